Context: an optimization exercise on an open-source flow, tuned for small area. The choices shown serve that exercise and are no tape-out recipe. At most, simulation tests tie the RTL to the original design; equivalence was not proved. Order is by start time. A run may have started before the one above it ended, and the first run may already hold edits. Some runs may be left out. An edit can pass the tests and still lose a function that they never use. The RTL of runs 9 and 10 was laid out without a check of its function. Power figures rest on the tool's default switching activity, not on a simulated workload.

## design/flow/design.v

```verilog
module memory_controller( CLK_48MHZ,RESET,SDRAM_STATUS,READ_CMD, GEIG_DATA, MAG_DATA, BA_READ,COL_READ, ROW_READ, 
BA_WRITE, COL_WRITE, ROW_WRITE
,NEXT_READ,NEXT_WRITE,DATA_OUT,BA_OUT,COL_OUT,ROW_OUT,CMD_OUT);
input CLK_48MHZ,RESET,SDRAM_STATUS, READ_CMD;
input [79:0] GEIG_DATA;
input [79:0] MAG_DATA;
input [1:0] BA_READ;
input [8:0] COL_READ;
input [12:0] ROW_READ;
input [1:0] BA_WRITE;
input [8:0] COL_WRITE;
input [12:0] ROW_WRITE;
output NEXT_READ, NEXT_WRITE;
output [15:0] DATA_OUT;
output [1:0] BA_OUT;
output [8:0] COL_OUT;
output [12:0] ROW_OUT;
output [1:0] CMD_OUT;
reg [79:0] geig_prev;
reg [79:0] geig_buffer;
parameter new_geig_cmd =2'b01;
parameter num_geig_cycles = 5;
reg [79:0] mag_prev;
reg [79:0] mag_buffer;
parameter new_mag_cmd =2'b10;
parameter num_mag_cycles = 5;
reg [79:0] data_buffer;
reg read_prev;
parameter new_read_cmd = 2'b11;
reg [23:0] read_address;
reg [23:0] write_address;
reg [7:0] schedule;
reg [2:0] num_cycles;
reg [2:0] write_count;
reg busy_hold;
reg next_write;
reg next_read;
reg [1:0] ba_out;
reg [12:0] row_out;
reg [8:0] col_out;
reg [15:0] data_out;
reg [1:0] cmd_out;
assign NEXT_WRITE = next_write;
assign NEXT_READ = next_read;
assign CMD_OUT = cmd_out;
assign BA_OUT = ba_out;
assign ROW_OUT = row_out;
assign COL_OUT = col_out;
assign DATA_OUT = data_out;
always @(posedge CLK_48MHZ or negedge RESET)
begin
if (RESET==1'b0) begin
    schedule = 8'b00000000;
    busy_hold = 1'b0;
    write_count=4'b0000;
    next_write<=0;
    next_read<=0;
    cmd_out<=2'b00;
    num_cycles=0;
    ba_out<=0;
    row_out<=0;
    col_out<=0;
    data_out<=0;
    write_address=0;
    read_address=0;
    mag_prev=80'b0;
    geig_prev=80'b0;
end else begin
write_address = {BA_WRITE,COL_WRITE,ROW_WRITE};
read_address = {BA_READ,COL_READ,ROW_READ};
if ((schedule[1:0] ==2'b00) && (RESET==1'b1)) begin
    schedule=schedule>>2;
end
if ((geig_prev!=GEIG_DATA) && (RESET==1'b1)) begin
    geig_buffer[79:0] = GEIG_DATA;
    geig_prev = GEIG_DATA;
    if (schedule[1:0] == 2'b00) begin
        schedule[1:0] = new_geig_cmd;
    end else if (schedule[3:2] ==2'b00) begin
        schedule[3:2] = new_geig_cmd;
    end else if (schedule[5:4] == 2'b00) begin
        schedule[5:4] = new_geig_cmd;
    end else begin
        schedule[7:6] = new_geig_cmd;
    end
end else begin
    geig_prev= GEIG_DATA;
end
if ((mag_prev!=MAG_DATA) && (RESET==1'b1)) begin
    mag_buffer[79:0] = MAG_DATA;
    mag_prev = MAG_DATA;
    if (schedule[1:0] == 2'b00) begin
        schedule[1:0] = new_mag_cmd;
    end else if (schedule[3:2] ==2'b00) begin
        schedule[3:2] = new_mag_cmd;
    end else if (schedule[5:4] == 2'b00) begin
        schedule[5:4] = new_mag_cmd;
    end else begin
        schedule[7:6] = new_mag_cmd;
    end
end else begin
    mag_prev=MAG_DATA;
end
if ((READ_CMD ==1'b1) && (read_prev ==1'b0) && (RESET==1'b1))begin
    read_prev=READ_CMD;
    if (schedule[1:0] == 2'b00) begin
        schedule[1:0] = new_read_cmd;
    end else if (schedule[3:2] ==2'b00) begin
        schedule[3:2] = new_read_cmd;
    end else if (schedule[5:4] == 2'b00) begin
        schedule[5:4] = new_read_cmd;
    end else begin
        schedule[7:6] = new_read_cmd;
    end
end else begin
    read_prev = READ_CMD;
end
if (((schedule[1:0] == new_geig_cmd) || (schedule[1:0] == new_mag_cmd)) && (RESET==1'b1)) begin
    if ((schedule[1:0] == new_geig_cmd) && (write_count==0)) begin
        num_cycles=num_geig_cycles;
        data_buffer[79:0] = geig_buffer;
    end else if ((schedule[1:0] == new_mag_cmd) && (write_count==0)) begin
        num_cycles = num_mag_cycles;
        data_buffer[79:0]=mag_buffer;
    end
    if (write_count<num_cycles) begin
        if ((SDRAM_STATUS==1'b1) && (busy_hold==1)) begin
            cmd_out<=2'b00;
        end
        if ((busy_hold==1'b1)&&(SDRAM_STATUS==1'b0)) begin
            next_write<=1'b1;
            data_buffer = data_buffer >>16;
            busy_hold=1'b0;
            write_count=write_count+1;
        end else if ((SDRAM_STATUS==1'b0) && (busy_hold==0)) begin
            next_write<=1'b0;
            cmd_out<=2'b10;
            ba_out<=BA_WRITE;
            row_out<=ROW_WRITE;
            col_out<=COL_WRITE;
            data_out<=data_buffer[15:0];
            busy_hold=1'b1;
        end
    end else if (write_count==num_cycles) begin
        write_count=0;
        schedule=schedule>>2;
    end
end else if ((schedule[1:0]==new_read_cmd) && (RESET==1'b1)) begin
    if (read_address == write_address) begin 
        schedule=schedule>>2;
    end else begin
        if ((SDRAM_STATUS==1'b1) && (busy_hold==1)) begin
            cmd_out<=2'b00;
        end    
        if ((SDRAM_STATUS==1'b0) && (busy_hold==1)) begin
            next_read<=1'b1;
            busy_hold=0;
            schedule=schedule>>2;
        end else if ((SDRAM_STATUS==1'b0) && (busy_hold==0)) begin
            next_read<=1'b0;
            cmd_out<=2'b01;
            ba_out<=BA_READ;
            row_out<=ROW_READ;
            col_out<=COL_READ;
            busy_hold=1'b1;
        end
    end
end
end  
end
endmodule
module sdram_interface(CLK_48MHZ,RESET,TIMESTAMP,A_IN_BANK,A_IN_COL,A_IN_ROW,D_IN,CMD_IN,
SDRAM_DQ_IN,SDRAM_DQ_OUT,SDRAM_DQ_OE,
SDRAM_A0,SDRAM_A1,SDRAM_A2,SDRAM_A3,SDRAM_A4,SDRAM_A5,SDRAM_A6,SDRAM_A7,SDRAM_A8,SDRAM_A9,SDRAM_A10,SDRAM_A11,
SDRAM_A12,
SDRAM_CLK_EN,SDRAM_BA0,SDRAM_BA1,SDRAM_CKE,SDRAM_CS,SDRAM_RAS,SDRAM_CAS,SDRAM_WE,SDRAM_DQML,SDRAM_DQMU,
STATUS,DATA_READ);
parameter t_rc = 4;  
parameter t_ras = 3;  
parameter t_rcd= 1;  
parameter t_rp = 2;  
parameter t_dpl = 1;  
parameter t_rrd =1;  
parameter t_ref = 1;  
input CLK_48MHZ;
input RESET;
input [23:0] TIMESTAMP;
input [1:0] CMD_IN;  
input [1:0] A_IN_BANK;
input [8:0] A_IN_COL;
input [12:0] A_IN_ROW;
input [15:0] D_IN;
input [15:0] SDRAM_DQ_IN;
output [15:0] SDRAM_DQ_OUT;
output SDRAM_DQ_OE;
output SDRAM_A0,SDRAM_A1,SDRAM_A2,SDRAM_A3,SDRAM_A4,SDRAM_A5,SDRAM_A6,SDRAM_A7,SDRAM_A8,SDRAM_A9,SDRAM_A10,
SDRAM_A11,SDRAM_A12,
SDRAM_CLK_EN,SDRAM_BA0,SDRAM_BA1,SDRAM_CKE,SDRAM_CS,SDRAM_RAS,SDRAM_CAS,SDRAM_WE,SDRAM_DQML,SDRAM_DQMU;
output STATUS;
output [15:0] DATA_READ;
reg busy;
assign STATUS=busy;
reg [15:0] dout;  
reg weVAL;  
assign SDRAM_DQ_OUT = dout;
assign SDRAM_DQ_OE = weVAL;
reg [15:0] dread;  
assign DATA_READ[0] = dread[0];
assign DATA_READ[1] = dread[1];
assign DATA_READ[2] = dread[2];
assign DATA_READ[3] = dread[3];
assign DATA_READ[4] = dread[4];
assign DATA_READ[5] = dread[5];
assign DATA_READ[6] = dread[6];
assign DATA_READ[7] = dread[7];
assign DATA_READ[8] = dread[8];
assign DATA_READ[9] = dread[9];
assign DATA_READ[10] = dread[10];
assign DATA_READ[11] = dread[11];
assign DATA_READ[12] = dread[12];
assign DATA_READ[13] = dread[13];
assign DATA_READ[14] = dread[14];
assign DATA_READ[15] = dread[15];
reg [12:0] address;
assign SDRAM_A0 = address[0];
assign SDRAM_A1 = address[1];
assign SDRAM_A2 = address[2];
assign SDRAM_A3 = address[3];
assign SDRAM_A4 = address[4];
assign SDRAM_A5 = address[5];
assign SDRAM_A6 = address[6];
assign SDRAM_A7 = address[7];
assign SDRAM_A8 = address[8];
assign SDRAM_A9 = address[9];
assign SDRAM_A10 = address[10];
assign SDRAM_A11 = address[11];
assign SDRAM_A12 = address[12];
reg pwr_up_hold;
reg pwr_stabalize;
reg [3:0] init_counter;
reg [23:0] ts_delay;
assign SDRAM_CLK_EN = pwr_stabalize;  
reg cke;
reg cs;
reg ras;
reg cas;
reg we;
reg ba0;
reg ba1;
reg dqmu;
reg dqml;
assign SDRAM_CKE = cke;
assign SDRAM_CS =  cs;
assign SDRAM_RAS=  ras;
assign SDRAM_CAS=  cas;
assign SDRAM_WE=   we;
assign SDRAM_BA0=  ba0;
assign SDRAM_BA1=  ba1;
assign SDRAM_DQMU= dqmu;
assign SDRAM_DQML= dqml;
reg write_cycle;
reg write_exit;
reg [3:0] write_counter;
reg read_cycle;
reg [3:0] read_counter;
reg read_exit;
reg idle_cycle;
always @(negedge CLK_48MHZ or negedge RESET)
begin
if (RESET==1'b0) begin
    weVAL<=1'b0;
    pwr_up_hold=1'b1;
    busy=1'b1;
    pwr_stabalize=1'b0;
    init_counter=4'b0;
    write_cycle=1'b0;
    write_exit=1'b0;
    write_counter=4'b0;
    read_cycle=1'b0;
    read_counter=4'b0;
    read_exit=1'b0;
    idle_cycle=1'b0;
    dout<=0;
    address=0;
    dread<=0;
    ts_delay=0;
    cke<=1'b0;
    cs<=1'b0;
    ras<=1'b0;
    cas<=1'b0;
    we<=1'b0;
    ba0<=1'b0;
    ba1<=1'b0;
    dqmu<=1'b0;
    dqml<=1'b0;
end else begin
    if (busy==0) begin
        if (CMD_IN==2) begin
            write_cycle=1;
            write_exit=0;
        end else if (CMD_IN==1) begin
            read_cycle=1;
            read_exit=0;
        end else begin
            idle_cycle=1;
        end
    end
    if (write_cycle==1) begin
        if (write_counter==t_rc+t_ras+2) begin
            cke<=0;
            cs<=0;
            ras<=0;
            cas<=0;
            we<=1;
            address=13'b0;
            busy=0;
            write_cycle=0;
            write_counter=0;
            write_exit=1;
        end
        if ((write_counter>t_rc+t_ras) && (write_counter<t_rc+t_ras+2)) begin
            cke<=1;
            cs<=0;
            ras<=1;
            cas<=1;
            we<=1;
            dqml<=1;
            dqmu<=1;
            weVAL<=0;
            address=13'b0;
            write_counter=write_counter+1;
        end
        if (write_counter==t_rc+t_ras) begin
            cke<=1;
            cs<=0;
            ras<=1;
            cas<=0;
            we<=0;
            address[8:0] = A_IN_COL;
            address[10] =1;
            weVAL<=1;
            dout<=D_IN;  
            write_counter=write_counter+1;
        end
        if ((write_counter>t_rc) && (write_counter<t_rc+t_ras)) begin
            cke<=1;
            cs<=0;
            ras<=1;
            cas<=1;
            we<=1;
            address=13'b0;
            write_counter=write_counter+1;
        end
        if (write_counter==t_rc) begin
            cke<=1;
            cs<=0;
            ras<=0;
            cas<=1;
            we<=1;
            dqmu<=0;
            dqml<=0;
            ba0<=A_IN_BANK[0];
            ba1<=A_IN_BANK[1];
            address=A_IN_ROW;
            write_counter=write_counter+1;
        end
        if ((write_counter>0) && (write_counter<t_rc)) begin
            cke<=1;
            cs<=0;
            ras<=1;
            cas<=1;
            we<=1;
            address=13'b0;
            write_counter=write_counter+1;
        end
        if ((write_counter==0) && (write_exit==0)) begin
            cke<=1;
            cs<=0;
            ras<=1;
            cas<=1;
            we<=1;
            busy=1;
            write_counter=write_counter+1;
        end
    end
    if (read_cycle==1) begin
        if (read_counter==t_rc+t_ras+5) begin
            cke<=0;
            cs<=0;
            ras<=0;
            cas<=0;
            we<=1;
            address=13'b0;
            busy=0;
            read_cycle=0;
            read_counter=0;
            read_exit=1;
        end
        if (read_counter==t_rc+t_ras+4) begin
            cke<=1;
            cs<=0;
            ras<=1;
            cas<=1;
            we<=1;
            dqmu<=1;
            dqml<=1;
            address=13'b0;
            read_counter=read_counter+1;
        end
        if (read_counter==t_rc+t_ras+3) begin
            cke<=1;
            cs<=0;
            ras<=1;
            cas<=1;
            we<=1;
            dread<=SDRAM_DQ_IN;
            address=13'b0;
            read_counter=read_counter+1;
        end
        if ((read_counter>t_rc+t_ras) && (read_counter<t_rc+t_ras+3)) begin
            cke<=1;
            cs<=0;
            ras<=1;
            cas<=1;
            we<=1;
            address=13'b0;
            read_counter=read_counter+1;
        end
        if (read_counter==t_rc+t_ras) begin
            cke<=1;
            cs<=0;
            ras<=1;
            cas<=0;
            we<=1;
            address[8:0] = A_IN_COL;
            address[10] =1; 
            dread<= 16'b0;
            read_counter=read_counter+1;
        end
        if ((read_counter>t_rc) && (read_counter<t_rc+t_ras)) begin
            cke<=1;
            cs<=0;
            ras<=1;
            cas<=1;
            we<=1;
            address=13'b0;
            read_counter=read_counter+1;
        end
        if (read_counter==t_rc) begin
            cke<=1;
            cs<=0;
            ras<=0;
            cas<=1;
            we<=1;
            dqmu<=0;
            dqml<=0;
            ba0<=A_IN_BANK[0];
            ba1<=A_IN_BANK[1];
            address=A_IN_ROW;
            read_counter=read_counter+1;
        end
        if ((read_counter>0) && (read_counter<t_rc)) begin
            cke<=1;
            cs<=0;
            ras<=1;
            cas<=1;
            we<=1;
            address=13'b0;
            read_counter=read_counter+1;
        end
        if ((read_counter==0) && (read_exit==0)) begin
            cke<=1;
            cs<=0;
            ras<=1;
            cas<=1;
            we<=1;
            busy=1;
            read_counter=read_counter+1;
        end
    end
    if (pwr_up_hold==1'b1) begin
        if (TIMESTAMP < 2) begin
            cke<=1'b0;
            cs<=1'b0;
            dqml<=1'b0;
            dqmu<=1'b0;
            dout<=16'b0;
            busy=1;
        end else if ((TIMESTAMP>=2)&&(TIMESTAMP<4)) begin
            pwr_stabalize=1'b1;
            cke<=1'b1;
            dqml<=1'b1;
            dqmu<=1'b1;
        end else if (TIMESTAMP>=4) begin  
            if (init_counter==t_rp+1+t_rc+1+1) begin
                cke<=0;
                cs<=0;
                ras<=0;
                cas<=0;
                we<=1;
                address=13'b0;
                pwr_up_hold=1'b0;  
                busy=0;
            end
            if (init_counter==t_rp+1+t_rc+1) begin
                cke<=1;
                cs<=0;
                ras<=1;
                cas<=1;
                we<=1;
                address=13'b0;
                init_counter=init_counter+1;
            end
            if (init_counter==t_rp+1+t_rc) begin
                cke<=1;
                cs<=0;
                ras<=0;
                cas<=0;
                we<=0;
                ba1<=0;
                ba0<=1;
                address=13'b0001000100000;
                init_counter=init_counter+1;
            end
            if ((init_counter>t_rp+1) && (init_counter<t_rp+1+t_rc)) begin
                cke<=1;
                cs<=0;
                ras<=1;
                cas<=1;
                we<=1;
                address=13'b0;
                init_counter=init_counter+1;
            end
            if ((init_counter==t_rp+1) && (TIMESTAMP==ts_delay)) begin
                cke<=1;
                cs<=0;
                ras<=1;
                cas<=1;
                we<=1;
                init_counter=init_counter+1;
            end
            if ((init_counter==t_rp+1) && (TIMESTAMP!=ts_delay)) begin
                cke<=0;
                cs<=0;
                ras<=1;
                cas<=1;
                we<=1;
                address=13'b0;
            end
            if (init_counter==t_rp) begin
                cke<=0;
                cs<=0;
                ras<=0;
                cas<=0;
                we<=1;
                address=13'b0;
                init_counter=init_counter+1;
                ts_delay=TIMESTAMP+1;
            end
            if ((init_counter>0) && (init_counter<t_rp)) begin
                cke<=1;
                cs<=0;
                ras<=1;
                cas<=1;
                we<=1;
                address=13'b0;
                init_counter=init_counter+1;
            end
            if (init_counter==0) begin
                cke<=1;
                cs<=0;
                ras<=0;
                cas<=1;
                we<=0;
                address[10]=1;
                init_counter=init_counter+1;
            end
        end
    end
end  
end
endmodule
module read_buffer( CLK_48MHZ,RESET,NEXT_BYTE,DATA_READ,ROW_WRITE,READ_CMD,BYTE_OUT);
input CLK_48MHZ, RESET, NEXT_BYTE;
input [15:0] DATA_READ;
input [12:0] ROW_WRITE;
output READ_CMD;
output [7:0] BYTE_OUT;
reg read_cmd;
reg [1:0] init_stage;
reg [8:0] init_wait;
reg [7:0] byte_out;
reg [1:0] position;
reg next_byte_prev;
reg [15:0] buffer_a;
reg [15:0] buffer_b;
assign BYTE_OUT = byte_out;
assign READ_CMD = read_cmd;
always @(posedge CLK_48MHZ or negedge RESET) begin
    if (RESET==1'b0) begin
        read_cmd<=1'b0;
        position<= 2'b00;
        byte_out<=8'b0;
        next_byte_prev<=1'b0;
        init_stage=1;
        init_wait=0;
        buffer_a<=0;
        buffer_b<=0;
    end else begin
        next_byte_prev<=NEXT_BYTE;
        if ((NEXT_BYTE==1'b1) && (next_byte_prev==1'b0) && (init_stage==0)) begin
            if (position==2'b00) begin
                byte_out<=buffer_a[7:0];
                position<=position+1;
            end else if (position==2'b01) begin
                byte_out<=buffer_a[15:8];
                position<=position+1;
            end else if (position==2'b10) begin
                byte_out<=buffer_b[7:0];
                position<=position+1;
            end else begin
                byte_out<=buffer_b[15:8];
                position<=2'b00;
            end
        end
        if ((init_stage==1) && (ROW_WRITE>=13'b0000000000011)) begin
            read_cmd<=1'b1;
            init_stage=2;
        end
        if (init_stage==2) begin
            if (init_wait<300) begin
                buffer_a<=DATA_READ;
                init_wait=init_wait+1;
            end else if ((init_wait>=300) && (init_wait<400)) begin
                read_cmd<=1'b0;
                init_wait=init_wait+1;
            end else if (init_wait>=400) begin
                read_cmd<=1'b1;
                init_wait=0;
                init_stage=0;
            end 
        end
        if ((position==2'b00) && (init_stage==0)) begin
            read_cmd<=1'b1;
        end
        if ((position==2'b01) && (init_stage==0)) begin
            read_cmd<=1'b0;
            buffer_b<=DATA_READ;
        end
        if ((position==2'b10) && (init_stage==0)) begin
            read_cmd<=1'b1;
        end
        if ((position==2'b11) && (init_stage==0)) begin
            buffer_a<=DATA_READ;
            read_cmd<=1'b0;
        end
    end
end
endmodule
module write_address_traversal( CLK,RESET,NEXT, BA_WRITE_OUT, ROW_WRITE_OUT,COL_WRITE_OUT );
input CLK, NEXT, RESET;
output [1:0] BA_WRITE_OUT;
output [8:0] COL_WRITE_OUT;
output [12:0] ROW_WRITE_OUT;
reg [23:0] current_count;
reg next_prev;  
assign BA_WRITE_OUT = current_count[23:22];
assign COL_WRITE_OUT = current_count[21:13];
assign ROW_WRITE_OUT = current_count[12:0];
always @(negedge CLK or negedge RESET)
begin
if (RESET==1'b0) begin
    current_count=24'b0;
    next_prev=1'b0;
end else begin
    if (NEXT && !next_prev) begin
    if (current_count == 24'b111111111111111111111111) begin
        current_count = 24'b0;
    end else begin
        current_count = current_count+1;
    end
end
    next_prev = NEXT;
end
end
endmodule
module read_address_traversal( CLK,NEXT,RESET, BA_READ_OUT, ROW_READ_OUT,COL_READ_OUT );
input CLK,NEXT,RESET;
output [1:0] BA_READ_OUT;
output [8:0] COL_READ_OUT;
output [12:0] ROW_READ_OUT;
reg [23:0] current_count;
reg next_prev;  
assign BA_READ_OUT = current_count[23:22];
assign COL_READ_OUT = current_count[21:13];
assign ROW_READ_OUT = current_count[12:0];
always @(negedge CLK or negedge RESET)
begin
if (RESET==1'b0) begin
    current_count=24'b0;
    next_prev=1'b0;
end else begin
    if (NEXT && !next_prev) begin
    if (current_count == 24'b111111111111111111111111) begin
        current_count = 24'b0;
    end else begin
        current_count = current_count+1;
    end
    end
    next_prev = NEXT;
    end
end
endmodule
module sdram_logger (
    input         clk,           
    input         rst_n,         
    input  [23:0] timestamp,     
    input  [79:0] geig_data,     
    input  [79:0] mag_data,      
    input         next_byte,     
    input  [15:0] sdram_dq_in,   
    output [15:0] sdram_dq_out,  
    output        sdram_dq_oe,   
    output [12:0] sdram_a,
    output [1:0]  sdram_ba,
    output        sdram_clk_en,
    output        sdram_cke,
    output        sdram_cs,
    output        sdram_ras,
    output        sdram_cas,
    output        sdram_we,
    output        sdram_dqml,
    output        sdram_dqmu,
    output [7:0]  byte_out       
);
wire        sdram_status;
wire [15:0] data_read;
wire        next_read, next_write, read_cmd;
wire [15:0] mc_data_out;
wire [1:0]  mc_ba_out, mc_cmd_out;
wire [8:0]  mc_col_out;
wire [12:0] mc_row_out;
wire [1:0]  ba_read, ba_write;
wire [8:0]  col_read, col_write;
wire [12:0] row_read, row_write;
memory_controller memory_controller_0(
    .CLK_48MHZ    ( clk ),
    .RESET        ( rst_n ),
    .SDRAM_STATUS ( sdram_status ),
    .READ_CMD     ( read_cmd ),
    .GEIG_DATA    ( geig_data ),
    .MAG_DATA     ( mag_data ),
    .BA_READ      ( ba_read ),
    .COL_READ     ( col_read ),
    .ROW_READ     ( row_read ),
    .BA_WRITE     ( ba_write ),
    .COL_WRITE    ( col_write ),
    .ROW_WRITE    ( row_write ),
    .NEXT_READ    ( next_read ),
    .NEXT_WRITE   ( next_write ),
    .DATA_OUT     ( mc_data_out ),
    .BA_OUT       ( mc_ba_out ),
    .COL_OUT      ( mc_col_out ),
    .ROW_OUT      ( mc_row_out ),
    .CMD_OUT      ( mc_cmd_out )
);
read_address_traversal read_address_traversal_0(
    .CLK          ( clk ),
    .NEXT         ( next_read ),
    .RESET        ( rst_n ),
    .BA_READ_OUT  ( ba_read ),
    .ROW_READ_OUT ( row_read ),
    .COL_READ_OUT ( col_read )
);
write_address_traversal write_address_traversal_0(
    .CLK           ( clk ),
    .RESET         ( rst_n ),
    .NEXT          ( next_write ),
    .BA_WRITE_OUT  ( ba_write ),
    .ROW_WRITE_OUT ( row_write ),
    .COL_WRITE_OUT ( col_write )
);
read_buffer read_buffer_0(
    .CLK_48MHZ ( clk ),
    .RESET     ( rst_n ),
    .NEXT_BYTE ( next_byte ),
    .DATA_READ ( data_read ),
    .ROW_WRITE ( row_write ),
    .READ_CMD  ( read_cmd ),
    .BYTE_OUT  ( byte_out )
);
sdram_interface sdram_interface_0(
    .CLK_48MHZ    ( clk ),
    .RESET        ( rst_n ),
    .TIMESTAMP    ( timestamp ),
    .A_IN_BANK    ( mc_ba_out ),
    .A_IN_COL     ( mc_col_out ),
    .A_IN_ROW     ( mc_row_out ),
    .D_IN         ( mc_data_out ),
    .CMD_IN       ( mc_cmd_out ),
    .SDRAM_DQ_IN  ( sdram_dq_in ),
    .SDRAM_DQ_OUT ( sdram_dq_out ),
    .SDRAM_DQ_OE  ( sdram_dq_oe ),
    .SDRAM_A0  ( sdram_a[0] ),  .SDRAM_A1  ( sdram_a[1] ),  .SDRAM_A2  ( sdram_a[2] ),
    .SDRAM_A3  ( sdram_a[3] ),  .SDRAM_A4  ( sdram_a[4] ),  .SDRAM_A5  ( sdram_a[5] ),
    .SDRAM_A6  ( sdram_a[6] ),  .SDRAM_A7  ( sdram_a[7] ),  .SDRAM_A8  ( sdram_a[8] ),
    .SDRAM_A9  ( sdram_a[9] ),  .SDRAM_A10 ( sdram_a[10] ), .SDRAM_A11 ( sdram_a[11] ),
    .SDRAM_A12 ( sdram_a[12] ),
    .SDRAM_CLK_EN ( sdram_clk_en ),
    .SDRAM_BA0    ( sdram_ba[0] ),
    .SDRAM_BA1    ( sdram_ba[1] ),
    .SDRAM_CKE    ( sdram_cke ),
    .SDRAM_CS     ( sdram_cs ),
    .SDRAM_RAS    ( sdram_ras ),
    .SDRAM_CAS    ( sdram_cas ),
    .SDRAM_WE     ( sdram_we ),
    .SDRAM_DQML   ( sdram_dqml ),
    .SDRAM_DQMU   ( sdram_dqmu ),
    .STATUS       ( sdram_status ),
    .DATA_READ    ( data_read )
);
endmodule
```

## design/flow/run.sh

```bash
#!/bin/bash
# synth_recipe.tcl (not shown) runs the flow's synth.tcl, then flattens the netlist and writes it again
# the make line also repeats each setting of config.mk as NAME=value (left out here)
make -C /OpenROAD-flow-scripts/flow DESIGN_CONFIG=/design/flow/config.mk WORK_HOME=/design/flow/orfs CLKGATE_MAP_FILE= SYNTH_SCRIPT=/design/flow/synth_recipe.tcl finish
```

## design/flow/config.mk

```make
export PLATFORM = sky130hd
export DESIGN_NAME = sdram_logger
export DESIGN_NICKNAME = sdram_logger
export VERILOG_FILES = /design/flow/design.v
export SDC_FILE = /design/flow/constraint.sdc
export NUM_CORES = 4
export LEC_CHECK = 0
export CAP_MARGIN = 20
export CORE_MARGIN = 2
export CORE_UTILIZATION = 40
export SLEW_MARGIN = 20
```

## design/flow/constraint.sdc

```tcl
create_clock -name core_clock -period 14.0 [get_ports {clk}]
set_input_delay 2.8000 -clock core_clock [delete_from_list [all_inputs] [get_ports {clk}]]
set_output_delay 2.8000 -clock core_clock [all_outputs]
set_load 0.01 [all_outputs]
```

==> results of run 1 <==
[metrics by stage]
| step | utilization (%) | cell area [um2] | setup slack (ps) | hold slack (ps) | cells |
|---|---|---|---|---|---|
| floorplan | - | 32900 | 1610 | 411 | 3075 |
| global placement | 44.2 | 36100 | 628 | 419 | 4244 |
| detailed placement | 44.2 | 36100 | 633 | 423 | 4244 |
| CTS | 47.3 | 38700 | 1270 | 425 | 4385 |
| global route | 47.3 | 38700 | 989 | 433 | 4387 |
| finish | 47.3 | 38700 | 1210 | 420 | 4389 |
[registers in the layout, summed over array words and instances (netlist names), 16 cells and up]
| name | flops |
|---|---|
| memory_controller_0.mag_buffer | 80 |
| sdram_interface_0.ts_delay | 24 |
| memory_controller_0.geig_prev | 80 |
| memory_controller_0.data_buffer | 80 |
| read_buffer_0.buffer_a | 16 |
| sdram_interface_0.dout | 16 |
| memory_controller_0.geig_buffer | 80 |
| sdram_interface_0.dread | 16 |
| read_buffer_0.buffer_b | 16 |
| memory_controller_0.data_out | 16 |
| read_address_traversal_0.current_count | 24 |
| write_address_traversal_0.current_count | 24 |
| memory_controller_0.mag_prev | 80 |
[worst max path at each step]
| stage | start | endpoint | slack [ps] | cells after the start |
|---|---|---|---|---|
| after floorplan | timestamp[8] | sdram_interface_0.ras | 1610 | 13 |
| after global placement | timestamp[8] | sdram_interface_0.ras | 630 | 13 |
| after detailed placement | timestamp[8] | sdram_interface_0.ras | 630 | 13 |
| after CTS | timestamp[8] | sdram_interface_0.ras | 1270 | 13 |
| after global routing | timestamp[8] | sdram_interface_0.ras | 990 | 13 |
| final | timestamp[8] | sdram_interface_0.ras | 1210 | 13 |
[cells by family after synthesis]
kind of cell               Yosys count
adders and majority gates           45
buffers and inverters              311
xor gates and xnor gates           279
muxes                              218
DFF                                663
and+or+nand+nor                    840
AOI/OAI and AO/OA                  719
[layout make-up]
class | count | area [um2] | area share, %
antenna | 4 | 10.0 | 0.0259
inverter | 127 | 479 | 1.24
multi-input combinational | 2101 | 13700 | 35.5
clock buffer | 94 | 2010 | 5.19
clock inverter | 48 | 539 | 1.39
sequential | 663 | 17800 | 46.0
timing repair buffer | 282 | 2770 | 7.17
tap | 1070 | 1340 | 3.46
[synthesized netlist by cell type (10+ instances only)]
library cell / count / share of area (%)
nand2_1: 318 / 3.6
dfrtp_1: 273 / 21
o21ai_0: 246 / 3.7
edfxtp_1: 241 / 22
nor2_1: 237 / 2.7
a21oi_1: 193 / 2.9
dfrtn_1: 146 / 11
xor2_1: 146 / 3.9
xnor2_1: 133 / 3.5
inv_1: 127 / 1.5
clkbuf_1: 123 / 1.4
mux2_2: 122 / 4.2
mux2i_1: 86 / 2.6
nand3_1: 61 / 0.93
a2bb2oi_1: 50 / 1.3
nand4_1: 45 / 0.86
ha_1: 44 / 1.7
nor4_1: 39 / 0.74
a31oi_1: 36 / 0.69
o22a_1: 34 / 0.91
and3_1: 26 / 0.49
a211oi_1: 21 / 0.48
buf_2: 19 / 0.29
a21o_1: 18 / 0.41
buf_4: 18 / 0.41
and2_1: 17 / 0.32
nand2b_1: 17 / 0.32
nor3_1: 17 / 0.26
nor2b_1: 14 / 0.27
o31ai_1: 14 / 0.32
a22o_1: 11 / 0.29
a22oi_1: 11 / 0.25
buf_1: 10 / 0.11
mux2_4: 10 / 0.46
o22ai_1: 10 / 0.19
[layer usage]
| layer | share of wire (%) | vias up | routed length (um) |
|---|---|---|---|
| li1 | - | 11250 | - |
| met1 | 44 | 11692 | 41300 |
| met2 | 47 | 632 | 44100 |
| met3 | 6.1 | 120 | 5710 |
| met4 | 2.3 | 14 | 2110 |
| met5 | 0.11 | - | 103 |
[report_power, final]
group | internal [mW] | switching (mW) | leakage [nW]
logic | 1.09 | 1.61 | 7.00
registers | 2.53 | 0.272 | 7.45
clock network | 1.17 | 0.865 | 1.25
[worst max-delay path, stage by stage]
cell and delay (ps):
clkdlybuf4s50_1 550, xor2_1 220, nor4_1 410, nand4_1 150
nor3_1 220, buf_4 190, nand3_1 360, mux2i_1 370
ha_1 260, nand3_1 240, nand2_1 160, a21oi_1 70
a31o_2 230
==> flow_metrics.env, run 1 <==
export IMPL_syn_avg_cell_area_um2=10.7
export IMPL_ff2ff_setup_slack_ps=3170
export IMPL_die_area_um2=84500
export IMPL_dr_total_vias=23708
export IMPL_viasPerCell=5.40
export IMPL_synth_simple_area_share_pct=11.8
export IMPL_antenna_found_initial=12
export IMPL_grt_pass1_wl_mm=142
export IMPL_post_cts_buffers=0
export IMPL_synthFlopType="dfrtp_1"
export IMPL_core_area_um2=81700
export IMPL_timing_rr_end="read_buffer_0.buffer_a[4]"
export IMPL_clkLatencyLatePin_ps=670
export IMPL_drive_gt1_share_pct=9.89
export IMPL_clock_root_buffer="clkbuf_16"
export IMPL_grt_max_degree=152
export IMPL_arrival_ps=6250
export IMPL_path_class="input port to register"
export IMPL_tns_ps=0
export IMPL_ant_nets=0
export IMPL_crit_path_end_kind="register"
export IMPL_leakagePower_nw=15.7
export IMPL_die_w_um=291
export IMPL_place_gp_congestion=0.844
export IMPL_power_mw=7.54
export IMPL_synth_compound_area_share_pct=13.5
export IMPL_overflow=0
export IMPL_tightest_slew_ps=1160
export IMPL_worstPathRequired_ps=7460
export IMPL_synth_seq_area_share_pct=54.2
export IMPL_slew_headroom_pct=22.1
export IMPL_synthCells=3075
export IMPL_start_util_pct=40.2
export IMPL_cts_repair_resized=0
export IMPL_hold_start="sdram_interface_0.pwr_stabalize"
export IMPL_io_buffers=250
export IMPL_r2r_start="write_address_traversal_0.current_count[0]"
export IMPL_ys_types=96
export IMPL_use_met1_pct=30.4
export IMPL_synth_xor_area_share_pct=7.43
export IMPL_htreeDepth=3
export IMPL_hold_path_class="register to register"
export IMPL_drv_slew=0
export IMPL_synth_top_family_by_area="compound AO/OA/AOI/OAI gates"
export IMPL_wirelength_mm=93.4
export IMPL_synth_area_um2=32900
export IMPL_synthArstFlopShare_pct=63.7
export IMPL_synth_seq_cells=663
export IMPL_rows=105
export IMPL_drtIter0Drc=2014
export IMPL_holdPathEnd="sdram_interface_0.pwr_stabalize"
export IMPL_maxCapViolations=0
export IMPL_busiest_layer="met2"
export IMPL_critPathLaunchType="input port"
export IMPL_grt_pass1_vias=23070
export IMPL_cts_tree="yes"
export IMPL_grt_use_total_pct=21.8
export IMPL_peakVddDrop_v=0.000105
export IMPL_synthMuxAreaShare_pct=7.26
export IMPL_final_common_cell="nand2_1"
export IMPL_synth_edf_count=241
export IMPL_ys_warn_count=5
export IMPL_syn_to_final_growth_pct=17.7
export IMPL_hold_buffers=0
export IMPL_skew_ps=86.1
export IMPL_finalNetCount=3499
export IMPL_max_clock_path_buffers=3
export IMPL_die_h_um=291
export IMPL_cts_sinks=663
export IMPL_finalSetupViolations=0
export IMPL_layout_common_cells="nand2_1, dfrtp_1, clkdlybuf4s50_1"
export IMPL_hpwl_mm=66.6
export IMPL_io_pins=251
export IMPL_cts_made_buffers=75
export IMPL_clk_pin_slew_ps=50
export IMPL_status="timing/DRC/antenna clean"
export IMPL_crit_fanout=13
export IMPL_drc_errors=0
export IMPL_hold_path_depth=1
export IMPL_powerDensity_nw_per_um2=195
export IMPL_met3_usage_pct=3.82
export IMPL_wl_per_cell_um=21.3
export IMPL_rsz0062_at_grt="false"
export IMPL_nFillCells=7581
export IMPL_synthAdderAreaFrac_pct=1.71
export IMPL_met2_usage_pct=35.0
export IMPL_drtPass1Iterations=6
export IMPL_r2r_cells=8
export IMPL_timing_hold_violations_final=0
==> run 2, diff against run 1 <==
==> design/flow/design.v (replaced) <==
module memory_controller(CLK_48MHZ, RESET, SDRAM_STATUS, READ_CMD, GEIG_DATA, MAG_DATA,
    READ_ADDR, WRITE_ADDR, NEXT_READ, NEXT_WRITE, BUSY_HOLD, OP_READ, WORD);
input CLK_48MHZ, RESET, SDRAM_STATUS, READ_CMD;
input [79:0] GEIG_DATA;
input [79:0] MAG_DATA;
input [23:0] READ_ADDR;
input [23:0] WRITE_ADDR;
output NEXT_READ, NEXT_WRITE;
output BUSY_HOLD;
output OP_READ;
output [15:0] WORD;
reg [79:0] geig_prev;
reg [79:0] mag_prev;
reg read_prev;
reg [7:0] schedule;    
reg [2:0] write_count;
reg busy_hold;
reg [15:0] word;
reg [47:0] pend;
assign BUSY_HOLD = busy_hold;
assign OP_READ = (schedule[1:0] == 2'b11);
assign WORD = word;
function [7:0] ins;
    input [7:0] s;
    input [1:0] cmd;
    begin
        ins = s;
        if (s[1:0] == 2'b00) ins[1:0] = cmd;
        else if (s[3:2] == 2'b00) ins[3:2] = cmd;
        else if (s[5:4] == 2'b00) ins[5:4] = cmd;
        else ins[7:6] = cmd;
    end
endfunction
reg [7:0] s_ins;
always @(*) begin
    s_ins = schedule;
    if (geig_prev != GEIG_DATA) s_ins = ins(s_ins, 2'b01);
    if (mag_prev != MAG_DATA) s_ins = ins(s_ins, 2'b10);
    if (READ_CMD && !read_prev) s_ins = ins(s_ins, 2'b11);
end
wire [1:0] head = s_ins[1:0];
wire is_write = (head == 2'b01) || (head == 2'b10);
wire is_read = (head == 2'b11);
wire [79:0] src = head[0] ? GEIG_DATA : MAG_DATA;
wire wc0 = (write_count == 3'd0);
wire wdone = (write_count == 3'd5);
wire step3 = busy_hold && !SDRAM_STATUS;    
wire step1 = !busy_hold && !SDRAM_STATUS;   
wire raw_eq = (READ_ADDR == WRITE_ADDR);
assign NEXT_WRITE = is_write && !wdone && step3;
assign NEXT_READ = is_read && step3;
always @(posedge CLK_48MHZ or negedge RESET) begin
    if (!RESET) begin
        geig_prev <= 80'b0;
        mag_prev <= 80'b0;
        schedule <= 8'b0;
        write_count <= 3'b0;
        busy_hold <= 1'b0;
    end else begin
        geig_prev <= GEIG_DATA;
        mag_prev <= MAG_DATA;
        schedule <= s_ins;
        if (is_write) begin
            if (wdone) begin
                write_count <= 3'd0;
                schedule <= s_ins >> 2;
            end else if (step3) begin
                busy_hold <= 1'b0;
                write_count <= write_count + 3'd1;
            end else if (step1) begin
                busy_hold <= 1'b1;
            end
        end else if (is_read) begin
            if (step3) begin
                busy_hold <= 1'b0;
                schedule <= s_ins >> 2;
            end else if (!busy_hold && raw_eq) begin
                schedule <= s_ins >> 2;
            end else if (step1) begin
                busy_hold <= 1'b1;
            end
        end
    end
end
always @(posedge CLK_48MHZ)
    read_prev <= READ_CMD;
always @(posedge CLK_48MHZ) begin
    if (is_write && !wdone) begin
        if (step3) begin
            if (wc0) begin
                word <= src[31:16];
                pend <= src[79:32];
            end else begin
                word <= pend[15:0];
                pend[31:0] <= pend[47:16];
            end
        end else if (step1 && wc0) begin
            word <= src[15:0];
        end
    end
end
endmodule
module sdram_interface(CLK_48MHZ, RESET, TIMESTAMP, START, OP_READ, A_BANK, A_COL, A_ROW,
    SDRAM_DQ_IN, SDRAM_DQ_OE, SDRAM_A, SDRAM_BA, SDRAM_CLK_EN, SDRAM_CKE, SDRAM_CS,
    SDRAM_RAS, SDRAM_CAS, SDRAM_WE, SDRAM_DQM, STATUS, DATA_READ);
input CLK_48MHZ;
input RESET;
input [23:0] TIMESTAMP;
input START;
input OP_READ;
input [1:0] A_BANK;
input [8:0] A_COL;
input [12:0] A_ROW;
input [15:0] SDRAM_DQ_IN;
output SDRAM_DQ_OE;
output [12:0] SDRAM_A;
output [1:0] SDRAM_BA;
output SDRAM_CLK_EN, SDRAM_CKE, SDRAM_CS, SDRAM_RAS, SDRAM_CAS, SDRAM_WE, SDRAM_DQM;
output STATUS;
output [15:0] DATA_READ;
reg pu;             
reg [3:0] c;
reg cke_pu;         
reg dqm;
reg [1:0] ba;
reg pwr_stabalize;
reg [23:0] ts_delay;
reg [15:0] dread;
wire acc = !pu && (c != 4'd0);
wire ts_lt2 = (TIMESTAMP[23:1] == 23'b0);
wire ts_lt4 = (TIMESTAMP[23:2] == 22'b0);
wire c_wait = (c == 4'd3) || (c == 4'd10);
wire ts_hit = (TIMESTAMP == ts_delay);
wire last = OP_READ ? (c == 4'd12) : (c == 4'd9);
assign STATUS = pu || (c != 4'd0);
assign SDRAM_CLK_EN = pwr_stabalize;
assign SDRAM_CS = 1'b0;
assign SDRAM_CKE = pu ? cke_pu : (c != 4'd0);
assign SDRAM_DQM = dqm;
assign SDRAM_BA = ba;
assign DATA_READ = dread;
assign SDRAM_DQ_OE = !pu && !OP_READ && (c == 4'd8);
assign SDRAM_RAS = pu ? !((c == 4'd0) || (c == 4'd1) || (c == 4'd3) || (c == 4'd8))
                      : !((c == 4'd0) || (c == 4'd5));
assign SDRAM_CAS = !((c == 4'd0) || (c == 4'd8) || (pu && (c == 4'd3)));
assign SDRAM_WE  = pu ? !((c == 4'd0) || (c == 4'd1) || (c == 4'd8))
                      : !((c == 4'd8) && !OP_READ);
assign SDRAM_A = (pu && (c == 4'd1)) ? 13'h0400 :
                 (pu && (c == 4'd8)) ? 13'h0220 :
                 (!pu && (c == 4'd5)) ? A_ROW :
                 (!pu && (c == 4'd8)) ? {3'b001, 1'b0, A_COL} : 13'h0000;
always @(negedge CLK_48MHZ or negedge RESET) begin
    if (!RESET) begin
        pu <= 1'b1;
        c <= 4'd0;
        cke_pu <= 1'b0;
        dqm <= 1'b0;
        ba <= 2'b00;
        pwr_stabalize <= 1'b0;
        ts_delay <= 24'b0;
        dread <= 16'b0;
    end else if (pu) begin
        if (ts_lt2) begin
            cke_pu <= 1'b0;
            dqm <= 1'b0;
        end else if (ts_lt4) begin
            pwr_stabalize <= 1'b1;
            cke_pu <= 1'b1;
            dqm <= 1'b1;
        end else begin
            case (c)
                4'd2: begin    
                    cke_pu <= 1'b0;
                    c <= 4'd3;
                    ts_delay <= TIMESTAMP + 24'd1;
                end
                4'd3, 4'd10: begin
                    cke_pu <= ts_hit;
                    c <= ts_hit ? 4'd4 : 4'd10;
                end
                4'd7: begin    
                    cke_pu <= 1'b1;
                    ba <= 2'b01;
                    c <= 4'd8;
                end
                4'd9: begin    
                    cke_pu <= 1'b0;
                    pu <= 1'b0;
                    c <= 4'd0;
                end
                default: begin   
                    cke_pu <= 1'b1;
                    c <= c + 4'd1;
                end
            endcase
        end
    end else if (c == 4'd0) begin
        if (START) c <= 4'd1;    
    end else begin
        if (last) c <= 4'd0;     
        else c <= c + 4'd1;
        if (c == 4'd4) begin     
            ba <= A_BANK;
            dqm <= 1'b0;
        end
        if (OP_READ ? (c == 4'd11) : (c == 4'd8)) dqm <= 1'b1;
        if (OP_READ && (c == 4'd7)) dread <= 16'b0;
        if (OP_READ && (c == 4'd10)) dread <= SDRAM_DQ_IN;
    end
end
endmodule
module read_buffer( CLK_48MHZ,RESET,NEXT_BYTE,DATA_READ,ROW_WRITE,READ_CMD,BYTE_OUT);
input CLK_48MHZ, RESET, NEXT_BYTE;
input [15:0] DATA_READ;
input [12:0] ROW_WRITE;
output READ_CMD;
output [7:0] BYTE_OUT;
reg read_cmd;
reg [1:0] init_stage;
reg [8:0] init_wait;
reg [7:0] byte_out;
reg [1:0] position;
reg next_byte_prev;
reg [7:0] lo, hi_a, hi_b;
assign BYTE_OUT = byte_out;
assign READ_CMD = read_cmd;
wire run = (init_stage == 2'd0);
wire enter = (init_stage == 2'd1) && (ROW_WRITE >= 13'd3);
wire st2 = (init_stage == 2'd2) || enter;    
wire fill = st2 && (init_wait < 9'd300);
always @(posedge CLK_48MHZ or negedge RESET) begin
    if (!RESET) begin
        read_cmd <= 1'b0;
        position <= 2'b00;
        byte_out <= 8'b0;
        next_byte_prev <= 1'b0;
        init_stage <= 2'd1;
        init_wait <= 9'd0;
    end else begin
        next_byte_prev <= NEXT_BYTE;
        if (NEXT_BYTE && !next_byte_prev && run) begin
            case (position)
                2'b00: byte_out <= lo;
                2'b01: byte_out <= hi_a;
                2'b10: byte_out <= lo;
                default: byte_out <= hi_b;
            endcase
            position <= position + 2'b01;
        end
        if (run) read_cmd <= !position[0];
        if (enter) begin
            read_cmd <= 1'b1;
            init_stage <= 2'd2;
        end
        if (st2) begin
            if (init_wait < 9'd300) begin
                init_wait <= init_wait + 9'd1;
            end else if (init_wait < 9'd400) begin
                read_cmd <= 1'b0;
                init_wait <= init_wait + 9'd1;
            end else begin
                read_cmd <= 1'b1;
                init_wait <= 9'd0;
                init_stage <= 2'd0;
            end
        end
    end
end
always @(posedge CLK_48MHZ) begin
    if (fill || (run && position[0])) lo <= DATA_READ[7:0];
    if (fill || (run && (position == 2'b11))) hi_a <= DATA_READ[15:8];
    if (run && (position == 2'b01)) hi_b <= DATA_READ[15:8];
end
endmodule
module write_address_traversal( CLK,RESET,NEXT, BA_WRITE_OUT, ROW_WRITE_OUT,COL_WRITE_OUT );
input CLK, NEXT, RESET;
output [1:0] BA_WRITE_OUT;
output [8:0] COL_WRITE_OUT;
output [12:0] ROW_WRITE_OUT;
reg [23:0] current_count;
assign BA_WRITE_OUT = current_count[23:22];
assign COL_WRITE_OUT = current_count[21:13];
assign ROW_WRITE_OUT = current_count[12:0];
always @(posedge CLK or negedge RESET)
    if (!RESET) current_count <= 24'b0;
    else current_count <= current_count + {23'b0, NEXT};
endmodule
module read_address_traversal( CLK,RESET,NEXT, BA_READ_OUT, ROW_READ_OUT,COL_READ_OUT );
input CLK, NEXT, RESET;
output [1:0] BA_READ_OUT;
output [8:0] COL_READ_OUT;
output [12:0] ROW_READ_OUT;
reg [23:0] current_count;
assign BA_READ_OUT = current_count[23:22];
assign COL_READ_OUT = current_count[21:13];
assign ROW_READ_OUT = current_count[12:0];
always @(posedge CLK or negedge RESET)
    if (!RESET) current_count <= 24'b0;
    else current_count <= current_count + {23'b0, NEXT};
endmodule
module sdram_logger (
    input         clk,           
    input         rst_n,         
    input  [23:0] timestamp,     
    input  [79:0] geig_data,     
    input  [79:0] mag_data,      
    input         next_byte,     
    input  [15:0] sdram_dq_in,   
    output [15:0] sdram_dq_out,  
    output        sdram_dq_oe,   
    output [12:0] sdram_a,
    output [1:0]  sdram_ba,
    output        sdram_clk_en,
    output        sdram_cke,
    output        sdram_cs,
    output        sdram_ras,
    output        sdram_cas,
    output        sdram_we,
    output        sdram_dqml,
    output        sdram_dqmu,
    output [7:0]  byte_out       
);
wire        sdram_status;
wire [15:0] data_read;
wire        next_read, next_write, read_cmd;
wire        busy_hold, op_read;
wire [1:0]  ba_read, ba_write;
wire [8:0]  col_read, col_write;
wire [12:0] row_read, row_write;
wire        dqm;
memory_controller memory_controller_0(
    .CLK_48MHZ    ( clk ),
    .RESET        ( rst_n ),
    .SDRAM_STATUS ( sdram_status ),
    .READ_CMD     ( read_cmd ),
    .GEIG_DATA    ( geig_data ),
    .MAG_DATA     ( mag_data ),
    .READ_ADDR    ( {ba_read, col_read, row_read} ),
    .WRITE_ADDR   ( {ba_write, col_write, row_write} ),
    .NEXT_READ    ( next_read ),
    .NEXT_WRITE   ( next_write ),
    .BUSY_HOLD    ( busy_hold ),
    .OP_READ      ( op_read ),
    .WORD         ( sdram_dq_out )
);
read_address_traversal read_address_traversal_0(
    .CLK          ( clk ),
    .NEXT         ( next_read ),
    .RESET        ( rst_n ),
    .BA_READ_OUT  ( ba_read ),
    .ROW_READ_OUT ( row_read ),
    .COL_READ_OUT ( col_read )
);
write_address_traversal write_address_traversal_0(
    .CLK           ( clk ),
    .RESET         ( rst_n ),
    .NEXT          ( next_write ),
    .BA_WRITE_OUT  ( ba_write ),
    .ROW_WRITE_OUT ( row_write ),
    .COL_WRITE_OUT ( col_write )
);
read_buffer read_buffer_0(
    .CLK_48MHZ ( clk ),
    .RESET     ( rst_n ),
    .NEXT_BYTE ( next_byte ),
    .DATA_READ ( data_read ),
    .ROW_WRITE ( row_write ),
    .READ_CMD  ( read_cmd ),
    .BYTE_OUT  ( byte_out )
);
sdram_interface sdram_interface_0(
    .CLK_48MHZ    ( clk ),
    .RESET        ( rst_n ),
    .TIMESTAMP    ( timestamp ),
    .START        ( busy_hold ),
    .OP_READ      ( op_read ),
    .A_BANK       ( op_read ? ba_read : ba_write ),
    .A_COL        ( op_read ? col_read : col_write ),
    .A_ROW        ( op_read ? row_read : row_write ),
    .SDRAM_DQ_IN  ( sdram_dq_in ),
    .SDRAM_DQ_OE  ( sdram_dq_oe ),
    .SDRAM_A      ( sdram_a ),
    .SDRAM_BA     ( sdram_ba ),
    .SDRAM_CLK_EN ( sdram_clk_en ),
    .SDRAM_CKE    ( sdram_cke ),
    .SDRAM_CS     ( sdram_cs ),
    .SDRAM_RAS    ( sdram_ras ),
    .SDRAM_CAS    ( sdram_cas ),
    .SDRAM_WE     ( sdram_we ),
    .SDRAM_DQM    ( dqm ),
    .STATUS       ( sdram_status ),
    .DATA_READ    ( data_read )
);
assign sdram_dqml = dqm;
assign sdram_dqmu = dqm;
endmodule
==> run 2 against run 1 <==
Utilization increased by 3.3 points; wire length shrank 47%; sequential share of layout area shrank 1.3 points; clock power decreased by 43%; critical path type is now register to primary output; largest power group unchanged.
==> flow_metrics.env, run 2 <==
export IMPL_synth_seq_area_share_pct=56.1
export IMPL_clock_root_buffer="clkbuf_16"
export IMPL_maxCapViolations=0
export IMPL_wirelength_mm=49.3
export IMPL_core_area_um2=44100
export IMPL_fin_cells=2411
export IMPL_clk_pin_slew_ps=40
export IMPL_drtIter0Drc=860
export IMPL_placed_area_um2=20900
export IMPL_drv_slew=0
export IMPL_synthAdderAreaFrac_pct=1.26
export IMPL_post_cts_buffers=0
export IMPL_path_class="register to primary output"
export IMPL_nFillCells=4028
export IMPL_drtPass1Iterations=5
export IMPL_start_util_pct=40.4
export IMPL_synth_top_family_by_area="XOR/XNOR gates"
export IMPL_synth_top_area_cell="dfrtp_1"
export IMPL_place_gp_congestion=0.877
export IMPL_whs_ps=423
export IMPL_finalNetCount=1999
export IMPL_rsz0062_at_grt="false"
export IMPL_crit_path_end_kind="primary output"
export IMPL_cts_tree="yes"
export IMPL_die_area_um2=46300
export IMPL_post_route_cell_area_um2=22300
export IMPL_htreeDepth=2
export IMPL_yosysMostFrequentCell="dfrtp_1"
export IMPL_ant_nets=0
export IMPL_hpwl_mm=35.6
export IMPL_skew_ps=50.4
export IMPL_final_core_util_pct=50.6
export IMPL_synth_simple_area_share_pct=11.2
export IMPL_antenna_found_initial=13
export IMPL_finalWorstSetupSlack_ps=1120
export IMPL_grt_max_degree=111
export IMPL_ys_warn_count=5
export IMPL_synth_commonest_cells="dfrtp_1, xnor2_1, nand2_1"
export IMPL_finalSetupViolations=0
export IMPL_synth_xor_area_share_pct=13.7
export IMPL_grt_pass1_vias=12750
export IMPL_dp_cells=2325
export IMPL_powerDensity_nw_per_um2=162
export IMPL_ff2ff_setup_slack_ps=2730
export IMPL_leakagePower_nw=9.27
export IMPL_crit_fanout=10
export IMPL_rows=77
export IMPL_layout_common_cells="clkdlybuf4s50_1, dfrtp_1, xnor2_1"
export IMPL_largestRegisters="memory_controller_0.geig_prev x80, memory_controller_0.mag_prev x80, memory_controller_0.pend x48"
export IMPL_die_h_um=215
export IMPL_synthCells=1539
export IMPL_status="timing/DRC/antenna clean"
export IMPL_io_pins=251
export IMPL_drive_gt1_share_pct=8.17
export IMPL_final_common_cell="clkdlybuf4s50_1"
export IMPL_cts_sinks=382
export IMPL_syn_avg_cell_area_um2=11.6
export IMPL_drc_errors=0
export IMPL_dpl_worst_slack_ps=1330
export IMPL_synthArstFlopShare_pct=76.7
export IMPL_synth_top_area_share_pct=34.0
export IMPL_syn_to_final_growth_pct=25.3
export IMPL_grt_use_total_pct=21.6
export IMPL_slew_headroom_pct=34.4
export IMPL_worstPathRequired_ps=11200
export IMPL_synthFlopType="dfrtp_1"
export IMPL_max_clock_path_buffers=3
export IMPL_critPathLaunchType="register"
export IMPL_clkLatencyLatePin_ps=610
export IMPL_synth_area_leaders="dfrtp_1, edfxtp_1, xnor2_1, dfrtn_1, xor2_1"
export IMPL_cts_repair_resized=0
export IMPL_arrival_ps=10080
export IMPL_tightest_slew_ps=983
export IMPL_dr_total_vias=12475
export IMPL_timing_hold_violations_final=0
export IMPL_synth_compound_area_share_pct=8.67
export IMPL_peakVddDrop_v=0.0000962
export IMPL_wl_per_cell_um=20.4
export IMPL_die_w_um=215
export IMPL_ys_types=61
export IMPL_synthMuxAreaShare_pct=6.73
export IMPL_synth_area_um2=17800
export IMPL_synth_seq_cells=382
export IMPL_overflow=0
export IMPL_power_mw=3.61
export IMPL_tns_ps=0
export IMPL_io_buffers=249
export IMPL_hold_path_class="register to register"
export IMPL_grt_pass1_wl_mm=76.7
export IMPL_hold_buffers=0
export IMPL_synth_edf_count=88
export IMPL_viasPerCell=5.17
export IMPL_cts_made_buffers=43
run 2: cell types whose count changed after synthesis, sizes merged, moves of 97 or more:
cell	delta
edfxtp	-153
dfrtn	-97
nor2	-152
o21ai	-146
nand2	-179
inv	-105
a21oi	-162
run 2: path summary, 6_finish.rpt:
kind	cells after the start	endpoint	from
worst max-delay path	5	sdram_a[2]	sdram_interface_0.c[3]
worst min-delay path	1	sdram_interface_0.pwr_stabalize	sdram_interface_0.pwr_stabalize
worst max register to register	14	write_address_traversal_0.current_count[23]	sdram_interface_0.c[0]
worst min register to register	1	sdram_interface_0.pwr_stabalize	sdram_interface_0.pwr_stabalize
max in group asynchronous	1	sdram_interface_0.dread[14]	rst_n
min in group asynchronous	1	read_address_traversal_0.current_count[22]	rst_n
run 2: critical path, cell delays in order (launching register included):
cell	delay [ps]
dfrtn_1	560
clkinv_1	290
nor2_1	310
nand3_1	370
o22ai_1	380
clkdlybuf4s50_1	600
run 2: layout make-up:
cell class,count,area (um2),area share [%]
antenna,7,17.5,0.0784
clock buffer,65,1290,5.77
clock inverter,15,159,0.712
inverter,23,86.3,0.387
multi-input combinational,1066,7460,33.4
sequential,382,10000,44.8
tap,592,741,3.32
timing repair buffer,261,2590,11.6
run 2: where the power goes:
part | leakage, nW | total [mW] | switching (mW) | internal [mW]
registers | 4.43 | 1.47 | 0.114 | 1.36
logic | 4.11 | 0.987 | 0.569 | 0.418
clock network | 0.723 | 1.15 | 0.471 | 0.678
total | 9.27 | 3.61 | 1.15 | 2.46
run 2: layer usage:
| metal | part of all wire (%) | up-vias | GRT usage (%) |
|---|---|---|---|
| li1 | - | 5924 | - |
| met1 | 44 | 6101 | 29.1 |
| met2 | 47 | 342 | 34.4 |
| met3 | 6.5 | 96 | 4.91 |
| met4 | 2.8 | 12 | 7.06 |
| met5 | 0.14 | - | 0 |
run 2: kinds of logic after synthesis:
logic type	count (synthesis)
adder cells (fa/ha/maj)	18
AO/OA/AOI/OAI	239
other	1
buffers and inverters	91
XOR/XNOR	278
multiplexers	110
AND/OR/NAND/NOR	420
flip-flops	382
==> run 3, diff against run 2 <==
--- a/design/flow/config.mk
+++ b/design/flow/config.mk
@@ -8,4 +8,5 @@
 export CAP_MARGIN = 20
 export CORE_MARGIN = 2
 export CORE_UTILIZATION = 40
+export CTS_BUF_LIST = sky130_fd_sc_hd__clkbuf_4
 export SLEW_MARGIN = 20
==> run 3 against run 2 <==
Total power down 1.6%; combinational power about the same; hold slack worse by 0.55 ps; wire length up 1.2%; first-iteration DRC count down 13%; utilization up 0.094 points; synthesized cell count unchanged; sequential power about the same; sequential cell count unchanged; count of clock-buffer cells in the layout up 99; critical endpoint unchanged; largest cell class unchanged; largest power group unchanged.
==> flow_metrics.env, run 3 <==
export IMPL_synth_seq_area_share_pct=56.1
export IMPL_rows=77
export IMPL_clkLatencyLatePin_ps=870
export IMPL_clk_pin_slew_ps=50
export IMPL_finalSetupViolations=0
export IMPL_hold_path_depth=1
export IMPL_hold_buffers=0
export IMPL_post_cts_buffers=0
export IMPL_drive_gt1_share_pct=13.5
export IMPL_cts_tree="yes"
export IMPL_critical_path_max_stage_delay_ps=600
export IMPL_crit_slowest_cell="clkdlybuf4s50_1"
export IMPL_synth_area_um2=17800
export IMPL_skew_ps=158
export IMPL_cts_made_buffers=104
export IMPL_r2r_cells=14
export IMPL_busiest_layer="met2"
export IMPL_powerDensity_nw_per_um2=159
export IMPL_dp_cells=2325
export IMPL_crit_fanout=10
export IMPL_syn_to_final_growth_pct=25.5
export IMPL_grt_pass1_vias=13152
export IMPL_dpl_worst_slack_ps=1330
export IMPL_die_area_um2=46300
export IMPL_crit_chain="clkinv_1 -> nor2_1 -> nand3_1 -> o22ai_1 -> clkdlybuf4s50_1"
export IMPL_drtPass1Iterations=5
export IMPL_ys_types=61
export IMPL_leakagePower_nw=9.45
export IMPL_peakVddDrop_v=0.0000742
export IMPL_rsz0062_at_grt="false"
export IMPL_slew_headroom_pct=35.1
export IMPL_whs_ps=423
export IMPL_ff2ff_setup_slack_ps=2780
export IMPL_synth_seq_cells=382
export IMPL_clock_root_buffer="clkbuf_4"
export IMPL_htreeDepth=3
export IMPL_syn_avg_cell_area_um2=11.6
export IMPL_antenna_found_initial=14
export IMPL_final_common_cell="clkdlybuf4s50_1"
export IMPL_met2_usage_pct=34.3
export IMPL_synth_commonest_cells="dfrtp_1, xnor2_1, nand2_1"
export IMPL_finalNetCount=2060
export IMPL_ant_nets=0
export IMPL_hold_start="sdram_interface_0.pwr_stabalize"
export IMPL_io_buffers=249
export IMPL_nFillCells=4100
export IMPL_timing_rr_end="write_address_traversal_0.current_count[23]"
export IMPL_max_clock_path_buffers=3
export IMPL_drtIter0Drc=749
export IMPL_drc_errors=0
export IMPL_fin_cells=2527
export IMPL_timing_hold_violations_final=0
export IMPL_die_w_um=215
export IMPL_seqCellArea_um2=10000
export IMPL_overflow=0
export IMPL_holdPathEnd="sdram_interface_0.pwr_stabalize"
export IMPL_path_delay_family="buffers and inverters"
export IMPL_tns_ps=0
export IMPL_wirelength_mm=49.9
export IMPL_largestRegisters="memory_controller_0.geig_prev x80, memory_controller_0.mag_prev x80, memory_controller_0.pend x48"
export IMPL_yosysMostFrequentCell="dfrtp_1"
export IMPL_path_class="register to primary output"
export IMPL_cts_repair_resized=0
export IMPL_arrival_ps=10260
export IMPL_status="timing/DRC/antenna clean"
export IMPL_synth_area_leaders="dfrtp_1, edfxtp_1, xnor2_1, dfrtn_1, xor2_1"
export IMPL_final_core_util_pct=50.7
export IMPL_dr_total_vias=12846
export IMPL_layout_common_cells="clkdlybuf4s50_1, dfrtp_1, clkbuf_4"
export IMPL_synth_edf_count=88
export IMPL_maxCapViolations=0
export IMPL_synthCells=1539
export IMPL_worstPathRequired_ps=11200
export IMPL_critPathLaunchType="register"
export IMPL_grt_max_degree=111
export IMPL_multi_input_area_um2=7460
export IMPL_met3_usage_pct=6.75
export IMPL_cts_sinks=382
export IMPL_io_pins=251
export IMPL_use_met1_pct=28.9
export IMPL_wl_per_cell_um=19.7
export IMPL_place_gp_congestion=0.877
export IMPL_synth_top_area_share_pct=34.0
export IMPL_crit_path_end_kind="primary output"
export IMPL_finalWorstSetupSlack_ps=940
export IMPL_drv_slew=0
export IMPL_die_h_um=215
export IMPL_hold_path_class="register to register"
export IMPL_hpwl_mm=35.6
export IMPL_viasPerCell=5.08
export IMPL_grt_pass1_wl_mm=77.3
export IMPL_crit_buf_inv=2
export IMPL_grt_use_total_pct=21.9
export IMPL_synth_top_area_cell="dfrtp_1"
export IMPL_synthArstFlopShare_pct=76.7
export IMPL_tightest_slew_ps=974
export IMPL_r2r_start="sdram_interface_0.c[0]"
export IMPL_start_util_pct=40.4
export IMPL_ys_warn_count=5
export IMPL_core_area_um2=44100
export IMPL_synthFlopType="dfrtp_1"
## run 3: area by class of cell
cell class | count | share of cell area (%)
Sequential cell | 382 | 44.7
Multi-Input combinational cell | 1066 | 33.3
Timing Repair Buffer | 261 | 11.6
Clock buffer | 164 | 5.50
Tap cell | 592 | 3.31
Clock inverter | 30 | 1.13
Inverter | 23 | 0.386
Antenna cell | 9 | 0.101
## run 3: where the power goes
group	internal (mW)	total (mW)	switching, mW
combinational	0.418	0.986	0.569
clock	0.607	1.09	0.487
sequential	1.36	1.47	0.113
## run 3: layer usage
layer / vias to the layer above / wire length (um)
met5: - / 87
met4: 14 / 1240
met3: 100 / 3170
met2: 380 / 23200
met1: 6235 / 22200
li1: 6117 / -
## run 3: metrics by stage
step / instance area [um2] / total power, mW
after CTS: 22300 / 3.60
after global placement: 20900 / 2.48
after floorplan: 17800 / 2.09
after detailed placement: 20900 / 2.49
after global routing: 22400 / 3.77
final: 22400 / 3.55
## run 3: cell families (layout without fill, tap and decap cells)
group | count (synthesis) | count (layout) | share of synthesized area (%)
xor gates and xnor gates | 278 | 278 | 13.7
other | 1 | 10 | 0.0210
muxes | 110 | 110 | 6.73
and+or+nand+nor | 420 | 420 | 11.2
AOI/OAI and AO/OA | 239 | 239 | 8.67
DFF | 382 | 382 | 56.1
adders and majority gates | 18 | 18 | 1.26
buffers and inverters | 91 | 478 | 2.37
## run 3: worst max-delay path by stage
stage / start / end / cells after the start
floorplan: timestamp[14] / sdram_interface_0.c[1] / 6
global placement: timestamp[10] / sdram_interface_0.ts_delay[22] / 7
detailed placement: timestamp[12] / sdram_interface_0.ts_delay[20] / 6
CTS: sdram_interface_0.c[3] / sdram_a[2] / 5
global route: sdram_interface_0.c[3] / sdram_a[2] / 5
finish: sdram_interface_0.c[3] / sdram_a[2] / 5
==> run 4, diff against run 3 <==
==> design/flow/flow/run.sh (new file) <==
#!/bin/bash
# Standard ORFS layout (standard.sh), with two changes:
#  - input/output ports are buffered with buf_1 instead of the default choice
#  - clock tree built from small clock buffers, no dummy loads
bash standard.sh \
  'BUFFER_PORTS_ARGS=-buffer_cell sky130_fd_sc_hd__buf_1' \
  'CTS_ARGS=-sink_clustering_enable -repair_clock_nets -dont_use_dummy_load -buf_list {sky130_fd_sc_hd__clkbuf_4}' \
  finish > standard.log 2>&1
==> design/flow/standard.sh (new file) <==
#!/bin/bash
# synth_recipe.tcl (not shown) runs the flow's synth.tcl, then flattens the netlist and writes it again
# the make line also repeats each setting of config.mk as NAME=value (left out here)
make -C /OpenROAD-flow-scripts/flow DESIGN_CONFIG=/design/flow/config.mk WORK_HOME=/design/flow/orfs CLKGATE_MAP_FILE= SYNTH_SCRIPT=/design/flow/synth_recipe.tcl "${@:-finish}"
--- a/design/flow/config.mk
+++ b/design/flow/config.mk
@@ -8,5 +8,4 @@
 export CAP_MARGIN = 20
 export CORE_MARGIN = 2
 export CORE_UTILIZATION = 40
-export CTS_BUF_LIST = sky130_fd_sc_hd__clkbuf_4
 export SLEW_MARGIN = 20
removed: design/flow/run.sh
==> run 4 against run 3 <==
Still clean; wire length is 2.4% lower; sequential share of layout area is 5.0 points higher; final cell count is 3.4% lower; hold slack better by 3.8 ps; total power is 13% lower; synthesized cell count stayed put; non-clock buffer count is 1 higher; global-route usage is 0.67 points lower; die area stayed put; critical path depth stayed put; critical endpoint unchanged.
==> flow_metrics.env, run 4 <==
export IMPL_slew_headroom_pct=29.7
export IMPL_grt_pass1_wl_mm=74.9
export IMPL_critical_path_max_stage_delay_ps=580
export IMPL_tns_ps=0
export IMPL_hpwl_mm=35.2
export IMPL_crit_fanout=10
export IMPL_final_common_cell="buf_1"
export IMPL_finalSetupViolations=0
export IMPL_grt_use_total_pct=21.2
export IMPL_drive_gt1_share_pct=9.97
export IMPL_drc_errors=0
export IMPL_synth_top_area_cell="dfrtp_1"
export IMPL_combinationalPowerShare_pct=28.9
export IMPL_whs_ps=426
export IMPL_rsz0062_at_grt="false"
export IMPL_synth_area_leaders="dfrtp_1, edfxtp_1, xnor2_1, dfrtn_1, xor2_1"
export IMPL_synth_seq_area_share_pct=56.1
export IMPL_synthCells=1539
export IMPL_die_h_um=215
export IMPL_synth_top_area_share_pct=34.0
export IMPL_grt_max_degree=158
export IMPL_core_area_um2=44100
export IMPL_synth_seq_cells=382
export IMPL_p_int_mw=2.02
export IMPL_viasPerCell=5.17
export IMPL_overflow=0
export IMPL_grt_pass1_vias=12902
export IMPL_p_sw_mw=1.09
export IMPL_crit_path_end_kind="primary output"
export IMPL_crit_slowest_cell="dfrtn_1"
export IMPL_hold_buffers=0
export IMPL_crit_chain="clkinv_1 -> nor2_1 -> nand3_1 -> o22ai_1 -> buf_1"
export IMPL_cts_repair_resized=0
export IMPL_finalWorstSetupSlack_ps=1360
export IMPL_peakVddDrop_v=0.0000860
export IMPL_dpl_worst_slack_ps=1760
export IMPL_clock_power_share_pct=23.8
export IMPL_clock_root_buffer="clkbuf_4"
export IMPL_worstPathRequired_ps=11200
export IMPL_swShare_pct=34.9
export IMPL_place_gp_congestion=0.870
export IMPL_start_util_pct=40.4
export IMPL_crit_buf_inv=2
export IMPL_drtPass1Iterations=5
export IMPL_maxCapViolations=0
export IMPL_largestRegisters="memory_controller_0.geig_prev x80, memory_controller_0.mag_prev x80, memory_controller_0.pend x48"
export IMPL_die_w_um=215
export IMPL_io_pins=251
export IMPL_ys_types=61
export IMPL_path_class="register to primary output"
export IMPL_powerDensity_nw_per_um2=154
export IMPL_timing_hold_violations_final=0
export IMPL_status="timing/DRC/antenna clean"
export IMPL_ys_warn_count=5
export IMPL_leakagePower_nw=8.36
export IMPL_critPathLaunchType="register"
export IMPL_io_buffers=249
export IMPL_skew_ps=158
export IMPL_max_clock_path_buffers=3
export IMPL_drtIter0Drc=718
export IMPL_synthArstFlopShare_pct=76.7
export IMPL_path_delay_family="simple AND/OR/NAND/NOR gates"
export IMPL_synth_edf_count=88
export IMPL_htreeDepth=3
export IMPL_yosysMostFrequentCell="dfrtp_1"
export IMPL_cts_made_buffers=102
export IMPL_antenna_found_initial=11
export IMPL_die_area_um2=46300
export IMPL_clk_pin_slew_ps=60
export IMPL_layout_common_cells="buf_1, dfrtp_1, xnor2_1"
export IMPL_pwr_share_seq_pct=47.3
export IMPL_synth_commonest_cells="dfrtp_1, xnor2_1, nand2_1"
export IMPL_cts_tree="yes"
export IMPL_dr_total_vias=12604
export IMPL_post_cts_buffers=0
export IMPL_rows=77
export IMPL_ant_nets=0
export IMPL_clkLatencyLatePin_ps=820
export IMPL_syn_to_final_growth_pct=12.9
export IMPL_wl_per_cell_um=19.9
export IMPL_arrival_ps=9840
export IMPL_power_mw=3.11
export IMPL_tightest_slew_ps=1060
export IMPL_synth_area_um2=17800
export IMPL_cts_sinks=382
export IMPL_finalNetCount=2059
export IMPL_wirelength_mm=48.6
export IMPL_synthFlopType="dfrtp_1"
export IMPL_drv_slew=0
export IMPL_hold_path_class="register to register"
export IMPL_syn_avg_cell_area_um2=11.6
run 4: layout make-up:
class                   count  area (um2)
fillers                  4271       24000
clock inverters             1        3.75
well taps                 592         741
flip-flops and latches    382       10000
clock buffers             102         766
diodes                     12        30.0
repair buffers            262        1050
multi-input cells        1066        7450
inverters                  23        86.3
run 4: layer usage:
metal | GRT usage, % | up-vias | share of wire (%)
met4 | 8.05 | 4 | 3.1
li1 | - | 6038 | -
met2 | 33.2 | 387 | 46
met5 | 0 | - | 0.068
met1 | 27.2 | 6072 | 44
met3 | 7.18 | 103 | 6.9
run 4: power groups by stage:
stage          logic [mW]  registers [mW]  clock network [mW]
2_1_floorplan       0.623            1.46            0.000894
5_1_grt             0.999            1.49               0.830
3_3_place_gp        0.898            1.49            0.000894
4_1_cts             0.912            1.47               0.777
6_report            0.898            1.47               0.739
3_5_place_dp        0.909            1.49            0.000894
run 4: worst paths after layout:
kind | end | cells after the start | slack, ps | start
worst max-delay path | sdram_a[2] | 5 | 1360 | sdram_interface_0.c[3]
worst min-delay path | memory_controller_0.read_prev | 0 | 430 | read_buffer_0.read_cmd
worst max register to register | write_address_traversal_0.current_count[23] | 15 | 2260 | sdram_interface_0.c[0]
worst min register to register | memory_controller_0.read_prev | 0 | 430 | read_buffer_0.read_cmd
max in group asynchronous | sdram_interface_0.pu | 2 | 3960 | rst_n
min in group asynchronous | read_buffer_0.byte_out[4] | 1 | 2060 | rst_n
run 4: logic make-up (layout without fill, tap and decap cells):
group           Yosys count  in the layout  share of synthesized area (%)
xor+xnor                278            278                           13.7
fa+ha+maj                18             18                           1.26
mux                     110            110                           6.73
simple gates            420            420                           11.2
compound gates          239            239                           8.67
other cells               1             13                         0.0210
flops                   382            382                           56.1
buf+inv                  91            388                           2.37
run 4: through the flow:
step	utilization [%]	instances	instance area (um2)
2_1_floorplan	-	1539	17800
3_3_place_gp	43.8	2326	19300
3_5_place_dp	43.8	2326	19300
4_1_cts	45.5	2428	20100
5_1_grt	45.6	2434	20100
6_report	45.6	2440	20100
==> run 5, diff against run 4 <==
==> design/flow/flow/run.sh (replaced) <==
#!/bin/bash
# The standard ORFS layout (standard.sh) with these changes:
#  - synthesis: ABC maps the logic with an area-oriented script (synth_area.tcl)
#  - input/output ports are buffered with buf_1
#  - clock tree built from small clock buffers, without dummy loads
# Each tool's output is in ./orfs/logs (ORFS) and ./standard.log (make).
set -uo pipefail
F=$(cd "$(dirname "$0")" && pwd)
export AREA_ABC_SCRIPT=$F/abc_area.script
CTS="${CTS_OVERRIDE:--sink_clustering_enable -repair_clock_nets -dont_use_dummy_load -buf_list {sky130_fd_sc_hd__clkbuf_4}}"
bash standard.sh \
  "SYNTH_SCRIPT=$F/synth_area.tcl" \
  'BUFFER_PORTS_ARGS=-buffer_cell sky130_fd_sc_hd__buf_1' \
  "CTS_ARGS=$CTS" \
  finish > standard.log 2>&1
==> design/flow/flow/abc_area.script (new file) <==
strash
dch
amap
strash
dch
amap
topo
dnsize -c
==> design/flow/flow/synth_area.tcl (new file) <==
# The standard flow's synthesis script (synth_recipe.tcl), with ABC's technology mapping
# run with an area-oriented script (abc_area.script beside this file) in place
# of ORFS's speed script. Registers are mapped before ABC and are unchanged.
proc synth {args} { yosys synth -nofsm -noshare {*}$args }
proc abc {args} {
  set i [lsearch -exact $args -script]
  if { $i >= 0 } { lset args [expr {$i + 1}] $::env(AREA_ABC_SCRIPT) }
  yosys abc {*}$args
}
source $::env(SCRIPTS_DIR)/synth.tcl
# left out here: clear keep_hierarchy, flatten, clean up, hide names made inside functions, write 1_2_yosys.v
==> run 5 against run 4 <==
Total power shrank 4.6%; highest routed layer unchanged; final cell count grew 7.3%; clock skew grew 21 ps; non-clock buffer count shrank 1; area after synthesis shrank 5.0%; global-route usage grew 1.3 points; die area shrank 4.9%; critical path type unchanged; still clean on timing, DRC and antenna.
==> flow_metrics.env, run 5 <==
export IMPL_crit_fanout=15
export IMPL_cts_repair_resized=0
export IMPL_worstPathRequired_ps=11200
export IMPL_io_buffers=249
export IMPL_synth_edf_count=88
export IMPL_swShare_pct=34.8
export IMPL_crit_path_end_kind="primary output"
export IMPL_core_area_um2=41900
export IMPL_drtPass1Iterations=5
export IMPL_clkLatencyLatePin_ps=850
export IMPL_cts_sinks=382
export IMPL_syn_avg_cell_area_um2=9.93
export IMPL_synth_compound_area_share_pct=21.4
export IMPL_r2r_cells=31
export IMPL_final_common_cell="buf_1"
export IMPL_synthArstFlopShare_pct=76.7
export IMPL_synth_seq_cells=382
export IMPL_hold_buffers=0
export IMPL_synth_commonest_cells="dfrtp_1, nor2_1, clkinv_1"
export IMPL_largestRegisters="memory_controller_0.geig_prev x80, memory_controller_0.mag_prev x80, memory_controller_0.pend x48"
export IMPL_grt_pass1_wl_mm=76.1
export IMPL_slew_headroom_pct=25.2
export IMPL_p_sw_mw=1.03
export IMPL_maxCapViolations=0
export IMPL_die_w_um=210
export IMPL_io_pins=251
export IMPL_status="timing/DRC/antenna clean"
export IMPL_viasPerCell=5.40
export IMPL_antenna_found_initial=12
export IMPL_arrival_ps=10040
export IMPL_clock_root_buffer="clkbuf_4"
export IMPL_synth_xor_area_share_pct=0.621
export IMPL_clock_power_share_pct=25.0
export IMPL_cts_made_buffers=103
export IMPL_layout_common_cells="buf_1, dfrtp_1, nor2_1"
export IMPL_die_h_um=210
export IMPL_post_cts_buffers=0
export IMPL_finalWorstSetupSlack_ps=1160
export IMPL_synth_seq_area_share_pct=59.0
export IMPL_powerDensity_nw_per_um2=152
export IMPL_critPathLaunchType="register"
export IMPL_max_clock_path_buffers=3
export IMPL_yosysMostFrequentCell="dfrtp_1"
export IMPL_wirelength_mm=49.1
export IMPL_critical_path_max_stage_delay_ps=700
export IMPL_rows=75
export IMPL_finalNetCount=2291
export IMPL_drtIter0Drc=839
export IMPL_synth_area_um2=16900
export IMPL_hold_path_class="register to register"
export IMPL_synth_top_area_cell="dfrtp_1"
export IMPL_grt_use_total_pct=22.5
export IMPL_htreeDepth=3
export IMPL_overflow=0
export IMPL_ant_nets=0
export IMPL_dr_total_vias=14144
export IMPL_drive_gt1_share_pct=6.04
export IMPL_multi_input_area_um2=6130
export IMPL_synth_top_area_share_pct=35.8
export IMPL_leakagePower_nw=7.41
export IMPL_die_area_um2=44000
export IMPL_peakVddDrop_v=0.0000849
export IMPL_skew_ps=178
export IMPL_drv_slew=0
export IMPL_synthCells=1706
export IMPL_nFillCells=4076
export IMPL_tightest_slew_ps=1120
export IMPL_syn_to_final_growth_pct=15.0
export IMPL_ys_warn_count=5
export IMPL_synthMuxAreaShare_pct=0
export IMPL_timing_hold_violations_final=0
export IMPL_ys_types=50
export IMPL_start_util_pct=40.5
export IMPL_path_class="register to primary output"
export IMPL_combinationalPowerShare_pct=26.5
export IMPL_grt_pass1_vias=13801
export IMPL_crit_slowest_cell="dfstp_2"
export IMPL_seqCellArea_um2=10000
export IMPL_cts_tree="yes"
export IMPL_drc_errors=0
export IMPL_rsz0062_at_grt="false"
export IMPL_p_int_mw=1.93
export IMPL_synth_simple_area_share_pct=12.6
export IMPL_hpwl_mm=35.3
export IMPL_synthAdderAreaFrac_pct=1.33
export IMPL_crit_chain="clkinv_1 -> nand2_1 -> nor2_1 -> a221o_1 -> buf_1"
export IMPL_hold_path_depth=0
export IMPL_synthFlopType="dfrtp_1"
export IMPL_power_mw=2.97
export IMPL_dpl_worst_slack_ps=630
export IMPL_tns_ps=0
export IMPL_finalSetupViolations=0
export IMPL_grt_max_degree=116
export IMPL_synth_top_family_by_area="compound AO/OA/AOI/OAI gates"
export IMPL_clk_pin_slew_ps=50
export IMPL_place_gp_congestion=0.886
export IMPL_synth_area_leaders="dfrtp_1, edfxtp_1, dfrtn_1, nor2_1, clkinv_1"
export IMPL_pwr_share_seq_pct=48.5
export IMPL_wl_per_cell_um=18.8
==> run 5: changes by cell type in the layout (fill, tap and decap cells not counted), moves of 42 or more <==
cell      delta
a21oi_1    +124
a22oi_1     +42
clkinv_1   +214
mux2i_1     -73
nor2_1     +150
o22ai_1     +86
xnor2_1    -148
xor2_1     -118
==> run 5: critical path: cells and delay by family, from the launching register on <==
kind | cells | cell delay [ps]
flip-flops | 1 | 700
AND/OR/NAND/NOR | 2 | 670
buffers and inverters | 2 | 540
AO/OA/AOI/OAI | 1 | 400
==> run 5: layer usage <==
| layer | global-route usage, % | up-vias | wire length, um |
|---|---|---|---|
| li1 | - | 7013 | - |
| met1 | 30.8 | 6600 | 22200 |
| met2 | 33.4 | 436 | 21800 |
| met3 | 6.58 | 91 | 3800 |
| met4 | 9.51 | 4 | 1330 |
| met5 | 0 | - | 25 |
==> run 5: kinds of logic after synthesis <==
logic type | count (synthesis)
flip-flops | 382
adder cells (fa/ha/maj) | 18
AO/OA/AOI/OAI | 572
AND/OR/NAND/NOR | 501
XOR/XNOR | 12
other | 1
buffers and inverters | 220
==> run 5: path summary, 6_finish.rpt <==
check | slack (ps) | endpoint | start
max in group asynchronous | 3770 | sdram_interface_0.ts_delay[20] | rst_n
min in group asynchronous | 2150 | write_address_traversal_0.current_count[22] | rst_n
min reg2reg | 430 | memory_controller_0.read_prev | read_buffer_0.read_cmd
max | 1160 | sdram_a[8] | sdram_interface_0.pu
max reg2reg | 1410 | write_address_traversal_0.current_count[22] | sdram_interface_0.c[0]
min | 430 | memory_controller_0.read_prev | read_buffer_0.read_cmd
==> run 5: area by class of cell <==
class,instances,area share (%)
Clock buffer,103,3.97
Sequential cell,382,51.3
Inverter,217,4.18
Tap cell,539,3.46
Timing Repair Buffer,261,5.45
Antenna cell,12,0.154
Clock inverter,1,0.0193
Multi-Input combinational cell,1104,31.5
==> run 5: power groups by stage <==
stage	Combinational [mW]	Clock, mW	Sequential, mW
3_3_place_gp	0.778	0.000972	1.45
6_report	0.786	0.742	1.44
5_1_grt	0.881	0.832	1.46
4_1_cts	0.790	0.780	1.44
3_5_place_dp	0.788	0.000972	1.46
2_1_floorplan	0.508	0.000972	1.43
==> run 5: stage by stage <==
step,area (um2),hold WS [ps],cells,utilization (%)
2_1_floorplan,16900,356,1706,-
3_3_place_gp,18700,429,2503,44.6
3_5_place_dp,18700,427,2503,44.6
4_1_cts,19400,435,2606,46.4
5_1_grt,19500,449,2612,46.5
6_report,19500,426,2619,46.6
==> run 6, diff against run 5 <==
--- a/design/flow/flow/run.sh
+++ b/design/flow/flow/run.sh
@@ -7,7 +7,7 @@
 set -uo pipefail
 F=$(cd "$(dirname "$0")" && pwd)
 export AREA_ABC_SCRIPT=$F/abc_area.script
-CTS="${CTS_OVERRIDE:--sink_clustering_enable -repair_clock_nets -dont_use_dummy_load -buf_list {sky130_fd_sc_hd__clkbuf_4}}"
+CTS="-sink_clustering_enable -repair_clock_nets -dont_use_dummy_load -sink_clustering_size 24 -sink_clustering_max_diameter 80 -buf_list {sky130_fd_sc_hd__clkbuf_16}"
 bash standard.sh \
   "SYNTH_SCRIPT=$F/synth_area.tcl" \
   'BUFFER_PORTS_ARGS=-buffer_cell sky130_fd_sc_hd__buf_1' \
==> run 6 against run 5 <==
Via count fell by 2.6%; highest routed layer unchanged; wire length fell by 1.6%; cell area fell by 0.68%; still clean on timing, DRC and antenna; first-iteration DRC count rose by 8.6%; combinational power barely moved; sequential power barely moved; count of clock-buffer cells in the layout fell by 77; synthesized cell count did not move; sequential share of layout area rose by 0.35 points; final cell count fell by 3.1%; utilization fell by 0.32 points; non-clock buffer count did not move.
==> flow_metrics.env, run 6 <==
export IMPL_status="timing/DRC/antenna clean"
export IMPL_rsz0062_at_grt="false"
export IMPL_worstPathRequired_ps=7420
export IMPL_hold_start="sdram_interface_0.pwr_stabalize"
export IMPL_timing_hold_violations_final=0
export IMPL_synth_seq_area_share_pct=59.0
export IMPL_post_cts_buffers=0
export IMPL_clock_power_share_pct=23.9
export IMPL_skew_ps=60.4
export IMPL_clk_pin_slew_ps=60
export IMPL_syn_to_final_growth_pct=14.3
export IMPL_leakagePower_nw=7.25
export IMPL_crit_path_end_kind="register"
export IMPL_synth_seq_cells=382
export IMPL_synth_edf_count=88
export IMPL_wl_per_cell_um=19.0
export IMPL_hpwl_mm=35.3
export IMPL_crit_fanout=4
export IMPL_layout_common_cells="buf_1, dfrtp_1, nor2_1"
export IMPL_synth_top_area_share_pct=35.8
export IMPL_p_int_mw=1.93
export IMPL_finalWorstSetupSlack_ps=1170
export IMPL_clock_root_buffer="clkbuf_16"
export IMPL_drv_slew=0
export IMPL_die_h_um=210
export IMPL_hold_buffers=0
export IMPL_p_sw_uw=987
export IMPL_synth_commonest_cells="dfrtp_1, nor2_1, clkinv_1"
export IMPL_nFillCells=4030
export IMPL_arrival_ps=6250
export IMPL_slew_headroom_pct=25.3
export IMPL_grt_pass1_wl_mm=74.5
export IMPL_grt_pass1_vias=13178
export IMPL_max_clock_path_buffers=3
export IMPL_path_delay_family="simple AND/OR/NAND/NOR gates"
export IMPL_io_pins=251
export IMPL_clkLatencyLatePin_ps=580
export IMPL_peakVddDrop_v=0.0000826
export IMPL_cp_startpoint="timestamp[1]"
export IMPL_pwr_share_seq_pct=49.2
export IMPL_die_area_um2=44000
export IMPL_die_w_um=210
export IMPL_final_common_cell="buf_1"
export IMPL_synthArstFlopShare_pct=76.7
export IMPL_synth_area_um2=16900
export IMPL_combinationalPowerShare_pct=26.9
export IMPL_hold_path_class="register to register"
export IMPL_synth_area_leaders="dfrtp_1, edfxtp_1, dfrtn_1, nor2_1, clkinv_1"
export IMPL_tightest_slew_ps=1120
export IMPL_cp_common_cell="nor2_1"
export IMPL_synth_top_area_cell="dfrtp_1"
export IMPL_crit_slowest_cell="nor3_1"
export IMPL_syn_avg_cell_area_um2=9.93
export IMPL_ys_types=50
export IMPL_grt_max_degree=116
export IMPL_synthCells=1706
export IMPL_place_gp_congestion=0.886
export IMPL_wirelength_mm=48.3
export IMPL_drc_errors=0
export IMPL_crit_chain="buf_1 -> clkinv_1 -> nor3_1 -> clkinv_1 -> nor3_1 -> clkinv_1 -> nor3_1 -> nand2_1 -> nor2_1 -> nand2_1 -> nor2_1 -> nand2_1 -> nor2_1 -> nand2_1 -> nor2_1 -> nand2_1 -> nor2_1 -> clkinv_1 -> nor3_1 -> clkinv_1 -> nor2_1 -> a31oi_1 -> o22a_1"
export IMPL_htreeDepth=1
export IMPL_powerDensity_nw_per_um2=151
export IMPL_swShare_pct=33.9
export IMPL_ys_warn_count=5
export IMPL_start_util_pct=40.5
export IMPL_cts_sinks=382
export IMPL_largestRegisters="memory_controller_0.geig_prev x80, memory_controller_0.mag_prev x80, memory_controller_0.pend x48"
export IMPL_antenna_found_initial=12
export IMPL_dr_total_vias=13777
export IMPL_critical_path_max_stage_delay_ps=330
export IMPL_dpl_worst_slack_ps=630
export IMPL_synthFlopType="dfrtp_1"
export IMPL_rows=75
export IMPL_r2r_start="sdram_interface_0.c[0]"
export IMPL_cts_repair_resized=0
export IMPL_cts_made_buffers=26
export IMPL_cts_tree="yes"
export IMPL_path_class="input port to register"
export IMPL_tns_ps=0
export IMPL_grt_use_total_pct=21.7
export IMPL_core_area_um2=41900
export IMPL_power_mw=2.92
export IMPL_viasPerCell=5.43
export IMPL_drtPass1Iterations=5
export IMPL_crit_buf_inv=6
export IMPL_maxCapViolations=0
export IMPL_drtIter0Drc=911
export IMPL_yosysMostFrequentCell="dfrtp_1"
export IMPL_finalSetupViolations=0
export IMPL_ant_nets=0
export IMPL_finalNetCount=2214
export IMPL_critPathLaunchType="input port"
export IMPL_io_buffers=249
export IMPL_overflow=0
export IMPL_drive_gt1_share_pct=2.41
## run 6: final cells by class
type	count	area, um2	share of cell area, %
Sequential cell	382	10000	51.7
Multi-Input combinational cell	1104	6130	31.7
Timing Repair Buffer	261	1060	5.48
Inverter	217	815	4.21
Tap cell	539	674	3.49
Clock buffer	26	651	3.36
Antenna cell	8	20.0	0.103
Clock inverter	1	3.75	0.0194
## run 6: per-stage QoR
step	std cells	hold WS [ps]	utilization, %	cell area, um2
2_1_floorplan	1706	356	-	16900
4_1_cts	2529	435	46.1	19300
3_3_place_gp	2503	429	44.6	18700
5_1_grt	2534	467	46.2	19300
3_5_place_dp	2503	427	44.6	18700
6_report	2538	430	46.2	19400
## run 6: final timing paths
check	endpoint	slack [ps]	cells past startpoint
max reg2reg	write_address_traversal_0.current_count[22]	1260	31
min	sdram_interface_0.pwr_stabalize	430	1
min reg2reg	sdram_interface_0.pwr_stabalize	430	1
max in group asynchronous	sdram_interface_0.ts_delay[21]	3600	2
min in group asynchronous	write_address_traversal_0.current_count[20]	2370	1
max	sdram_interface_0.ts_delay[23]	1170	23
## run 6: kinds of logic (layout without fill, tap and decap cells)
logic type               Yosys count  after routing  share of synthesized area (%)
adder cells (fa/ha/maj)           18             18                           1.33
other                              1              9                         0.0221
XOR/XNOR                          12             12                          0.621
AO/OA/AOI/OAI                    572            572                           21.4
buffers and inverters            220            505                           4.92
flip-flops                       382            382                           59.0
AND/OR/NAND/NOR                  501            501                           12.6
## run 6: worst reg2reg max path: cells and delay by family, from the launching register on
| kind | cells | cell delay [ps] |
|---|---|---|
| buffers and inverters | 11 | 1260 |
| AO/OA/AOI/OAI | 1 | 130 |
| AND/OR/NAND/NOR | 15 | 3090 |
| adder cells (fa/ha/maj) | 4 | 700 |
| flip-flops | 1 | 400 |
## run 6: layer usage
metal  wire length, um  global-route usage [%]
met1             22200                    31.0
met2             21500                    33.5
met5                83                       0
met4              1150                    6.19
met3              3380                    4.82
## run 6: power groups by stage
stage / combinational, mW / sequential [mW] / clock, mW
after global routing: 0.880 / 1.46 / 0.763
after detailed placement: 0.788 / 1.46 / 0.000972
after global placement: 0.778 / 1.45 / 0.000972
after floorplan: 0.508 / 1.43 / 0.000972
after CTS: 0.789 / 1.44 / 0.723
final: 0.785 / 1.44 / 0.697
==> run 7, diff against run 6 <==
--- a/design/flow/flow/run.sh
+++ b/design/flow/flow/run.sh
@@ -7,7 +7,7 @@
 set -uo pipefail
 F=$(cd "$(dirname "$0")" && pwd)
 export AREA_ABC_SCRIPT=$F/abc_area.script
-CTS="-sink_clustering_enable -repair_clock_nets -dont_use_dummy_load -sink_clustering_size 24 -sink_clustering_max_diameter 80 -buf_list {sky130_fd_sc_hd__clkbuf_16}"
+CTS="-sink_clustering_enable -repair_clock_nets -dont_use_dummy_load -sink_clustering_size 16 -sink_clustering_max_diameter 60 -buf_list {sky130_fd_sc_hd__clkbuf_8}"
 bash standard.sh \
   "SYNTH_SCRIPT=$F/synth_area.tcl" \
   'BUFFER_PORTS_ARGS=-buffer_cell sky130_fd_sc_hd__buf_1' \
==> run 7 against run 6 <==
Still clean on timing, DRC and antenna; clock power fell by 12%; critical path depth unchanged; hold slack improved by 5.9 ps; final cell count is 0.47% higher; synthesized cell count is the same; die area stayed put; total power shrank 2.9%; global-route usage is 0.31 points higher; first-iteration DRC count down 1.4%; count of clock-buffer cells in the layout up 12; critical endpoint unchanged; largest cell class unchanged; largest power group unchanged.
==> flow_metrics.env, run 7 <==
export IMPL_grt_use_total_pct=22.1
export IMPL_synth_seq_area_share_pct=59.0
export IMPL_largestRegisters="memory_controller_0.geig_prev x80, memory_controller_0.mag_prev x80, memory_controller_0.pend x48"
export IMPL_rows=75
export IMPL_ys_warn_count=5
export IMPL_final_common_cell="buf_1"
export IMPL_drc_errors=0
export IMPL_synth_edf_count=88
export IMPL_drtPass1Iterations=6
export IMPL_yosysMostFrequentCell="dfrtp_1"
export IMPL_grt_max_degree=116
export IMPL_synth_top_area_share_pct=35.8
export IMPL_synthCells=1706
export IMPL_cts_made_buffers=38
export IMPL_start_util_pct=40.5
export IMPL_syn_to_final_growth_pct=13.5
export IMPL_whs_ps=436
export IMPL_leakagePower_nw=7.21
export IMPL_grt_pass1_vias=13269
export IMPL_die_w_um=210
export IMPL_ant_nets=0
export IMPL_finalNetCount=2226
export IMPL_fin_cells=2550
export IMPL_place_gp_congestion=0.886
export IMPL_path_class="input port to register"
export IMPL_tightest_slew_ps=1100
export IMPL_clock_root_buffer="clkbuf_8"
export IMPL_rsz0062_at_grt="false"
export IMPL_die_h_um=210
export IMPL_finalSetupViolations=0
export IMPL_skew_ps=85.4
export IMPL_viasPerCell=5.42
export IMPL_timing_hold_violations_final=0
export IMPL_dp_cells=2503
export IMPL_drive_gt1_share_pct=3.00
export IMPL_hold_path_class="register to register"
export IMPL_hold_buffers=0
export IMPL_cts_tree="yes"
export IMPL_maxCapViolations=0
export IMPL_dr_total_vias=13821
export IMPL_antenna_found_initial=11
export IMPL_drv_slew=0
export IMPL_crit_fanout=5
export IMPL_slew_headroom_pct=26.7
export IMPL_max_clock_path_buffers=3
export IMPL_io_pins=251
export IMPL_die_area_um2=44000
export IMPL_powerDensity_nw_per_um2=147
export IMPL_synth_top_area_cell="dfrtp_1"
export IMPL_critPathLaunchType="input port"
export IMPL_peakVddDrop_v=0.0000721
export IMPL_nFillCells=4034
export IMPL_wl_per_cell_um=19.0
export IMPL_wirelength_mm=48.5
export IMPL_grt_pass1_wl_mm=74.9
export IMPL_overflow=0
export IMPL_synth_area_um2=16900
export IMPL_core_area_um2=41900
export IMPL_tns_ps=0
export IMPL_synthFlopType="dfrtp_1"
export IMPL_post_cts_buffers=0
export IMPL_status="timing/DRC/antenna clean"
export IMPL_synth_seq_cells=382
export IMPL_ys_types=50
export IMPL_clk_pin_slew_ps=50
export IMPL_htreeDepth=2
export IMPL_synth_commonest_cells="dfrtp_1, nor2_1, clkinv_1"
export IMPL_clkLatencyLatePin_ps=630
export IMPL_drtIter0Drc=898
export IMPL_cts_sinks=382
export IMPL_crit_path_end_kind="register"
export IMPL_io_buffers=249
export IMPL_arrival_ps=6240
export IMPL_syn_avg_cell_area_um2=9.93
export IMPL_cts_repair_resized=0
export IMPL_worstPathRequired_ps=7390
export IMPL_synth_area_leaders="dfrtp_1, edfxtp_1, dfrtn_1, nor2_1, clkinv_1"
export IMPL_hpwl_mm=35.3
export IMPL_synthArstFlopShare_pct=76.7
export IMPL_layout_common_cells="buf_1, dfrtp_1, nor2_1"
==> run 7: cell types whose count changed in the layout (fill, tap and decap cells not counted) <==
cell       before  now
clkbuf_8        0   38
clkbuf_16      26    0
==> run 7: critical path: stages <==
cell      delay [ps]
buf_1            130
clkinv_1         160
nor3_1           270
clkinv_1         120
nor3_1           260
clkinv_1         130
nor3_1           200
nand2_1          100
nor2_1           120
nand2_1           80
nor2_1           130
nand2_1           80
nor2_1           140
nand2_1           90
nor2_1           130
nand2_1           80
nor2_1           150
clkinv_1         100
nor3_1           340
clkinv_1         170
nor2_1           190
a31oi_1          110
o22a_1           170
==> run 7: final timing paths <==
path / startpoint / end / slack (ps) / depth (start not counted)
max: timestamp[2] / sdram_interface_0.ts_delay[23] / 1150 / 23
min: sdram_interface_0.pwr_stabalize / sdram_interface_0.pwr_stabalize / 440 / 1
max reg2reg: sdram_interface_0.c[0] / write_address_traversal_0.current_count[22] / 1300 / 31
min reg2reg: sdram_interface_0.pwr_stabalize / sdram_interface_0.pwr_stabalize / 440 / 1
max in group asynchronous: rst_n / sdram_interface_0.ts_delay[23] / 3610 / 2
min in group asynchronous: rst_n / write_address_traversal_0.current_count[20] / 2330 / 1
==> run 7: layer usage <==
| layer | track usage [%] | vias to the layer above | wire, um |
|---|---|---|---|
| li1 | - | 6856 | - |
| met1 | 31.0 | 6480 | 22100 |
| met2 | 33.4 | 386 | 21500 |
| met3 | 5.37 | 89 | 3490 |
| met4 | 7.63 | 10 | 1290 |
| met5 | 0 | - | 75 |
==> run 7: power by group <==
part | total (mW) | internal [mW] | switching [mW]
clock | 0.613 | 0.243 | 0.370
sequential | 1.43 | 1.33 | 0.104
combinational | 0.784 | 0.270 | 0.514
total | 2.83 | 1.84 | 0.988
==> run 7: layout make-up <==
class                   instances  area, um2  share of cell area, %
flip-flops and latches        382      10000                   52.0
well taps                     539        674                   3.51
inverters                     217        815                   4.24
repair buffers                261       1060                   5.52
clock inverters                 1       3.75                 0.0195
diodes                          8       20.0                  0.104
clock buffers                  38        523                   2.72
multi-input cells            1104       6130                   31.9
==> run 7: stage by stage <==
stage	cell area (um2)	worst slack (ps)	utilization, %	total power, mW
global route	19200	479	45.9	3.02
global placement	18700	693	44.6	2.23
detailed placement	18700	630	44.6	2.24
finish	19200	1150	45.9	2.83
floorplan	16900	43.3	-	1.94
CTS	19200	1200	45.8	2.86
==> run 7: kinds of logic after synthesis <==
kind of cell	after synthesis	synth area share [%]
AO/OA/AOI/OAI	572	21.4
buffers and inverters	220	4.92
adder cells (fa/ha/maj)	18	1.33
AND/OR/NAND/NOR	501	12.6
flip-flops	382	59.0
XOR/XNOR	12	0.621
other	1	0.0221
==> run 8, diff against run 7 <==
--- a/design/flow/design.v
+++ b/design/flow/design.v
@@ -11,15 +11,15 @@
 output [15:0] WORD;
 reg [79:0] geig_prev;
 reg [79:0] mag_prev;
+reg prev_clr;          
 reg read_prev;
 reg [7:0] schedule;    
 reg [2:0] write_count;
 reg busy_hold;
-reg [15:0] word;
-reg [47:0] pend;
+reg [15:0] w01, w2, w3, w4;
 assign BUSY_HOLD = busy_hold;
 assign OP_READ = (schedule[1:0] == 2'b11);
-assign WORD = word;
+assign WORD = write_count[2] ? w4 : !write_count[1] ? w01 : write_count[0] ? w3 : w2;
 function [7:0] ins;
     input [7:0] s;
     input [1:0] cmd;
@@ -31,11 +31,13 @@
         else ins[7:6] = cmd;
     end
 endfunction
+wire geig_chg = prev_clr ? (GEIG_DATA != 80'b0) : (geig_prev != GEIG_DATA);
+wire mag_chg = prev_clr ? (MAG_DATA != 80'b0) : (mag_prev != MAG_DATA);
 reg [7:0] s_ins;
 always @(*) begin
     s_ins = schedule;
-    if (geig_prev != GEIG_DATA) s_ins = ins(s_ins, 2'b01);
-    if (mag_prev != MAG_DATA) s_ins = ins(s_ins, 2'b10);
+    if (geig_chg) s_ins = ins(s_ins, 2'b01);
+    if (mag_chg) s_ins = ins(s_ins, 2'b10);
     if (READ_CMD && !read_prev) s_ins = ins(s_ins, 2'b11);
 end
 wire [1:0] head = s_ins[1:0];
@@ -51,14 +53,12 @@
 assign NEXT_READ = is_read && step3;
 always @(posedge CLK_48MHZ or negedge RESET) begin
     if (!RESET) begin
-        geig_prev <= 80'b0;
-        mag_prev <= 80'b0;
+        prev_clr <= 1'b1;
         schedule <= 8'b0;
         write_count <= 3'b0;
         busy_hold <= 1'b0;
     end else begin
-        geig_prev <= GEIG_DATA;
-        mag_prev <= MAG_DATA;
+        prev_clr <= 1'b0;
         schedule <= s_ins;
         if (is_write) begin
             if (wdone) begin
@@ -82,22 +82,23 @@
         end
     end
 end
-always @(posedge CLK_48MHZ)
+always @(posedge CLK_48MHZ) begin
+    geig_prev <= GEIG_DATA;
+    mag_prev <= MAG_DATA;
     read_prev <= READ_CMD;
+end
+wire ld = is_write && !wdone && wc0;
+wire ld3 = ld && step3;              
+wire ld1 = ld && !step3 && step1;    
+wire ld3g = ld3 && head[0], ld3m = ld3 && !head[0];
+wire ld1g = ld1 && head[0], ld1m = ld1 && !head[0];
+wire hold01 = !(ld3 || ld1);
 always @(posedge CLK_48MHZ) begin
-    if (is_write && !wdone) begin
-        if (step3) begin
-            if (wc0) begin
-                word <= src[31:16];
-                pend <= src[79:32];
-            end else begin
-                word <= pend[15:0];
-                pend[31:0] <= pend[47:16];
-            end
-        end else if (step1 && wc0) begin
-            word <= src[15:0];
-        end
-    end
+    w01 <= ({16{ld3g}} & GEIG_DATA[31:16]) | ({16{ld3m}} & MAG_DATA[31:16]) |
+           ({16{ld1g}} & GEIG_DATA[15:0]) | ({16{ld1m}} & MAG_DATA[15:0]) | ({16{hold01}} & w01);
+    w2 <= ({16{ld3g}} & GEIG_DATA[47:32]) | ({16{ld3m}} & MAG_DATA[47:32]) | ({16{!ld3}} & w2);
+    w3 <= ({16{ld3g}} & GEIG_DATA[63:48]) | ({16{ld3m}} & MAG_DATA[63:48]) | ({16{!ld3}} & w3);
+    w4 <= ({16{ld3g}} & GEIG_DATA[79:64]) | ({16{ld3m}} & MAG_DATA[79:64]) | ({16{!ld3}} & w4);
 end
 endmodule
 module sdram_interface(CLK_48MHZ, RESET, TIMESTAMP, START, OP_READ, A_BANK, A_COL, A_ROW,
@@ -124,13 +125,14 @@
 reg dqm;
 reg [1:0] ba;
 reg pwr_stabalize;
-reg [23:0] ts_delay;
+reg [23:0] ts_cap;     
+reg ts_wait_prev;
 reg [15:0] dread;
 wire acc = !pu && (c != 4'd0);
 wire ts_lt2 = (TIMESTAMP[23:1] == 23'b0);
 wire ts_lt4 = (TIMESTAMP[23:2] == 22'b0);
 wire c_wait = (c == 4'd3) || (c == 4'd10);
-wire ts_hit = (TIMESTAMP == ts_delay);
+wire ts_hit = (TIMESTAMP == ts_cap + 24'd1);
 wire last = OP_READ ? (c == 4'd12) : (c == 4'd9);
 assign STATUS = pu || (c != 4'd0);
 assign SDRAM_CLK_EN = pwr_stabalize;
@@ -157,7 +159,6 @@
         dqm <= 1'b0;
         ba <= 2'b00;
         pwr_stabalize <= 1'b0;
-        ts_delay <= 24'b0;
         dread <= 16'b0;
     end else if (pu) begin
         if (ts_lt2) begin
@@ -172,7 +173,6 @@
                 4'd2: begin    
                     cke_pu <= 1'b0;
                     c <= 4'd3;
-                    ts_delay <= TIMESTAMP + 24'd1;
                 end
                 4'd3, 4'd10: begin
                     cke_pu <= ts_hit;
@@ -208,6 +208,11 @@
         if (OP_READ && (c == 4'd10)) dread <= SDRAM_DQ_IN;
     end
 end
+wire ts_wait = pu && c_wait;
+always @(posedge CLK_48MHZ) begin
+    ts_wait_prev <= ts_wait;
+    if (ts_wait && !ts_wait_prev) ts_cap <= TIMESTAMP;
+end
 endmodule
 module read_buffer( CLK_48MHZ,RESET,NEXT_BYTE,DATA_READ,ROW_WRITE,READ_CMD,BYTE_OUT);
 input CLK_48MHZ, RESET, NEXT_BYTE;
==> design/flow/flow/abc_area.script (replaced) <==
&get -n
&st
&dch -f
&nf -a
&put
strash
dch -f
amap
strash
dch -f
amap
topo
dnsize -c
==> run 8 against run 7 <==
Still clean on timing, DRC and antenna; first-iteration DRC count up 42%; wire length up 2.2%; global-route usage up 1.2 points; critical path type unchanged.
==> flow_metrics.env, run 8 <==
export IMPL_start_util_pct=40.7
export IMPL_layout_common_cells="clkinv_1, buf_1, nor2_1"
export IMPL_core_area_um2=40000
export IMPL_synth_area_um2=16300
export IMPL_route_met2_wl_mm=22.8
export IMPL_dr_total_vias=14523
export IMPL_io_buffers=249
export IMPL_finalSetupViolations=0
export IMPL_path_class="input port to register"
export IMPL_die_w_um=206
export IMPL_synth_seq_area_share_pct=53.6
export IMPL_power_mw=2.67
export IMPL_critPathLaunchType="input port"
export IMPL_worstPathRequired_ps=7330
export IMPL_synth_simple_area_share_pct=15.5
export IMPL_post_cts_buffers=0
export IMPL_post_route_cell_area_um2=18500
export IMPL_peakVddDrop_v=0.0000902
export IMPL_tightest_slew_ps=1030
export IMPL_timing_hold_violations_final=0
export IMPL_ys_types=59
export IMPL_hold_path_class="register to register"
export IMPL_viasPerCell=5.58
export IMPL_wirelength_met1_mm=21.5
export IMPL_arrival_ps=6290
export IMPL_drive_gt1_share_pct=2.84
export IMPL_max_clock_path_buffers=3
export IMPL_synth_top_area_cell="dfxtp_1"
export IMPL_synth_commonest_cells="clkinv_1, nor2_1, dfxtp_1"
export IMPL_hpwl_mm=37.7
export IMPL_synth_edf_count=48
export IMPL_seqCellArea_um2=8720
export IMPL_grt_pass1_wl_mm=76.6
export IMPL_clkLatencyLatePin_ps=640
export IMPL_drv_slew=0
export IMPL_place_gp_congestion=0.895
export IMPL_clock_root_buffer="clkbuf_8"
export IMPL_crit_fanout=5
export IMPL_dp_cells=2562
export IMPL_drtPass1Iterations=8
export IMPL_rows=73
export IMPL_htreeDepth=2
export IMPL_die_area_um2=42300
export IMPL_powerDensity_nw_per_um2=144
export IMPL_synth_top_family_by_area="compound AO/OA/AOI/OAI gates"
export IMPL_synth_seq_cells=384
export IMPL_multi_input_area_um2=6600
export IMPL_synthArstFlopShare_pct=28.6
export IMPL_fin_cells=2601
export IMPL_ys_warn_count=5
export IMPL_wirelength_mm=49.5
export IMPL_cts_tree="yes"
export IMPL_tns_ps=0
export IMPL_slew_headroom_pct=30.9
export IMPL_synthAdderAreaFrac_pct=1.38
export IMPL_grt_use_total_pct=23.3
export IMPL_syn_to_final_growth_pct=13.6
export IMPL_final_common_cell="clkinv_1"
export IMPL_wl_met3_mm=3.50
export IMPL_drc_errors=0
export IMPL_yosysMostFrequentCell="clkinv_1"
export IMPL_finalNetCount=2298
export IMPL_cts_repair_resized=0
export IMPL_synthMuxAreaShare_pct=0
export IMPL_io_pins=251
export IMPL_skew_ps=112
export IMPL_largestRegisters="memory_controller_0.geig_prev x80, memory_controller_0.mag_prev x80"
export IMPL_highest_layer="met5"
export IMPL_wl_per_cell_um=19.0
export IMPL_clk_pin_slew_ps=50
export IMPL_crit_path_end_kind="register"
export IMPL_overflow=0
export IMPL_ant_nets=0
export IMPL_synth_area_leaders="dfxtp_1, dfrtp_1, edfxtp_1, clkinv_1, nor2_1"
export IMPL_synth_top_area_share_pct=27.8
export IMPL_maxCapViolations=0
export IMPL_antenna_found_initial=5
export IMPL_rsz0062_at_grt="false"
export IMPL_cts_sinks=384
export IMPL_synth_compound_area_share_pct=22.7
export IMPL_syn_avg_cell_area_um2=9.15
export IMPL_leakagePower_nw=6.44
export IMPL_hold_buffers=0
export IMPL_synth_xor_area_share_pct=0.699
export IMPL_synthCells=1780
export IMPL_drtIter0Drc=1271
export IMPL_grt_pass1_vias=13800
export IMPL_cts_made_buffers=38
export IMPL_nFillCells=4016
export IMPL_synthFlopType="dfxtp_1"
export IMPL_placed_area_um2=18000
export IMPL_die_h_um=206
export IMPL_grt_max_degree=52
export IMPL_status="timing/DRC/antenna clean"
[run 8: cells by family after synthesis]
family | count (synthesis)
simple gates | 549
compound gates | 550
fa+ha+maj | 18
other cells | 1
flops | 384
buf+inv | 265
xor+xnor | 13
[run 8: metal layers]
layer	global-route usage, %	vias to the layer above
met5	0	-
met4	8.47	8
met3	4.64	101
met2	37.7	448
met1	30.9	6821
li1	-	7145
[run 8: critical path: stages]
cell and delay, ps:
buf_1 120, nor2_1 100, a21oi_1 50, a21oi_1 100, o21ai_0 110, or4_1 580
a2111o_1 350, or4_1 470, or4b_1 480, nor4b_1 550, nor2_1 110, nor3_1 190
a21oi_1 60, a21oi_1 140, a22oi_1 80
[run 8: stage by stage]
stage / util [%] / setup slack (ps) / hold slack [ps]
5_1_grt: 46.2 / 765 / 422
2_1_floorplan: - / 1170 / 361
4_1_cts: 46.2 / 1020 / 408
6_report: 46.2 / 1040 / 402
3_3_place_gp: 44.9 / 595 / 406
3_5_place_dp: 44.9 / 445 / 406
[run 8: worst paths after layout]
check                                                start                                         end  slack [ps]  depth (start not counted)
min in group asynchronous                            rst_n  read_address_traversal_0.current_count[12]        2210                          1
hold / removal             sdram_interface_0.pwr_stabalize             sdram_interface_0.pwr_stabalize         400                          1
setup reg to reg                    sdram_interface_0.c[0]  read_address_traversal_0.current_count[22]        1640                         28
hold reg to reg            sdram_interface_0.pwr_stabalize             sdram_interface_0.pwr_stabalize         400                          1
setup / recovery                              timestamp[1]                      sdram_interface_0.c[1]        1040                         15
max in group asynchronous                            rst_n                 sdram_interface_0.dread[12]        3830                          2
[run 8: power breakdown]
| part | internal [mW] | leakage, nW | switching, mW | total, mW |
|---|---|---|---|---|
| combinational | 0.229 | 2.58 | 0.441 | 0.671 |
| clock | 0.243 | 0.275 | 0.373 | 0.616 |
| sequential | 1.27 | 3.58 | 0.111 | 1.39 |
[run 8: layout make-up]
type	count	share of cell area [%]
Multi-Input combinational cell	1132	35.7
Clock buffer	38	2.83
Inverter	262	5.32
Tap cell	525	3.55
Sequential cell	384	47.1
Antenna cell	1	0.0135
Clock inverter	1	0.0203
Timing Repair Buffer	258	5.44
==> run 9, diff against run 8 <==
--- a/design/flow/design.v
+++ b/design/flow/design.v
@@ -159,7 +159,6 @@
         dqm <= 1'b0;
         ba <= 2'b00;
         pwr_stabalize <= 1'b0;
-        dread <= 16'b0;
     end else if (pu) begin
         if (ts_lt2) begin
             cke_pu <= 1'b0;
@@ -204,10 +203,14 @@
             dqm <= 1'b0;
         end
         if (OP_READ ? (c == 4'd11) : (c == 4'd8)) dqm <= 1'b1;
-        if (OP_READ && (c == 4'd7)) dread <= 16'b0;
-        if (OP_READ && (c == 4'd10)) dread <= SDRAM_DQ_IN;
     end
 end
+wire dr_clr = acc && OP_READ && (c == 4'd7);
+wire dr_cap = acc && OP_READ && (c == 4'd10);
+wire dr_keep = !(dr_clr || dr_cap);
+always @(negedge CLK_48MHZ or negedge RESET)
+    if (!RESET) dread <= 16'b0;
+    else dread <= ({16{dr_cap}} & SDRAM_DQ_IN) | ({16{dr_keep}} & dread);
 wire ts_wait = pu && c_wait;
 always @(posedge CLK_48MHZ) begin
     ts_wait_prev <= ts_wait;
@@ -286,9 +289,10 @@
 assign BA_WRITE_OUT = current_count[23:22];
 assign COL_WRITE_OUT = current_count[21:13];
 assign ROW_WRITE_OUT = current_count[12:0];
+wire [24:0] carry = {carry[23:0] & current_count, NEXT};
 always @(posedge CLK or negedge RESET)
     if (!RESET) current_count <= 24'b0;
-    else current_count <= current_count + {23'b0, NEXT};
+    else current_count <= current_count ^ carry[23:0];
 endmodule
 module read_address_traversal( CLK,RESET,NEXT, BA_READ_OUT, ROW_READ_OUT,COL_READ_OUT );
 input CLK, NEXT, RESET;
@@ -299,9 +303,10 @@
 assign BA_READ_OUT = current_count[23:22];
 assign COL_READ_OUT = current_count[21:13];
 assign ROW_READ_OUT = current_count[12:0];
+wire [24:0] carry = {carry[23:0] & current_count, NEXT};
 always @(posedge CLK or negedge RESET)
     if (!RESET) current_count <= 24'b0;
-    else current_count <= current_count + {23'b0, NEXT};
+    else current_count <= current_count ^ carry[23:0];
 endmodule
 module sdram_logger (
     input         clk,           
==> design/flow/flow/abc_area.script (replaced) <==
&get -n
&st
&dch
&nf -a -R 1000
&put
strash
dch
amap
topo
dnsize -c
--- a/design/flow/config.mk
+++ b/design/flow/config.mk
@@ -7,5 +7,5 @@
 export LEC_CHECK = 0
 export CAP_MARGIN = 20
 export CORE_MARGIN = 2
-export CORE_UTILIZATION = 40
+export CORE_UTILIZATION = 65
 export SLEW_MARGIN = 20
==> run 9 against run 8 <==
Still clean; sequential cell count unchanged; cell area fell by 3.0%; setup slack lost 470 ps; utilization rose by 28 points; non-clock buffer count unchanged; highest routed layer is now met4.
==> flow_metrics.env, run 9 <==
export IMPL_arrival_ps=13920
export IMPL_rsz0062_at_grt="false"
export IMPL_ff2ff_setup_slack_ps=560
export IMPL_finalWorstSetupSlack_ps=564
export IMPL_r2r_start="sdram_interface_0.c[0]"
export IMPL_clock_power_share_pct=18.7
export IMPL_status="timing/DRC/antenna clean"
export IMPL_synthCells=1673
export IMPL_core_area_um2=24300
export IMPL_max_clock_path_buffers=3
export IMPL_timing_rr_end="write_address_traversal_0.current_count[23]"
export IMPL_path_delay_family="adder cells"
export IMPL_synth_commonest_cells="nor2_1, dfxtp_1, a21oi_1"
export IMPL_skew_ps=98.5
export IMPL_syn_to_final_growth_pct=11.7
export IMPL_nFillCells=1892
export IMPL_cts_repair_resized=0
export IMPL_drv_slew=0
export IMPL_ant_nets=0
export IMPL_ys_warn_count=5
export IMPL_die_h_um=161
export IMPL_tns_ps=0
export IMPL_placed_area_um2=17500
export IMPL_synth_top_area_share_pct=28.2
export IMPL_pwr_share_seq_pct=52.2
export IMPL_drive_gt1_share_pct=2.55
export IMPL_wirelength_mm=40.4
export IMPL_synthFlopType="dfxtp_1"
export IMPL_cp_common_cell="ha_1"
export IMPL_synth_edf_count=48
export IMPL_place_gp_congestion=0.933
export IMPL_maxCapViolations=0
export IMPL_slew_headroom_pct=33.2
export IMPL_leakagePower_nw=6.88
export IMPL_die_w_um=161
export IMPL_synth_seq_cells=384
export IMPL_yosysMostFrequentCell="nor2_1"
export IMPL_clk_pin_slew_ps=100
export IMPL_drc_errors=0
export IMPL_viasPerCell=6.01
export IMPL_peakVddDrop_v=0.000117
export IMPL_p_int_mw=1.83
export IMPL_clock_root_buffer="clkbuf_8"
export IMPL_critical_path_max_stage_delay_ps=460
export IMPL_worstPathRequired_ps=14480
export IMPL_synth_area_um2=16100
export IMPL_crit_path_end_kind="register"
export IMPL_htreeDepth=1
export IMPL_synth_seq_area_share_pct=54.3
export IMPL_die_area_um2=26000
export IMPL_io_pins=251
export IMPL_cts_tree="yes"
export IMPL_hold_path_class="register to register"
export IMPL_cp_depth=34
export IMPL_synth_area_leaders="dfxtp_1, dfrtp_1, edfxtp_1, nor2_1, a21oi_1"
export IMPL_finalNetCount=2224
export IMPL_post_cts_buffers=0
export IMPL_hpwl_mm=30.4
export IMPL_drtPass1Iterations=7
export IMPL_combinationalPowerShare_pct=29.1
export IMPL_path_class="register to register"
export IMPL_largestRegisters="memory_controller_0.geig_prev x80, memory_controller_0.mag_prev x80"
export IMPL_wl_per_cell_um=17.7
export IMPL_syn_avg_cell_area_um2=9.60
export IMPL_post_route_cell_area_um2=17900
export IMPL_clkLatencyLatePin_ps=620
export IMPL_finalSetupViolations=0
export IMPL_dr_total_vias=13731
export IMPL_powerDensity_nw_per_um2=157
export IMPL_timing_hold_violations_final=0
export IMPL_grt_use_total_pct=30.5
export IMPL_crit_end="write_address_traversal_0.current_count[23]"
export IMPL_final_common_cell="nor2_1"
export IMPL_r2r_cells=34
export IMPL_tightest_slew_ps=1000
export IMPL_crit_buf_inv=4
export IMPL_cts_made_buffers=30
export IMPL_hold_buffers=0
export IMPL_crit_fanout=5
export IMPL_ys_types=54
export IMPL_overflow=0
export IMPL_layout_common_cells="nor2_1, buf_1, dfxtp_1"
export IMPL_rows=57
export IMPL_dpl_worst_slack_ps=509
export IMPL_cp_startpoint="sdram_interface_0.c[0]"
export IMPL_antenna_found_initial=2
export IMPL_grt_max_degree=56
export IMPL_critPathLaunchType="register"
export IMPL_start_util_pct=66.1
export IMPL_crit_slowest_cell="dfrtn_1"
export IMPL_synthArstFlopShare_pct=28.6
export IMPL_grt_pass1_wl_mm=63.9
export IMPL_drtIter0Drc=1506
export IMPL_synth_top_area_cell="dfxtp_1"
export IMPL_cts_sinks=384
export IMPL_swShare_pct=35.2
export IMPL_p_sw_uw=994
export IMPL_io_buffers=249
export IMPL_grt_pass1_vias=12709
[run 9: cell count changes after synthesis, sizes merged, moves of 11 or more]
cell / delta
a2111oi: -11
a21oi: +43
clkinv: -73
ha: +41
nand2: -22
nand3: -15
nor2: +34
nor3: -23
o21ai: -45
o22ai: -43
or4: +27
[run 9: cell type report]
| class | instances | area [um2] | area share [%] |
|---|---|---|---|
| tap | 324 | 405 | 2.26 |
| sequential | 384 | 8720 | 48.6 |
| multi-input combinational | 1098 | 6660 | 37.1 |
| antenna | 2 | 5.00 | 0.0279 |
| inverter | 189 | 709 | 3.95 |
| timing repair buffer | 258 | 1020 | 5.68 |
| clock inverter | 1 | 3.75 | 0.0209 |
| clock buffer | 30 | 413 | 2.30 |
[run 9: logic make-up after synthesis]
family | Yosys count | synth area share (%)
buffers and inverters | 192 | 4.53
DFF | 384 | 54.3
adders and majority gates | 59 | 4.59
xor gates and xnor gates | 11 | 0.600
other | 1 | 0.0233
AOI/OAI and AO/OA | 479 | 20.1
and+or+nand+nor | 547 | 15.8
[run 9: how the worst min path moves through the flow]
| stage | slack (ps) | cells after the start | endpoint | startpoint |
|---|---|---|---|---|
| after global placement | 400 | 0 | memory_controller_0.read_prev | read_buffer_0.read_cmd |
| after CTS | 420 | 0 | memory_controller_0.read_prev | read_buffer_0.read_cmd |
| after global routing | 430 | 0 | memory_controller_0.read_prev | read_buffer_0.read_cmd |
| after floorplan | 360 | 0 | memory_controller_0.read_prev | read_buffer_0.read_cmd |
| after detailed placement | 400 | 0 | memory_controller_0.read_prev | read_buffer_0.read_cmd |
| final | 390 | 0 | memory_controller_0.read_prev | read_buffer_0.read_cmd |
[run 9: metrics by stage]
step	instances	hold slack [ps]	total power, mW	util [%]
2_1_floorplan	1674	361	1.99	-
3_3_place_gp	2253	396	2.27	71.9
3_5_place_dp	2253	405	2.30	71.9
4_1_cts	2283	418	2.82	73.6
5_1_grt	2285	431	2.98	73.8
6_report	2286	390	2.82	73.8
[run 9: layer usage]
layer / part of all wire [%] / GRT usage [%] / vias up
li1: - / - / 6777
met2: 48 / 52.1 / 483
met3: 6.8 / 3.49 / 78
met5: 0 / 0 / -
met4: 3.0 / 8.81 / 0
met1: 42 / 41.6 / 6393
[run 9: power groups by stage]
stage / clock network (mW) / logic [mW] / registers [mW]
after floorplan: 0.000972 / 0.539 / 1.45
final: 0.527 / 0.821 / 1.47
after global routing: 0.576 / 0.915 / 1.49
after global placement: 0.000972 / 0.784 / 1.48
after detailed placement: 0.000972 / 0.808 / 1.49
after CTS: 0.535 / 0.813 / 1.47
==> run 10, diff against run 9 <==
--- a/design/flow/flow/run.sh
+++ b/design/flow/flow/run.sh
@@ -7,7 +7,7 @@
 set -uo pipefail
 F=$(cd "$(dirname "$0")" && pwd)
 export AREA_ABC_SCRIPT=$F/abc_area.script
-CTS="-sink_clustering_enable -repair_clock_nets -dont_use_dummy_load -sink_clustering_size 16 -sink_clustering_max_diameter 60 -buf_list {sky130_fd_sc_hd__clkbuf_8}"
+CTS="-sink_clustering_enable -repair_clock_nets -dont_use_dummy_load -sink_clustering_size 20 -sink_clustering_max_diameter 70 -buf_list {sky130_fd_sc_hd__clkbuf_8}"
 bash standard.sh \
   "SYNTH_SCRIPT=$F/synth_area.tcl" \
   'BUFFER_PORTS_ARGS=-buffer_cell sky130_fd_sc_hd__buf_1' \
==> run 10 against run 9 <==
Still clean on timing, DRC and antenna; register-to-register slack barely moved; non-clock buffer count fell by 1; sequential share of layout area rose by 0.28 points; sequential power barely moved; synthesized cell count did not move; global-route usage barely moved; final cell count fell by 0.31%; sequential cell count did not move; cell area fell by 0.57%; critical path type unchanged; highest routed layer unchanged.
==> flow_metrics.env, run 10 <==
export IMPL_status="timing/DRC/antenna clean"
export IMPL_layout_common_cells="nor2_1, buf_1, dfxtp_1"
export IMPL_die_area_um2=26000
export IMPL_drtIter0Drc=1445
export IMPL_timing_rr_end="write_address_traversal_0.current_count[23]"
export IMPL_hold_start="read_buffer_0.read_cmd"
export IMPL_hold_path_depth=0
export IMPL_dr_total_vias=13637
export IMPL_finalNetCount=2217
export IMPL_antenna_found_initial=1
export IMPL_drc_errors=0
export IMPL_grt_pass1_wl_mm=64.1
export IMPL_holdPathEnd="memory_controller_0.read_prev"
export IMPL_synth_seq_cells=384
export IMPL_tightest_slew_ps=1140
export IMPL_whs_ps=418
export IMPL_yosysMostFrequentCell="nor2_1"
export IMPL_rows=57
export IMPL_die_h_um=161
export IMPL_final_core_util_pct=73.3
export IMPL_synth_commonest_cells="nor2_1, dfxtp_1, a21oi_1"
export IMPL_cts_made_buffers=24
export IMPL_synthCells=1673
export IMPL_timing_hold_violations_final=0
export IMPL_skew_ps=78.6
export IMPL_multi_input_area_um2=6660
export IMPL_die_w_um=161
export IMPL_ff2ff_setup_slack_ps=570
export IMPL_rsz0062_at_grt="false"
export IMPL_peakVddDrop_v=0.000125
export IMPL_seqCellArea_um2=8720
export IMPL_overflow=0
export IMPL_synthFlopType="dfxtp_1"
export IMPL_r2r_start="sdram_interface_0.c[0]"
export IMPL_cts_repair_resized=0
export IMPL_drv_slew=0
export IMPL_ys_types=54
export IMPL_drtPass1Iterations=10
export IMPL_critPathLaunchType="register"
export IMPL_core_area_um2=24300
export IMPL_crit_slowest_cell="dfrtn_1"
export IMPL_post_cts_buffers=0
export IMPL_hold_path_class="register to register"
export IMPL_dp_cells=2253
export IMPL_critical_path_max_stage_delay_ps=460
export IMPL_largestRegisters="memory_controller_0.geig_prev x80, memory_controller_0.mag_prev x80"
export IMPL_clock_root_buffer="clkbuf_8"
export IMPL_arrival_ps=13920
export IMPL_drive_gt1_share_pct=2.20
export IMPL_slew_headroom_pct=23.8
export IMPL_worstPathRequired_ps=14490
export IMPL_clkLatencyLatePin_ps=580
export IMPL_crit_fanout=5
export IMPL_cp_common_cell="ha_1"
export IMPL_viasPerCell=5.98
export IMPL_final_common_cell="nor2_1"
export IMPL_finalSetupViolations=0
export IMPL_synthArstFlopShare_pct=28.6
export IMPL_path_class="register to register"
export IMPL_ant_nets=0
export IMPL_grt_max_degree=56
export IMPL_r2r_cells=34
export IMPL_synth_area_um2=16100
export IMPL_grt_pass1_vias=12704
export IMPL_ys_warn_count=5
export IMPL_maxCapViolations=0
export IMPL_cts_tree="yes"
export IMPL_syn_avg_cell_area_um2=9.60
export IMPL_hold_buffers=0
export IMPL_post_route_cell_area_um2=17800
export IMPL_wl_per_cell_um=17.6
export IMPL_wirelength_mm=40.2
export IMPL_htreeDepth=1
export IMPL_io_buffers=249
export IMPL_placed_area_um2=17500
export IMPL_fin_cells=2279
export IMPL_synth_top_area_cell="dfxtp_1"
export IMPL_synth_edf_count=48
export IMPL_grt_use_total_pct=30.6
export IMPL_nFillCells=1891
export IMPL_max_clock_path_buffers=3
export IMPL_tns_ps=0
export IMPL_powerDensity_nw_per_um2=155
export IMPL_leakagePower_nw=6.83
export IMPL_start_util_pct=66.1
export IMPL_place_gp_congestion=0.933
export IMPL_syn_to_final_growth_pct=11.0
export IMPL_synth_seq_area_share_pct=54.3
export IMPL_clk_pin_slew_ps=120
export IMPL_synth_area_leaders="dfxtp_1, dfrtp_1, edfxtp_1, nor2_1, a21oi_1"
export IMPL_synth_top_area_share_pct=28.2
export IMPL_io_pins=251
export IMPL_cts_sinks=384
export IMPL_hpwl_mm=30.4
export IMPL_crit_path_end_kind="register"
run 10: changes by cell type in the layout (fill, tap and decap cells not counted):
cell / delta
clkbuf_8: -6
buf_12: -1
run 10: cell families (layout without fill, tap and decap cells):
logic type / count (synthesis) / count (layout) / share of synthesized area, %
xor+xnor: 11 / 11 / 0.600
simple gates: 547 / 547 / 15.8
fa+ha+maj: 59 / 59 / 4.59
buf+inv: 192 / 471 / 4.53
flops: 384 / 384 / 54.3
compound gates: 479 / 479 / 20.1
other cells: 1 / 4 / 0.0233
run 10: stage by stage:
step	setup slack, ps	total power [mW]
after detailed placement	509	2.30
after floorplan	1130	1.99
after CTS	544	2.77
final	569	2.77
after global placement	752	2.27
after global routing	233	2.93
run 10: power by group:
part           leakage (nW)  internal, mW  switching, mW
logic                  2.97         0.301          0.517
clock network         0.174         0.155          0.325
registers              3.69          1.33          0.137
total                  6.83          1.79          0.979
run 10: layout make-up:
type,instances,area share (%)
sequential,384,48.9
antenna,2,0.0281
timing repair buffer,257,5.60
multi-input combinational,1098,37.3
inverter,189,3.98
clock inverter,1,0.0210
tap,324,2.27
clock buffer,24,1.85
run 10: how the worst max path moves through the flow:
| stage | startpoint | end | slack (ps) |
|---|---|---|---|
| after floorplan | sdram_interface_0.c[0] | write_address_traversal_0.current_count[23] | 1130 |
| after detailed placement | sdram_interface_0.c[0] | write_address_traversal_0.current_count[23] | 510 |
| after global routing | sdram_interface_0.c[0] | write_address_traversal_0.current_count[23] | 230 |
| after CTS | sdram_interface_0.c[0] | write_address_traversal_0.current_count[23] | 540 |
| final | sdram_interface_0.c[0] | write_address_traversal_0.current_count[23] | 570 |
| after global placement | sdram_interface_0.c[0] | write_address_traversal_0.current_count[23] | 750 |
run 10: layer usage:
| layer | wire (um) | GRT usage [%] | vias up |
|---|---|---|---|
| li1 | - | - | 6767 |
| met1 | 17400 | 41.4 | 6375 |
| met2 | 19100 | 52.4 | 424 |
| met3 | 2490 | 3.24 | 71 |
| met4 | 1230 | 9.42 | 0 |
| met5 | 0 | 0 | - |
run 10: critical path, delay by kind of cell (launching register included):
family / cells / cell delay, ps
adders and majority gates: 25 / 5030
DFF: 1 / 460
and+or+nand+nor: 4 / 330
AOI/OAI and AO/OA: 1 / 40
buffers and inverters: 4 / 500
==> run 11, diff against run 10 <==
--- a/design/flow/design.v
+++ b/design/flow/design.v
@@ -16,10 +16,11 @@
 reg [7:0] schedule;    
 reg [2:0] write_count;
 reg busy_hold;
-reg [15:0] w01, w2, w3, w4;
+reg [15:0] word;
+reg [47:0] pend;
 assign BUSY_HOLD = busy_hold;
 assign OP_READ = (schedule[1:0] == 2'b11);
-assign WORD = write_count[2] ? w4 : !write_count[1] ? w01 : write_count[0] ? w3 : w2;
+assign WORD = word;
 function [7:0] ins;
     input [7:0] s;
     input [1:0] cmd;
@@ -90,15 +91,21 @@
 wire ld = is_write && !wdone && wc0;
 wire ld3 = ld && step3;              
 wire ld1 = ld && !step3 && step1;    
+wire sh = is_write && !wdone && !wc0 && step3;
 wire ld3g = ld3 && head[0], ld3m = ld3 && !head[0];
 wire ld1g = ld1 && head[0], ld1m = ld1 && !head[0];
-wire hold01 = !(ld3 || ld1);
+wire hold_w = !(ld3 || ld1 || sh);
+wire hold_p = !(ld3 || sh);
 always @(posedge CLK_48MHZ) begin
-    w01 <= ({16{ld3g}} & GEIG_DATA[31:16]) | ({16{ld3m}} & MAG_DATA[31:16]) |
-           ({16{ld1g}} & GEIG_DATA[15:0]) | ({16{ld1m}} & MAG_DATA[15:0]) | ({16{hold01}} & w01);
-    w2 <= ({16{ld3g}} & GEIG_DATA[47:32]) | ({16{ld3m}} & MAG_DATA[47:32]) | ({16{!ld3}} & w2);
-    w3 <= ({16{ld3g}} & GEIG_DATA[63:48]) | ({16{ld3m}} & MAG_DATA[63:48]) | ({16{!ld3}} & w3);
-    w4 <= ({16{ld3g}} & GEIG_DATA[79:64]) | ({16{ld3m}} & MAG_DATA[79:64]) | ({16{!ld3}} & w4);
+    word <= ({16{ld3g}} & GEIG_DATA[31:16]) | ({16{ld3m}} & MAG_DATA[31:16]) |
+            ({16{ld1g}} & GEIG_DATA[15:0]) | ({16{ld1m}} & MAG_DATA[15:0]) |
+            ({16{sh}} & pend[15:0]) | ({16{hold_w}} & word);
+    pend[15:0] <= ({16{ld3g}} & GEIG_DATA[47:32]) | ({16{ld3m}} & MAG_DATA[47:32]) |
+                  ({16{sh}} & pend[31:16]) | ({16{hold_p}} & pend[15:0]);
+    pend[31:16] <= ({16{ld3g}} & GEIG_DATA[63:48]) | ({16{ld3m}} & MAG_DATA[63:48]) |
+                   ({16{sh}} & pend[47:32]) | ({16{hold_p}} & pend[31:16]);
+    pend[47:32] <= ({16{ld3g}} & GEIG_DATA[79:64]) | ({16{ld3m}} & MAG_DATA[79:64]) |
+                   ({16{!ld3}} & pend[47:32]);
 end
 endmodule
 module sdram_interface(CLK_48MHZ, RESET, TIMESTAMP, START, OP_READ, A_BANK, A_COL, A_ROW,
@@ -233,6 +240,10 @@
 assign BYTE_OUT = byte_out;
 assign READ_CMD = read_cmd;
 wire run = (init_stage == 2'd0);
+wire nb = NEXT_BYTE && !next_byte_prev && run;
+wire nb_lo = nb && !position[0];
+wire nb_ha = nb && (position == 2'b01);
+wire nb_hb = nb && (position == 2'b11);
 wire enter = (init_stage == 2'd1) && (ROW_WRITE >= 13'd3);
 wire st2 = (init_stage == 2'd2) || enter;    
 wire fill = st2 && (init_wait < 9'd300);
@@ -246,15 +257,8 @@
         init_wait <= 9'd0;
     end else begin
         next_byte_prev <= NEXT_BYTE;
-        if (NEXT_BYTE && !next_byte_prev && run) begin
-            case (position)
-                2'b00: byte_out <= lo;
-                2'b01: byte_out <= hi_a;
-                2'b10: byte_out <= lo;
-                default: byte_out <= hi_b;
-            endcase
-            position <= position + 2'b01;
-        end
+        byte_out <= ({8{nb_lo}} & lo) | ({8{nb_ha}} & hi_a) | ({8{nb_hb}} & hi_b) | ({8{!nb}} & byte_out);
+        if (nb) position <= position + 2'b01;
         if (run) read_cmd <= !position[0];
         if (enter) begin
             read_cmd <= 1'b1;
--- a/design/flow/flow/run.sh
+++ b/design/flow/flow/run.sh
@@ -7,7 +7,7 @@
 set -uo pipefail
 F=$(cd "$(dirname "$0")" && pwd)
 export AREA_ABC_SCRIPT=$F/abc_area.script
-CTS="-sink_clustering_enable -repair_clock_nets -dont_use_dummy_load -sink_clustering_size 20 -sink_clustering_max_diameter 70 -buf_list {sky130_fd_sc_hd__clkbuf_8}"
+CTS="-sink_clustering_enable -repair_clock_nets -dont_use_dummy_load -sink_clustering_size 16 -sink_clustering_max_diameter 60 -buf_list {sky130_fd_sc_hd__clkbuf_8}"
 bash standard.sh \
   "SYNTH_SCRIPT=$F/synth_area.tcl" \
   'BUFFER_PORTS_ARGS=-buffer_cell sky130_fd_sc_hd__buf_1' \
--- a/design/flow/config.mk
+++ b/design/flow/config.mk
@@ -7,5 +7,5 @@
 export LEC_CHECK = 0
 export CAP_MARGIN = 20
 export CORE_MARGIN = 2
-export CORE_UTILIZATION = 65
+export CORE_UTILIZATION = 75
 export SLEW_MARGIN = 20
==> run 11 against run 10 <==
Largest power group unchanged; critical path type unchanged; synthesized cell count fell by 3.7%; still clean; count of clock-buffer cells in the layout rose by 4; wire length rose by 7.2%; setup slack got worse by 120 ps; sequential cell count did not move; global-route usage rose by 8.0 points; sequential share of layout area rose by 0.90 points; register-to-register slack got worse by 120 ps; first-iteration DRC count rose by 13%; largest cell class unchanged; final cell count fell by 4.7%.
==> flow_metrics.env, run 11 <==
export IMPL_status="timing/DRC/antenna clean"
export IMPL_maxCapViolations=0
export IMPL_synth_area_leaders="dfxtp_1, dfrtp_1, edfxtp_1, nor2_1, a21oi_1"
export IMPL_tns_ps=0
export IMPL_crit_path_end_kind="register"
export IMPL_timing_hold_violations_final=0
export IMPL_rsz0062_at_grt="false"
export IMPL_die_h_um=149
export IMPL_ys_warn_count=5
export IMPL_final_common_cell="nor2_1"
export IMPL_clk_pin_slew_ps=110
export IMPL_multi_input_area_um2=6450
export IMPL_tightest_slew_ps=1140
export IMPL_peakVddDrop_v=0.000133
export IMPL_synthFlopType="dfxtp_1"
export IMPL_critical_path_max_stage_delay_ps=490
export IMPL_crit_fanout=6
export IMPL_drive_gt1_share_pct=2.69
export IMPL_die_w_um=149
export IMPL_largestRegisters="memory_controller_0.geig_prev x80, memory_controller_0.mag_prev x80, memory_controller_0.pend x48"
export IMPL_post_cts_buffers=0
export IMPL_fin_cells=2172
export IMPL_cts_made_buffers=28
export IMPL_overflow=0
export IMPL_start_util_pct=77.0
export IMPL_p_int_mw=1.80
export IMPL_p_sw_uw=951
export IMPL_worstPathRequired_ps=14460
export IMPL_skew_ps=82.9
export IMPL_cts_repair_resized=0
export IMPL_synthArstFlopShare_pct=28.6
export IMPL_critPathLaunchType="register"
export IMPL_clkLatencyLatePin_ps=600
export IMPL_hold_path_depth=0
export IMPL_io_buffers=249
export IMPL_viasPerCell=6.58
export IMPL_antenna_found_initial=2
export IMPL_hold_path_class="register to register"
export IMPL_finalNetCount=2160
export IMPL_synth_top_area_share_pct=28.8
export IMPL_crit_slowest_cell="dfrtn_1"
export IMPL_ys_types=51
export IMPL_pwr_share_seq_pct=54.8
export IMPL_synth_top_area_cell="dfxtp_1"
export IMPL_cts_tree="yes"
export IMPL_die_area_um2=22100
export IMPL_layout_common_cells="nor2_1, buf_1, dfxtp_1"
export IMPL_leakagePower_nw=6.87
export IMPL_power_mw=2.75
export IMPL_io_pins=251
export IMPL_hpwl_mm=31.4
export IMPL_hold_buffers=0
export IMPL_seqCellArea_um2=8720
export IMPL_synth_seq_area_share_pct=55.5
export IMPL_nFillCells=1153
export IMPL_wirelength_mm=43.1
export IMPL_ant_nets=0
export IMPL_place_gp_congestion=0.983
export IMPL_whs_ps=404
export IMPL_synth_area_um2=15700
export IMPL_combinationalPowerShare_pct=26.9
export IMPL_rows=52
export IMPL_dp_cells=2141
export IMPL_synth_commonest_cells="nor2_1, dfxtp_1, a21oi_1"
export IMPL_yosysMostFrequentCell="nor2_1"
export IMPL_powerDensity_nw_per_um2=157
export IMPL_r2r_cells=36
export IMPL_synth_seq_cells=384
export IMPL_timing_rr_end="write_address_traversal_0.current_count[23]"
export IMPL_arrival_ps=14010
export IMPL_grt_pass1_wl_mm=68.0
export IMPL_max_clock_path_buffers=3
export IMPL_grt_pass1_vias=13797
export IMPL_drtPass1Iterations=9
export IMPL_r2r_start="sdram_interface_0.c[0]"
export IMPL_ff2ff_setup_slack_ps=450
export IMPL_path_class="register to register"
export IMPL_cp_common_cell="ha_1"
export IMPL_clock_power_share_pct=18.3
export IMPL_syn_avg_cell_area_um2=9.76
export IMPL_synthCells=1611
export IMPL_dr_total_vias=14294
export IMPL_drv_slew=0
export IMPL_slew_headroom_pct=23.8
export IMPL_htreeDepth=1
export IMPL_grt_max_degree=71
export IMPL_hold_start="read_buffer_0.read_cmd"
export IMPL_drc_errors=0
export IMPL_path_delay_family="adder cells"
export IMPL_syn_to_final_growth_pct=11.4
export IMPL_core_area_um2=20400
export IMPL_wl_per_cell_um=19.8
export IMPL_crit_buf_inv=5
export IMPL_swShare_pct=34.5
export IMPL_synth_edf_count=48
export IMPL_clock_root_buffer="clkbuf_8"
export IMPL_finalSetupViolations=0
export IMPL_cts_sinks=384
export IMPL_holdPathEnd="memory_controller_0.read_prev"
export IMPL_grt_use_total_pct=38.6
export IMPL_drtIter0Drc=1630
-- run 11: power groups by stage --
stage / registers (mW) / logic, mW / clock network (mW)
finish: 1.51 / 0.741 / 0.504
global route: 1.53 / 0.824 / 0.543
CTS: 1.50 / 0.729 / 0.505
detailed placement: 1.52 / 0.719 / 0.000972
global placement: 1.50 / 0.684 / 0.000972
floorplan: 1.49 / 0.464 / 0.000972
-- run 11: layer usage --
| layer | share of wire, % | vias up | track usage (%) |
|---|---|---|---|
| met5 | 0.060 | - | 0 |
| met4 | 5.2 | 4 | 18.7 |
| met3 | 10 | 201 | 7.49 |
| met2 | 47 | 865 | 64.4 |
| met1 | 37 | 6622 | 48.8 |
| li1 | - | 6602 | - |
-- run 11: final cells by class --
type                            count  area share, %
Timing Repair Buffer              261           5.87
Inverter                          154           3.30
Sequential cell                   384           49.8
Multi-Input combinational cell   1071           36.8
Tap cell                          270           1.93
Clock buffer                       28           2.20
Clock inverter                      1         0.0214
Antenna cell                        3         0.0429
-- run 11: worst max-delay path by stage --
stage                           start                                          end  slack [ps]  cells after the start
2_1_floorplan  sdram_interface_0.c[0]  write_address_traversal_0.current_count[23]         560                     36
3_3_place_gp   sdram_interface_0.c[0]  write_address_traversal_0.current_count[23]         810                     36
3_5_place_dp   sdram_interface_0.c[0]  write_address_traversal_0.current_count[23]         490                     36
4_1_cts        sdram_interface_0.c[0]  write_address_traversal_0.current_count[23]         480                     36
5_1_grt        sdram_interface_0.c[0]  write_address_traversal_0.current_count[23]          20                     36
6_report       sdram_interface_0.c[0]  write_address_traversal_0.current_count[23]         450                     36
-- run 11: cells by family (layout without fill, tap and decap cells) --
logic type / after synthesis / in the layout / share of synthesized area, %
AOI/OAI and AO/OA: 464 / 464 / 20.1
buffers and inverters: 157 / 444 / 3.80
DFF: 384 / 384 / 55.5
adders and majority gates: 56 / 56 / 4.46
xor gates and xnor gates: 15 / 15 / 0.836
other: 1 / 5 / 0.0239
and+or+nand+nor: 534 / 534 / 15.4
-- run 11: per-stage QoR --
| step | setup slack [ps] | instance area (um2) | utilization [%] |
|---|---|---|---|
| floorplan | 561 | 15700 | - |
| global placement | 806 | 17100 | 83.8 |
| detailed placement | 487 | 17100 | 83.8 |
| CTS | 484 | 17500 | 85.7 |
| global route | 17.7 | 17500 | 85.7 |
| finish | 450 | 17500 | 85.7 |
==> run 12, diff against run 11 <==
--- a/design/flow/flow/run.sh
+++ b/design/flow/flow/run.sh
@@ -7,7 +7,7 @@
 set -uo pipefail
 F=$(cd "$(dirname "$0")" && pwd)
 export AREA_ABC_SCRIPT=$F/abc_area.script
-CTS="-sink_clustering_enable -repair_clock_nets -dont_use_dummy_load -sink_clustering_size 16 -sink_clustering_max_diameter 60 -buf_list {sky130_fd_sc_hd__clkbuf_8}"
+CTS="-sink_clustering_enable -repair_clock_nets -dont_use_dummy_load -sink_clustering_size 18 -sink_clustering_max_diameter 64 -buf_list {sky130_fd_sc_hd__clkbuf_8}"
 bash standard.sh \
   "SYNTH_SCRIPT=$F/synth_area.tcl" \
   'BUFFER_PORTS_ARGS=-buffer_cell sky130_fd_sc_hd__buf_1' \
--- a/design/flow/config.mk
+++ b/design/flow/config.mk
@@ -7,5 +7,5 @@
 export LEC_CHECK = 0
 export CAP_MARGIN = 20
 export CORE_MARGIN = 2
-export CORE_UTILIZATION = 75
+export CORE_UTILIZATION = 65
 export SLEW_MARGIN = 20
==> run 12 against run 11 <==
Sequential power barely moved; die area rose by 15%; first-iteration DRC count fell by 8.0%; sequential cell count did not move; synthesized cell count did not move; non-clock buffer count rose by 2; total power fell by 1.2%; critical path depth did not move; still clean on timing, DRC and antenna; largest power group unchanged; area after synthesis did not move; sequential share of layout area fell by 0.15 points; cell area rose by 0.29%.
==> flow_metrics.env, run 12 <==
export IMPL_critPathLaunchType="register"
export IMPL_die_w_um=160
export IMPL_clock_power_share_pct=18.5
export IMPL_clkLatencyLatePin_ps=610
export IMPL_p_sw_uw=924
export IMPL_status="timing/DRC/antenna clean"
export IMPL_start_util_pct=66.6
export IMPL_clock_root_buffer="clkbuf_8"
export IMPL_viasPerCell=6.08
export IMPL_nFillCells=1776
export IMPL_synthCells=1611
export IMPL_cts_repair_resized=0
export IMPL_grt_use_total_pct=29.8
export IMPL_overflow=0
export IMPL_finalSetupViolations=0
export IMPL_r2r_cells=36
export IMPL_cp_depth=36
export IMPL_synthArstFlopShare_pct=28.6
export IMPL_finalWorstSetupSlack_ps=555
export IMPL_crit_fanout=6
export IMPL_io_buffers=249
export IMPL_wl_per_cell_um=17.7
export IMPL_antenna_found_initial=1
export IMPL_ff2ff_setup_slack_ps=550
export IMPL_path_class="register to register"
export IMPL_powerDensity_nw_per_um2=155
export IMPL_synth_commonest_cells="nor2_1, dfxtp_1, a21oi_1"
export IMPL_ys_types=51
export IMPL_final_common_cell="nor2_1"
export IMPL_die_area_um2=25400
export IMPL_synth_area_leaders="dfxtp_1, dfrtp_1, edfxtp_1, nor2_1, a21oi_1"
export IMPL_maxCapViolations=0
export IMPL_largestRegisters="memory_controller_0.geig_prev x80, memory_controller_0.mag_prev x80, memory_controller_0.pend x48"
export IMPL_path_delay_family="adder cells"
export IMPL_die_h_um=160
export IMPL_leakagePower_nw=6.87
export IMPL_hold_path_class="register to register"
export IMPL_power_mw=2.72
export IMPL_tns_ps=0
export IMPL_swShare_pct=33.9
export IMPL_finalNetCount=2161
export IMPL_drtIter0Drc=1500
export IMPL_timing_hold_violations_final=0
export IMPL_drtPass1Iterations=8
export IMPL_max_clock_path_buffers=3
export IMPL_crit_buf_inv=5
export IMPL_peakVddDrop_v=0.000133
export IMPL_crit_path_end_kind="register"
export IMPL_grt_max_degree=63
export IMPL_io_pins=251
export IMPL_cp_common_cell="ha_1"
export IMPL_htreeDepth=1
export IMPL_layout_common_cells="nor2_1, buf_1, dfxtp_1"
export IMPL_ys_warn_count=5
export IMPL_crit_end="write_address_traversal_0.current_count[23]"
export IMPL_arrival_ps=13900
export IMPL_drive_gt1_share_pct=2.74
export IMPL_synth_seq_area_share_pct=55.5
export IMPL_hold_buffers=0
export IMPL_crit_slowest_cell="dfrtn_1"
export IMPL_cts_made_buffers=27
export IMPL_dr_total_vias=13501
export IMPL_cts_sinks=384
export IMPL_grt_pass1_vias=12546
export IMPL_whs_ps=420
export IMPL_timing_rr_end="write_address_traversal_0.current_count[23]"
export IMPL_wirelength_mm=39.2
export IMPL_pwr_share_seq_pct=55.2
export IMPL_p_int_mw=1.80
export IMPL_worstPathRequired_ps=14450
export IMPL_combinationalPowerShare_pct=26.3
export IMPL_clk_pin_slew_ps=100
export IMPL_cts_tree="yes"
export IMPL_grt_pass1_wl_mm=61.8
export IMPL_syn_avg_cell_area_um2=9.76
export IMPL_cp_startpoint="sdram_interface_0.c[0]"
export IMPL_synth_area_um2=15700
export IMPL_post_cts_buffers=0
export IMPL_tightest_slew_ps=1110
export IMPL_slew_headroom_pct=25.6
export IMPL_drv_slew=0
export IMPL_synth_top_area_share_pct=28.8
export IMPL_ant_nets=0
export IMPL_hpwl_mm=29.6
export IMPL_yosysMostFrequentCell="nor2_1"
export IMPL_place_gp_congestion=0.909
export IMPL_drc_errors=0
export IMPL_synthFlopType="dfxtp_1"
export IMPL_skew_ps=96.0
export IMPL_critical_path_max_stage_delay_ps=500
export IMPL_synth_top_area_cell="dfxtp_1"
export IMPL_r2r_start="sdram_interface_0.c[0]"
export IMPL_rsz0062_at_grt="false"
export IMPL_synth_edf_count=48
export IMPL_syn_to_final_growth_pct=11.7
export IMPL_synth_seq_cells=384
export IMPL_core_area_um2=23600
export IMPL_rows=56
export IMPL_dpl_worst_slack_ps=473
[run 12: cell counts after synthesis]
No cell type changed its count.
[run 12: cells by family (layout without fill, tap and decap cells)]
group	count (synthesis)	in the layout	synth area share, %
compound gates	464	464	20.1
xor+xnor	15	15	0.836
fa+ha+maj	56	56	4.46
buf+inv	157	445	3.80
flops	384	384	55.5
other cells	1	3	0.0239
simple gates	534	534	15.4
[run 12: worst min path at each step]
stage,to,cells after the start,slack (ps),from
4_1_cts,memory_controller_0.read_prev,0,430,read_buffer_0.read_cmd
3_3_place_gp,memory_controller_0.read_prev,0,400,read_buffer_0.read_cmd
3_5_place_dp,memory_controller_0.read_prev,0,390,read_buffer_0.read_cmd
5_1_grt,memory_controller_0.read_prev,0,440,read_buffer_0.read_cmd
2_1_floorplan,memory_controller_0.read_prev,0,360,read_buffer_0.read_cmd
6_report,memory_controller_0.read_prev,0,420,read_buffer_0.read_cmd
[run 12: power groups by stage]
stage	Sequential (mW)	Combinational [mW]	Clock [mW]
2_1_floorplan	1.49	0.464	0.000972
3_3_place_gp	1.51	0.686	0.000972
3_5_place_dp	1.52	0.711	0.000972
4_1_cts	1.50	0.714	0.508
5_1_grt	1.52	0.808	0.546
6_report	1.50	0.717	0.504
[run 12: per-layer routing]
layer  share of wire, %  up-vias  GRT usage [%]  routed length, um
li1                   -     6606              -                  -
met1                 42     6249           41.0              16600
met2                 46      577           48.5              18100
met3                8.8       69           5.13               3440
met4                2.8        0           9.13               1100
met5                  0        -              0                  0
[run 12: layout make-up]
class	count	area (um2)	area share [%]
diodes	1	2.50	0.0142
repair buffers	263	1040	5.94
flip-flops and latches	384	8720	49.7
clock inverters	1	3.75	0.0214
clock buffers	27	372	2.12
well taps	319	399	2.27
multi-input cells	1071	6440	36.7
inverters	154	578	3.29
[run 12: per-stage QoR]
| step | area [um2] | utilization (%) | instances |
|---|---|---|---|
| 2_1_floorplan | 15700 | - | 1612 |
| 3_3_place_gp | 17200 | 72.8 | 2191 |
| 4_1_cts | 17600 | 74.3 | 2218 |
| 5_1_grt | 17600 | 74.4 | 2220 |
| 3_5_place_dp | 17200 | 72.8 | 2191 |
| 6_report | 17600 | 74.4 | 2220 |
==> run 13, diff against run 12 <==
--- a/design/flow/flow/run.sh
+++ b/design/flow/flow/run.sh
@@ -7,7 +7,7 @@
 set -uo pipefail
 F=$(cd "$(dirname "$0")" && pwd)
 export AREA_ABC_SCRIPT=$F/abc_area.script
-CTS="-sink_clustering_enable -repair_clock_nets -dont_use_dummy_load -sink_clustering_size 18 -sink_clustering_max_diameter 64 -buf_list {sky130_fd_sc_hd__clkbuf_8}"
+CTS="-sink_clustering_enable -repair_clock_nets -dont_use_dummy_load -sink_clustering_size 16 -sink_clustering_max_diameter 60 -buf_list {sky130_fd_sc_hd__clkbuf_8}"
 bash standard.sh \
   "SYNTH_SCRIPT=$F/synth_area.tcl" \
   'BUFFER_PORTS_ARGS=-buffer_cell sky130_fd_sc_hd__buf_1' \
==> design/flow/flow/abc_area.script (replaced) <==
&get -n
&st
&dch
&nf -a -R 1000
&put
strash
dch
amap -F 20 -A 60
topo
dnsize -c
--- a/design/flow/config.mk
+++ b/design/flow/config.mk
@@ -7,5 +7,5 @@
 export LEC_CHECK = 0
 export CAP_MARGIN = 20
 export CORE_MARGIN = 2
-export CORE_UTILIZATION = 65
+export CORE_UTILIZATION = 75
 export SLEW_MARGIN = 20
==> run 13 against run 12 <==
Still clean; first-iteration DRC count up 18%; wire length grew 5.6%; hold slack improved by 8.4 ps; critical path type unchanged; largest power group unchanged.
==> flow_metrics.env, run 13 <==
export IMPL_synth_edf_count=48
export IMPL_cts_sinks=384
export IMPL_synthArstFlopShare_pct=28.6
export IMPL_dr_total_vias=13880
export IMPL_largestRegisters="memory_controller_0.geig_prev x80, memory_controller_0.mag_prev x80, memory_controller_0.pend x48"
export IMPL_wirelength_met1_mm=15.9
export IMPL_highest_layer="met4"
export IMPL_finalNetCount=2135
export IMPL_grt_pass1_wl_mm=63.9
export IMPL_ant_nets=0
export IMPL_htreeDepth=1
export IMPL_hpwl_mm=30.1
export IMPL_wl_met3_mm=4.15
export IMPL_drv_slew=0
export IMPL_synthFlopType="dfxtp_1"
export IMPL_antenna_found_initial=1
export IMPL_status="timing/DRC/antenna clean"
export IMPL_finalSetupViolations=0
export IMPL_power_mw=2.62
export IMPL_clock_root_buffer="clkbuf_8"
export IMPL_drc_errors=0
export IMPL_fin_cells=2148
export IMPL_dpl_worst_slack_ps=999
export IMPL_crit_slowest_cell="dfrtn_1"
export IMPL_finalWorstSetupSlack_ps=794
export IMPL_grt_use_total_pct=36.2
export IMPL_overflow=0
export IMPL_rows=52
export IMPL_cts_made_buffers=28
export IMPL_dp_cells=2115
export IMPL_crit_path_end_kind="register"
export IMPL_clk_pin_slew_ps=100
export IMPL_io_buffers=249
export IMPL_cp_startpoint="sdram_interface_0.c[0]"
export IMPL_maxCapViolations=0
export IMPL_synth_commonest_cells="dfxtp_1, nand2_1, nor2_1"
export IMPL_layout_common_cells="buf_1, dfxtp_1, nand2_1"
export IMPL_cts_tree="yes"
export IMPL_syn_avg_cell_area_um2=9.84
export IMPL_crit_fanout=5
export IMPL_critPathLaunchType="register"
export IMPL_start_util_pct=76.9
export IMPL_powerDensity_nw_per_um2=151
export IMPL_wl_per_cell_um=19.3
export IMPL_arrival_ps=13660
export IMPL_die_h_um=148
export IMPL_synth_top_area_cell="dfxtp_1"
export IMPL_rsz0062_at_grt="false"
export IMPL_synth_area_um2=15600
export IMPL_max_clock_path_buffers=3
export IMPL_synth_area_leaders="dfxtp_1, dfrtp_1, edfxtp_1, a222oi_1, nand2_1"
export IMPL_ys_warn_count=5
export IMPL_synthCells=1586
export IMPL_peakVddDrop_v=0.000148
export IMPL_leakagePower_nw=6.85
export IMPL_hold_path_class="register to register"
export IMPL_clkLatencyLatePin_ps=600
export IMPL_drtIter0Drc=1772
export IMPL_drtPass1Iterations=10
export IMPL_yosysMostFrequentCell="dfxtp_1"
export IMPL_route_met2_wl_mm=19.7
export IMPL_hold_buffers=0
export IMPL_worstPathRequired_ps=14450
export IMPL_cts_repair_resized=0
export IMPL_r2r_start="sdram_interface_0.c[0]"
export IMPL_synth_seq_area_share_pct=55.9
export IMPL_synth_seq_cells=384
export IMPL_viasPerCell=6.46
export IMPL_tightest_slew_ps=964
export IMPL_slew_headroom_pct=35.1
export IMPL_timing_rr_end="write_address_traversal_0.current_count[23]"
export IMPL_synth_top_area_share_pct=29.0
export IMPL_grt_pass1_vias=12960
export IMPL_ys_types=53
export IMPL_ff2ff_setup_slack_ps=790
export IMPL_critical_path_max_stage_delay_ps=490
export IMPL_die_w_um=148
export IMPL_place_gp_congestion=0.923
export IMPL_path_class="register to register"
export IMPL_die_area_um2=22000
export IMPL_r2r_cells=32
export IMPL_core_area_um2=20300
export IMPL_tns_ps=0
export IMPL_crit_end="write_address_traversal_0.current_count[23]"
export IMPL_wirelength_mm=41.4
export IMPL_grt_max_degree=62
export IMPL_timing_hold_violations_final=0
export IMPL_io_pins=251
export IMPL_post_cts_buffers=0
export IMPL_syn_to_final_growth_pct=11.6
export IMPL_cp_common_cell="ha_1"
export IMPL_drive_gt1_share_pct=2.72
export IMPL_skew_ps=77.8
export IMPL_final_common_cell="buf_1"
## run 13: cell count changes in the layout (fill, tap and decap cells not counted), moves of 16 or more
cell | before | now
nand2_1 | 113 | 189
nor2_1 | 255 | 179
o21ai_0 | 47 | 104
a21oi_1 | 177 | 133
clkinv_1 | 155 | 124
or4_1 | 5 | 35
xor2_1 | 6 | 36
a222oi_1 | 65 | 83
a2111o_1 | 17 | 1
## run 13: logic make-up after synthesis
family | Yosys count | synth area share [%]
AOI/OAI and AO/OA | 431 | 18.2
xor gates and xnor gates | 38 | 2.13
adders and majority gates | 56 | 4.49
buffers and inverters | 126 | 3.08
DFF | 384 | 55.9
other | 1 | 0.0240
and+or+nand+nor | 550 | 16.2
## run 13: cell type report
cell class / instances / area [um2]
Sequential cell: 384 / 8720
Multi-Input combinational cell: 1077 / 6440
Fill cell: 1152 / 2890
Timing Repair Buffer: 261 / 1050
Inverter: 123 / 462
Clock buffer: 28 / 385
Tap cell: 270 / 338
Antenna cell: 4 / 10.0
Clock inverter: 1 / 3.75
## run 13: critical path, delay by kind of cell, from the launching register on
| kind | cells | cell delay (ps) |
|---|---|---|
| fa+ha+maj | 25 | 4930 |
| simple gates | 3 | 280 |
| buf+inv | 3 | 360 |
| compound gates | 1 | 50 |
| flops | 1 | 490 |
## run 13: per-stage QoR
stage,hold slack (ps),cell area [um2],util (%)
6_report,428,17400,85.8
5_1_grt,452,17400,85.7
4_1_cts,429,17400,85.6
3_5_place_dp,408,17000,83.7
3_3_place_gp,395,17000,83.7
2_1_floorplan,361,15600,-
## run 13: power by group
group	internal (mW)	switching, mW
clock network	0.179	0.329
registers	1.31	0.130
logic	0.237	0.434
total	1.73	0.893
## run 13: worst min path at each step
stage	startpoint	to	slack (ps)	cells after the start
3_3_place_gp	read_buffer_0.read_cmd	memory_controller_0.read_prev	400	0
2_1_floorplan	read_buffer_0.read_cmd	memory_controller_0.read_prev	360	0
6_report	read_buffer_0.read_cmd	memory_controller_0.read_prev	430	0
4_1_cts	read_buffer_0.read_cmd	memory_controller_0.read_prev	430	0
3_5_place_dp	read_buffer_0.read_cmd	memory_controller_0.read_prev	410	0
5_1_grt	read_buffer_0.read_cmd	memory_controller_0.read_prev	450	0
## run 13: routing by layer
layer	vias up	global-route usage (%)
li1	6497	-
met5	-	0
met4	0	12.8
met1	6449	48.8
met3	125	5.80
met2	809	60.3
==> run 14, diff against run 13 <==
--- a/design/flow/config.mk
+++ b/design/flow/config.mk
@@ -7,5 +7,5 @@
 export LEC_CHECK = 0
 export CAP_MARGIN = 20
 export CORE_MARGIN = 2
-export CORE_UTILIZATION = 75
+export CORE_UTILIZATION = 85
 export SLEW_MARGIN = 20
==> run 14 against run 13 <==
Area after synthesis is the same; the run now fails in global placement; synthesized cell count is the same.
==> flow_metrics.env, run 14 <==
export IMPL_synth_seq_cells=384
export IMPL_synth_top_area_share_pct=29.0
export IMPL_yosysMostFrequentCell="dfxtp_1"
export IMPL_synthArstFlopShare_pct=28.6
export IMPL_rows=49
export IMPL_synth_commonest_cells="dfxtp_1, nand2_1, nor2_1"
export IMPL_ys_warn_count=5
export IMPL_synth_edf_count=48
export IMPL_start_util_pct=86.9
export IMPL_synthCells=1586
export IMPL_status="stopped before the end"
export IMPL_synth_area_um2=15600
export IMPL_synth_top_area_cell="dfxtp_1"
export IMPL_synth_seq_area_share_pct=55.9
export IMPL_io_buffers=249
export IMPL_die_h_um=139
export IMPL_lastStage="global placement"
export IMPL_syn_avg_cell_area_um2=9.84
export IMPL_synth_area_leaders="dfxtp_1, dfrtp_1, edfxtp_1, a222oi_1, nand2_1"
export IMPL_ys_types=53
export IMPL_stop_error="[ERROR GPL-0301] Utilization 101.305 % exceeds 100%."
export IMPL_die_w_um=139
export IMPL_synthFlopType="dfxtp_1"
export IMPL_io_pins=251
-- run 14: cell counts after synthesis --
No cell type changed its count.
-- run 14: cells by family after synthesis --
kind of cell               after synthesis  share of synthesized area [%]
AOI/OAI and AO/OA                      431                           18.2
xor gates and xnor gates                38                           2.13
adders and majority gates               56                           4.49
buffers and inverters                  126                           3.08
DFF                                    384                           55.9
other                                    1                         0.0240
and+or+nand+nor                        550                           16.2
==> run 15, diff against run 14 <==
==> design/flow/flow/abc_area.script (replaced) <==
&get -n
&st
&dch
&nf -a -R 2000 -F 20 -A 40
&put
strash
dch
amap -F 20 -A 60
topo
dnsize -c
--- a/design/flow/config.mk
+++ b/design/flow/config.mk
@@ -7,5 +7,7 @@
 export LEC_CHECK = 0
 export CAP_MARGIN = 20
 export CORE_MARGIN = 2
-export CORE_UTILIZATION = 85
+export CORE_UTILIZATION = 75
+export GPL_ROUTABILITY_DRIVEN = 0
+export GPL_TIMING_DRIVEN = 0
 export SLEW_MARGIN = 20
==> run 15 against run 14 <==
Synthesized cell count fell by 1.6%; area after synthesis fell by 0.24%; now clean on timing, DRC and antenna.
==> flow_metrics.env, run 15 <==
export IMPL_wl_per_cell_um=18.8
export IMPL_synth_area_um2=15600
export IMPL_syn_avg_cell_area_um2=9.98
export IMPL_die_w_um=148
export IMPL_synth_commonest_cells="dfxtp_1, nor2_1, nand2_1"
export IMPL_drtIter0Drc=1680
export IMPL_clock_root_buffer="clkbuf_8"
export IMPL_cp_common_cell="ha_1"
export IMPL_grt_pass1_wl_mm=63.9
export IMPL_hold_buffers=0
export IMPL_cts_made_buffers=29
export IMPL_drc_errors=0
export IMPL_synth_top_area_cell="dfxtp_1"
export IMPL_finalNetCount=2111
export IMPL_drv_slew=0
export IMPL_synthCells=1560
export IMPL_hold_path_class="register to register"
export IMPL_grt_max_degree=35
export IMPL_synth_top_area_share_pct=29.1
export IMPL_synth_area_leaders="dfxtp_1, dfrtp_1, edfxtp_1, a222oi_1, a21oi_1"
export IMPL_rows=52
export IMPL_powerDensity_nw_per_um2=151
export IMPL_htreeDepth=1
export IMPL_max_clock_path_buffers=3
export IMPL_grt_use_total_pct=36.1
export IMPL_tightest_slew_ps=906
export IMPL_dr_total_vias=13687
export IMPL_hpwl_mm=29.4
export IMPL_maxCapViolations=0
export IMPL_ant_nets=0
export IMPL_ys_types=46
export IMPL_post_cts_buffers=0
export IMPL_hold_path_depth=1
export IMPL_io_pins=251
export IMPL_syn_to_final_growth_pct=12.3
export IMPL_leakagePower_nw=6.90
export IMPL_critPathLaunchType="register"
export IMPL_synthFlopType="dfxtp_1"
export IMPL_layout_common_cells="buf_1, dfxtp_1, nor2_1"
export IMPL_synthArstFlopShare_pct=28.6
export IMPL_viasPerCell=6.45
export IMPL_yosysMostFrequentCell="dfxtp_1"
export IMPL_clk_pin_slew_ps=90
export IMPL_largestRegisters="memory_controller_0.geig_prev x80, memory_controller_0.mag_prev x80, memory_controller_0.pend x48"
export IMPL_final_common_cell="buf_1"
export IMPL_rsz0062_at_grt="false"
export IMPL_cts_repair_resized=0
export IMPL_synth_seq_cells=384
export IMPL_overflow=0
export IMPL_crit_fanout=6
export IMPL_finalSetupViolations=0
export IMPL_antenna_found_initial=3
export IMPL_synth_seq_area_share_pct=56.0
export IMPL_die_area_um2=21900
export IMPL_wirelength_mm=39.9
export IMPL_crit_slowest_cell="dfrtn_1"
export IMPL_timing_hold_violations_final=0
export IMPL_cts_sinks=384
export IMPL_cts_tree="yes"
export IMPL_ys_warn_count=5
export IMPL_die_h_um=148
export IMPL_path_class="register to register"
export IMPL_final_core_util_pct=86.1
export IMPL_drive_gt1_share_pct=2.97
export IMPL_critical_path_max_stage_delay_ps=500
export IMPL_slew_headroom_pct=39.0
export IMPL_start_util_pct=76.7
export IMPL_core_area_um2=20300
export IMPL_nFillCells=1161
export IMPL_drtPass1Iterations=10
export IMPL_status="timing/DRC/antenna clean"
export IMPL_synth_edf_count=48
export IMPL_io_buffers=249
export IMPL_tns_ps=0
export IMPL_r2r_cells=32
export IMPL_clkLatencyLatePin_ps=600
export IMPL_worstPathRequired_ps=14480
export IMPL_crit_path_end_kind="register"
export IMPL_arrival_ps=13570
export IMPL_grt_pass1_vias=13008
export IMPL_post_route_cell_area_um2=17500
export IMPL_placed_area_um2=17100
export IMPL_skew_ps=67.0
export IMPL_peakVddDrop_v=0.000110
[run 15: metrics by stage]
step | total power, mW | setup slack [ps] | hold WS, ps | instances
finish | 2.65 | 910 | 423 | 2122
global route | 2.79 | 573 | 442 | 2121
CTS | 2.63 | 941 | 426 | 2119
detailed placement | 2.13 | 898 | 398 | 2090
global placement | 2.07 | -1350 | 409 | 2080
floorplan | 1.87 | 1500 | 361 | 1561
[run 15: cell type report]
| type | instances | area (um2) | area share (%) |
|---|---|---|---|
| inverter | 130 | 488 | 2.79 |
| clock inverter | 1 | 3.75 | 0.0215 |
| clock buffer | 29 | 399 | 2.28 |
| multi-input combinational | 1044 | 6390 | 36.5 |
| tap | 270 | 338 | 1.93 |
| buffer | 2 | 15.0 | 0.0859 |
| antenna | 2 | 5.00 | 0.0286 |
| sequential | 384 | 8720 | 49.9 |
| timing repair buffer | 260 | 1130 | 6.45 |
[run 15: per-layer routing]
layer	track usage, %	vias up	part of all wire [%]
met3	6.13	127	9.7
met5	0	-	0.033
met4	11.7	2	3.2
met1	47.4	6405	39
met2	61.7	761	48
li1	-	6392	-
[run 15: cell families (layout without fill, tap and decap cells)]
kind of cell	Yosys count	after routing	synth area share, %
AO/OA/AOI/OAI	411	411	17.6
XOR/XNOR	60	60	3.38
adder cells (fa/ha/maj)	56	56	4.50
buffers and inverters	133	422	3.26
flip-flops	384	384	56.0
other	1	4	0.0241
AND/OR/NAND/NOR	515	515	15.2
[run 15: worst paths after layout]
kind	from	endpoint	slack, ps
min reg2reg	sdram_interface_0.pwr_stabalize	sdram_interface_0.pwr_stabalize	420
min in group asynchronous	rst_n	read_buffer_0.byte_out[1]	2170
min	sdram_interface_0.pwr_stabalize	sdram_interface_0.pwr_stabalize	420
max reg2reg	sdram_interface_0.c[0]	write_address_traversal_0.current_count[23]	910
max	sdram_interface_0.c[0]	write_address_traversal_0.current_count[23]	910
max in group asynchronous	rst_n	sdram_interface_0.c[3]	4080
[run 15: power by group]
| part | total (mW) | switching (mW) | internal (mW) | leakage, nW |
|---|---|---|---|---|
| Clock | 0.517 | 0.332 | 0.185 | 0.210 |
| Sequential | 1.48 | 0.141 | 1.34 | 3.73 |
| Combinational | 0.647 | 0.408 | 0.239 | 2.96 |
[run 15: critical path: cells and delay by family, from the launching register on]
kind	cells	cell delay [ps]
flip-flops	1	500
adder cells (fa/ha/maj)	25	4790
buffers and inverters	3	400
AO/OA/AOI/OAI	1	40
AND/OR/NAND/NOR	3	290
==> run 16, diff against run 15 <==
--- a/design/flow/config.mk
+++ b/design/flow/config.mk
@@ -8,6 +8,4 @@
 export CAP_MARGIN = 20
 export CORE_MARGIN = 2
 export CORE_UTILIZATION = 75
-export GPL_ROUTABILITY_DRIVEN = 0
-export GPL_TIMING_DRIVEN = 0
 export SLEW_MARGIN = 20
==> run 16 against run 15 <==
Area after synthesis did not move; cell area fell by 0.69%; still clean on timing, DRC and antenna; highest routed layer is now met4; sequential power barely moved.
==> flow_metrics.env, run 16 <==
export IMPL_synth_seq_cells=384
export IMPL_clk_pin_slew_ps=110
export IMPL_core_area_um2=20300
export IMPL_clock_root_buffer="clkbuf_8"
export IMPL_synth_edf_count=48
export IMPL_finalNetCount=2106
export IMPL_tightest_slew_ps=1040
export IMPL_wirelength_mm=41.8
export IMPL_grt_pass1_wl_mm=66.1
export IMPL_grt_use_total_pct=37.4
export IMPL_largestRegisters="memory_controller_0.geig_prev x80, memory_controller_0.mag_prev x80, memory_controller_0.pend x48"
export IMPL_grt_pass1_vias=13468
export IMPL_max_clock_path_buffers=3
export IMPL_final_common_cell="buf_1"
export IMPL_start_util_pct=76.7
export IMPL_die_area_um2=21900
export IMPL_ff2ff_setup_slack_ps=930
export IMPL_die_h_um=148
export IMPL_worstPathRequired_ps=14480
export IMPL_critPathLaunchType="register"
export IMPL_tns_ps=0
export IMPL_synth_top_area_cell="dfxtp_1"
export IMPL_rsz0062_at_grt="false"
export IMPL_wl_met3_mm=3.98
export IMPL_peakVddDrop_v=0.000110
export IMPL_timing_hold_violations_final=0
export IMPL_synth_area_leaders="dfxtp_1, dfrtp_1, edfxtp_1, a222oi_1, a21oi_1"
export IMPL_htreeDepth=1
export IMPL_ys_types=46
export IMPL_slew_headroom_pct=30.1
export IMPL_r2r_start="sdram_interface_0.c[0]"
export IMPL_syn_to_final_growth_pct=11.6
export IMPL_seqCellArea_um2=8720
export IMPL_synthArstFlopShare_pct=28.6
export IMPL_layout_common_cells="buf_1, dfxtp_1, nor2_1"
export IMPL_timing_rr_end="write_address_traversal_0.current_count[23]"
export IMPL_cts_made_buffers=28
export IMPL_grt_max_degree=76
export IMPL_overflow=0
export IMPL_antenna_found_initial=0
export IMPL_ys_warn_count=5
export IMPL_route_met2_wl_mm=20.5
export IMPL_drv_slew=0
export IMPL_synthFlopType="dfxtp_1"
export IMPL_hold_path_depth=1
export IMPL_crit_slowest_cell="dfrtn_1"
export IMPL_hpwl_mm=29.9
export IMPL_hold_path_class="register to register"
export IMPL_synth_seq_area_share_pct=56.0
export IMPL_powerDensity_nw_per_um2=153
export IMPL_cp_common_cell="ha_1"
export IMPL_synth_top_area_share_pct=29.1
export IMPL_cts_sinks=384
export IMPL_drive_gt1_share_pct=2.66
export IMPL_viasPerCell=6.52
export IMPL_synth_area_um2=15600
export IMPL_nFillCells=1144
export IMPL_drc_errors=0
export IMPL_wirelength_met1_mm=16.1
export IMPL_finalSetupViolations=0
export IMPL_post_route_cell_area_um2=17400
export IMPL_hold_buffers=0
export IMPL_yosysMostFrequentCell="dfxtp_1"
export IMPL_clkLatencyLatePin_ps=590
export IMPL_drtIter0Drc=1691
export IMPL_cp_depth=32
export IMPL_highest_layer="met4"
export IMPL_io_pins=251
export IMPL_wl_per_cell_um=19.8
export IMPL_r2r_cells=32
export IMPL_crit_fanout=6
export IMPL_post_cts_buffers=0
export IMPL_path_class="register to register"
export IMPL_drtPass1Iterations=14
export IMPL_skew_ps=71.3
export IMPL_path_delay_family="adder cells"
export IMPL_synthCells=1560
export IMPL_leakagePower_nw=6.85
export IMPL_arrival_ps=13560
export IMPL_dr_total_vias=13786
export IMPL_placed_area_um2=16900
export IMPL_cts_tree="yes"
export IMPL_critical_path_max_stage_delay_ps=480
export IMPL_place_gp_congestion=0.922
export IMPL_ant_nets=0
export IMPL_maxCapViolations=0
export IMPL_io_buffers=249
export IMPL_crit_path_end_kind="register"
export IMPL_status="timing/DRC/antenna clean"
export IMPL_multi_input_area_um2=6380
export IMPL_synth_commonest_cells="dfxtp_1, nor2_1, nand2_1"
export IMPL_power_mw=2.66
export IMPL_holdPathEnd="sdram_interface_0.pwr_stabalize"
export IMPL_cts_repair_resized=0
export IMPL_die_w_um=148
export IMPL_rows=52
export IMPL_hold_start="sdram_interface_0.pwr_stabalize"
export IMPL_crit_buf_inv=3
export IMPL_syn_avg_cell_area_um2=9.98
run 16: cell counts after synthesis:
Identical to the previous run, type by type.
run 16: logic make-up (layout without fill, tap and decap cells):
group	count (synthesis)	after routing	share of synthesized area (%)
AOI/OAI and AO/OA	411	411	17.6
xor gates and xnor gates	60	60	3.38
adders and majority gates	56	56	4.50
buffers and inverters	133	417	3.26
DFF	384	384	56.0
other	1	3	0.0241
and+or+nand+nor	515	515	15.2
run 16: per-stage QoR:
stage          worst slack, ps  utilization (%)  instances  hold slack, ps
6_report                   925             85.6       2116             424
5_1_grt                    625             85.5       2115             460
4_1_cts                    959             85.2       2113             431
3_5_place_dp              1010             83.3       2085             428
3_3_place_gp              1210             83.3       2085             419
2_1_floorplan             1500                -       1561             361
run 16: how the worst max path moves through the flow:
| stage | slack [ps] | end | from |
|---|---|---|---|
| 5_1_grt | 620 | read_address_traversal_0.current_count[23] | sdram_interface_0.c[0] |
| 3_5_place_dp | 1010 | read_address_traversal_0.current_count[23] | sdram_interface_0.c[0] |
| 3_3_place_gp | 1210 | read_address_traversal_0.current_count[23] | sdram_interface_0.c[0] |
| 2_1_floorplan | 1500 | write_address_traversal_0.current_count[23] | sdram_interface_0.c[0] |
| 6_report | 930 | write_address_traversal_0.current_count[23] | sdram_interface_0.c[0] |
| 4_1_cts | 960 | write_address_traversal_0.current_count[23] | sdram_interface_0.c[0] |
run 16: routing by layer:
layer  global-route usage (%)  up-vias
li1                         -     6384
met2                     64.5      769
met3                     6.35      113
met1                     48.6     6520
met4                     12.0        0
met5                        0        -
run 16: report_power, final:
group / total, mW / switching (mW) / internal, mW
Clock: 0.511 / 0.331 / 0.179
Combinational: 0.665 / 0.426 / 0.238
Sequential: 1.48 / 0.143 / 1.34
run 16: layout make-up:
| class | count | share of cell area, % |
|---|---|---|
| inverters | 130 | 2.81 |
| repair buffers | 258 | 6.02 |
| multi-input cells | 1044 | 36.7 |
| flip-flops and latches | 384 | 50.2 |
| clock inverters | 1 | 0.0216 |
| clock buffers | 28 | 2.22 |
| diodes | 1 | 0.0144 |
| well taps | 270 | 1.95 |
==> run 17, diff against run 16 <==
--- a/design/flow/config.mk
+++ b/design/flow/config.mk
@@ -5,7 +5,7 @@
 export SDC_FILE = /design/flow/constraint.sdc
 export NUM_CORES = 4
 export LEC_CHECK = 0
-export CAP_MARGIN = 20
+export CAP_MARGIN = 0
 export CORE_MARGIN = 2
 export CORE_UTILIZATION = 75
-export SLEW_MARGIN = 20
+export SLEW_MARGIN = 0
==> run 17 against run 16 <==
Die area is the same; non-clock buffer count shrank 2; clock power is essentially flat; final cell count is essentially flat; sequential share of layout area grew 0.17 points; total power shrank 0.36%; sequential power is essentially flat; critical endpoint unchanged; area after synthesis is the same; count of clock-buffer cells in the layout is the same; first-iteration DRC count shrank 5.5%; critical path type unchanged; clock skew grew 1.0 ps.
==> flow_metrics.env, run 17 <==
export IMPL_synth_seq_cells=384
export IMPL_layout_common_cells="buf_1, dfxtp_1, nor2_1"
export IMPL_power_mw=2.65
export IMPL_grt_pass1_wl_mm=66.1
export IMPL_cp_common_cell="ha_1"
export IMPL_cts_sinks=384
export IMPL_critPathLaunchType="register"
export IMPL_wl_per_cell_um=19.7
export IMPL_synth_top_area_cell="dfxtp_1"
export IMPL_drtPass1Iterations=10
export IMPL_drive_gt1_share_pct=2.44
export IMPL_tightest_slew_ps=1260
export IMPL_drtIter0Drc=1598
export IMPL_syn_avg_cell_area_um2=9.98
export IMPL_critical_path_max_stage_delay_ps=480
export IMPL_cts_tree="yes"
export IMPL_die_area_um2=21900
export IMPL_overflow=0
export IMPL_grt_pass1_vias=13468
export IMPL_cts_made_buffers=28
export IMPL_hold_buffers=0
export IMPL_core_area_um2=20300
export IMPL_hold_path_class="register to register"
export IMPL_clkLatencyLatePin_ps=590
export IMPL_synth_area_um2=15600
export IMPL_drc_errors=0
export IMPL_status="timing/DRC/antenna clean"
export IMPL_rows=52
export IMPL_worstPathRequired_ps=14480
export IMPL_final_common_cell="buf_1"
export IMPL_synth_area_leaders="dfxtp_1, dfrtp_1, edfxtp_1, a222oi_1, a21oi_1"
export IMPL_drv_slew=0
export IMPL_path_class="register to register"
export IMPL_rsz0062_at_grt="false"
export IMPL_grt_use_total_pct=37.4
export IMPL_timing_hold_violations_final=0
export IMPL_max_clock_path_buffers=3
export IMPL_skew_ps=72.3
export IMPL_largestRegisters="memory_controller_0.geig_prev x80, memory_controller_0.mag_prev x80, memory_controller_0.pend x48"
export IMPL_synthMuxAreaShare_pct=0
export IMPL_final_core_util_pct=85.3
export IMPL_crit_fanout=6
export IMPL_powerDensity_nw_per_um2=153
export IMPL_synth_top_area_share_pct=29.1
export IMPL_synthAdderAreaFrac_pct=4.50
export IMPL_io_buffers=249
export IMPL_cts_repair_resized=0
export IMPL_die_h_um=148
export IMPL_hpwl_mm=29.9
export IMPL_synth_edf_count=48
export IMPL_viasPerCell=6.52
export IMPL_synth_simple_area_share_pct=15.2
export IMPL_wirelength_mm=41.6
export IMPL_synth_compound_area_share_pct=17.6
export IMPL_synth_seq_area_share_pct=56.0
export IMPL_synthArstFlopShare_pct=28.6
export IMPL_crit_path_end_kind="register"
export IMPL_slew_headroom_pct=15.7
export IMPL_clock_root_buffer="clkbuf_8"
export IMPL_dr_total_vias=13774
export IMPL_finalNetCount=2104
export IMPL_synthCells=1560
export IMPL_leakagePower_nw=6.82
export IMPL_yosysMostFrequentCell="dfxtp_1"
export IMPL_synth_top_family_by_area="compound AO/OA/AOI/OAI gates"
export IMPL_arrival_ps=13540
export IMPL_finalSetupViolations=0
export IMPL_maxCapViolations=0
export IMPL_io_pins=251
export IMPL_syn_to_final_growth_pct=11.2
export IMPL_ys_types=46
export IMPL_clk_pin_slew_ps=100
export IMPL_ant_nets=0
export IMPL_synth_xor_area_share_pct=3.38
export IMPL_htreeDepth=1
export IMPL_grt_max_degree=76
export IMPL_die_w_um=148
export IMPL_post_cts_buffers=0
export IMPL_place_gp_congestion=0.922
export IMPL_crit_slowest_cell="dfrtn_1"
export IMPL_synth_commonest_cells="dfxtp_1, nor2_1, nand2_1"
export IMPL_peakVddDrop_v=0.000109
export IMPL_start_util_pct=76.7
export IMPL_ys_warn_count=5
export IMPL_synthFlopType="dfxtp_1"
export IMPL_tns_ps=0
export IMPL_antenna_found_initial=0
==> run 17: cell counts after synthesis <==
Identical to the previous run, type by type.
==> run 17: stage by stage <==
stage | hold WS, ps | worst slack (ps) | std cells | instance area, um2
finish | 424 | 939 | 2114 | 17300
global route | 460 | 625 | 2113 | 17300
CTS | 431 | 959 | 2113 | 17300
detailed placement | 428 | 1010 | 2085 | 16900
global placement | 419 | 1210 | 2085 | 16900
floorplan | 361 | 1500 | 1561 | 15600
==> run 17: path summary, 6_finish.rpt <==
| kind | from | to | slack [ps] | depth (start not counted) |
|---|---|---|---|---|
| max in group asynchronous | rst_n | sdram_interface_0.c[0] | 3530 | 2 |
| setup reg to reg | sdram_interface_0.c[0] | write_address_traversal_0.current_count[23] | 940 | 32 |
| setup / recovery | sdram_interface_0.c[0] | write_address_traversal_0.current_count[23] | 940 | 32 |
| hold reg to reg | sdram_interface_0.pwr_stabalize | sdram_interface_0.pwr_stabalize | 420 | 1 |
| min in group asynchronous | rst_n | read_buffer_0.byte_out[7] | 2400 | 1 |
| hold / removal | sdram_interface_0.pwr_stabalize | sdram_interface_0.pwr_stabalize | 420 | 1 |
==> run 17: report_power, final <==
part / internal (mW) / leakage, nW / total [mW] / switching (mW)
Sequential: 1.34 / 3.73 / 1.48 / 0.143
Clock: 0.179 / 0.203 / 0.510 / 0.331
Combinational: 0.233 / 2.89 / 0.656 / 0.423
==> run 17: cells by family after synthesis <==
group                    Yosys count
AND/OR/NAND/NOR                  515
AO/OA/AOI/OAI                    411
flip-flops                       384
buffers and inverters            133
XOR/XNOR                          60
adder cells (fa/ha/maj)           56
other                              1
==> run 17: critical path: cells and delay by family (launching register included) <==
family	cells	cell delay [ps]
AND/OR/NAND/NOR	3	280
AO/OA/AOI/OAI	1	50
flip-flops	1	480
adder cells (fa/ha/maj)	25	4800
buffers and inverters	3	370
==> run 17: final cells by class <==
class / count / area, um2
antenna: 1 / 2.50
clock buffer: 28 / 385
fill: 1163 / 2990
clock inverter: 1 / 3.75
multi-input combinational: 1044 / 6380
tap: 270 / 338
sequential: 384 / 8720
timing repair buffer: 256 / 991
inverter: 130 / 488
==> run 17: metal layers <==
metal | vias up | GRT usage [%] | share of wire (%)
li1 | 6374 | - | -
met1 | 6518 | 48.6 | 38
met2 | 775 | 64.5 | 49
met3 | 107 | 6.35 | 10
met4 | 0 | 12.0 | 3.1
met5 | - | 0 | 0
==> run 18, diff against run 17 <==
--- a/design/flow/flow/run.sh
+++ b/design/flow/flow/run.sh
@@ -7,7 +7,7 @@
 set -uo pipefail
 F=$(cd "$(dirname "$0")" && pwd)
 export AREA_ABC_SCRIPT=$F/abc_area.script
-CTS="-sink_clustering_enable -repair_clock_nets -dont_use_dummy_load -sink_clustering_size 16 -sink_clustering_max_diameter 60 -buf_list {sky130_fd_sc_hd__clkbuf_8}"
+CTS="-sink_clustering_enable -repair_clock_nets -dont_use_dummy_load -sink_clustering_size 18 -sink_clustering_max_diameter 64 -buf_list {sky130_fd_sc_hd__clkbuf_8}"
 bash standard.sh \
   "SYNTH_SCRIPT=$F/synth_area.tcl" \
   'BUFFER_PORTS_ARGS=-buffer_cell sky130_fd_sc_hd__buf_1' \
==> run 18 against run 17 <==
Still clean; critical path depth stayed put; count of clock-buffer cells in the layout down 2; total power fell by 0.95%; critical path type unchanged.
==> flow_metrics.env, run 18 <==
export IMPL_antenna_found_initial=1
export IMPL_hold_buffers=0
export IMPL_die_area_um2=21900
export IMPL_ys_types=46
export IMPL_hold_path_class="register to register"
export IMPL_leakagePower_nw=6.81
export IMPL_finalSetupViolations=0
export IMPL_cts_sinks=384
export IMPL_maxCapViolations=0
export IMPL_dr_total_vias=13782
export IMPL_cts_made_buffers=26
export IMPL_ant_nets=0
export IMPL_syn_avg_cell_area_um2=9.98
export IMPL_grt_use_total_pct=37.0
export IMPL_rsz0062_at_grt="false"
export IMPL_timing_hold_violations_final=0
export IMPL_synth_seq_area_share_pct=56.0
export IMPL_path_class="register to register"
export IMPL_hpwl_mm=29.9
export IMPL_met3_usage_pct=6.20
export IMPL_synth_area_um2=15600
export IMPL_combinationalPowerShare_pct=24.8
export IMPL_synth_xor_area_share_pct=3.38
export IMPL_use_met1_pct=48.8
export IMPL_pwr_share_seq_pct=56.5
export IMPL_synth_seq_cells=384
export IMPL_drive_gt1_share_pct=2.34
export IMPL_drc_errors=0
export IMPL_cts_tree="yes"
export IMPL_rows=52
export IMPL_cp_common_cell="ha_1"
export IMPL_crit_fanout=6
export IMPL_synth_top_area_share_pct=29.1
export IMPL_synthAdderAreaFrac_pct=4.50
export IMPL_synthFlopType="dfxtp_1"
export IMPL_peakVddDrop_v=0.0000995
export IMPL_largestRegisters="memory_controller_0.geig_prev x80, memory_controller_0.mag_prev x80, memory_controller_0.pend x48"
export IMPL_synth_area_leaders="dfxtp_1, dfrtp_1, edfxtp_1, a222oi_1, a21oi_1"
export IMPL_status="timing/DRC/antenna clean"
export IMPL_post_cts_buffers=0
export IMPL_core_area_um2=20300
export IMPL_max_clock_path_buffers=3
export IMPL_critical_path_max_stage_delay_ps=490
export IMPL_drv_slew=0
export IMPL_wirelength_mm=41.1
export IMPL_nFillCells=1149
export IMPL_clk_pin_slew_ps=110
export IMPL_tightest_slew_ps=1330
export IMPL_grt_pass1_vias=13458
export IMPL_finalNetCount=2102
export IMPL_met2_usage_pct=63.1
export IMPL_synth_top_area_cell="dfxtp_1"
export IMPL_grt_pass1_wl_mm=65.6
export IMPL_busiest_layer="met2"
export IMPL_clkLatencyLatePin_ps=580
export IMPL_synth_edf_count=48
export IMPL_ys_warn_count=5
export IMPL_start_util_pct=76.7
export IMPL_synthMuxAreaShare_pct=0
export IMPL_final_common_cell="buf_1"
export IMPL_skew_ps=72.3
export IMPL_swShare_pct=33.7
export IMPL_viasPerCell=6.53
export IMPL_io_buffers=249
export IMPL_syn_to_final_growth_pct=11.0
export IMPL_synthArstFlopShare_pct=28.6
export IMPL_synth_compound_area_share_pct=17.6
export IMPL_crit_path_end_kind="register"
export IMPL_tns_ps=0
export IMPL_clock_root_buffer="clkbuf_8"
export IMPL_io_pins=251
export IMPL_synth_simple_area_share_pct=15.2
export IMPL_overflow=0
export IMPL_layout_common_cells="buf_1, dfxtp_1, nor2_1"
export IMPL_p_int_mw=1.74
export IMPL_yosysMostFrequentCell="dfxtp_1"
export IMPL_die_h_um=148
export IMPL_worstPathRequired_ps=14470
export IMPL_die_w_um=148
export IMPL_place_gp_congestion=0.922
export IMPL_clock_power_share_pct=18.8
export IMPL_powerDensity_nw_per_um2=152
export IMPL_synthCells=1560
export IMPL_synth_commonest_cells="dfxtp_1, nor2_1, nand2_1"
export IMPL_synth_top_family_by_area="compound AO/OA/AOI/OAI gates"
export IMPL_ff2ff_setup_slack_ps=1000
export IMPL_cts_repair_resized=0
export IMPL_htreeDepth=1
export IMPL_critPathLaunchType="register"
export IMPL_drtPass1Iterations=10
export IMPL_slew_headroom_pct=11.3
export IMPL_arrival_ps=13470
export IMPL_crit_slowest_cell="dfrtn_1"
export IMPL_drtIter0Drc=1727
export IMPL_wl_per_cell_um=19.5
export IMPL_grt_max_degree=76
export IMPL_whs_ps=425
export IMPL_p_sw_uw=884
-- run 18: cell count changes in the layout (fill, tap and decap cells not counted) --
cell / change
clkbuf_8: -2
-- run 18: cells by family (layout without fill, tap and decap cells) --
logic type	after synthesis	after routing
fa+ha+maj	56	56
buf+inv	133	413
other cells	1	3
compound gates	411	411
xor+xnor	60	60
flops	384	384
simple gates	515	515
-- run 18: power by group through the flow --
stage | Combinational [mW] | Clock (mW) | Sequential [mW]
after floorplan | 0.406 | 0.000972 | 1.46
after global placement | 0.598 | 0.000972 | 1.48
after detailed placement | 0.636 | 0.000972 | 1.50
after CTS | 0.642 | 0.492 | 1.47
after global routing | 0.725 | 0.532 | 1.50
final | 0.650 | 0.492 | 1.48
-- run 18: path summary, 6_finish.rpt --
path | start | depth (start not counted) | end
min in group asynchronous | rst_n | 1 | read_buffer_0.byte_out[2]
max in group asynchronous | rst_n | 2 | sdram_interface_0.c[2]
worst min-delay path | sdram_interface_0.pwr_stabalize | 1 | sdram_interface_0.pwr_stabalize
worst min register to register | sdram_interface_0.pwr_stabalize | 1 | sdram_interface_0.pwr_stabalize
worst max-delay path | sdram_interface_0.c[0] | 32 | write_address_traversal_0.current_count[23]
worst max register to register | sdram_interface_0.c[0] | 32 | write_address_traversal_0.current_count[23]
-- run 18: area by class of cell --
type                    instances  area (um2)  share of cell area [%]
flip-flops and latches        384        8720                    50.5
multi-input cells            1044        6380                    36.9
repair buffers                256         991                    5.73
inverters                     130         488                    2.82
clock buffers                  26         358                    2.07
well taps                     270         338                    1.96
clock inverters                 1        3.75                  0.0217
diodes                          1        2.50                  0.0145
-- run 18: metrics by stage --
| step | util [%] | setup slack (ps) | instances | power [mW] | cell area, um2 |
|---|---|---|---|---|---|
| floorplan | - | 1500 | 1561 | 1.87 | 15600 |
| global placement | 83.3 | 1210 | 2085 | 2.08 | 16900 |
| detailed placement | 83.3 | 1010 | 2085 | 2.13 | 16900 |
| CTS | 85.1 | 1030 | 2111 | 2.61 | 17300 |
| global route | 85.1 | 674 | 2111 | 2.75 | 17300 |
| finish | 85.1 | 1000 | 2112 | 2.62 | 17300 |
-- run 18: critical path, delay by kind of cell (launching register included) --
kind | cells | cell delay (ps)
buf+inv | 3 | 380
flops | 1 | 490
compound gates | 1 | 50
simple gates | 3 | 280
fa+ha+maj | 25 | 4710
-- run 18: per-layer routing --
| metal | up-vias | wire (um) |
|---|---|---|
| li1 | 6361 | - |
| met5 | - | 13 |
| met2 | 782 | 20000 |
| met1 | 6519 | 15700 |
| met4 | 2 | 1230 |
| met3 | 118 | 4140 |
==> run 19, diff against run 18 <==
--- a/design/flow/config.mk
+++ b/design/flow/config.mk
@@ -6,6 +6,8 @@
 export NUM_CORES = 4
 export LEC_CHECK = 0
 export CAP_MARGIN = 0
+export CELL_PAD_IN_SITES_DETAIL_PLACEMENT = 0
+export CELL_PAD_IN_SITES_GLOBAL_PLACEMENT = 0
 export CORE_MARGIN = 2
-export CORE_UTILIZATION = 75
+export CORE_UTILIZATION = 85
 export SLEW_MARGIN = 0
==> run 19 against run 18 <==
Synthesized cell count did not move; area after synthesis unchanged; the run now fails in global placement.
==> flow_metrics.env, run 19 <==
export IMPL_stop_error="[ERROR GPL-0301] Utilization 100.429 % exceeds 100%."
export IMPL_syn_avg_cell_area_um2=9.98
export IMPL_die_w_um=139
export IMPL_synth_seq_cells=384
export IMPL_start_util_pct=86.6
export IMPL_io_pins=251
export IMPL_synth_top_area_share_pct=29.1
export IMPL_lastStage="global placement"
export IMPL_synth_top_area_cell="dfxtp_1"
export IMPL_synthCells=1560
export IMPL_ys_warn_count=5
export IMPL_synth_seq_area_share_pct=56.0
export IMPL_io_buffers=249
export IMPL_synth_commonest_cells="dfxtp_1, nor2_1, nand2_1"
export IMPL_synthArstFlopShare_pct=28.6
export IMPL_synthFlopType="dfxtp_1"
export IMPL_synth_edf_count=48
export IMPL_rows=49
export IMPL_yosysMostFrequentCell="dfxtp_1"
export IMPL_status="stopped before the end"
export IMPL_ys_types=46
export IMPL_synth_area_um2=15600
export IMPL_synth_area_leaders="dfxtp_1, dfrtp_1, edfxtp_1, a222oi_1, a21oi_1"
export IMPL_die_h_um=139
[run 19: cell counts after synthesis]
Identical to the previous run, type by type.
[run 19: kinds of logic after synthesis]
group,count (synthesis),synth area share (%)
XOR/XNOR,60,3.38
AND/OR/NAND/NOR,515,15.2
AO/OA/AOI/OAI,411,17.6
other,1,0.0241
buffers and inverters,133,3.26
flip-flops,384,56.0
adder cells (fa/ha/maj),56,4.50
==> run 20, diff against run 19 <==
--- a/design/flow/config.mk
+++ b/design/flow/config.mk
@@ -9,5 +9,5 @@
 export CELL_PAD_IN_SITES_DETAIL_PLACEMENT = 0
 export CELL_PAD_IN_SITES_GLOBAL_PLACEMENT = 0
 export CORE_MARGIN = 2
-export CORE_UTILIZATION = 85
+export CORE_UTILIZATION = 80
 export SLEW_MARGIN = 0
==> run 20 against run 19 <==
The run now finishes clean; area after synthesis is the same; synthesized cell count unchanged.
==> flow_metrics.env, run 20 <==
export IMPL_status="timing/DRC/antenna clean"
export IMPL_final_core_util_pct=89.6
export IMPL_whs_ps=420
export IMPL_power_mw=2.63
export IMPL_skew_ps=109
export IMPL_synthFlopType="dfxtp_1"
export IMPL_placed_area_um2=16900
export IMPL_max_clock_path_buffers=3
export IMPL_diodes=0
export IMPL_viasPerCell=6.62
export IMPL_wirelength_mm=41.5
export IMPL_yosysMostFrequentCell="dfxtp_1"
export IMPL_finalSetupViolations=0
export IMPL_critPathLaunchType="register"
export IMPL_clkLatencyLatePin_ps=610
export IMPL_peakVddDrop_v=0.000126
export IMPL_crit_path_end_kind="register"
export IMPL_fin_cells=2106
export IMPL_io_buffers=249
export IMPL_synth_seq_area_share_pct=56.0
export IMPL_holdPathEnd="memory_controller_0.read_prev"
export IMPL_synthArstFlopShare_pct=28.6
export IMPL_htreeDepth=1
export IMPL_dp_cells=2081
export IMPL_cts_made_buffers=25
export IMPL_clock_root_buffer="clkbuf_8"
export IMPL_hold_buffers=0
export IMPL_layout_common_cells="buf_1, dfxtp_1, nor2_1"
export IMPL_dr_total_vias=13936
export IMPL_synth_top_area_share_pct=29.1
export IMPL_critical_path_max_stage_delay_ps=500
export IMPL_hpwl_mm=30.1
export IMPL_wl_per_cell_um=19.7
export IMPL_p_int_mw=1.73
export IMPL_synth_seq_cells=384
export IMPL_p_sw_uw=892
export IMPL_arrival_ps=13470
export IMPL_hold_path_depth=0
export IMPL_cp_startpoint="sdram_interface_0.c[0]"
export IMPL_rows=51
export IMPL_grt_pass1_wl_mm=64.4
export IMPL_combinationalPowerShare_pct=25.0
export IMPL_drv_slew=0
export IMPL_syn_avg_cell_area_um2=9.98
export IMPL_overflow=0
export IMPL_synth_area_um2=15600
export IMPL_drive_gt1_share_pct=2.34
export IMPL_path_class="register to register"
export IMPL_start_util_pct=80.8
export IMPL_core_area_um2=19300
export IMPL_ff2ff_setup_slack_ps=920
export IMPL_maxCapViolations=0
export IMPL_cts_tree="yes"
export IMPL_cts_repair_resized=0
export IMPL_hold_start="read_buffer_0.read_cmd"
export IMPL_synthCells=1560
export IMPL_r2r_cells=30
export IMPL_synth_commonest_cells="dfxtp_1, nor2_1, nand2_1"
export IMPL_die_area_um2=20600
export IMPL_powerDensity_nw_per_um2=152
export IMPL_ant_nets=0
export IMPL_worstPathRequired_ps=14380
export IMPL_timing_rr_end="read_address_traversal_0.current_count[22]"
export IMPL_antenna_found_initial=1
export IMPL_timing_hold_violations_final=0
export IMPL_cts_sinks=384
export IMPL_grt_max_degree=65
export IMPL_die_h_um=143
export IMPL_post_route_cell_area_um2=17300
export IMPL_finalNetCount=2102
export IMPL_io_pins=251
export IMPL_cp_common_cell="ha_1"
export IMPL_grt_pass1_vias=13032
export IMPL_crit_fanout=6
export IMPL_grt_use_total_pct=39.4
export IMPL_synth_top_area_cell="dfxtp_1"
export IMPL_synth_edf_count=48
export IMPL_die_w_um=143
export IMPL_synth_area_leaders="dfxtp_1, dfrtp_1, edfxtp_1, a222oi_1, a21oi_1"
export IMPL_ys_warn_count=5
export IMPL_drc_errors=0
export IMPL_post_cts_buffers=0
export IMPL_crit_slowest_cell="dfrtn_1"
export IMPL_hold_path_class="register to register"
export IMPL_place_gp_congestion=1.06
export IMPL_tns_ps=0
export IMPL_r2r_start="sdram_interface_0.c[0]"
export IMPL_tightest_slew_ps=1240
export IMPL_finalWorstSetupSlack_ps=917
export IMPL_clock_power_share_pct=18.5
export IMPL_syn_to_final_growth_pct=10.9
export IMPL_slew_headroom_pct=17.1
export IMPL_drtPass1Iterations=15
export IMPL_final_common_cell="buf_1"
export IMPL_dpl_worst_slack_ps=1050
export IMPL_largestRegisters="memory_controller_0.geig_prev x80, memory_controller_0.mag_prev x80, memory_controller_0.pend x48"
export IMPL_drtIter0Drc=1991
export IMPL_ys_types=46
export IMPL_pwr_share_seq_pct=56.5
export IMPL_rsz0062_at_grt="false"
export IMPL_leakagePower_nw=6.81
export IMPL_swShare_pct=34.0
export IMPL_clk_pin_slew_ps=110
-- run 20: cell counts after synthesis --
No cell type changed its count.
-- run 20: power by group through the flow --
stage                     Clock [mW]  Sequential, mW  Combinational [mW]
after floorplan             0.000972            1.46               0.406
after global routing           0.521            1.50               0.734
after detailed placement    0.000972            1.50               0.631
after CTS                      0.485            1.48               0.643
final                          0.485            1.48               0.658
after global placement      0.000972            1.48               0.592
-- run 20: worst max-delay path by stage --
| stage | slack [ps] | end | cells past startpoint |
|---|---|---|---|
| final | 920 | read_address_traversal_0.current_count[22] | 30 |
| after global placement | 1220 | write_address_traversal_0.current_count[23] | 32 |
| after global routing | 570 | read_address_traversal_0.current_count[23] | 32 |
| after floorplan | 1500 | write_address_traversal_0.current_count[23] | 32 |
| after CTS | 980 | read_address_traversal_0.current_count[22] | 30 |
| after detailed placement | 1050 | read_address_traversal_0.current_count[23] | 32 |
-- run 20: cell families after synthesis --
logic type | Yosys count | share of synthesized area, %
AND/OR/NAND/NOR | 515 | 15.2
AO/OA/AOI/OAI | 411 | 17.6
buffers and inverters | 133 | 3.26
XOR/XNOR | 60 | 3.38
other | 1 | 0.0241
flip-flops | 384 | 56.0
adder cells (fa/ha/maj) | 56 | 4.50
-- run 20: area by class of cell --
class,count,area [um2]
clock buffers,25,344
clock inverters,1,3.75
fillers,935,2010
inverters,130,488
multi-input cells,1044,6380
flip-flops and latches,384,8720
well taps,265,332
repair buffers,257,998
-- run 20: per-layer routing --
layer	vias up	GRT usage (%)	wire, um
met5	-	0	0
met1	6518	52.6	15600
met3	141	6.80	4360
met4	0	13.9	1630
met2	903	65.5	19900
li1	6374	-	-
-- run 20: worst max-delay path, delay by kind of cell (launching register included) --
| kind | cells | cell delay (ps) |
|---|---|---|
| buffers and inverters | 3 | 380 |
| AND/OR/NAND/NOR | 2 | 160 |
| adder cells (fa/ha/maj) | 25 | 4880 |
| flip-flops | 1 | 500 |
